This is an optimization exercise on Yosys and OpenROAD, whose aim is small area, not a production implementation.
Where RTL was checked, it was by simulation tests only, not by an equivalence proof against the original.
Order is by start time. A run may have started before the one above it ended, and the first run may already hold edits.
Some runs may be left out. An edit can pass the tests and still lose a function that they never use.
No functional check of the RTL was part of runs 1, 4 and 5.
In runs 6 to 19 the design's own scripts or RTL, not TritonCTS, make the clock network.
No driver is modelled on the clock port, so clock power and skew are understated where the tree is cut down; a real chip needs a root buffer or a tree.
No activity file was given, so power comes from the tool's default toggle rates.

`flow/config.mk`:
```
export PLATFORM = sky130hd
export DESIGN_NAME = measure_cotr
export DESIGN_NICKNAME = measure_cotr
export VERILOG_FILES = /design/flow/design.v
export SDC_FILE = /design/flow/constraint.sdc
export NUM_CORES = 4
export LEC_CHECK = 0
export CAP_MARGIN = 20
export CORE_MARGIN = 2
export CORE_UTILIZATION = 40
export SLEW_MARGIN = 20
```
`flow/constraint.sdc`:
```
create_clock -name core_clock -period 10.0 [get_ports {clk_sys}]
set_input_delay 2.0000 -clock core_clock [delete_from_list [all_inputs] [get_ports {clk_sys}]]
set_output_delay 2.0000 -clock core_clock [all_outputs]
set_load 0.01 [all_outputs]
```
`flow/design.v`:
```
`timescale 1ns / 1ps
module mult1(
    input  [11:0] A,
    input  [11:0] B,
    output [21:0] P,
    input         CLK,
    input         CE,
    input         SCLR
);
    wire [23:0] prod = A * B;
    reg  [21:0] p_reg;
    assign P = p_reg;
    always @(posedge CLK) begin
        if (SCLR)
            p_reg <= 22'd0;
        else if (CE)
            p_reg <= prod[21:0];
    end
endmodule
`timescale 1ns / 1ps
module measure(
    input clk_sys,
    input clk_samp, 
    input rst_n,
    input mearsure_start,
    input [11:0] AD_data,
    output measure_done_q,
    output [21:0] data_out
);
    parameter cnt_clear = 22'd255; 
    reg clk_samp_buf0;
    reg clk_samp_buf1;
    wire clk_samp_impluse;
    wire [21:0] mult_data;
    reg [16:0] cnt;
    reg [39:0] sig_energy;
    reg [21:0] data_out_buf;
    reg measure_en;
    wire measure_done;
    assign measure_done = (cnt == cnt_clear) ? 1'b1:1'b0;
    assign measure_done_q = measure_done;
    assign data_out  = data_out_buf;
    assign clk_samp_impluse = clk_samp_buf0 & ~clk_samp_buf1; 
    always@(posedge clk_sys) begin
        clk_samp_buf0 <= clk_samp;
        clk_samp_buf1 <= clk_samp_buf0; 
    end
    always@(posedge clk_sys) begin
        if(!rst_n) begin
            measure_en <= 1'b0;
        end
        else if(mearsure_start)
            measure_en <= 1'b1;
        else if(measure_done)
            measure_en <= 1'b0;
        else
            measure_en <= measure_en;
    end
    always@(posedge clk_sys) begin
        if(!rst_n) begin
            sig_energy <= 40'd0;
            cnt <= 17'd0;
            data_out_buf <= 22'd0;
        end
        else if(cnt == cnt_clear) begin
            sig_energy <= 40'd0;
            data_out_buf <= sig_energy[39:8];
            cnt <= 17'd0;
        end
        else if(clk_samp_impluse && measure_en) begin
            cnt <= cnt + 17'd1;
            sig_energy <= sig_energy + mult_data;
        end
        else begin
            sig_energy <= sig_energy;
            data_out_buf <= data_out_buf;
            cnt <= cnt;
        end
    end
   mult1 mult1_inst(
    .A(AD_data),
    .B(AD_data),
    .P(mult_data),
    .CLK(clk_sys),
    .CE(clk_samp_impluse),
    .SCLR(~rst_n)
    );
endmodule
`timescale 1ns / 1ps
module measure_cotr
(
    input           clk_sys,
    input           clk_samp, 
    input           rst_n,
    input [11:0]    AD_data,
    output [1:0]    cotr_sig,
    output  [23:0]  data_out
);
parameter          Vrms_gata = 22'd13141;
reg [1:0]           cotr_sig_buf;
wire                measure_done_buf;
wire [21:0]         measure_data;
reg [23:0]          data_out_buf;
reg  [2:0]          state;
reg                 measure_start;
reg                 measure_done;
always@(posedge clk_sys) begin
    measure_done <= measure_done_buf;
end
always@(posedge clk_sys) begin
    if(!rst_n)
    begin
        state <= 3'd0;
        cotr_sig_buf <= 2'd0;
        measure_start <= 1'b0;
        data_out_buf <= 24'd0;
    end
    else
    begin
        case(state)
            3'd0:begin 
                measure_start <= 1'b0; 
                state <= 3'd1; 
            end
            3'd1:begin 
                cotr_sig_buf <= 2'b00; 
                measure_start <= 1'b1; 
                state <= 3'd2; 
            end
            3'd2:begin 
                measure_start <= 1'b0; 
                if(measure_done)begin 
                    if(measure_data>=Vrms_gata) begin 
                        data_out_buf <= {2'b00,measure_data}; 
                        state <= 3'd0; 
                    end 
                    else state <= 3'd3; 
                end 
             end
            3'd3:begin 
                cotr_sig_buf <= 2'b01; 
                measure_start <= 1'b1; 
                state <= 3'd4; 
            end
            3'd4:begin 
                measure_start <= 1'b0; 
                if(measure_done)begin 
                    if(measure_data>=Vrms_gata) begin 
                        data_out_buf <= {2'b00,measure_data}; 
                        state <= 3'd0; 
                    end 
                    else state <= 3'd5; 
                end 
            end
            3'd5:begin 
                cotr_sig_buf <= 2'b10; 
                measure_start <= 1'b1; 
                state <= 3'd6; 
            end
            3'd6:begin 
                measure_start <= 1'b0; 
                if(measure_done)begin 
                    data_out_buf <= {2'b10,measure_data};  
                    state <= 3'd0; 
                end 
            end
        endcase
    end
end
    measure measure_inst
    (
    .clk_sys(clk_sys),
    .clk_samp(clk_samp),
    .rst_n(rst_n),
    .mearsure_start(measure_start),
    .AD_data(AD_data),
    .measure_done_q(measure_done_buf),
    .data_out(measure_data)
    );
    assign data_out = data_out_buf;
    assign cotr_sig = cotr_sig_buf;
endmodule
```
`flow/run.sh`:
```
#!/bin/bash
# synth_recipe.tcl (not shown) runs the flow's synth.tcl, then flattens the netlist and writes it again
# the make line also repeats each setting of config.mk as NAME=value (left out here)
make -C /OpenROAD-flow-scripts/flow DESIGN_CONFIG=/design/flow/config.mk WORK_HOME=/design/flow/orfs CLKGATE_MAP_FILE= SYNTH_SCRIPT=/design/flow/synth_recipe.tcl finish
```
==> results of run 1 <==
-- per-layer routing --
metal / share of wire [%] / wire (um)
met5: 0 / 0
met4: 1.5 / 309
met3: 2.5 / 512
met2: 47 / 9690
met1: 49 / 10100
-- synthesized netlist by cell type, types with 26 or more instances --
master | number | share of area [%]
a21oi_1 | 57 | 2.9
a21boi_0 | 28 | 2.2
and2_1 | 39 | 2.5
dfxtp_1 | 123 | 25
ha_1 | 76 | 9.8
nor2_1 | 60 | 2.3
inv_1 | 157 | 6.1
clkbuf_1 | 50 | 1.9
fa_1 | 81 | 17
nand2_1 | 167 | 6.4
o21ai_0 | 61 | 3.1
xnor2_1 | 32 | 2.9
xor2_1 | 26 | 2.3
nand3_1 | 55 | 2.8
-- power by group --
| part | total (mW) | switching [mW] | internal [mW] |
|---|---|---|---|
| clock network | 0.580 | 0.232 | 0.348 |
| logic | 1.26 | 0.716 | 0.545 |
| registers | 0.540 | 0.0218 | 0.518 |
-- critical path: cells and delay by family --
family | cells | cell delay, ns
compound gates | 5 | 1.03
xor+xnor | 1 | 0.17
fa+ha+maj | 6 | 2.73
buf+inv | 5 | 0.99
simple gates | 3 | 0.69
-- through the flow --
step                hold WS [ns]  worst slack (ns)  util (%)
CTS                        0.385              2.75      45.4
detailed placement         0.368              2.32      43.0
global placement           0.374              2.38      43.0
global route               0.394              2.43      45.4
floorplan                  0.356              3.15         -
finish                     0.385              2.74      45.4
-- final cells by class --
class | count | area [um^2] | area share, %
Tap cell | 324 | 405 | 3.71
Clock inverter | 14 | 121 | 1.11
Multi-Input combinational cell | 844 | 6460 | 59.1
Inverter | 158 | 593 | 5.42
Timing Repair Buffer | 48 | 453 | 4.14
Sequential cell | 123 | 2460 | 22.5
Clock buffer | 18 | 439 | 4.02
-- how the worst min path moves through the flow --
stage	startpoint	end	slack [ns]	cells past startpoint
global route	measure_inst.clk_samp_buf0	measure_inst.clk_samp_buf1	0.39	0
finish	measure_inst.clk_samp_buf0	measure_inst.clk_samp_buf1	0.39	0
CTS	measure_inst.clk_samp_buf0	measure_inst.clk_samp_buf1	0.39	0
global placement	measure_inst.clk_samp_buf0	measure_inst.clk_samp_buf1	0.37	0
floorplan	measure_inst.clk_samp_buf0	measure_inst.clk_samp_buf1	0.36	0
detailed placement	measure_inst.clk_samp_buf0	measure_inst.clk_samp_buf1	0.37	0
-- logic make-up (layout without fill, tap and decap cells) --
group           count (synthesis)  in the layout
flops                         123            123
compound gates                230            230
other cells                     1              1
buf+inv                       215            238
mux                             4              4
xor+xnor                       58             58
simple gates                  394            394
fa+ha+maj                     157            157
==> metrics.csv, run 1 <==
stage,metric,value,unit
sta,setup_viol,0,
synthesis,synthArstFlopShare,0,%
synthesis,synthCells,1182,
placement,post-place-cells,1497,
sta,finalCritPeriodShare,72.6,%
synthesis,yosysSeqAreaShare,25.3,%
floorplan,core-area,0.0241,mm^2
critical_path,endpoint,measure_inst.mult1_inst.p_reg[21],
floorplan,ios,41,
global_routing,grt_overflow,0,
critical_path,cp_data_required_time,10.34,ns
critical_path,worstReg2RegEnd,measure_inst.sig_energy[20],
synthesis,yosys_warnings,3,
critical_path,end_kind,flip-flop,
sta,slew_viol_final,0,
detailed_routing,postRouteAntennaNets,0,
finish,antenna_cells,0,
finish,final_area,0.0109,mm^2
synthesis,synthSimpleGateAreaFrac,19.1,%
floorplan,initial_core_util,40.4,%
global_routing,busiest_layer,met2,
finish,area_growth,12.4,%
finish,mostFrequentLayoutCell,nand2_1,
finish,top_regs,"measure_inst.sig_energy: 30 flops, data_out_buf: 23 flops, measure_inst.data_out_buf: 22 flops",
sta,finalHoldViolCount,0,
synthesis,synth_cell_types,63,
floorplan,num_rows,57,
synthesis,synth_top_flop_cell,dfxtp_1,
critical_path,crit_start,AD_data[4],
clock_tree,cts_hold_buf,0,
clock_tree,cts_num_sinks,123,
critical_path,arrival,7.60,ns
worst_hold_path,hp-class,reg2reg,
detailed_routing,vias_per_cell,5.05,
run,drv_cap,0,
clock_tree,htree_num_levels,4,
synthesis,synth-seq-cells,123,
synthesis,synth_top_family_by_area,adder cells,
clock_tree,clock_latency,0.42,ns
clock_tree,root_buffer,clkbuf_16,
critical_path,r2r_cells,9,
synthesis,synth_edf_count,0,
sta,worst_pin_slew,0.804,ns
finish,final_nets,1364,
finish,top_register,measure_inst.sig_energy,
global_routing,grt_start_max_net_pins,58,
detailed_routing,vias,7718,
global_routing,grt_pass1_vias,7708,
clock_tree,cts.reportedPaths.clkPinSlew,0.06,ns
critical_path,setup.worst_path.start_class,primary input,
synthesis,synth_compound_area_share,15.1,%
finish,n_fill_cell,2430,
sta,fmax,0.138,GHz
synthesis,synth-xor-area-share,5.22,%
global_routing,grtUsageMet2,29.1,%
critical_path,r2r-start,measure_inst.cnt[0],
floorplan,die_y,160,um
placement,hpwl,15.9,mm
finish,fin_cells,1529,
clock_tree,cts_max_path_buffers,2,
placement,place.gp.congestion,0.878,
detailed_routing,drt-total-wl,20.6,mm
finish,final_cell_mix,"nand2_1, inv_1, dfxtp_1",
detailed_routing,drc_errors,0,
sta,min_period,7.26,ns
critical_path,worst-path-max-fanout,13,
critical_path,r2r_setup_slack,6.96,ns
sta,rsz0062_at_grt,no,
global_routing,grt.total_usage,17.1,%
global_routing,grt_first_pass_wirelength,36.3,mm
clock_tree,cts_buffers,17,
detailed_routing,drt-initial-drc-count,462,
floorplan,die_w,160,um
placement,placedInstanceArea,0.0104,mm^2
synthesis,syn_avg_cell_area,8.23,um^2
clock_tree,cts_setup_buffers,0,
sta,setup_tns,0,ns
finish,drive_above_1_share,5.06,%
pwr,ir_drop,0.000171,V
synthesis,synthAdderAreaFrac,26.4,%
global_routing,antenna_found_initial,0,
detailed_routing,firstDrtPassIters,7,
critical_path,critPathSlowestCell,clkdlybuf4s50_1,
sta,fin_skew,0.0108,ns
synthesis,syn_nets,1354,
clock_tree,cts_tree,built,
critical_path,worstPathCellList,"clkdlybuf4s50_1, nand2_1, xnor2_1, ha_1, fa_1, inv_1, fa_1, inv_1, fa_1, inv_1, fa_1, inv_1, ha_1, a21o_1, o32a_1, nand2_1, o21ai_0, a2bb2oi_1, or4_1, a31oi_1",
placement,port_buffers,39,
floorplan,dieArea,0.0256,mm^2
critical_path,worst_path_largest_cell_delay,0.78,ns
pwr,power_leakage,4.87,nW
pwr,p_per_area,218,mW/mm^2
global_routing,met3_usage,2.42,%
synthesis,muxShareOfSynthArea,0.437,%
synthesis,syn-cell-area,0.00973,mm^2
global_routing,use_met1,22.7,%
pwr,p_total,2.38,mW
sta,max_slew_margin,46.2,%
status,outcome,finished clean,
clock_tree,cts_resized,0,
detailed_routing,wl_per_cell,13.5,um
finish,largest_reg_flops,30,
critical_path,crit_type,in2reg,
==> run 2: changes to the inputs <==
==> flow/design.v (replaced) <==
`timescale 1ns / 1ps
module measure_cotr
(
    input           clk_sys,
    input           clk_samp,
    input           rst_n,
    input [11:0]    AD_data,
    output [1:0]    cotr_sig,
    output [23:0]   data_out
);
    localparam [2:0] PH_IDLE0 = 3'd0,
                     PH_IDLE1 = 3'd1,
                     PH_START = 3'd2,
                     PH_COUNT = 3'd3,
                     PH_DONE  = 3'd4,
                     PH_W     = 3'd5;
    reg        samp0, samp1;
    reg [2:0]  ph;
    reg [1:0]  cotr;
    reg [7:0]  cnt;
    reg [22:0] dout;
    reg [3:0]  k;
    reg        m;
    reg        c;
    reg [13:0] P;
    reg [11:0] Q;
    reg [29:0] S;
    wire strobe   = samp0 & ~samp1;
    wire counting = (ph == PH_COUNT);
    wire cnt_full = &cnt;
    wire cnt_last = (cnt == 8'd254);
    wire active   = |k;
    wire [12:0] term = Q[0] ? {Q[11:1], 1'b0, 1'b1} : 13'd0;
    wire [13:0] V    = {2'b00, P[13:2]} + {1'b0, term};
    wire [1:0]  d    = (k <= 4'd11) ? V[1:0] : 2'b00;
    wire [1:0]  a    = m ? 2'b00 : S[1:0];
    wire        s0   = a[0] ^ d[0] ^ c;
    wire        c0   = (a[0] & d[0]) | (a[0] & c) | (d[0] & c);
    wire        s1   = a[1] ^ d[1] ^ c0;
    wire        c1   = (a[1] & d[1]) | (a[1] & c0) | (d[1] & c0);
    wire [21:0] res  = S[27:6];
    always @(posedge clk_sys) begin
        samp0 <= clk_samp;
        samp1 <= samp0;
    end
    always @(posedge clk_sys) begin
        Q <= strobe ? AD_data : {1'b0, Q[11:1]};
        P <= strobe ? 14'd0 : V;
        c <= active & c1;
        if (active)
            S <= {s1, s0, S[29:2]};
    end
    always @(posedge clk_sys) begin
        if (!rst_n) begin
            k <= 4'd0;
            m <= 1'b1;
        end else begin
            k <= (strobe | active) ? k + 4'd1 : 4'd0;
            if (strobe)
                m <= m | ~counting | cnt_last;
            else if (&k)
                m <= 1'b0;
        end
    end
    always @(posedge clk_sys) begin
        if (!rst_n) begin
            ph   <= PH_IDLE0;
            cotr <= 2'b00;
            cnt  <= 8'd0;
            dout <= 23'd0;
        end else begin
            case (ph)
                PH_IDLE0: ph <= PH_IDLE1;
                PH_IDLE1: begin
                    cotr <= 2'b00;
                    ph   <= PH_START;
                end
                PH_W: begin
                    cotr <= {cotr[0], ~cotr[0]};
                    ph   <= PH_START;
                end
                PH_START: ph <= PH_COUNT;
                PH_COUNT: begin
                    if (cnt_full) begin
                        cnt <= 8'd0;
                        ph  <= PH_DONE;
                    end else if (strobe)
                        cnt <= cnt + 8'd1;
                end
                PH_DONE: begin
                    if (res >= 22'd13141 || cotr[1]) begin
                        dout <= {cotr[1], res};
                        ph   <= PH_IDLE0;
                    end else
                        ph <= PH_W;
                end
                default: ph <= PH_IDLE0;
            endcase
        end
    end
    assign cotr_sig = cotr;
    assign data_out = {dout[22], 1'b0, dout[21:0]};
endmodule
==> metrics.csv, run 2 <==
stage,metric,value,unit,change
status,outcome,finished clean,,
sta,worst_pin_slew,0.833,ns,+0.0292 ns
synthesis,syn_nets,439,,-68%
detailed_routing,vias_per_cell,4.97,,-1.6%
pwr,p_per_area,170,mW/mm^2,-22%
critical_path,r2r_cells,7,,-2
synthesis,yosysSeqAreaShare,54.6,%,+29 points
synthesis,muxShareOfSynthArea,0.272,%,-0.17 points
critical_path,cp_data_required_time,8.00,ns,-2.34 ns
critical_path,critPathSlowestCell,clkdlybuf4s50_1,,
worst_hold_path,hold-path-cell-count,0,,unchanged
placement,hpwl,5.19,mm,-67%
clock_tree,cts.reportedPaths.clkPinSlew,0.10,ns,+0.04 ns
synthesis,synth-xor-area-share,3.17,%,-2.1 points
finish,utilization,47.7,%,+2.4 points
run,drv_cap,0,,unchanged
pwr,power_leakage,1.88,nW,-61%
finish,drive_above_1_share,5.79,%,+0.73 points
global_routing,grt_overflow,0,,unchanged
sta,min_period,3.34,ns,-3.92 ns
finish,final_nets,477,,-65%
synthesis,synth_compound_area_share,14.2,%,-0.90 points
synthesis,synthArstFlopShare,0,%,unchanged
finish,final_area,0.00486,mm^2,-56%
synthesis,syn-cell-area,0.00415,mm^2,-57%
critical_path,arrival,1.34,ns,-6.26 ns
critical_path,crit_family,buffers and inverters,,
detailed_routing,routed.top_layer,met4,,
global_routing,grt.total_usage,14.6,%,-2.5 points
clock_tree,clock_latency,0.36,ns,-0.06 ns
pwr,ir_drop,0.0000619,V,-64%
synthesis,synth_cell_types,52,,-17%
synthesis,yosys_warnings,1,,-2
detailed_routing,firstDrtPassIters,4,,-3
finish,top_regs,"S: 30 flops, dout: 23 flops",,
synthesis,synthAdderAreaFrac,5.80,%,-21 points
global_routing,grt_first_pass_wirelength,13.1,mm,-64%
floorplan,core-area,0.0102,mm^2,-58%
synthesis,synth_top_family_by_area,simple AND/OR/NAND/NOR gates,,
clock_tree,cts_setup_buffers,0,,unchanged
floorplan,die_w,106,um,-34%
critical_path,worst_path_largest_cell_delay,0.56,ns,-0.22 ns
detailed_routing,wl_per_cell,12.7,um,-5.5%
detailed_routing,met2_length,3.36,mm,-65%
finish,antenna_cells,0,,unchanged
placement,port_buffers,39,,unchanged
synthesis,synth_top_flop_cell,dfxtp_1,,
clock_tree,cts_resized,0,,unchanged
placement,placedInstanceArea,0.00464,mm^2,-55%
clock_tree,htree_num_levels,3,,-1
critical_path,crit_type,reg2out,,
detailed_routing,postRouteAntennaNets,0,,unchanged
clock_tree,cts_hold_buf,0,,unchanged
sta,max_slew_margin,44.4,%,-1.7 points
floorplan,die_y,106,um,-34%
clock_tree,cts_max_path_buffers,2,,unchanged
sta,setup_tns,0,ns,unchanged
critical_path,cp_num_buf_inv,1,,-4
synthesis,synth_edf_count,30,,+30
finish,largest_reg_flops,30,,unchanged
synthesis,synth_most_common_cell,nand2_1,,
sta,fin_skew,0.00842,ns,-0.00233 ns
critical_path,worst-path-max-fanout,4,,-9
placement,place.gp.congestion,0.783,,-11%
sta,finalCritPeriodShare,33.4,%,-39 points
sta,setup_viol,0,,unchanged
detailed_routing,wl_met3,223,um,-56%
synthesis,synth_top_cell_area_share,32.8,%,+7.5 points
clock_tree,cts_tree,built,,
synthesis,synthCells,406,,-66%
finish,area_growth,17.3,%,
global_routing,grt_pass1_vias,2774,,-64%
sta,fmax,0.300,GHz,+120%
clock_tree,cts_buffers,9,,-8
sta,rsz0062_at_grt,no,,
detailed_routing,drt-total-wl,7.45,mm,-64%
detailed_routing,vias,2905,,-62%
worst_hold_path,hp-class,reg2reg,,
global_routing,antenna_found_initial,0,,unchanged
clock_tree,cts_num_sinks,98,,-20%
detailed_routing,drt-initial-drc-count,129,,-72%
floorplan,ios,41,,unchanged
sta,holdWs,0.372,ns,-0.0136 ns
floorplan,dieArea,0.0112,mm^2,-56%
synthesis,syn_avg_cell_area,10.2,um^2,+24%
sta,slew_viol_final,0,,unchanged
synthesis,synthSimpleGateAreaFrac,19.2,%,+0.11 points
synthesis,synth-seq-cells,98,,-20%
finish,mostFrequentLayoutCell,nand2_1,,
synthesis,synth_area_leaders,"dfxtp_1, edfxtp_1, nand2_1",,
synthesis,ys_top_cells_by_count,"nand2_1, dfxtp_1, edfxtp_1, nor2_1, a21boi_1",,
detailed_routing,drc_errors,0,,unchanged
critical_path,end_kind,output port,,
critical_path,cp_num_cells,1,,-95%
critical_path,setup.worst_path.start_class,flip-flop,,
detailed_routing,wl_met1,3.71,mm,-63%
finish,final_cell_mix,"nand2_1, dfxtp_1, clkdlybuf4s50_1",,
floorplan,initial_core_util,40.7,%,+0.34 points
finish,top_register,S,,
sta,finalHoldViolCount,0,,unchanged
clock_tree,root_buffer,clkbuf_8,,
critical_path,worstPathCellList,clkdlybuf4s50_1,,
floorplan,num_rows,37,,-35%
global_routing,grt_start_max_net_pins,38,,-34%
synthesis,yosys.area.top_type,dfxtp_1,,
==> run 2: cell count changes in the layout (fill, tap and decap cells not counted), moves of 26 or more <==
cell and change:
fa_1 -79, nor2_1 -34, a21boi_0 -26, o21ai_0 -57, nand3_1 -48, inv_1 -148, ha_1 -60, dfxtp_1 -55
nand2_1 -79, a21oi_1 -47, edfxtp_1 +30
==> run 2: metal layers <==
layer  up-vias  track usage (%)
met5         -                0
met4         0             6.48
met3        13             3.53
met2        39             22.4
met1      1363             19.6
li1       1490                -
==> run 2: layout make-up <==
cell class              instances  area, um^2
clock inverters                 7         101
well taps                     136         170
multi-input cells             285        1770
inverters                       9        33.8
repair buffers                 41         400
flip-flops and latches         98        2260
clock buffers                   9         124
fillers                       982        5320
==> run 2: cell families after synthesis <==
logic type,count (synthesis)
AO/OA/AOI/OAI,77
XOR/XNOR,15
adder cells (fa/ha/maj),18
buffers and inverters,23
flip-flops,98
multiplexers,1
other,1
AND/OR/NAND/NOR,173
==> run 2: metrics by stage <==
stage / worst slack (ns) / power (mW) / std cells
4_1_cts: 6.53 / 0.835 / 585
6_report: 6.66 / 0.825 / 585
5_1_grt: 6.57 / 0.866 / 585
2_1_floorplan: 7.29 / 0.523 / 406
3_3_place_gp: 6.19 / 0.546 / 569
3_5_place_dp: 6.14 / 0.549 / 569
==> run 2: final timing paths <==
check / from / endpoint / slack [ns]
worst max-delay path: cotr[1] / cotr_sig[1] / 6.66
worst min-delay path: samp0 / samp1 / 0.37
worst max register to register: Q[0] / P[12] / 7.56
worst min register to register: samp0 / samp1 / 0.37
==> run 2: power breakdown <==
part | internal [mW] | switching [mW]
clock | 0.143 | 0.142
sequential | 0.442 | 0.0171
combinational | 0.0345 | 0.0457
==> run 3: changes to the inputs <==
--- a/flow/config.mk
+++ b/flow/config.mk
@@ -7,5 +7,8 @@
 export LEC_CHECK = 0
 export CAP_MARGIN = 20
 export CORE_MARGIN = 2
-export CORE_UTILIZATION = 40
+export CORE_UTILIZATION = 85
+export CTS_BUF_LIST = sky130_fd_sc_hd__clkbuf_2
+export CTS_CLUSTER_SIZE = 20
+export PLACE_DENSITY = 0.9
 export SLEW_MARGIN = 20
==> metrics.csv, run 3 <==
stage,metric,value,unit,change
status,outcome,stopped before the end,,
status,stop_stage,global placement (3_3_place_gp),,
status,run.stop_error,[ERROR GPL-0301] Utilization 104.081 % exceeds 100%.,,
synthesis,synthSimpleGateAreaFrac,19.2,%,unchanged
placement,port_buffers,39,,unchanged
synthesis,synth_top_cell_area_share,32.8,%,unchanged
floorplan,die_w,73.8,um,-30%
synthesis,synth_cell_types,52,,unchanged
synthesis,synth_top_family_by_area,simple AND/OR/NAND/NOR gates,,
synthesis,muxShareOfSynthArea,0.272,%,unchanged
synthesis,synthAdderAreaFrac,5.80,%,unchanged
synthesis,synth_top_flop_cell,dfxtp_1,,
synthesis,synth_area_leaders,"dfxtp_1, edfxtp_1, nand2_1",,
synthesis,synthArstFlopShare,0,%,unchanged
synthesis,synth-xor-area-share,3.17,%,unchanged
synthesis,synthCells,406,,unchanged
synthesis,synth_compound_area_share,14.2,%,unchanged
synthesis,yosys.area.top_type,dfxtp_1,,
synthesis,yosysSeqAreaShare,54.6,%,unchanged
floorplan,die_y,73.8,um,-30%
synthesis,syn_avg_cell_area,10.2,um^2,unchanged
synthesis,synth-seq-cells,98,,unchanged
synthesis,syn-cell-area,0.00415,mm^2,unchanged
floorplan,initial_core_util,87.8,%,+47 points
synthesis,ys_top_cells_by_count,"nand2_1, dfxtp_1, edfxtp_1, nor2_1, a21boi_1",,
floorplan,ios,41,,unchanged
synthesis,synth_edf_count,30,,unchanged
synthesis,syn_nets,439,,unchanged
synthesis,yosys_warnings,1,,unchanged
synthesis,synth_most_common_cell,nand2_1,,
floorplan,num_rows,25,,-32%
[run 3: cell counts after synthesis]
No cell type changed its count.
[run 3: logic make-up after synthesis]
group / count (synthesis)
DFF: 98
muxes: 1
other: 1
xor gates and xnor gates: 15
AOI/OAI and AO/OA: 77
buffers and inverters: 23
and+or+nand+nor: 173
adders and majority gates: 18
==> run 4: changes to the inputs <==
--- a/flow/design.v
+++ b/flow/design.v
@@ -12,8 +12,9 @@
                      PH_IDLE1 = 3'd1,
                      PH_START = 3'd2,
                      PH_COUNT = 3'd3,
-                     PH_DONE  = 3'd4,
-                     PH_W     = 3'd5;
+                     PH_LAST  = 3'd4,
+                     PH_DONE  = 3'd5,
+                     PH_W     = 3'd6;
     reg        samp0, samp1;
     reg [2:0]  ph;
     reg [1:0]  cotr;
@@ -22,16 +23,15 @@
     reg [3:0]  k;
     reg        m;
     reg        c;
-    reg [13:0] P;
+    reg [10:0] P;
     reg [11:0] Q;
     reg [29:0] S;
     wire strobe   = samp0 & ~samp1;
     wire counting = (ph == PH_COUNT);
-    wire cnt_full = &cnt;
-    wire cnt_last = (cnt == 8'd254);
+    wire cnt_last = (cnt == 8'h80);      
     wire active   = |k;
     wire [12:0] term = Q[0] ? {Q[11:1], 1'b0, 1'b1} : 13'd0;
-    wire [13:0] V    = {2'b00, P[13:2]} + {1'b0, term};
+    wire [12:0] V    = {2'b00, P} + term;
     wire [1:0]  d    = (k <= 4'd11) ? V[1:0] : 2'b00;
     wire [1:0]  a    = m ? 2'b00 : S[1:0];
     wire        s0   = a[0] ^ d[0] ^ c;
@@ -45,7 +45,7 @@
     end
     always @(posedge clk_sys) begin
         Q <= strobe ? AD_data : {1'b0, Q[11:1]};
-        P <= strobe ? 14'd0 : V;
+        P <= strobe ? 11'd0 : V[12:2];
         c <= active & c1;
         if (active)
             S <= {s1, s0, S[29:2]};
@@ -66,7 +66,7 @@
         if (!rst_n) begin
             ph   <= PH_IDLE0;
             cotr <= 2'b00;
-            cnt  <= 8'd0;
+            cnt  <= 8'h01;
             dout <= 23'd0;
         end else begin
             case (ph)
@@ -81,12 +81,13 @@
                 end
                 PH_START: ph <= PH_COUNT;
                 PH_COUNT: begin
-                    if (cnt_full) begin
-                        cnt <= 8'd0;
-                        ph  <= PH_DONE;
-                    end else if (strobe)
-                        cnt <= cnt + 8'd1;
+                    if (strobe) begin
+                        cnt <= {cnt[6:0], cnt[7] ^ cnt[5] ^ cnt[4] ^ cnt[3]};
+                        if (cnt_last)
+                            ph <= PH_LAST;
+                    end
                 end
+                PH_LAST: ph <= PH_DONE;
                 PH_DONE: begin
                     if (res >= 22'd13141 || cotr[1]) begin
                         dout <= {cotr[1], res};
--- a/flow/config.mk
+++ b/flow/config.mk
@@ -7,8 +7,8 @@
 export LEC_CHECK = 0
 export CAP_MARGIN = 20
 export CORE_MARGIN = 2
-export CORE_UTILIZATION = 85
-export CTS_BUF_LIST = sky130_fd_sc_hd__clkbuf_2
-export CTS_CLUSTER_SIZE = 20
-export PLACE_DENSITY = 0.9
+export CORE_UTILIZATION = 70
+export CTS_BUF_LIST = sky130_fd_sc_hd__clkbuf_8
+export CTS_CLUSTER_DIAMETER = 100
+export CTS_CLUSTER_SIZE = 30
 export SLEW_MARGIN = 20
==> metrics.csv, run 4 <==
stage,metric,value,unit,change
finish,regArea,0.00224,mm^2,
sta,max_slew_margin,36.8,%,
floorplan,initial_core_util,71.4,%,-16 points
critical_path,crit_type,reg2out,,
detailed_routing,drt-total-wl,7.59,mm,
synthesis,yosys_warnings,1,,unchanged
clock_tree,cts_resized,0,,
finish,drive_above_1_share,9.58,%,
sta,slew_viol_final,0,,
synthesis,syn_avg_cell_area,10.1,um^2,-1.5%
clock_tree,cts_buffers,9,,
run,drv_cap,0,,
synthesis,synth_top_cell_area_share,32.3,%,-0.53 points
finish,n_fill_cell,358,,
placement,placedInstanceArea,0.00454,mm^2,
synthesis,ys_top_cells_by_count,"nand2_1, dfxtp_1, nand3_1, edfxtp_1, nor2_1",,
synthesis,synth-seq-cells,97,,-1.0%
clock_tree,cts_tree,built,,
synthesis,syn-cell-area,0.00415,mm^2,+0.15%
critical_path,worstPathCellList,clkdlybuf4s50_1,,
critical_path,end_kind,output port,,
clock_tree,cts_num_sinks,97,,
sta,finalHoldViolCount,0,,
finish,largest_reg_flops,30,,
critical_path,critPathSlowestCell,clkdlybuf4s50_1,,
detailed_routing,vias_per_cell,5.71,,
sta,fin_skew,0.0129,ns,
synthesis,synthArstFlopShare,0,%,unchanged
pwr,ir_drop,0.000212,V,
global_routing,grt.total_usage,25.0,%,
worst_hold_path,hp-class,reg2reg,,
global_routing,grt_start_max_net_pins,62,,
synthesis,synthCells,413,,+1.7%
synthesis,yosys.area.top_type,dfxtp_1,,
clock_tree,cts_max_path_buffers,2,,
critical_path,worst-path-max-fanout,5,,
critical_path,cp_data_required_time,8.00,ns,
pwr,power_leakage,1.80,nW,
detailed_routing,vias,2994,,
finish,area_growth,15.1,%,
detailed_routing,wl_per_cell,14.5,um,
sta,finalCritPeriodShare,33.7,%,
detailed_routing,drt-initial-drc-count,187,,
floorplan,core-area,0.00582,mm^2,
sta,fmax,0.297,GHz,
synthesis,synth_edf_count,30,,unchanged
finish,final_cell_mix,"nand2_1, dfxtp_1, clkdlybuf4s50_1",,
clock_tree,cts_setup_buffers,0,,
synthesis,syn_nets,443,,+0.91%
critical_path,crit_family,buffers and inverters,,
sta,setup_tns,0,ns,
detailed_routing,drc_errors,0,,
floorplan,die_w,81.0,um,+9.7%
finish,top_register,S,,
placement,hpwl,5.10,mm,
critical_path,setup.worst_path.start_class,flip-flop,,
finish,mostFrequentLayoutCell,nand2_1,,
placement,port_buffers,39,,unchanged
floorplan,num_rows,28,,+12%
clock_tree,clock_latency,0.36,ns,
finish,final_area,0.00478,mm^2,
finish,top_regs,"S: 30 flops, dout: 23 flops, Q: 12 flops",,
floorplan,dieArea,0.00656,mm^2,
global_routing,grt_overflow,0,,
global_routing,grt_pass1_vias,2765,,
clock_tree,root_buffer,clkbuf_8,,
sta,min_period,3.37,ns,
synthesis,synth_cell_types,47,,-9.6%
floorplan,ios,41,,unchanged
global_routing,grt_first_pass_wirelength,12.6,mm,
pwr,p_per_area,180,mW/mm^2,
detailed_routing,firstDrtPassIters,4,,
synthesis,synth_area_leaders,"dfxtp_1, edfxtp_1, nand2_1",,
critical_path,cp_num_buf_inv,1,,
critical_path,arrival,1.37,ns,
placement,place.gp.congestion,0.821,,
clock_tree,htree_num_levels,3,,
finish,final_nets,474,,
finish,multi_input_area,0.00175,mm^2,
floorplan,die_y,81.0,um,+9.7%
sta,worst_pin_slew,0.948,ns,
finish,antenna_cells,0,,
critical_path,worst_path_largest_cell_delay,0.58,ns,
sta,setup_viol,0,,
synthesis,yosysSeqAreaShare,54.0,%,-0.56 points
clock_tree,cts_hold_buf,0,,
synthesis,synth_most_common_cell,nand2_1,,
detailed_routing,postRouteAntennaNets,0,,
sta,rsz0062_at_grt,no,,
status,outcome,finished clean,,
clock_tree,cts.reportedPaths.clkPinSlew,0.09,ns,
synthesis,synth_top_flop_cell,dfxtp_1,,
global_routing,antenna_found_initial,0,,
run 4: cells by family (layout without fill, tap and decap cells):
group,after synthesis,after routing,synth area share (%)
AO/OA/AOI/OAI,70,70,12.3
XOR/XNOR,11,11,2.32
adder cells (fa/ha/maj),15,15,4.88
buffers and inverters,32,68,3.86
flip-flops,97,97,54.0
multiplexers,8,8,1.93
other,1,1,0.0903
AND/OR/NAND/NOR,179,179,20.6
run 4: worst paths after layout:
kind | from | end | slack, ns | cells past startpoint
min reg2reg | samp0 | samp1 | 0.37 | 0
min | samp0 | samp1 | 0.37 | 0
max | cotr[1] | cotr_sig[1] | 6.63 | 1
max reg2reg | Q[0] | P[8] | 7.69 | 7
run 4: per-layer routing:
layer,wire (um),track usage [%],vias up,share of wire [%]
li1,-,-,1499,-
met1,3490,32.7,1414,46
met2,3700,41.6,70,49
met3,303,6.44,11,4.0
met4,98,6.44,0,1.3
met5,0,0,-,0
run 4: layout make-up:
| cell class | instances | area share [%] |
|---|---|---|
| clock inverter | 7 | 2.44 |
| sequential | 97 | 46.9 |
| timing repair buffer | 43 | 8.70 |
| tap | 75 | 1.96 |
| clock buffer | 9 | 2.59 |
| multi-input combinational | 284 | 36.7 |
| inverter | 9 | 0.707 |
run 4: through the flow:
step                utilization (%)  setup WS [ns]  power (mW)  instances  hold WS [ns]
CTS                            82.1           6.63       0.863        524         0.375
global route                   82.1           6.58       0.897        524         0.384
floorplan                         -           7.30       0.540        413         0.345
finish                         82.1           6.63       0.860        524         0.375
detailed placement             78.0           6.66       0.567        508         0.364
global placement               78.0           6.68       0.562        508         0.359
run 4: where the power goes:
group	total [mW]	internal (mW)	leakage (nW)	switching [mW]
clock	0.300	0.166	0.121	0.134
sequential	0.460	0.441	0.827	0.0189
combinational	0.0994	0.0402	0.855	0.0592
total	0.860	0.648	1.80	0.212
==> run 5: changes to the inputs <==
==> flow/flow/run.sh (new file) <==
#!/bin/bash
# Standard layout, with the port buffers made from buf_1 and no dummy clock loads.
export BUFFER_PORTS_ARGS="-buffer_cell sky130_fd_sc_hd__buf_1"
bash standard.sh > standard.log 2>&1
==> flow/standard.sh (new file) <==
#!/bin/bash
# synth_recipe.tcl (not shown) runs the flow's synth.tcl, then flattens the netlist and writes it again
# the make line also repeats each setting of config.mk as NAME=value (left out here)
make -C /OpenROAD-flow-scripts/flow DESIGN_CONFIG=/design/flow/config.mk WORK_HOME=/design/flow/orfs CLKGATE_MAP_FILE= SYNTH_SCRIPT=/design/flow/synth_recipe.tcl "${@:-finish}"
--- a/flow/config.mk
+++ b/flow/config.mk
@@ -8,7 +8,4 @@
 export CAP_MARGIN = 20
 export CORE_MARGIN = 2
 export CORE_UTILIZATION = 70
-export CTS_BUF_LIST = sky130_fd_sc_hd__clkbuf_8
-export CTS_CLUSTER_DIAMETER = 100
-export CTS_CLUSTER_SIZE = 30
 export SLEW_MARGIN = 20
removed: flow/run.sh
==> metrics.csv, run 5 <==
stage,metric,value,unit,change
status,outcome,finished clean,,
sta,finalHoldViolCount,0,,unchanged
sta,setup_tns,0,ns,unchanged
clock_tree,clock_latency,0.36,ns,about the same
placement,hpwl,4.80,mm,-6.0%
finish,area_growth,8.65,%,
sta,worst_pin_slew,0.979,ns,+0.0312 ns
synthesis,synth_cell_types,47,,unchanged
sta,finalWorstSetupSlack,6.99,ns,+0.359 ns
global_routing,grt_start_max_net_pins,62,,unchanged
detailed_routing,wl_per_cell,13.9,um,-4.2%
critical_path,cp_data_required_time,10.29,ns,+2.29 ns
critical_path,arrival,3.30,ns,+1.93 ns
sta,max_slew_margin,34.7,%,-2.1 points
global_routing,grt_pass1_vias,2640,,-4.5%
synthesis,synth-xor-area-share,2.32,%,unchanged
placement,port_buffers,39,,unchanged
critical_path,worst_path_largest_cell_delay,0.73,ns,+0.15 ns
synthesis,yosys_warnings,1,,unchanged
synthesis,synth_top_flop_cell,dfxtp_1,,
pwr,power_leakage,1.70,nW,-5.9%
synthesis,synthSimpleGateAreaFrac,20.6,%,unchanged
sta,rsz0062_at_grt,no,,
synthesis,synthAdderAreaFrac,4.88,%,unchanged
finish,final_cell_mix,"nand2_1, dfxtp_1, buf_1",,
finish,top_regs,"S: 30 flops, dout: 23 flops, Q: 12 flops",,
global_routing,grt.total_usage,23.9,%,-1.1 points
detailed_routing,drc_errors,0,,unchanged
sta,finalCritPeriodShare,30.1,%,-3.6 points
synthesis,synth-seq-cells,97,,unchanged
synthesis,synthCells,413,,unchanged
sta,min_period,3.01,ns,-0.359 ns
critical_path,end_kind,flip-flop,,
detailed_routing,drt-initial-drc-count,172,,-8.0%
synthesis,syn_nets,443,,unchanged
global_routing,antenna_found_initial,0,,unchanged
finish,top_register,S,,
placement,placedInstanceArea,0.00430,mm^2,-5.2%
critical_path,worst-path-max-fanout,61,,+56
finish,mostFrequentLayoutCell,nand2_1,,
sta,fin_skew,0.0139,ns,+0.000985 ns
clock_tree,cts_tree,built,,
floorplan,dieArea,0.00656,mm^2,unchanged
global_routing,grt_first_pass_wirelength,12.0,mm,-4.5%
critical_path,critPathSlowestCell,buf_2,,
synthesis,yosysSeqAreaShare,54.0,%,unchanged
floorplan,initial_core_util,71.4,%,unchanged
clock_tree,cts.reportedPaths.clkPinSlew,0.08,ns,about the same
finish,drive_above_1_share,9.80,%,+0.22 points
sta,slew_viol_final,0,,unchanged
worst_hold_path,hp-class,reg2reg,,
floorplan,die_y,81.0,um,unchanged
synthesis,synth_area_leaders,"dfxtp_1, edfxtp_1, nand2_1",,
detailed_routing,firstDrtPassIters,4,,unchanged
finish,antenna_cells,0,,unchanged
placement,place.gp.congestion,0.802,,-2.4%
sta,fmax,0.332,GHz,+12%
detailed_routing,drt-total-wl,7.27,mm,-4.2%
pwr,ir_drop,0.000117,V,-45%
clock_tree,root_buffer,clkbuf_8,,
placement,dp_slack,6.53,ns,-0.128 ns
clock_tree,cts_resized,0,,unchanged
synthesis,syn-cell-area,0.00415,mm^2,unchanged
finish,final_nets,474,,unchanged
synthesis,synth_edf_count,30,,unchanged
clock_tree,htree_num_levels,3,,unchanged
detailed_routing,vias,2939,,-1.8%
clock_tree,cts_hold_buf,0,,unchanged
synthesis,yosys.area.top_type,dfxtp_1,,
synthesis,ys_top_cells_by_count,"nand2_1, dfxtp_1, nand3_1, edfxtp_1, nor2_1",,
critical_path,setup.worst_path.start_class,primary input,,
synthesis,synth_compound_area_share,12.3,%,unchanged
floorplan,die_w,81.0,um,unchanged
floorplan,core-area,0.00582,mm^2,unchanged
synthesis,syn_avg_cell_area,10.1,um^2,unchanged
detailed_routing,vias_per_cell,5.61,,-1.8%
clock_tree,cts_num_sinks,97,,unchanged
clock_tree,cts_setup_buffers,0,,unchanged
critical_path,worstPathCellList,"buf_2, o21ai_0, nor2_1",,
synthesis,synthArstFlopShare,0,%,unchanged
pwr,p_per_area,182,mW/mm^2,+1.3%
run,drv_cap,0,,unchanged
finish,final_area,0.00451,mm^2,-5.6%
clock_tree,cts_max_path_buffers,2,,unchanged
synthesis,muxShareOfSynthArea,1.93,%,unchanged
floorplan,num_rows,28,,unchanged
global_routing,grt_overflow,0,,unchanged
finish,largest_reg_flops,30,,unchanged
critical_path,crit_type,in2reg,,
sta,setup_viol,0,,unchanged
floorplan,ios,41,,unchanged
synthesis,synth_most_common_cell,nand2_1,,
synthesis,synth_top_family_by_area,simple AND/OR/NAND/NOR gates,,
detailed_routing,postRouteAntennaNets,0,,unchanged
synthesis,synth_top_cell_area_share,32.3,%,unchanged
clock_tree,cts_buffers,9,,unchanged
run 5: cells by family (layout without fill, tap and decap cells):
group / Yosys count / count (layout)
adders and majority gates: 15 / 15
buffers and inverters: 32 / 68
muxes: 8 / 8
other: 1 / 1
xor gates and xnor gates: 11 / 11
AOI/OAI and AO/OA: 70 / 70
and+or+nand+nor: 179 / 179
DFF: 97 / 97
run 5: cell type report:
type	count	area [um^2]
well taps	75	93.8
inverters	9	33.8
clock inverters	5	60.1
clock buffers	11	151
repair buffers	43	178
fillers	424	1310
multi-input cells	284	1750
flip-flops and latches	97	2240
run 5: path summary, 6_finish.rpt:
kind	start	end	slack, ns	depth (start not counted)
max	rst_n	k[2]	6.99	3
min	samp0	samp1	0.39	0
max reg2reg	Q[0]	P[8]	7.76	7
min reg2reg	samp0	samp1	0.39	0
run 5: per-layer routing:
layer	vias to the layer above	routed length, um	track usage [%]
met5	-	0	0
met4	0	191	11.0
met3	18	321	4.11
met2	61	3380	37.9
met1	1350	3380	32.3
li1	1510	-	-
run 5: stage by stage:
stage	hold slack, ns	power [mW]	util [%]	instances
finish	0.385	0.822	77.6	524
global route	0.394	0.858	77.6	524
CTS	0.386	0.828	77.6	524
detailed placement	0.366	0.564	73.9	508
global placement	0.353	0.559	73.9	508
floorplan	0.345	0.540	-	413
run 5: power by group:
group / total (mW) / switching [mW] / internal, mW
Combinational: 0.0959 / 0.0592 / 0.0367
Clock: 0.266 / 0.135 / 0.131
Sequential: 0.460 / 0.0185 / 0.441
run 5: worst max-delay path: cells and delay by family:
family | cells | cell delay (ns)
buf+inv | 1 | 0.73
simple gates | 1 | 0.17
compound gates | 1 | 0.37
==> run 6: changes to the inputs <==
--- a/flow/design.v
+++ b/flow/design.v
@@ -31,7 +31,23 @@
     wire cnt_last = (cnt == 8'h80);      
     wire active   = |k;
     wire [12:0] term = Q[0] ? {Q[11:1], 1'b0, 1'b1} : 13'd0;
-    wire [12:0] V    = {2'b00, P} + term;
+    wire [12:0] V;
+    wire [12:0] vc;
+    assign V[0]  = P[0] ^ term[0];
+    assign vc[0] = P[0] & term[0];
+    assign V[1]  = P[1] ^ vc[0];
+    assign vc[1] = P[1] & vc[0];
+    genvar gi;
+    generate
+        for (gi = 2; gi <= 10; gi = gi + 1) begin : g_fa
+            assign V[gi]  = P[gi] ^ term[gi] ^ vc[gi-1];
+            assign vc[gi] = (P[gi] & term[gi]) | (P[gi] & vc[gi-1]) | (term[gi] & vc[gi-1]);
+        end
+    endgenerate
+    assign V[11]  = term[11] ^ vc[10];
+    assign vc[11] = term[11] & vc[10];
+    assign V[12]  = term[12] ^ vc[11];
+    assign vc[12] = 1'b0;
     wire [1:0]  d    = (k <= 4'd11) ? V[1:0] : 2'b00;
     wire [1:0]  a    = m ? 2'b00 : S[1:0];
     wire        s0   = a[0] ^ d[0] ^ c;
@@ -62,12 +78,16 @@
                 m <= 1'b0;
         end
     end
+    wire load = (ph == PH_DONE) && (res >= 22'd13141 || cotr[1]);
+    always @(posedge clk_sys) begin
+        if (!rst_n || load)
+            dout <= {cotr[1], res} & {23{rst_n}};
+    end
     always @(posedge clk_sys) begin
         if (!rst_n) begin
             ph   <= PH_IDLE0;
             cotr <= 2'b00;
             cnt  <= 8'h01;
-            dout <= 23'd0;
         end else begin
             case (ph)
                 PH_IDLE0: ph <= PH_IDLE1;
@@ -89,10 +109,9 @@
                 end
                 PH_LAST: ph <= PH_DONE;
                 PH_DONE: begin
-                    if (res >= 22'd13141 || cotr[1]) begin
-                        dout <= {cotr[1], res};
-                        ph   <= PH_IDLE0;
-                    end else
+                    if (load)
+                        ph <= PH_IDLE0;
+                    else
                         ph <= PH_W;
                 end
                 default: ph <= PH_IDLE0;
==> flow/flow/run.sh (replaced) <==
#!/bin/bash
# Standard ORFS layout with two changes: the port buffers are buf_1 cells, and the
# clock tree is a single level of buffers placed by flow/cts.tcl instead of TritonCTS.
set -euo pipefail
export BUFFER_PORTS_ARGS="-buffer_cell sky130_fd_sc_hd__buf_1"
bash standard.sh place > 1_place.log 2>&1
openroad -no_init -exit flow/cts.tcl > 2_cts.log 2>&1
bash standard.sh finish > 3_finish.log 2>&1
==> flow/flow/cts.tcl (new file) <==
# Clock tree: the clock port drives NBUF buffers, each serving one cluster of the
# clock sinks (k-means on the placed sink locations).
set res orfs/results/sky130hd/measure_cotr/base
set plat $::env(FLOW_HOME)/platforms/sky130hd
read_lef $plat/lef/sky130_fd_sc_hd.tlef
read_lef $plat/lef/sky130_fd_sc_hd_merged.lef
read_liberty $plat/lib/sky130_fd_sc_hd__tt_025C_1v80.lib
read_db $res/3_place.odb
read_sdc $res/3_place.sdc
source $plat/setRC.tcl
source flow/manual_cts.tcl
manual_cts 4 sky130_fd_sc_hd__clkbuf_16
set_propagated_clock [all_clocks]
estimate_parasitics -placement
detailed_placement
check_placement -verbose
estimate_parasitics -placement
report_clock_skew
report_checks -path_delay min
report_check_types -max_slew -max_capacitance -violators
write_db $res/4_1_cts.odb
write_sdc -no_timestamp $res/4_cts.sdc
==> flow/flow/manual_cts.tcl (new file) <==
# manual_cts NBUF BUFCELL: split the sinks of net clk_sys into NBUF clusters by
# k-means on their locations, and drive each cluster from its own BUFCELL
# instance, placed at the cluster's centroid and fed by clk_sys.
proc manual_cts { nbuf bufcell } {
  set block [ord::get_db_block]
  set db [ord::get_db]
  set clknet [$block findNet clk_sys]
  set master [$db findMaster $bufcell]
  set pts {}
  foreach it [$clknet getITerms] {
    set loc [[$it getInst] getLocation]
    lappend pts [list [lindex $loc 0] [lindex $loc 1] $it]
  }
  set pts [lsort -integer -index 0 $pts]
  set n [llength $pts]
  # initial centres: spread along x
  set cx {}; set cy {}
  for {set b 0} {$b < $nbuf} {incr b} {
    set p [lindex $pts [expr {($b * $n + $n / 2) / $nbuf}]]
    lappend cx [lindex $p 0]; lappend cy [lindex $p 1]
  }
  for {set iter 0} {$iter < 30} {incr iter} {
    set sx [lrepeat $nbuf 0]; set sy [lrepeat $nbuf 0]; set sn [lrepeat $nbuf 0]
    set asg {}
    foreach p $pts {
      set best 0; set bd -1
      for {set b 0} {$b < $nbuf} {incr b} {
        set d [expr {abs([lindex $p 0] - [lindex $cx $b]) + abs([lindex $p 1] - [lindex $cy $b])}]
        if {$bd < 0 || $d < $bd} { set bd $d; set best $b }
      }
      lappend asg $best
      lset sx $best [expr {[lindex $sx $best] + [lindex $p 0]}]
      lset sy $best [expr {[lindex $sy $best] + [lindex $p 1]}]
      lset sn $best [expr {[lindex $sn $best] + 1}]
    }
    for {set b 0} {$b < $nbuf} {incr b} {
      if {[lindex $sn $b] > 0} {
        lset cx $b [expr {[lindex $sx $b] / [lindex $sn $b]}]
        lset cy $b [expr {[lindex $sy $b] / [lindex $sn $b]}]
      }
    }
  }
  for {set b 0} {$b < $nbuf} {incr b} {
    if {[lindex $sn $b] == 0} { continue }
    set net [odb::dbNet_create $block "clknet_m$b"]
    $net setSigType CLOCK
    set inst [odb::dbInst_create $block $master "clkbuf_m$b"]
    $inst setLocation [lindex $cx $b] [lindex $cy $b]
    $inst setPlacementStatus PLACED
    [$inst findITerm A] connect $clknet
    [$inst findITerm X] connect $net
  }
  foreach p $pts b $asg {
    set it [lindex $p 2]
    $it disconnect
    $it connect [$block findNet "clknet_m$b"]
  }
  puts "manual_cts: cluster sizes $sn"
}
==> metrics.csv, run 6 <==
stage,metric,value,unit,change
status,outcome,finished clean,,
finish,area_growth,7.40,%,
global_routing,grt_pass1_vias,2153,,-18%
sta,rsz0062_at_grt,no,,
synthesis,synthCells,294,,-29%
synthesis,synth_top_cell_area_share,41.9,%,+9.5 points
critical_path,crit_family,adder cells,,
floorplan,ios,41,,unchanged
detailed_routing,drc_errors,0,,unchanged
clock_tree,clock_latency,0.18,ns,-0.18 ns
synthesis,ys_top_cells_by_count,"edfxtp_1, dfxtp_1, and2_1, nand2_1, nor2_1",,
pwr,ir_drop,0.000161,V,+38%
worst_hold_path,holdPathEnd,samp1,,
critical_path,arrival,4.69,ns,+1.39 ns
finish,final_cell_mix,"edfxtp_1, dfxtp_1, and2_1",,
worst_hold_path,hp-class,reg2reg,,
critical_path,r2r-start,Q[0],,
pwr,power_leakage,1.52,nW,-10%
placement,hpwl,3.90,mm,-19%
synthesis,synth_top_flop_cell,edfxtp_1,,
detailed_routing,postRouteAntennaNets,0,,unchanged
sta,fin_skew,0.0441,ns,+0.0303 ns
detailed_routing,vias,2196,,-25%
finish,top_register,S,,
critical_path,end_kind,flip-flop,,
synthesis,syn-cell-area,0.00380,mm^2,-8.4%
pwr,p_per_area,175,mW/mm^2,-4.0%
placement,port_buffers,39,,unchanged
synthesis,yosysSeqAreaShare,65.0,%,+11 points
finish,drive_above_1_share,4.27,%,-5.5 points
detailed_routing,drt-initial-drc-count,111,,-35%
synthesis,syn_nets,325,,-27%
critical_path,worst-path-max-fanout,12,,-80%
sta,finalCritPeriodShare,46.5,%,+16 points
global_routing,busiest_layer,met2,,
sta,finalWorstSetupSlack,5.35,ns,-1.64 ns
critical_path,cp_num_buf_inv,2,,+1
placement,place.gp.congestion,0.794,,-0.95%
critical_path,worst_path_largest_cell_delay,0.40,ns,-0.33 ns
critical_path,critPathSlowestCell,dfxtp_1,,
floorplan,initial_core_util,73.5,%,+2.1 points
synthesis,synth_area_leaders,"edfxtp_1, dfxtp_1, and2_1",,
synthesis,synth_edf_count,53,,+77%
critical_path,worstPathCellList,"ha_1, ha_1, fa_1, inv_1, fa_1, inv_1, fa_1, fa_1, fa_1, fa_1, fa_1, fa_1, fa_1, ha_1, and2_1",,
finish,fin_cells,398,,-24%
sta,min_period,4.65,ns,+1.64 ns
worst_hold_path,hold-path-cell-count,0,,unchanged
sta,finalHoldViolCount,0,,unchanged
synthesis,synth-seq-cells,97,,unchanged
global_routing,grt_first_pass_wirelength,9.87,mm,-18%
critical_path,setup.worst_path.start_class,flip-flop,,
floorplan,num_rows,26,,-7.1%
floorplan,core-area,0.00517,mm^2,-11%
global_routing,antenna_found_initial,0,,unchanged
finish,top_regs,"S: 30 flops, dout: 23 flops, Q: 12 flops",,
worst_hold_path,worstHoldStart,samp0,,
floorplan,dieArea,0.00604,mm^2,-8.0%
global_routing,grt_overflow,0,,unchanged
critical_path,cp_data_required_time,10.04,ns,-0.25 ns
global_routing,grtUsageMet2,37.1,%,-0.86 points
detailed_routing,wl_per_cell,14.2,um,+2.1%
synthesis,syn_avg_cell_area,12.9,um^2,+29%
detailed_routing,firstDrtPassIters,4,,unchanged
detailed_routing,vias_per_cell,5.52,,-1.6%
synthesis,yosys.area.top_type,edfxtp_1,,
placement,post-place-cells,394,,-22%
finish,final_nets,361,,-24%
critical_path,r2r_setup_slack,5.35,ns,-2.41 ns
finish,largest_reg_flops,30,,unchanged
sta,setup_tns,0,ns,unchanged
clock_tree,cts.reportedPaths.clkPinSlew,0.08,ns,about the same
critical_path,crit_type,reg2reg,,
synthesis,yosys_warnings,1,,unchanged
global_routing,met3_usage,1.40,%,-2.7 points
critical_path,r2r_cells,15,,+8
synthesis,synth_most_common_cell,edfxtp_1,,
finish,antenna_cells,0,,unchanged
sta,max_slew_margin,35.3,%,+0.51 points
global_routing,use_met1,26.3,%,-6.0 points
sta,worst_pin_slew,0.971,ns,-0.00765 ns
sta,setup_viol,0,,unchanged
floorplan,die_w,77.7,um,-4.1%
sta,slew_viol_final,0,,unchanged
run,drv_cap,0,,unchanged
global_routing,grt_start_max_net_pins,33,,-47%
placement,dp_slack,5.31,ns,-1.22 ns
synthesis,synthArstFlopShare,0,%,unchanged
floorplan,die_y,77.7,um,-4.1%
sta,fmax,0.215,GHz,-35%
global_routing,grt.total_usage,20.0,%,-3.9 points
detailed_routing,drt-total-wl,5.64,mm,-22%
critical_path,worstReg2RegEnd,P[9],,
critical_path,cp_common_cell,fa_1,,
synthesis,synth_cell_types,41,,-13%
finish,mostFrequentLayoutCell,edfxtp_1,,
[run 6: changes by cell type after synthesis, sizes merged, moves of 9 or more]
cell | previous run | this run
nand3 | 32 | 5
a21oi | 13 | 3
dfxtp | 67 | 44
nand2 | 76 | 42
o21ai | 33 | 4
edfxtp | 30 | 53
fa | 2 | 11
and2 | 12 | 43
[run 6: worst max path at each step]
| stage | start | endpoint | depth (start not counted) |
|---|---|---|---|
| final | Q[0] | P[9] | 15 |
| after global routing | Q[0] | P[10] | 16 |
| after detailed placement | Q[0] | P[10] | 16 |
| after global placement | Q[0] | P[9] | 15 |
| after floorplan | Q[0] | P[9] | 15 |
[run 6: per-layer routing]
| layer | up-vias | part of all wire (%) |
|---|---|---|
| li1 | 1061 | - |
| met1 | 1062 | 41 |
| met2 | 64 | 52 |
| met3 | 9 | 4.7 |
| met4 | 0 | 1.9 |
| met5 | - | 0 |
[run 6: final cells by class]
class                           count  area (um^2)
Sequential cell                    97         2470
Timing Repair Buffer               41          161
Buffer                              4          100
Fill cell                         326         1090
Tap cell                           70         87.6
Multi-Input combinational cell    177         1230
Inverter                            9         33.8
[run 6: power breakdown]
group,leakage (nW),total (mW),switching [mW],internal (mW)
registers,0.876,0.482,0.0199,0.462
logic,0.598,0.0682,0.0398,0.0285
clock network,0.0493,0.165,0.0914,0.0732
total,1.52,0.715,0.151,0.564
[run 6: through the flow]
stage	util (%)	total power [mW]	hold WS [ns]	area [um^2]
2_1_floorplan	-	0.535	0.345	3800
3_3_place_gp	77.0	0.553	0.352	3980
3_5_place_dp	77.0	0.559	0.356	3980
5_1_grt	79.0	0.746	0.388	4080
6_report	79.0	0.715	0.375	4080
[run 6: logic make-up (layout without fill, tap and decap cells)]
kind of cell | after synthesis | after routing | synth area share (%)
AOI/OAI and AO/OA | 20 | 20 | 3.95
and+or+nand+nor | 126 | 126 | 17.3
xor gates and xnor gates | 6 | 6 | 1.38
other | 1 | 1 | 0.0986
adders and majority gates | 16 | 16 | 7.44
muxes | 8 | 8 | 2.11
DFF | 97 | 97 | 65.0
buffers and inverters | 20 | 54 | 2.67
[run 6: worst register-to-register path, stage by stage, from the launching register on]
cell and delay, ns:
dfxtp_1 0.40, ha_1 0.23, ha_1 0.19, fa_1 0.36
inv_1 0.07, fa_1 0.15, inv_1 0.05, fa_1 0.38
fa_1 0.39, fa_1 0.39, fa_1 0.39, fa_1 0.40
fa_1 0.40, fa_1 0.38, ha_1 0.27, and2_1 0.13
==> run 7: changes to the inputs <==
--- a/flow/design.v
+++ b/flow/design.v
@@ -9,12 +9,12 @@
     output [23:0]   data_out
 );
     localparam [2:0] PH_IDLE0 = 3'd0,
-                     PH_IDLE1 = 3'd1,
-                     PH_START = 3'd2,
-                     PH_COUNT = 3'd3,
+                     PH_IDLE1 = 3'd3,
+                     PH_START = 3'd1,
+                     PH_COUNT = 3'd5,
                      PH_LAST  = 3'd4,
-                     PH_DONE  = 3'd5,
-                     PH_W     = 3'd6;
+                     PH_DONE  = 3'd6,
+                     PH_W     = 3'd2;
     reg        samp0, samp1;
     reg [2:0]  ph;
     reg [1:0]  cotr;
@@ -84,10 +84,13 @@
             dout <= {cotr[1], res} & {23{rst_n}};
     end
     always @(posedge clk_sys) begin
+        if (!rst_n || (counting && strobe))
+            cnt <= rst_n ? {cnt[6:0], cnt[7] ^ cnt[5] ^ cnt[4] ^ cnt[3]} : 8'h01;
+    end
+    always @(posedge clk_sys) begin
         if (!rst_n) begin
             ph   <= PH_IDLE0;
             cotr <= 2'b00;
-            cnt  <= 8'h01;
         end else begin
             case (ph)
                 PH_IDLE0: ph <= PH_IDLE1;
@@ -101,11 +104,8 @@
                 end
                 PH_START: ph <= PH_COUNT;
                 PH_COUNT: begin
-                    if (strobe) begin
-                        cnt <= {cnt[6:0], cnt[7] ^ cnt[5] ^ cnt[4] ^ cnt[3]};
-                        if (cnt_last)
-                            ph <= PH_LAST;
-                    end
+                    if (strobe && cnt_last)
+                        ph <= PH_LAST;
                 end
                 PH_LAST: ph <= PH_DONE;
                 PH_DONE: begin
--- a/flow/flow/cts.tcl
+++ b/flow/flow/cts.tcl
@@ -9,7 +9,7 @@
 read_sdc $res/3_place.sdc
 source $plat/setRC.tcl
 source flow/manual_cts.tcl
-manual_cts 4 sky130_fd_sc_hd__clkbuf_16
+manual_cts 4 sky130_fd_sc_hd__buf_12
 set_propagated_clock [all_clocks]
 estimate_parasitics -placement
 detailed_placement
--- a/flow/flow/manual_cts.tcl
+++ b/flow/flow/manual_cts.tcl
@@ -21,17 +21,26 @@
   }
   for {set iter 0} {$iter < 30} {incr iter} {
     set sx [lrepeat $nbuf 0]; set sy [lrepeat $nbuf 0]; set sn [lrepeat $nbuf 0]
-    set asg {}
+    # balanced assignment: nearest centre with room, shortest distances first
+    set cap [expr {($n + $nbuf - 1) / $nbuf}]
+    set pairs {}
+    set i 0
     foreach p $pts {
-      set best 0; set bd -1
       for {set b 0} {$b < $nbuf} {incr b} {
         set d [expr {abs([lindex $p 0] - [lindex $cx $b]) + abs([lindex $p 1] - [lindex $cy $b])}]
-        if {$bd < 0 || $d < $bd} { set bd $d; set best $b }
+        lappend pairs [list $d $i $b]
       }
-      lappend asg $best
-      lset sx $best [expr {[lindex $sx $best] + [lindex $p 0]}]
-      lset sy $best [expr {[lindex $sy $best] + [lindex $p 1]}]
-      lset sn $best [expr {[lindex $sn $best] + 1}]
+      incr i
+    }
+    set asg [lrepeat $n -1]
+    foreach pr [lsort -integer -index 0 $pairs] {
+      lassign $pr d i b
+      if {[lindex $asg $i] >= 0 || [lindex $sn $b] >= $cap} { continue }
+      lset asg $i $b
+      set p [lindex $pts $i]
+      lset sx $b [expr {[lindex $sx $b] + [lindex $p 0]}]
+      lset sy $b [expr {[lindex $sy $b] + [lindex $p 1]}]
+      lset sn $b [expr {[lindex $sn $b] + 1}]
     }
     for {set b 0} {$b < $nbuf} {incr b} {
       if {[lindex $sn $b] > 0} {
--- a/flow/config.mk
+++ b/flow/config.mk
@@ -7,5 +7,5 @@
 export LEC_CHECK = 0
 export CAP_MARGIN = 20
 export CORE_MARGIN = 2
-export CORE_UTILIZATION = 70
+export CORE_UTILIZATION = 75
 export SLEW_MARGIN = 20
==> metrics.csv, run 7 <==
stage,metric,value,unit,change
sta,fmax,0.212,GHz,-1.5%
detailed_routing,vias,2013,,-8.3%
synthesis,synth_top_flop_cell,edfxtp_1,,
synthesis,synth_top_cell_area_share,49.1,%,+7.3 points
detailed_routing,postRouteAntennaNets,0,,unchanged
floorplan,die_y,74.5,um,-4.1%
sta,setup_viol,0,,unchanged
sta,finalCritPeriodShare,47.2,%,+0.73 points
sta,min_period,4.72,ns,+0.0726 ns
finish,final_nets,344,,-4.7%
floorplan,die_w,74.5,um,-4.1%
floorplan,ios,41,,unchanged
synthesis,synth_edf_count,61,,+15%
global_routing,grt_pass1_vias,1840,,-15%
synthesis,synth_cell_types,41,,unchanged
detailed_routing,drt-total-wl,5.33,mm,-5.5%
pwr,p_per_area,180,mW/mm^2,+2.7%
critical_path,worst-path-max-fanout,12,,unchanged
synthesis,synthArstFlopShare,0,%,unchanged
finish,top_regs,"S: 30 flops, dout: 23 flops, Q: 12 flops",,
global_routing,grt.total_usage,20.9,%,+0.88 points
pwr,p_int,0.568,mW,+0.86%
floorplan,num_rows,25,,-3.8%
placement,hpwl,3.74,mm,-4.1%
synthesis,syn_avg_cell_area,13.6,um^2,+5.2%
finish,area_growth,8.12,%,
finish,antenna_cells,0,,unchanged
floorplan,dieArea,0.00555,mm^2,-8.0%
global_routing,grt_first_pass_wirelength,8.83,mm,-11%
clock_tree,clock_latency,0.13,ns,-0.05 ns
synthesis,synthCells,274,,-6.8%
sta,slew_viol_final,0,,unchanged
pwr,p_sw_share,21.6,%,+0.42 points
floorplan,core-area,0.00475,mm^2,-8.1%
sta,finalHoldViolCount,0,,unchanged
finish,largest_reg_flops,30,,unchanged
synthesis,syn_nets,305,,-6.2%
critical_path,arrival,4.75,ns,+0.06 ns
global_routing,antenna_found_initial,0,,unchanged
detailed_routing,drc_errors,0,,unchanged
critical_path,setup.worst_path.start_class,flip-flop,,
placement,port_buffers,39,,unchanged
synthesis,yosys_warnings,1,,unchanged
critical_path,cp_data_required_time,10.03,ns,about the same
placement,place.gp.congestion,0.734,,-7.5%
detailed_routing,drt-initial-drc-count,177,,+59%
sta,fin_skew,0.00730,ns,-0.0368 ns
pwr,ir_drop,0.000164,V,+1.8%
finish,drive_above_1_share,4.18,%,-0.088 points
synthesis,yosys.area.top_type,edfxtp_1,,
run,drv_cap,0,,unchanged
floorplan,initial_core_util,78.4,%,+4.9 points
finish,n_fill_cell,259,,-21%
clock_tree,cts.reportedPaths.clkPinSlew,0.09,ns,about the same
pwr,comb_power_share,10.5,%,+1.0 points
global_routing,grt_start_max_net_pins,38,,+15%
pwr,p_total,0.725,mW,+1.4%
synthesis,ys_top_cells_by_count,"edfxtp_1, and2_1, nand2_1, dfxtp_1, fa_1",,
global_routing,grt_overflow,0,,unchanged
pwr,p_sw,0.156,mW,+3.4%
worst_hold_path,hp-class,reg2reg,,
synthesis,synth_area_leaders,"edfxtp_1, dfxtp_1, and2_1",,
finish,final_cell_mix,"edfxtp_1, and2_1, buf_1",,
detailed_routing,firstDrtPassIters,4,,unchanged
critical_path,end_kind,flip-flop,,
pwr,seqPwrFrac,68.0,%,+0.6 points
sta,max_slew_margin,52.2,%,+17 points
sta,worst_pin_slew,0.717,ns,-0.255 ns
status,outcome,finished clean,,
sta,rsz0062_at_grt,no,,
detailed_routing,vias_per_cell,5.33,,-3.5%
synthesis,syn-cell-area,0.00373,mm^2,-1.9%
synthesis,synth_most_common_cell,edfxtp_1,,
detailed_routing,wl_per_cell,14.1,um,-0.50%
pwr,power.share.clock,21.5,%,-1.5 points
pwr,power_leakage,1.53,nW,+0.65%
synthesis,yosysSeqAreaShare,68.5,%,+3.4 points
sta,setup_tns,0,ns,unchanged
synthesis,synth-seq-cells,97,,unchanged
finish,top_register,S,,
finish,mostFrequentLayoutCell,edfxtp_1,,
critical_path,crit_type,reg2reg,,
==> run 7: critical path: stages (launching register included) <==
cell	delay (ns)
dfxtp_1	0.40
ha_1	0.22
ha_1	0.19
fa_1	0.37
inv_1	0.08
fa_1	0.16
inv_1	0.05
fa_1	0.37
fa_1	0.39
fa_1	0.39
fa_1	0.40
fa_1	0.41
fa_1	0.41
fa_1	0.39
ha_1	0.20
xor2_1	0.15
nor2_1	0.05
==> run 7: path summary, 6_finish.rpt <==
kind | endpoint | slack (ns) | cells after the start | from
worst max-delay path | P[10] | 5.28 | 16 | Q[0]
worst max register to register | P[10] | 5.28 | 16 | Q[0]
worst min-delay path | samp1 | 0.37 | 0 | samp0
worst min register to register | samp1 | 0.37 | 0 | samp0
==> run 7: final cells by class <==
class,instances,area (um^2),area share (%)
Sequential cell,97,2550,63.3
Multi-Input combinational cell,158,1100,27.4
Timing Repair Buffer,43,176,4.38
Tap cell,67,83.8,2.08
Buffer,4,80.1,1.99
Inverter,9,33.8,0.838
==> run 7: kinds of logic after synthesis <==
group,Yosys count,synth area share (%)
AOI/OAI and AO/OA,20,3.93
xor gates and xnor gates,6,1.41
and+or+nand+nor,115,16.4
other,1,0.101
buffers and inverters,19,2.08
adders and majority gates,16,7.58
DFF,97,68.5
==> run 7: metrics by stage <==
stage                     cells  util [%]  worst slack (ns)  hold slack, ns  instance area (um^2)
after floorplan             274         -              5.62           0.345                  3730
after global placement      374      83.1              5.43           0.354                  3950
after detailed placement    374      83.1              5.29           0.358                  3950
after global routing        378      84.8              5.00           0.385                  4030
final                       378      84.8              5.28           0.371                  4030
==> run 7: routing by layer <==
metal / routed length [um] / vias up / global-route usage, %
li1: - / 998 / -
met1: 2330 / 946 / 29.9
met2: 2630 / 56 / 35.2
met3: 199 / 13 / 2.03
met4: 172 / 0 / 5.16
met5: 0 / - / 0
==> run 7: power groups by stage <==
stage	sequential [mW]	combinational (mW)	clock (mW)
2_1_floorplan	0.499	0.0507	0
3_3_place_gp	0.500	0.0710	0
3_5_place_dp	0.502	0.0756	0
5_1_grt	0.498	0.0888	0.169
6_report	0.493	0.0757	0.156
==> run 8: changes to the inputs <==
==> flow/config.mk (replaced) <==
export PLATFORM = sky130hd
export DESIGN_NAME = measure_cotr
export DESIGN_NICKNAME = measure_cotr
export VERILOG_FILES = /design/flow/design.v
export SDC_FILE = /design/flow/constraint.sdc
export NUM_CORES = 4
export LEC_CHECK = 0
export CAP_MARGIN = 0
export CORE_MARGIN = 2
export CORE_UTILIZATION = 80
export SLEW_MARGIN = 0
==> metrics.csv, run 8 <==
stage,metric,value,unit,change
critical_path,worst_path_largest_cell_delay,0.42,ns,about the same
synthesis,syn_nets,305,,unchanged
synthesis,yosys_warnings,1,,unchanged
placement,placedInstanceArea,0.00393,mm^2,-0.48%
placement,place.gp.congestion,0.783,,+6.6%
synthesis,yosys.area.top_type,edfxtp_1,,
sta,max_slew_margin,51.9,%,-0.37 points
detailed_routing,postRouteAntennaNets,0,,unchanged
pwr,p_per_area,183,mW/mm^2,+1.9%
critical_path,cp_common_cell,fa_1,,
pwr,power_leakage,1.53,nW,unchanged
critical_path,setup.worst_path.start_class,flip-flop,,
critical_path,r2r_cells,16,,unchanged
sta,slew_viol_final,0,,unchanged
global_routing,grt_pass1_vias,2137,,+16%
critical_path,end_kind,flip-flop,,
finish,final_cell_mix,"edfxtp_1, and2_1, buf_1",,
pwr,ir_drop,0.000172,V,+5.2%
sta,worst_pin_slew,0.722,ns,+0.00554 ns
critical_path,crit_type,reg2reg,,
critical_path,worstReg2RegEnd,P[10],,
floorplan,core-area,0.00441,mm^2,-7.2%
finish,n_fill_cell,170,,-34%
global_routing,antenna_found_initial,0,,unchanged
synthesis,synth_top_cell_area_share,49.1,%,unchanged
critical_path,worstPathCellList,"ha_1, ha_1, fa_1, inv_1, fa_1, inv_1, fa_1, fa_1, fa_1, fa_1, fa_1, fa_1, fa_1, ha_1, xor2_1, nor2_1",,
sta,finalCritPeriodShare,47.7,%,+0.47 points
floorplan,num_rows,24,,-4.0%
finish,antenna_cells,0,,unchanged
critical_path,r2r-start,Q[0],,
global_routing,grt_first_pass_wirelength,10.6,mm,+20%
finish,top_register,S,,
finish,area_growth,7.62,%,
critical_path,cp_num_cells,16,,unchanged
floorplan,die_y,72.3,um,-3.0%
synthesis,syn-cell-area,0.00373,mm^2,unchanged
run,drv_cap,0,,unchanged
worst_hold_path,hp-class,reg2reg,,
floorplan,initial_core_util,84.5,%,+6.0 points
pwr,p_total,0.735,mW,+1.5%
critical_path,r2r_setup_slack,5.23,ns,-0.05 ns
placement,port_buffers,39,,unchanged
finish,final_area,0.00401,mm^2,-0.47%
finish,final_nets,344,,unchanged
detailed_routing,vias,2189,,+8.7%
floorplan,dieArea,0.00522,mm^2,-5.9%
finish,top_regs,"S: 30 flops, dout: 23 flops, Q: 12 flops",,
detailed_routing,drt-total-wl,6.61,mm,+24%
synthesis,synthCells,274,,unchanged
detailed_routing,firstDrtPassIters,5,,+1
synthesis,synthArstFlopShare,0,%,unchanged
synthesis,synth-seq-cells,97,,unchanged
floorplan,ios,41,,unchanged
synthesis,synth_area_leaders,"edfxtp_1, dfxtp_1, and2_1",,
sta,finalHoldViolCount,0,,unchanged
detailed_routing,vias_per_cell,6.03,,+13%
floorplan,die_w,72.3,um,-3.0%
finish,mostFrequentLayoutCell,edfxtp_1,,
placement,hpwl,4.44,mm,+19%
sta,setup_viol,0,,unchanged
synthesis,synth_cell_types,41,,unchanged
synthesis,synth_edf_count,61,,unchanged
finish,largest_reg_flops,30,,unchanged
synthesis,yosysSeqAreaShare,68.5,%,unchanged
critical_path,cp_num_buf_inv,2,,unchanged
critical_path,crit_family,adder cells,,
worst_hold_path,hold-path-cell-count,0,,unchanged
status,outcome,finished clean,,
sta,rsz0062_at_grt,no,,
finish,drive_above_1_share,4.18,%,unchanged
worst_hold_path,holdPathEnd,samp1,,
detailed_routing,drc_errors,0,,unchanged
detailed_routing,wl_per_cell,18.2,um,+29%
critical_path,arrival,4.80,ns,+0.05 ns
sta,setup_tns,0,ns,unchanged
sta,min_period,4.77,ns,+0.0474 ns
sta,fmax,0.210,GHz,-0.99%
clock_tree,clock_latency,0.13,ns,about the same
clock_tree,cts.reportedPaths.clkPinSlew,0.09,ns,about the same
sta,fin_skew,0.00673,ns,-0.000568 ns
global_routing,grt_start_max_net_pins,38,,unchanged
critical_path,cp_data_required_time,10.02,ns,about the same
synthesis,ys_top_cells_by_count,"edfxtp_1, and2_1, nand2_1, dfxtp_1, fa_1",,
global_routing,grt_overflow,0,,unchanged
detailed_routing,drt-initial-drc-count,205,,+16%
global_routing,grt.total_usage,26.7,%,+5.8 points
synthesis,syn_avg_cell_area,13.6,um^2,unchanged
synthesis,synth_top_flop_cell,edfxtp_1,,
synthesis,synth_most_common_cell,edfxtp_1,,
critical_path,critPathSlowestCell,dfxtp_1,,
worst_hold_path,worstHoldStart,samp0,,
critical_path,worst-path-max-fanout,12,,unchanged
[run 8: worst max path at each step]
| stage | endpoint | slack (ns) | start |
|---|---|---|---|
| 2_1_floorplan | P[9] | 5.62 | Q[0] |
| 3_3_place_gp | P[9] | 5.44 | Q[0] |
| 3_5_place_dp | P[10] | 5.30 | Q[0] |
| 5_1_grt | P[10] | 5.07 | Q[0] |
| 6_report | P[10] | 5.23 | Q[0] |
[run 8: cells by family (layout without fill, tap and decap cells)]
logic type / Yosys count / after routing / share of synthesized area (%)
other: 1 / 1 / 0.101
AND/OR/NAND/NOR: 115 / 115 / 16.4
adder cells (fa/ha/maj): 16 / 16 / 7.58
buffers and inverters: 19 / 56 / 2.08
AO/OA/AOI/OAI: 20 / 20 / 3.93
XOR/XNOR: 6 / 6 / 1.41
flip-flops: 97 / 97 / 68.5
[run 8: routing by layer]
metal,share of wire [%],global-route usage [%]
met1,40,35.7
met2,50,48.1
met3,7.7,2.50
met4,2.3,6.08
met5,0,0
[run 8: final cells by class]
class	instances	area [um^2]	share of cell area, %
Buffer	4	80.1	2.00
Inverter	9	33.8	0.842
Multi-Input combinational cell	158	1100	27.5
Sequential cell	97	2550	63.6
Tap cell	52	65.1	1.62
Timing Repair Buffer	43	176	4.40
[run 8: worst register-to-register path, delay by kind of cell, from the launching register on]
kind                       cells  cell delay, ns
xor gates and xnor gates       1            0.16
DFF                            1            0.42
adders and majority gates     12            3.89
buffers and inverters          2            0.14
and+or+nand+nor                1            0.05
[run 8: power by group]
part           switching (mW)  leakage, nW  total, mW  internal [mW]
registers              0.0248        0.893      0.497          0.472
logic                  0.0483        0.603     0.0813         0.0330
clock network          0.0922       0.0376      0.157         0.0651
[run 8: through the flow]
step | hold WS (ns) | worst slack [ns] | instances | util (%)
finish | 0.377 | 5.23 | 363 | 90.9
global route | 0.397 | 5.07 | 363 | 90.9
detailed placement | 0.363 | 5.30 | 359 | 89.1
global placement | 0.353 | 5.44 | 359 | 89.1
floorplan | 0.345 | 5.62 | 274 | -
==> run 9: changes to the inputs <==
==> flow/flow/run.sh (replaced) <==
#!/bin/bash
# Standard ORFS layout with these changes: synthesis buffers are removed before
# placement (flow/pre_place.tcl), the port buffers are buf_1 cells, and the
# clock tree is a single level of buffers placed by flow/cts.tcl instead of TritonCTS.
set -euo pipefail
export BUFFER_PORTS_ARGS="-buffer_cell sky130_fd_sc_hd__buf_1"
bash standard.sh floorplan > 1_floorplan.log 2>&1
openroad -no_init -exit flow/pre_place.tcl > 2_pre_place.log 2>&1
bash standard.sh place > 3_place.log 2>&1
openroad -no_init -exit flow/cts.tcl > 4_cts.log 2>&1
bash standard.sh finish > 5_finish.log 2>&1
==> flow/flow/pre_place.tcl (new file) <==
# Before placement: remove the buffers synthesis inserted (timing-driven
# global placement, which would otherwise do it, is off in this flow).
set res orfs/results/sky130hd/measure_cotr/base
set plat $::env(FLOW_HOME)/platforms/sky130hd
read_lef $plat/lef/sky130_fd_sc_hd.tlef
read_lef $plat/lef/sky130_fd_sc_hd_merged.lef
read_liberty $plat/lib/sky130_fd_sc_hd__tt_025C_1v80.lib
read_db $res/2_floorplan.odb
read_sdc $res/2_floorplan.sdc
source $plat/setRC.tcl
remove_buffers
write_db $res/2_floorplan.odb
--- a/flow/config.mk
+++ b/flow/config.mk
@@ -5,7 +5,8 @@
 export SDC_FILE = /design/flow/constraint.sdc
 export NUM_CORES = 4
 export LEC_CHECK = 0
-export CAP_MARGIN = 0
+export CAP_MARGIN = 20
 export CORE_MARGIN = 2
-export CORE_UTILIZATION = 80
-export SLEW_MARGIN = 0
+export CORE_UTILIZATION = 75
+export GPL_TIMING_DRIVEN = 0
+export SLEW_MARGIN = 20
==> metrics.csv, run 9 <==
stage,metric,value,unit,change
detailed_routing,firstDrtPassIters,4,,-1
synthesis,synth_cell_types,41,,unchanged
floorplan,num_rows,25,,+4.2%
critical_path,endpoint,P[10],,
floorplan,die_w,74.5,um,+3.1%
floorplan,die_y,74.5,um,+3.1%
sta,slew_viol_final,0,,unchanged
sta,fin_skew,0.0125,ns,+0.00576 ns
finish,final_cell_mix,"edfxtp_1, and2_1, buf_1",,
finish,regArea,0.00255,mm^2,unchanged
placement,hpwl,3.64,mm,-18%
finish,final_nets,340,,-1.2%
critical_path,r2r-start,Q[0],,
pwr,ir_drop,0.000188,V,+8.9%
critical_path,end_kind,flip-flop,,
critical_path,crit_family,adder cells,,
finish,top_register,S,,
detailed_routing,vias_per_cell,5.38,,-11%
sta,max_slew_margin,47.3,%,-4.6 points
clock_tree,clock_latency,0.13,ns,about the same
sta,finalCritPeriodShare,47.2,%,-0.49 points
synthesis,synthCells,274,,unchanged
synthesis,synth_top_flop_cell,edfxtp_1,,
floorplan,initial_core_util,78.4,%,-6.0 points
global_routing,grt_first_pass_wirelength,8.68,mm,-18%
synthesis,syn_avg_cell_area,13.6,um^2,unchanged
pwr,p_total,0.722,mW,-1.9%
critical_path,crit_start,Q[0],,
critical_path,worst-path-max-fanout,12,,unchanged
detailed_routing,drc_errors,0,,unchanged
critical_path,setup.worst_path.start_class,flip-flop,,
floorplan,dieArea,0.00555,mm^2,+6.3%
detailed_routing,wl_per_cell,14.2,um,-22%
critical_path,worstPathCellList,"ha_1, ha_1, fa_1, inv_1, fa_1, inv_1, fa_1, fa_1, fa_1, fa_1, fa_1, fa_1, fa_1, ha_1, xor2_1, nor2_1",,
floorplan,ios,41,,unchanged
detailed_routing,drt-initial-drc-count,72,,-65%
finish,drive_above_1_share,3.91,%,-0.27 points
critical_path,cp_common_cell,fa_1,,
global_routing,antenna_found_initial,0,,unchanged
sta,min_period,4.72,ns,-0.0494 ns
synthesis,synth-seq-cells,97,,unchanged
sta,setup_viol,0,,unchanged
worst_hold_path,hp-class,reg2reg,,
finish,multi_input_area,0.00112,mm^2,+1.0%
run,drv_cap,0,,unchanged
finish,largest_reg_flops,30,,unchanged
sta,fmax,0.212,GHz,+1.0%
synthesis,yosys_warnings,1,,unchanged
critical_path,cp_data_required_time,9.99,ns,-0.03 ns
critical_path,crit_type,reg2reg,,
detailed_routing,drt-total-wl,5.32,mm,-20%
finish,mostFrequentLayoutCell,edfxtp_1,,
sta,finalHoldViolCount,0,,unchanged
synthesis,synth_area_leaders,"edfxtp_1, dfxtp_1, and2_1",,
synthesis,synth_most_common_cell,edfxtp_1,,
clock_tree,cts.reportedPaths.clkPinSlew,0.10,ns,about the same
synthesis,yosys.area.top_type,edfxtp_1,,
finish,n_fill_cell,277,,+63%
global_routing,grt.total_usage,20.3,%,-6.4 points
finish,area_growth,7.65,%,about the same
synthesis,syn_nets,305,,unchanged
global_routing,grt_pass1_vias,1886,,-12%
synthesis,syn-cell-area,0.00373,mm^2,unchanged
detailed_routing,vias,2011,,-8.1%
global_routing,grt_overflow,0,,unchanged
finish,antenna_cells,0,,unchanged
placement,port_buffers,39,,unchanged
critical_path,cp_num_buf_inv,2,,unchanged
critical_path,arrival,4.71,ns,-0.09 ns
placement,place.gp.congestion,0.707,,-9.7%
critical_path,r2r_setup_slack,5.28,ns,+0.05 ns
synthesis,synth_edf_count,61,,unchanged
sta,rsz0062_at_grt,no,,
synthesis,ys_top_cells_by_count,"edfxtp_1, and2_1, nand2_1, dfxtp_1, fa_1",,
critical_path,r2r_cells,16,,unchanged
detailed_routing,postRouteAntennaNets,0,,unchanged
critical_path,critPathSlowestCell,dfxtp_1,,
finish,top_regs,"S: 30 flops, dout: 23 flops, Q: 12 flops",,
pwr,power_leakage,1.52,nW,-1.1%
pwr,p_per_area,180,mW/mm^2,-1.9%
critical_path,worstReg2RegEnd,P[10],,
synthesis,synthArstFlopShare,0,%,unchanged
critical_path,worst_path_largest_cell_delay,0.43,ns,about the same
synthesis,yosysSeqAreaShare,68.5,%,unchanged
status,outcome,finished clean,,
sta,setup_tns,0,ns,unchanged
global_routing,grt_start_max_net_pins,38,,unchanged
synthesis,synth_top_cell_area_share,49.1,%,unchanged
floorplan,core-area,0.00475,mm^2,+7.7%
sta,worst_pin_slew,0.791,ns,+0.0686 ns
critical_path,cp_num_cells,16,,unchanged
==> run 9: final cells by class <==
class	instances	area share, %
inverters	9	0.842
well taps	67	2.09
flip-flops and latches	97	63.6
plain buffers	4	2.00
repair buffers	39	3.68
multi-input cells	158	27.8
==> run 9: worst min-delay path by stage <==
stage,from,to,cells after the start
final,samp0,samp1,0
after global routing,samp0,samp1,0
after detailed placement,samp0,samp1,0
after global placement,samp0,samp1,0
after floorplan,samp0,samp1,0
==> run 9: routing by layer <==
layer	wire length [um]	GRT usage (%)
met1	2270	28.3
met2	2840	37.1
met5	0	0
met3	132	1.08
met4	79	2.18
==> run 9: where the power goes <==
group	internal, mW	switching [mW]	leakage, nW
clock	0.0651	0.0916	0.0376
combinational	0.0304	0.0415	0.586
sequential	0.472	0.0211	0.893
total	0.567	0.154	1.52
==> run 9: cells by family after synthesis <==
group | share of synthesized area (%)
compound gates | 3.93
xor+xnor | 1.41
fa+ha+maj | 7.58
buf+inv | 2.08
flops | 68.5
other cells | 0.101
simple gates | 16.4
==> run 9: per-stage QoR <==
stage	cell area, um^2	worst slack (ns)	hold slack (ns)	utilization [%]	instances
after floorplan	3730	5.62	0.345	-	274
after global placement	3920	5.10	0.352	82.3	370
after detailed placement	3930	5.25	0.360	82.7	370
after global routing	4010	5.06	0.379	84.4	374
final	4010	5.28	0.371	84.4	374
==> run 9: worst reg2reg max path, stage by stage, from the launching register on <==
cell,delay [ns]
dfxtp_1,0.43
ha_1,0.23
ha_1,0.20
fa_1,0.35
inv_1,0.07
fa_1,0.15
inv_1,0.05
fa_1,0.37
fa_1,0.39
fa_1,0.39
fa_1,0.39
fa_1,0.39
fa_1,0.41
fa_1,0.38
ha_1,0.20
xor2_1,0.15
nor2_1,0.05
==> run 10: changes to the inputs <==
==> flow/flow/run.sh (replaced) <==
#!/bin/bash
# Standard ORFS layout with these changes:
#  - synthesis maps logic with an area-oriented ABC script (flow/abc.script);
#    everything else in synthesis, including the registers, is the standard one;
#  - synthesis buffers are removed before placement (flow/pre_place.tcl);
#  - the port buffers are buf_1 cells;
#  - the clock tree is one level of buffers placed by flow/cts.tcl.
set -euo pipefail
export BUFFER_PORTS_ARGS="-buffer_cell sky130_fd_sc_hd__buf_1"
rm -rf scripts_abc
cp -r "$FLOW_HOME/scripts" scripts_abc
cp flow/abc.script scripts_abc/abc_speed.script
bash standard.sh SCRIPTS_DIR="$PWD/scripts_abc" synth > 0_synth.log 2>&1
bash standard.sh floorplan > 1_floorplan.log 2>&1
openroad -no_init -exit flow/pre_place.tcl > 2_pre_place.log 2>&1
bash standard.sh place > 3_place.log 2>&1
openroad -no_init -exit flow/cts.tcl > 4_cts.log 2>&1
bash standard.sh finish > 5_finish.log 2>&1
==> flow/flow/abc.script (new file) <==
strash
&get -n
&fraig -x
&put
scorr
dc2
strash
&get -n
&dch -f
&nf -p -R 1000
&put
topo
dnsize -c
==> metrics.csv, run 10 <==
stage,metric,value,unit,change
global_routing,grt_start_max_net_pins,38,,unchanged
pwr,p_total,0.742,mW,+2.8%
sta,worst_pin_slew,0.781,ns,-0.00957 ns
synthesis,synth_most_common_cell,edfxtp_1,,
placement,place.gp.congestion,0.745,,+5.3%
sta,finalHoldViolCount,0,,unchanged
detailed_routing,drt-total-wl,4.84,mm,-8.9%
critical_path,cp_data_required_time,10.05,ns,+0.06 ns
synthesis,synth_area_leaders,"edfxtp_1, dfxtp_1, and2_0",,
floorplan,die_w,73.6,um,-1.2%
critical_path,arrival,4.89,ns,+0.18 ns
synthesis,synthCells,241,,-12%
detailed_routing,wl_per_cell,14.3,um,+0.45%
pwr,comb_power_share,12.0,%,+2.0 points
run,drv_cap,0,,unchanged
floorplan,initial_core_util,77.5,%,-0.95 points
placement,port_buffers,39,,unchanged
floorplan,die_y,73.6,um,-1.2%
finish,top_register,S,,
detailed_routing,drc_errors,0,,unchanged
clock_tree,clock_latency,0.12,ns,about the same
global_routing,antenna_found_initial,0,,unchanged
synthesis,synth-seq-cells,97,,unchanged
finish,top_regs,"S: 30 flops, dout: 23 flops, Q: 12 flops",,
finish,area_growth,8.92,%,
pwr,power.share.clock,20.5,%,-1.2 points
placement,hpwl,3.41,mm,-6.2%
finish,mostFrequentLayoutCell,edfxtp_1,,
synthesis,yosysSeqAreaShare,70.2,%,+1.8 points
sta,slew_viol_final,0,,unchanged
synthesis,syn_nets,272,,-11%
sta,fmax,0.207,GHz,-2.3%
finish,n_fill_cell,235,,-15%
finish,final_nets,318,,-6.5%
pwr,ir_drop,0.000149,V,-21%
synthesis,synth_top_flop_cell,edfxtp_1,,
pwr,power_leakage,1.41,nW,-6.9%
detailed_routing,postRouteAntennaNets,0,,unchanged
synthesis,syn-cell-area,0.00363,mm^2,-2.5%
global_routing,grt_first_pass_wirelength,8.13,mm,-6.4%
clock_tree,cts.reportedPaths.clkPinSlew,0.09,ns,about the same
pwr,p_int,0.583,mW,+2.8%
synthesis,yosys_warnings,1,,unchanged
synthesis,synth_cell_types,30,,-27%
detailed_routing,vias,1864,,-7.3%
floorplan,dieArea,0.00542,mm^2,-2.4%
global_routing,grt.total_usage,19.1,%,-1.1 points
pwr,p_per_area,187,mW/mm^2,+4.2%
critical_path,setup.worst_path.start_class,flip-flop,,
floorplan,ios,41,,unchanged
synthesis,synthArstFlopShare,0,%,unchanged
global_routing,grt_overflow,0,,unchanged
critical_path,worst-path-max-fanout,13,,+1
finish,drive_above_1_share,3.51,%,-0.40 points
status,outcome,finished clean,,
pwr,p_sw,0.158,mW,+2.6%
sta,setup_viol,0,,unchanged
finish,antenna_cells,0,,unchanged
sta,rsz0062_at_grt,no,,
synthesis,yosys.area.top_type,edfxtp_1,,
finish,largest_reg_flops,30,,unchanged
pwr,p_sw_share,21.3,%,-0.039 points
detailed_routing,vias_per_cell,5.50,,+2.3%
detailed_routing,drt-initial-drc-count,46,,-36%
synthesis,syn_avg_cell_area,15.1,um^2,+11%
critical_path,crit_type,reg2reg,,
critical_path,end_kind,flip-flop,,
detailed_routing,firstDrtPassIters,4,,unchanged
synthesis,ys_top_cells_by_count,"edfxtp_1, and2_0, dfxtp_1, nor2b_1",,
sta,finalCritPeriodShare,48.3,%,+1.1 points
synthesis,synth_edf_count,61,,unchanged
sta,setup_tns,0,ns,unchanged
floorplan,num_rows,25,,unchanged
global_routing,grt_pass1_vias,1829,,-3.0%
sta,max_slew_margin,47.9,%,+0.64 points
sta,fin_skew,0.00363,ns,-0.00887 ns
synthesis,synth_top_cell_area_share,50.4,%,+1.3 points
pwr,seqPwrFrac,67.6,%,-0.7 points
worst_hold_path,hp-class,reg2reg,,
floorplan,core-area,0.00469,mm^2,-1.3%
sta,min_period,4.83,ns,+0.113 ns
sta,holdWs,0.363,ns,-0.00767 ns
finish,final_cell_mix,"edfxtp_1, and2_0, buf_1",,
run 10: logic make-up after synthesis:
group                      count (synthesis)  synth area share [%]
DFF                                       97                  70.2
and+or+nand+nor                           85                  13.5
AOI/OAI and AO/OA                         18                  2.96
adders and majority gates                 16                  7.78
muxes                                     11                  3.41
buffers and inverters                      9                  1.03
xor gates and xnor gates                   4                 0.964
other                                      1                 0.103
run 10: final timing paths:
| check | cells after the start | start | slack, ns | end |
|---|---|---|---|---|
| max | 16 | Q[0] | 5.17 | P[10] |
| min | 0 | samp0 | 0.36 | samp1 |
| max reg2reg | 16 | Q[0] | 5.17 | P[10] |
| min reg2reg | 0 | samp0 | 0.36 | samp1 |
run 10: layout make-up:
type,instances,area [um^2],share of cell area (%)
plain buffers,4,80.1,2.02
inverters,8,30.0,0.759
multi-input cells,135,1050,26.5
flip-flops and latches,97,2550,64.5
well taps,54,67.6,1.71
repair buffers,41,178,4.49
run 10: power by group through the flow:
stage / Sequential, mW / Clock, mW / Combinational, mW
floorplan: 0.507 / 0 / 0.0595
global placement: 0.509 / 0 / 0.0826
finish: 0.501 / 0.152 / 0.0887
detailed placement: 0.510 / 0 / 0.0894
global route: 0.507 / 0.163 / 0.103
run 10: stage by stage:
stage / util, % / std cells / setup slack [ns] / cell area, um^2
global route: 84.4 / 339 / 4.95 / 3960
detailed placement: 82.7 / 335 / 5.23 / 3880
finish: 84.4 / 339 / 5.17 / 3960
floorplan: - / 241 / 5.45 / 3630
global placement: 81.9 / 333 / 4.95 / 3840
run 10: routing by layer:
layer / global-route usage (%) / wire length, um / vias up
met5: 0 / 0 / -
met3: 1.10 / 125 / 8
met2: 35.4 / 2530 / 33
met4: 2.42 / 74 / 0
met1: 25.9 / 2110 / 896
li1: - / - / 927
run 10: worst max-delay path, stage by stage, from the launching register on:
cell      delay, ns
dfxtp_1        0.42
ha_1           0.23
ha_1           0.20
fa_1           0.38
clkinv_1       0.06
fa_1           0.16
clkinv_1       0.07
fa_1           0.38
fa_1           0.39
fa_1           0.40
fa_1           0.39
fa_1           0.39
fa_1           0.40
fa_1           0.38
ha_1           0.20
and3_1         0.18
nor3_1         0.11
==> run 11: changes to the inputs <==
--- a/flow/flow/run.sh
+++ b/flow/flow/run.sh
@@ -4,7 +4,8 @@
 #    everything else in synthesis, including the registers, is the standard one;
 #  - synthesis buffers are removed before placement (flow/pre_place.tcl);
 #  - the port buffers are buf_1 cells;
-#  - the clock tree is one level of buffers placed by flow/cts.tcl.
+#  - after placement, cells and buffers larger than slew and capacitance need are
+#    downsized, and the clock tree is one level of buffers (flow/cts.tcl).
 set -euo pipefail
 export BUFFER_PORTS_ARGS="-buffer_cell sky130_fd_sc_hd__buf_1"
 rm -rf scripts_abc
--- a/flow/flow/cts.tcl
+++ b/flow/flow/cts.tcl
@@ -1,4 +1,5 @@
-# Clock tree: the clock port drives NBUF buffers, each serving one cluster of the
+# Downsizing of over-sized logic cells and buffers (flow/downsize.tcl), then the
+# clock tree: the clock port drives NBUF buffers, each serving one cluster of the
 # clock sinks (k-means on the placed sink locations).
 set res orfs/results/sky130hd/measure_cotr/base
 set plat $::env(FLOW_HOME)/platforms/sky130hd
@@ -9,6 +10,9 @@
 read_sdc $res/3_place.sdc
 source $plat/setRC.tcl
 source flow/manual_cts.tcl
+source flow/downsize.tcl
+estimate_parasitics -placement
+downsize_cells 0.3
 manual_cts 4 sky130_fd_sc_hd__buf_12
 set_propagated_clock [all_clocks]
 estimate_parasitics -placement
==> flow/flow/downsize.tcl (new file) <==
# downsize_cells MARGIN: give each non-register, non-port-buffer cell the smallest
# drive strength of its function for which every max-slew and max-capacitance
# check keeps at least MARGIN of its limit as slack and setup slack stays positive
# (placement parasitics).  Returns the area saved.
proc ds_ok { margin } {
  estimate_parasitics -placement
  if {[sta::max_slew_check_slack_limit] < $margin} { return 0 }
  if {[sta::max_capacitance_check_slack_limit] < $margin} { return 0 }
  if {[sta::worst_slack_cmd max] < 1e-9} { return 0 }
  return 1
}
proc downsize_cells { margin } {
  set db [ord::get_db]
  set saved 0
  foreach inst [[ord::get_db_block] getInsts] {
    set name [$inst getName]
    set m [[$inst getMaster] getName]
    if {![regexp {^(sky130_fd_sc_hd__(\w+?))_(\d+)$} $m -> base fn drive]} { continue }
    if {$drive < 2 || [string match "*df*" $fn] || [string match "input*" $name] || [string match "output*" $name]
        || [string match "clkbuf_m*" $name] || $fn eq "conb" || [string match "tap*" $fn] || [string match "fill*" $fn]} { continue }
    set a0 [$inst getMaster]
    set area0 [expr {[$a0 getWidth] * [$a0 getHeight]}]
    foreach d {0 1 2 4 6 8} {
      if {$d >= $drive} { break }
      set cand "${base}_$d"
      set cm [$db findMaster $cand]
      if {$cm eq "NULL" || [get_lib_cells -quiet $cand] eq ""} { continue }
      if {[$cm getWidth] * [$cm getHeight] >= $area0} { continue }
      replace_cell [get_cells $name] [get_lib_cells $cand]
      if {[ds_ok $margin]} {
        puts "downsize $name $m -> $cand"
        set saved [expr {$saved + $area0 - [$cm getWidth] * [$cm getHeight]}]
        break
      }
      replace_cell [get_cells $name] [get_lib_cells $m]
    }
  }
  estimate_parasitics -placement
  puts "downsize saved [expr {$saved / 1e6}] um2"
}
==> metrics.csv, run 11 <==
stage,metric,value,unit,change
critical_path,end_kind,flip-flop,,
placement,dp_slack,5.23,ns,unchanged
synthesis,synthAdderAreaFrac,7.78,%,unchanged
global_routing,grt_start_max_net_pins,38,,unchanged
placement,hpwl,3.41,mm,unchanged
finish,largest_reg_flops,30,,unchanged
finish,n_fill_cell,239,,+1.7%
floorplan,initial_core_util,77.5,%,unchanged
synthesis,yosys.area.top_type,edfxtp_1,,
floorplan,dieArea,0.00542,mm^2,unchanged
finish,multi_input_area,0.00104,mm^2,-0.60%
global_routing,antenna_found_initial,0,,unchanged
finish,mostFrequentLayoutCell,edfxtp_1,,
run,drv_cap,0,,unchanged
sta,finalWorstSetupSlack,5.16,ns,-0.00781 ns
sta,fmax,0.207,GHz,-0.16%
clock_tree,cts.reportedPaths.clkPinSlew,0.09,ns,about the same
sta,finalCritPeriodShare,48.4,%,+0.078 points
synthesis,synth-xor-area-share,0.964,%,unchanged
sta,setup_viol,0,,unchanged
global_routing,met3_usage,1.65,%,+0.55 points
floorplan,core-area,0.00469,mm^2,unchanged
sta,fin_skew,0.00261,ns,-0.00101 ns
detailed_routing,wl_per_cell,13.9,um,-2.4%
synthesis,synth_top_cell_area_share,50.4,%,unchanged
pwr,p_per_area,188,mW/mm^2,+0.51%
sta,min_period,4.84,ns,+0.00781 ns
critical_path,crit_type,reg2reg,,
synthesis,ys_top_cells_by_count,"edfxtp_1, and2_0, dfxtp_1, nor2b_1",,
global_routing,busiest_layer,met2,,
placement,port_buffers,39,,unchanged
pwr,power_leakage,1.40,nW,-1.0%
floorplan,die_w,73.6,um,unchanged
synthesis,yosysSeqAreaShare,70.2,%,unchanged
critical_path,critPathSlowestCell,dfxtp_1,,
floorplan,die_y,73.6,um,unchanged
synthesis,synth_area_leaders,"edfxtp_1, dfxtp_1, and2_0",,
detailed_routing,drt-total-wl,4.73,mm,-2.4%
finish,top_register,S,,
sta,holdWs,0.360,ns,-0.00339 ns
synthesis,muxShareOfSynthArea,3.41,%,unchanged
critical_path,crit_family,adder cells,,
sta,setup_tns,0,ns,unchanged
placement,place.gp.congestion,0.745,,unchanged
synthesis,synth_compound_area_share,2.96,%,unchanged
finish,antenna_cells,0,,unchanged
finish,final_nets,318,,unchanged
critical_path,worst-path-max-fanout,13,,unchanged
critical_path,cp_num_buf_inv,2,,unchanged
synthesis,synthArstFlopShare,0,%,unchanged
critical_path,worstPathCellList,"ha_1, ha_1, fa_1, clkinv_1, fa_1, clkinv_1, fa_1, fa_1, fa_1, fa_1, fa_1, fa_1, fa_1, ha_1, and3_1, nor3_1",,
floorplan,num_rows,25,,unchanged
finish,top_regs,"S: 30 flops, dout: 23 flops, Q: 12 flops",,
critical_path,arrival,4.89,ns,about the same
detailed_routing,vias_per_cell,5.45,,-0.86%
synthesis,syn-cell-area,0.00363,mm^2,unchanged
sta,rsz0062_at_grt,no,,
global_routing,grt_overflow,0,,unchanged
synthesis,syn_avg_cell_area,15.1,um^2,unchanged
detailed_routing,postRouteAntennaNets,0,,unchanged
finish,regArea,0.00255,mm^2,unchanged
sta,slew_viol_final,0,,unchanged
synthesis,yosys_warnings,1,,unchanged
detailed_routing,firstDrtPassIters,4,,unchanged
global_routing,grt.total_usage,18.8,%,-0.30 points
synthesis,synthCells,241,,unchanged
synthesis,synth_top_family_by_area,simple AND/OR/NAND/NOR gates,,
detailed_routing,drt-initial-drc-count,79,,+72%
pwr,p_total,0.740,mW,-0.22%
detailed_routing,vias,1848,,-0.86%
pwr,ir_drop,0.000154,V,+3.7%
placement,placedInstanceArea,0.00388,mm^2,unchanged
floorplan,ios,41,,unchanged
status,outcome,finished clean,,
clock_tree,clock_latency,0.13,ns,about the same
synthesis,synth_most_common_cell,edfxtp_1,,
synthesis,synth_edf_count,61,,unchanged
synthesis,synth_cell_types,30,,unchanged
worst_hold_path,hp-class,reg2reg,,
synthesis,synth_top_flop_cell,edfxtp_1,,
global_routing,grt_pass1_vias,1820,,-0.49%
finish,final_area,0.00393,mm^2,-0.73%
detailed_routing,drc_errors,0,,unchanged
critical_path,setup.worst_path.start_class,flip-flop,,
sta,finalHoldViolCount,0,,unchanged
synthesis,synth-seq-cells,97,,unchanged
synthesis,synthSimpleGateAreaFrac,13.5,%,unchanged
finish,area_growth,8.12,%,
synthesis,syn_nets,272,,unchanged
critical_path,cp_data_required_time,10.05,ns,about the same
critical_path,cp_common_cell,fa_1,,
global_routing,use_met1,26.2,%,+0.29 points
sta,worst_pin_slew,0.924,ns,+0.143 ns
finish,drive_above_1_share,2.11,%,-1.4 points
finish,final_cell_mix,"edfxtp_1, and2_0, buf_1",,
sta,max_slew_margin,38.3,%,-9.6 points
global_routing,grt_first_pass_wirelength,8.05,mm,-1.0%
critical_path,worst_path_largest_cell_delay,0.42,ns,about the same
global_routing,grtUsageMet2,33.9,%,-1.5 points
## run 11: cell counts after synthesis
Identical to the previous run, type by type.
## run 11: routing by layer
layer  vias up  share of wire (%)
met5         -                  0
met4         0                1.1
met3         5                2.5
met2        34                 51
met1       883                 45
li1        926                  -
## run 11: power breakdown
| group | leakage [nW] | switching (mW) | internal (mW) |
|---|---|---|---|
| Sequential | 0.894 | 0.0231 | 0.478 |
| Clock | 0.0376 | 0.0872 | 0.0650 |
| Combinational | 0.466 | 0.0473 | 0.0398 |
## run 11: per-stage QoR
step	util, %	std cells
floorplan	-	241
global placement	81.9	333
detailed placement	82.7	335
global route	83.8	339
finish	83.8	339
## run 11: final timing paths
kind | depth (start not counted) | endpoint | slack [ns] | startpoint
hold / removal | 0 | samp1 | 0.36 | samp0
setup / recovery | 16 | P[10] | 5.16 | Q[0]
hold reg to reg | 0 | samp1 | 0.36 | samp0
setup reg to reg | 16 | P[10] | 5.16 | Q[0]
## run 11: layout make-up
cell class | count | share of cell area (%)
well taps | 54 | 1.72
flip-flops and latches | 97 | 64.9
multi-input cells | 135 | 26.6
repair buffers | 41 | 3.95
plain buffers | 4 | 2.04
inverters | 8 | 0.764
## run 11: logic make-up (layout without fill, tap and decap cells)
| family | count (synthesis) | in the layout |
|---|---|---|
| flops | 97 | 97 |
| simple gates | 85 | 85 |
| compound gates | 18 | 18 |
| fa+ha+maj | 16 | 16 |
| mux | 11 | 11 |
| buf+inv | 9 | 53 |
| xor+xnor | 4 | 4 |
| other cells | 1 | 1 |
## run 11: worst reg2reg max path, delay by kind of cell (launching register included)
family / cells / cell delay [ns]
buffers and inverters: 2 / 0.14
adder cells (fa/ha/maj): 12 / 3.91
AND/OR/NAND/NOR: 2 / 0.29
flip-flops: 1 / 0.42
==> run 12: changes to the inputs <==
--- a/flow/design.v
+++ b/flow/design.v
@@ -60,7 +60,7 @@
         samp1 <= samp0;
     end
     always @(posedge clk_sys) begin
-        Q <= strobe ? AD_data : {1'b0, Q[11:1]};
+        Q <= ({1'b0, Q[11:1]} & {12{active}}) | (AD_data & {12{strobe}});
         P <= strobe ? 11'd0 : V[12:2];
         c <= active & c1;
         if (active)
==> metrics.csv, run 12 <==
stage,metric,value,unit,change
status,outcome,finished clean,,
pwr,p_total,0.677,mW,-8.5%
floorplan,dieArea,0.00538,mm^2,-0.65%
pwr,p_per_area,173,mW/mm^2,-8.0%
floorplan,die_w,73.4,um,-0.33%
pwr,power.share.clock,23.2,%,+2.6 points
finish,regArea,0.00255,mm^2,unchanged
finish,final_cell_mix,"edfxtp_1, and2_0, buf_1",,
sta,rsz0062_at_grt,no,,
global_routing,grt_start_max_net_pins,40,,+5.3%
detailed_routing,vias,1975,,+6.9%
placement,place.gp.congestion,0.744,,-0.17%
finish,mostFrequentLayoutCell,edfxtp_1,,
finish,fin_cells,344,,+1.5%
detailed_routing,drt-total-wl,5.18,mm,+9.7%
finish,drive_above_1_share,2.07,%,-0.036 points
synthesis,yosys.area.top_type,edfxtp_1,,
synthesis,syn_avg_cell_area,14.7,um^2,-2.3%
floorplan,die_y,73.4,um,-0.33%
finish,n_fill_cell,266,,+11%
detailed_routing,drc_errors,0,,unchanged
synthesis,synth_most_common_cell,edfxtp_1,,
sta,finalHoldViolCount,0,,unchanged
finish,multi_input_area,0.00102,mm^2,-2.0%
synthesis,synthArstFlopShare,0,%,unchanged
synthesis,syn_nets,276,,+1.5%
clock_tree,cts.reportedPaths.clkPinSlew,0.10,ns,about the same
detailed_routing,postRouteAntennaNets,0,,unchanged
synthesis,synth_top_family_by_area,simple AND/OR/NAND/NOR gates,,
sta,finalCritPeriodShare,48.5,%,+0.13 points
sta,slew_viol_final,0,,unchanged
global_routing,grt_pass1_vias,1868,,+2.6%
detailed_routing,firstDrtPassIters,4,,unchanged
synthesis,synth_top_flop_cell,edfxtp_1,,
finish,top_regs,"S: 30 flops, dout: 23 flops, Q: 12 flops",,
pwr,ir_drop,0.000183,V,+19%
pwr,p_int,0.540,mW,-7.2%
pwr,seqPwrFrac,69.9,%,+2.2 points
sta,worst_pin_slew,0.907,ns,-0.0162 ns
global_routing,antenna_found_initial,0,,unchanged
floorplan,num_rows,25,,unchanged
finish,area_growth,8.32,%,
floorplan,core-area,0.00469,mm^2,unchanged
synthesis,synth_edf_count,61,,unchanged
floorplan,initial_core_util,76.9,%,-0.53 points
pwr,p_sw_share,20.2,%,-1.1 points
synthesis,yosysSeqAreaShare,70.7,%,+0.49 points
synthesis,synthAdderAreaFrac,7.83,%,+0.054 points
synthesis,yosys_warnings,1,,unchanged
pwr,power_leakage,1.41,nW,+1.2%
pwr,p_sw,0.137,mW,-13%
sta,fin_skew,0.00852,ns,+0.00591 ns
pwr,comb_power_share,6.8,%,-5.0 points
global_routing,grt_overflow,0,,unchanged
worst_hold_path,hp-class,reg2reg,,
synthesis,synthSimpleGateAreaFrac,13.9,%,+0.34 points
global_routing,grt_first_pass_wirelength,8.78,mm,+9.1%
placement,post-place-cells,340,,+1.5%
critical_path,cp_data_required_time,10.05,ns,about the same
clock_tree,clock_latency,0.13,ns,about the same
finish,antenna_cells,0,,unchanged
finish,top_register,S,,
placement,port_buffers,39,,unchanged
finish,largest_reg_flops,30,,unchanged
sta,min_period,4.85,ns,+0.0127 ns
floorplan,ios,41,,unchanged
sta,holdWs,0.358,ns,-0.00202 ns
critical_path,arrival,4.91,ns,+0.02 ns
placement,hpwl,3.62,mm,+6.0%
sta,setup_tns,0,ns,unchanged
sta,setup_viol,0,,unchanged
critical_path,worst-path-max-fanout,13,,unchanged
global_routing,grt.total_usage,20.7,%,+1.9 points
sta,fmax,0.206,GHz,-0.26%
synthesis,synth-seq-cells,97,,unchanged
detailed_routing,wl_per_cell,15.1,um,+8.1%
synthesis,synth-xor-area-share,0.971,%,+0.0067 points
synthesis,synth_compound_area_share,5.58,%,+2.6 points
synthesis,synthCells,245,,+1.7%
sta,max_slew_margin,39.4,%,+1.1 points
detailed_routing,vias_per_cell,5.74,,+5.3%
run,drv_cap,0,,unchanged
synthesis,ys_top_cells_by_count,"edfxtp_1, and2_0, dfxtp_1, nor2b_1, nand2_1",,
finish,final_nets,323,,+1.6%
synthesis,syn-cell-area,0.00361,mm^2,-0.69%
detailed_routing,drt-initial-drc-count,141,,+78%
synthesis,muxShareOfSynthArea,0,%,-3.4 points
synthesis,synth_cell_types,27,,-10%
synthesis,synth_top_cell_area_share,50.7,%,+0.35 points
critical_path,r2r_setup_slack,5.15,ns,about the same
critical_path,setup.worst_path.start_class,flip-flop,,
synthesis,synth_area_leaders,"edfxtp_1, dfxtp_1, and2_0",,
critical_path,crit_type,reg2reg,,
critical_path,end_kind,flip-flop,,
-- run 12: worst paths after layout --
check / start / cells past startpoint / endpoint
worst max-delay path: Q[0] / 16 / P[10]
worst max register to register: Q[0] / 16 / P[10]
worst min-delay path: samp0 / 0 / samp1
worst min register to register: samp0 / 0 / samp1
-- run 12: cell families (layout without fill, tap and decap cells) --
kind of cell / after synthesis / count (layout)
compound gates: 29 / 29
xor+xnor: 4 / 4
fa+ha+maj: 16 / 16
buf+inv: 8 / 53
flops: 97 / 97
other cells: 1 / 1
simple gates: 90 / 90
-- run 12: area by class of cell --
cell class | count | area share, %
tap | 54 | 1.73
timing repair buffer | 42 | 4.10
buffer | 4 | 2.05
sequential | 97 | 65.3
inverter | 7 | 0.672
multi-input combinational | 140 | 26.2
-- run 12: worst max-delay path, stage by stage (launching register included) --
cell and delay, ns:
dfxtp_1 0.44, ha_1 0.25, ha_1 0.20, fa_1 0.37, clkinv_1 0.07, fa_1 0.16
clkinv_1 0.07, fa_1 0.38, fa_1 0.38, fa_1 0.39, fa_1 0.40, fa_1 0.40
fa_1 0.39, fa_1 0.38, ha_1 0.20, and3_1 0.18, nor3_1 0.12
-- run 12: power by group through the flow --
stage | registers, mW | clock network, mW | logic [mW]
2_1_floorplan | 0.482 | 0 | 0.0268
3_3_place_gp | 0.482 | 0 | 0.0437
3_5_place_dp | 0.482 | 0 | 0.0497
5_1_grt | 0.477 | 0.169 | 0.0528
6_report | 0.474 | 0.157 | 0.0462
-- run 12: metrics by stage --
step / util, % / setup slack, ns / cell area [um^2]
after floorplan: - / 5.46 / 3610
after global placement: 81.3 / 4.91 / 3820
after detailed placement: 82.5 / 5.16 / 3870
after global routing: 83.3 / 4.90 / 3910
final: 83.3 / 5.15 / 3910
-- run 12: metal layers --
| layer | up-vias | global-route usage (%) | share of wire, % | wire, um |
|---|---|---|---|---|
| li1 | 945 | - | - | - |
| met1 | 975 | 28.4 | 44 | 2290 |
| met2 | 46 | 38.2 | 52 | 2680 |
| met3 | 9 | 1.10 | 2.7 | 142 |
| met4 | 0 | 2.42 | 1.3 | 69 |
| met5 | - | 0 | 0 | 0 |
==> run 13: changes to the inputs <==
--- a/flow/flow/run.sh
+++ b/flow/flow/run.sh
@@ -5,7 +5,7 @@
 #  - synthesis buffers are removed before placement (flow/pre_place.tcl);
 #  - the port buffers are buf_1 cells;
 #  - after placement, cells and buffers larger than slew and capacitance need are
-#    downsized, and the clock tree is one level of buffers (flow/cts.tcl).
+#    downsized, and the clock tree is two levels of inverters (flow/cts.tcl).
 set -euo pipefail
 export BUFFER_PORTS_ARGS="-buffer_cell sky130_fd_sc_hd__buf_1"
 rm -rf scripts_abc
--- a/flow/flow/cts.tcl
+++ b/flow/flow/cts.tcl
@@ -1,5 +1,5 @@
 # Downsizing of over-sized logic cells and buffers (flow/downsize.tcl), then the
-# clock tree: the clock port drives NBUF buffers, each serving one cluster of the
+# clock tree: the clock port drives one inverter, which drives five inverters, each serving one cluster of the
 # clock sinks (k-means on the placed sink locations).
 set res orfs/results/sky130hd/measure_cotr/base
 set plat $::env(FLOW_HOME)/platforms/sky130hd
@@ -13,7 +13,7 @@
 source flow/downsize.tcl
 estimate_parasitics -placement
 downsize_cells 0.3
-manual_cts 4 sky130_fd_sc_hd__buf_12
+manual_cts 5 sky130_fd_sc_hd__inv_8 sky130_fd_sc_hd__inv_4
 set_propagated_clock [all_clocks]
 estimate_parasitics -placement
 detailed_placement
==> flow/flow/manual_cts.tcl (replaced) <==
# manual_cts NLEAF LEAFCELL ROOTCELL: split the sinks of net clk_sys into NLEAF
# equal-size clusters (capacity-limited k-means on the placed sink locations) and
# drive each cluster from its own LEAFCELL instance placed at the cluster's
# centroid.  The leaves are fed by one ROOTCELL instance, the only cell on the
# clock port.  ROOTCELL and LEAFCELL are both inverters, so the sinks see the
# clock with its own polarity.
proc manual_cts { nleaf leafcell rootcell } {
  set block [ord::get_db_block]
  set db [ord::get_db]
  set clknet [$block findNet clk_sys]
  set pts {}
  foreach it [$clknet getITerms] {
    set loc [[$it getInst] getLocation]
    lappend pts [list [lindex $loc 0] [lindex $loc 1] $it]
  }
  set pts [lsort -integer -index 0 $pts]
  set n [llength $pts]
  set cx {}; set cy {}
  for {set b 0} {$b < $nleaf} {incr b} {
    set p [lindex $pts [expr {($b * $n + $n / 2) / $nleaf}]]
    lappend cx [lindex $p 0]; lappend cy [lindex $p 1]
  }
  set cap [expr {($n + $nleaf - 1) / $nleaf}]
  for {set iter 0} {$iter < 30} {incr iter} {
    set sx [lrepeat $nleaf 0]; set sy [lrepeat $nleaf 0]; set sn [lrepeat $nleaf 0]
    # balanced assignment: nearest centre with room, shortest distances first
    set pairs {}
    set i 0
    foreach p $pts {
      for {set b 0} {$b < $nleaf} {incr b} {
        set d [expr {abs([lindex $p 0] - [lindex $cx $b]) + abs([lindex $p 1] - [lindex $cy $b])}]
        lappend pairs [list $d $i $b]
      }
      incr i
    }
    set asg [lrepeat $n -1]
    foreach pr [lsort -integer -index 0 $pairs] {
      lassign $pr d i b
      if {[lindex $asg $i] >= 0 || [lindex $sn $b] >= $cap} { continue }
      lset asg $i $b
      set p [lindex $pts $i]
      lset sx $b [expr {[lindex $sx $b] + [lindex $p 0]}]
      lset sy $b [expr {[lindex $sy $b] + [lindex $p 1]}]
      lset sn $b [expr {[lindex $sn $b] + 1}]
    }
    for {set b 0} {$b < $nleaf} {incr b} {
      if {[lindex $sn $b] > 0} {
        lset cx $b [expr {[lindex $sx $b] / [lindex $sn $b]}]
        lset cy $b [expr {[lindex $sy $b] / [lindex $sn $b]}]
      }
    }
  }
  # root cell at the centre of the leaves
  set rnet [odb::dbNet_create $block "clknet_root"]
  $rnet setSigType CLOCK
  set rinst [odb::dbInst_create $block [$db findMaster $rootcell] "clkroot"]
  set rx 0; set ry 0
  for {set b 0} {$b < $nleaf} {incr b} {
    set rx [expr {$rx + [lindex $cx $b]}]; set ry [expr {$ry + [lindex $cy $b]}]
  }
  $rinst setLocation [expr {$rx / $nleaf}] [expr {$ry / $nleaf}]
  $rinst setPlacementStatus PLACED
  [$rinst findITerm A] connect $clknet
  [$rinst findITerm Y] connect $rnet
  set leafmaster [$db findMaster $leafcell]
  for {set b 0} {$b < $nleaf} {incr b} {
    set net [odb::dbNet_create $block "clknet_m$b"]
    $net setSigType CLOCK
    set inst [odb::dbInst_create $block $leafmaster "clkbuf_m$b"]
    $inst setLocation [lindex $cx $b] [lindex $cy $b]
    $inst setPlacementStatus PLACED
    [$inst findITerm A] connect $rnet
    [$inst findITerm Y] connect $net
  }
  foreach p $pts b $asg {
    set it [lindex $p 2]
    $it disconnect
    $it connect [$block findNet "clknet_m$b"]
  }
  puts "manual_cts: cluster sizes $sn"
}
==> metrics.csv, run 13 <==
stage,metric,value,unit,change
detailed_routing,drt-total-wl,5.12,mm,-1.3%
synthesis,syn_nets,276,,unchanged
finish,area_growth,7.83,%,
floorplan,num_rows,25,,unchanged
floorplan,initial_core_util,76.9,%,unchanged
detailed_routing,postRouteAntennaNets,0,,unchanged
sta,slew_viol_final,0,,unchanged
synthesis,synth_most_common_cell,edfxtp_1,,
critical_path,cp_common_cell,fa_1,,
sta,setup_tns,0,ns,unchanged
pwr,p_per_area,170,mW/mm^2,-1.9%
detailed_routing,routed.top_layer,met4,,
global_routing,antenna_found_initial,0,,unchanged
sta,max_slew_margin,40.1,%,+0.75 points
critical_path,crit_family,adder cells,,
placement,port_buffers,39,,unchanged
finish,mostFrequentLayoutCell,edfxtp_1,,
synthesis,synth_top_flop_cell,edfxtp_1,,
synthesis,synthSimpleGateAreaFrac,13.9,%,unchanged
sta,finalHoldViolCount,0,,unchanged
critical_path,end_kind,flip-flop,,
placement,hpwl,3.62,mm,unchanged
synthesis,synth_top_cell_area_share,50.7,%,unchanged
worst_hold_path,hp-class,reg2reg,,
finish,top_regs,"S: 30 flops, dout: 23 flops, Q: 12 flops",,
clock_tree,cts.reportedPaths.clkPinSlew,0.10,ns,about the same
clock_tree,clock_latency,0.22,ns,+0.09 ns
sta,setup_viol,0,,unchanged
synthesis,synthAdderAreaFrac,7.83,%,unchanged
floorplan,dieArea,0.00538,mm^2,unchanged
synthesis,synthCells,245,,unchanged
detailed_routing,firstDrtPassIters,4,,unchanged
sta,holdWs,0.361,ns,+0.00386 ns
pwr,power_leakage,1.41,nW,-0.20%
sta,fin_skew,0.00699,ns,-0.00153 ns
placement,post-place-cells,340,,unchanged
detailed_routing,wl_per_cell,14.8,um,-1.8%
sta,worst_pin_slew,0.896,ns,-0.0113 ns
global_routing,grt.total_usage,20.5,%,-0.18 points
finish,fin_cells,346,,+0.58%
global_routing,grt_first_pass_wirelength,8.67,mm,-1.2%
synthesis,yosys.area.top_type,edfxtp_1,,
synthesis,synth_top_family_by_area,simple AND/OR/NAND/NOR gates,,
detailed_routing,drc_errors,0,,unchanged
pwr,p_total,0.662,mW,-2.3%
status,outcome,finished clean,,
synthesis,synth-seq-cells,97,,unchanged
critical_path,cp_data_required_time,10.15,ns,+0.10 ns
floorplan,core-area,0.00469,mm^2,unchanged
placement,place.gp.congestion,0.744,,unchanged
critical_path,setup.worst_path.start_class,flip-flop,,
finish,top_register,S,,
floorplan,ios,41,,unchanged
detailed_routing,wl_met1,2.20,mm,-4.2%
synthesis,ys_top_cells_by_count,"edfxtp_1, and2_0, dfxtp_1, nor2b_1, nand2_1",,
finish,utilization,83.0,%,-0.37 points
critical_path,worst-path-max-fanout,13,,unchanged
sta,min_period,4.86,ns,+0.00391 ns
synthesis,synth_edf_count,61,,unchanged
synthesis,synth-xor-area-share,0.971,%,unchanged
finish,drive_above_1_share,2.74,%,+0.67 points
finish,final_nets,325,,+0.62%
detailed_routing,met2_length,2.66,mm,-0.78%
detailed_routing,drt-initial-drc-count,159,,+13%
critical_path,crit_type,reg2reg,,
critical_path,cp_num_buf_inv,2,,unchanged
critical_path,r2r_setup_slack,5.14,ns,about the same
synthesis,muxShareOfSynthArea,0,%,unchanged
run,drv_cap,0,,unchanged
detailed_routing,vias,1967,,-0.41%
synthesis,synthArstFlopShare,0,%,unchanged
finish,final_cell_mix,"edfxtp_1, and2_0, buf_1",,
global_routing,grt_overflow,0,,unchanged
pwr,ir_drop,0.000139,V,-24%
floorplan,die_y,73.4,um,unchanged
sta,fmax,0.206,GHz,about the same
global_routing,grt_pass1_vias,1891,,+1.2%
synthesis,syn_avg_cell_area,14.7,um^2,unchanged
critical_path,worstPathCellList,"ha_1, ha_1, fa_1, clkinv_1, fa_1, clkinv_1, fa_1, fa_1, fa_1, fa_1, fa_1, fa_1, fa_1, ha_1, and3_1, nor3_1",,
detailed_routing,wl_met3,193,um,+36%
synthesis,yosysSeqAreaShare,70.7,%,unchanged
critical_path,worst_path_largest_cell_delay,0.43,ns,about the same
detailed_routing,vias_per_cell,5.68,,-0.98%
critical_path,arrival,5.01,ns,+0.10 ns
synthesis,synth_compound_area_share,5.58,%,unchanged
sta,finalCritPeriodShare,48.6,%,about the same
synthesis,syn-cell-area,0.00361,mm^2,unchanged
finish,largest_reg_flops,30,,unchanged
finish,antenna_cells,0,,unchanged
floorplan,die_w,73.4,um,unchanged
synthesis,synth_area_leaders,"edfxtp_1, dfxtp_1, and2_0",,
synthesis,yosys_warnings,1,,unchanged
sta,rsz0062_at_grt,no,,
critical_path,critPathSlowestCell,dfxtp_1,,
synthesis,synth_cell_types,27,,unchanged
global_routing,grt_start_max_net_pins,40,,unchanged
[run 13: through the flow]
| step | cell area, um^2 | worst slack (ns) |
|---|---|---|
| 3_3_place_gp | 3820 | 4.91 |
| 5_1_grt | 3890 | 4.91 |
| 2_1_floorplan | 3610 | 5.46 |
| 6_report | 3890 | 5.14 |
| 3_5_place_dp | 3870 | 5.16 |
[run 13: layer usage]
| layer | GRT usage, % | vias up |
|---|---|---|
| met5 | 0 | - |
| met4 | 2.83 | 0 |
| met3 | 1.78 | 8 |
| met2 | 37.7 | 58 |
| met1 | 27.6 | 954 |
| li1 | - | 947 |
[run 13: cell type report]
class,count,area (um^2)
Fill cell,268,800
Inverter,13,88.8
Multi-Input combinational cell,140,1020
Sequential cell,97,2550
Tap cell,54,67.6
Timing Repair Buffer,42,160
[run 13: path summary, 6_finish.rpt]
path	startpoint	endpoint	depth (start not counted)
setup / recovery	Q[0]	P[10]	16
hold / removal	samp0	samp1	0
setup reg to reg	Q[0]	P[10]	16
hold reg to reg	samp0	samp1	0
[run 13: report_power, final]
group          switching, mW  internal [mW]  leakage [nW]
combinational         0.0294         0.0165         0.487
clock                  0.123         0.0191        0.0347
sequential            0.0149          0.458         0.890
[run 13: cell families after synthesis]
family | Yosys count
other cells | 1
xor+xnor | 4
compound gates | 29
buf+inv | 8
flops | 97
fa+ha+maj | 16
simple gates | 90
==> run 14: changes to the inputs <==
--- a/flow/config.mk
+++ b/flow/config.mk
@@ -7,6 +7,6 @@
 export LEC_CHECK = 0
 export CAP_MARGIN = 20
 export CORE_MARGIN = 2
-export CORE_UTILIZATION = 75
+export CORE_UTILIZATION = 80
 export GPL_TIMING_DRIVEN = 0
 export SLEW_MARGIN = 20
==> metrics.csv, run 14 <==
stage,metric,value,unit,change
finish,final_cell_mix,"edfxtp_1, and2_0, buf_1",,
global_routing,grt.total_usage,23.4,%,+2.9 points
sta,fin_skew,0.00733,ns,+0.000341 ns
synthesis,syn-cell-area,0.00361,mm^2,unchanged
worst_hold_path,worstHoldStart,samp0,,
synthesis,syn_nets,276,,unchanged
floorplan,dieArea,0.00507,mm^2,-5.9%
critical_path,r2r_cells,16,,unchanged
finish,top_regs,"S: 30 flops, dout: 23 flops, Q: 12 flops",,
detailed_routing,drt-initial-drc-count,144,,-9.4%
critical_path,r2r_setup_slack,5.12,ns,-0.02 ns
worst_hold_path,holdPathEnd,samp1,,
critical_path,setup.worst_path.start_class,flip-flop,,
finish,regArea,0.00255,mm^2,unchanged
global_routing,antenna_found_initial,0,,unchanged
placement,port_buffers,39,,unchanged
detailed_routing,firstDrtPassIters,6,,+2
critical_path,critPathSlowestCell,dfxtp_1,,
clock_tree,cts.reportedPaths.clkPinSlew,0.10,ns,about the same
finish,final_nets,325,,unchanged
critical_path,worstPathCellList,"ha_1, ha_1, fa_1, clkinv_1, fa_1, clkinv_1, fa_1, fa_1, fa_1, fa_1, fa_1, fa_1, fa_1, ha_1, and3_1, nor3_1",,
sta,finalCritPeriodShare,48.8,%,+0.21 points
finish,top_register,S,,
floorplan,ios,41,,unchanged
pwr,p_sw_share,26.0,%,+0.69 points
sta,fmax,0.205,GHz,-0.43%
critical_path,worst_path_largest_cell_delay,0.44,ns,about the same
synthesis,synth-seq-cells,97,,unchanged
synthesis,synth_most_common_cell,edfxtp_1,,
floorplan,num_rows,24,,-4.0%
finish,n_fill_cell,177,,-34%
sta,worst_pin_slew,0.949,ns,+0.0527 ns
floorplan,core-area,0.00435,mm^2,-7.2%
sta,setup_tns,0,ns,unchanged
synthesis,synth_edf_count,61,,unchanged
sta,slew_viol_final,0,,unchanged
synthesis,synth_top_flop_cell,edfxtp_1,,
finish,drive_above_1_share,2.74,%,unchanged
pwr,power.share.clock,22.0,%,+0.5 points
sta,max_slew_margin,36.1,%,-4.1 points
pwr,p_sw,0.174,mW,+3.7%
pwr,power_leakage,1.41,nW,about the same
placement,post-place-cells,338,,-0.59%
global_routing,grt_start_max_net_pins,40,,unchanged
clock_tree,clock_latency,0.24,ns,+0.02 ns
synthesis,yosysSeqAreaShare,70.7,%,unchanged
worst_hold_path,hp-class,reg2reg,,
critical_path,worst-path-max-fanout,13,,unchanged
synthesis,synth_area_leaders,"edfxtp_1, dfxtp_1, and2_0",,
critical_path,arrival,5.04,ns,+0.03 ns
critical_path,cp_data_required_time,10.16,ns,about the same
finish,mostFrequentLayoutCell,edfxtp_1,,
synthesis,synthArstFlopShare,0,%,unchanged
placement,hpwl,3.95,mm,+9.2%
finish,fin_cells,344,,-0.58%
detailed_routing,postRouteAntennaNets,0,,unchanged
synthesis,yosys_warnings,1,,unchanged
pwr,comb_power_share,7.1,%,+0.2 points
critical_path,crit_start,Q[0],,
run,drv_cap,0,,unchanged
finish,antenna_cells,0,,unchanged
detailed_routing,drc_errors,0,,unchanged
status,outcome,finished clean,,
synthesis,syn_avg_cell_area,14.7,um^2,unchanged
detailed_routing,drt-total-wl,5.60,mm,+9.3%
worst_hold_path,hold-path-cell-count,0,,unchanged
detailed_routing,wl_per_cell,16.3,um,+10%
sta,rsz0062_at_grt,no,,
floorplan,die_y,71.2,um,-3.0%
sta,min_period,4.88,ns,+0.0211 ns
floorplan,initial_core_util,82.9,%,+6.0 points
pwr,ir_drop,0.000172,V,+24%
sta,setup_viol,0,,unchanged
global_routing,grt_first_pass_wirelength,9.26,mm,+6.8%
critical_path,cp_common_cell,fa_1,,
detailed_routing,vias,1977,,+0.51%
critical_path,crit_type,reg2reg,,
critical_path,end_kind,flip-flop,,
pwr,p_int,0.494,mW,about the same
global_routing,grt_pass1_vias,2012,,+6.4%
synthesis,synthCells,245,,unchanged
synthesis,ys_top_cells_by_count,"edfxtp_1, and2_0, dfxtp_1, nor2b_1, nand2_1",,
synthesis,synth_cell_types,27,,unchanged
critical_path,worstReg2RegEnd,P[10],,
pwr,seqPwrFrac,70.9,%,-0.6 points
synthesis,synth_top_cell_area_share,50.7,%,unchanged
floorplan,die_w,71.2,um,-3.0%
finish,multi_input_area,0.00102,mm^2,unchanged
finish,largest_reg_flops,30,,unchanged
critical_path,r2r-start,Q[0],,
detailed_routing,vias_per_cell,5.75,,+1.1%
global_routing,grt_overflow,0,,unchanged
sta,finalHoldViolCount,0,,unchanged
synthesis,yosys.area.top_type,edfxtp_1,,
finish,area_growth,7.76,%,about the same
pwr,p_per_area,172,mW/mm^2,+1.1%
placement,place.gp.congestion,0.767,,+3.2%
-- run 14: cell count changes in the layout (fill, tap and decap cells not counted) --
cell     before  now
o21ai_0       6    7
o21ai_1       1    0
-- run 14: how the worst max path moves through the flow --
| stage | endpoint | slack, ns | cells after the start |
|---|---|---|---|
| floorplan | P[9] | 5.46 | 15 |
| finish | P[10] | 5.12 | 16 |
| global route | P[10] | 4.95 | 16 |
| detailed placement | P[10] | 5.18 | 16 |
| global placement | dout[0] | 4.88 | 2 |
-- run 14: cell families (layout without fill, tap and decap cells) --
kind of cell	Yosys count	in the layout	synth area share, %
XOR/XNOR	4	4	0.971
buffers and inverters	8	55	0.936
flip-flops	97	97	70.7
adder cells (fa/ha/maj)	16	16	7.83
other	1	1	0.104
AO/OA/AOI/OAI	29	29	5.58
AND/OR/NAND/NOR	90	90	13.9
-- run 14: worst max-delay path, delay by kind of cell, from the launching register on --
family                     cells  cell delay, ns
DFF                            1            0.44
and+or+nand+nor                2            0.29
adders and majority gates     12            3.94
buffers and inverters          2            0.14
-- run 14: through the flow --
| stage | area, um^2 | utilization (%) | setup slack [ns] | total power, mW | hold slack [ns] |
|---|---|---|---|---|---|
| floorplan | 3610 | - | 5.46 | 0.509 | 0.324 |
| global placement | 3810 | 87.6 | 4.88 | 0.526 | 0.329 |
| detailed placement | 3870 | 88.8 | 5.18 | 0.533 | 0.342 |
| global route | 3890 | 89.3 | 4.95 | 0.690 | 0.367 |
| finish | 3890 | 89.3 | 5.12 | 0.668 | 0.359 |
-- run 14: area by class of cell --
type                            count  share of cell area [%]
Sequential cell                    97                    65.6
Multi-Input combinational cell    140                    26.3
Timing Repair Buffer               42                    4.12
Inverter                           13                    2.28
Tap cell                           52                    1.67
-- run 14: power groups by stage --
stage | sequential (mW) | combinational [mW] | clock (mW)
after floorplan | 0.482 | 0.0268 | 0
after global placement | 0.482 | 0.0435 | 0
after detailed placement | 0.483 | 0.0506 | 0
after global routing | 0.477 | 0.0525 | 0.160
final | 0.474 | 0.0472 | 0.147
-- run 14: metal layers --
layer,share of wire [%],global-route usage (%),up-vias,wire (um)
met3,4.7,2.71,13,265
met1,42,30.4,949,2340
met5,0,0,-,0
met2,52,43.2,61,2890
li1,-,-,954,-
met4,1.9,4.61,0,107
==> run 15: changes to the inputs <==
--- a/flow/design.v
+++ b/flow/design.v
@@ -30,6 +30,7 @@
     wire counting = (ph == PH_COUNT);
     wire cnt_last = (cnt == 8'h80);      
     wire active   = |k;
+    wire k_end    = (k == 4'b1000);
     wire [12:0] term = Q[0] ? {Q[11:1], 1'b0, 1'b1} : 13'd0;
     wire [12:0] V;
     wire [12:0] vc;
@@ -48,7 +49,8 @@
     assign vc[11] = term[11] & vc[10];
     assign V[12]  = term[12] ^ vc[11];
     assign vc[12] = 1'b0;
-    wire [1:0]  d    = (k <= 4'd11) ? V[1:0] : 2'b00;
+    wire        k_tail = k[3] & (k[2] | ~k[1]) & (k[1] | ~k[0]);
+    wire [1:0]  d    = k_tail ? 2'b00 : V[1:0];
     wire [1:0]  a    = m ? 2'b00 : S[1:0];
     wire        s0   = a[0] ^ d[0] ^ c;
     wire        c0   = (a[0] & d[0]) | (a[0] & c) | (d[0] & c);
@@ -71,10 +73,10 @@
             k <= 4'd0;
             m <= 1'b1;
         end else begin
-            k <= (strobe | active) ? k + 4'd1 : 4'd0;
+            k <= strobe ? 4'b0001 : (k_end ? 4'd0 : {k[2:0], k[3] ^ k[2]});
             if (strobe)
                 m <= m | ~counting | cnt_last;
-            else if (&k)
+            else if (k_end)
                 m <= 1'b0;
         end
     end
--- a/flow/config.mk
+++ b/flow/config.mk
@@ -7,6 +7,6 @@
 export LEC_CHECK = 0
 export CAP_MARGIN = 20
 export CORE_MARGIN = 2
-export CORE_UTILIZATION = 80
+export CORE_UTILIZATION = 75
 export GPL_TIMING_DRIVEN = 0
 export SLEW_MARGIN = 20
==> metrics.csv, run 15 <==
stage,metric,value,unit,change
sta,rsz0062_at_grt,no,,
floorplan,ios,41,,unchanged
critical_path,setup.worst_path.start_class,flip-flop,,
critical_path,end_kind,flip-flop,,
detailed_routing,firstDrtPassIters,4,,-2
pwr,p_per_area,166,mW/mm^2,-3.1%
floorplan,num_rows,25,,+4.2%
run,drv_cap,0,,unchanged
floorplan,die_y,73.3,um,+3.0%
synthesis,ys_top_cells_by_count,"edfxtp_1, and2_0, dfxtp_1, a22o_1, fa_1",,
detailed_routing,drc_errors,0,,unchanged
synthesis,yosys.area.top_type,edfxtp_1,,
finish,antenna_cells,0,,unchanged
finish,utilization,83.9,%,-5.4 points
detailed_routing,wl_per_cell,16.1,um,-1.1%
synthesis,synth_edf_count,61,,unchanged
synthesis,syn_nets,272,,-1.4%
global_routing,grt_first_pass_wirelength,9.05,mm,-2.3%
finish,final_nets,320,,-1.5%
finish,n_fill_cell,245,,+38%
sta,min_period,4.87,ns,-0.0120 ns
pwr,ir_drop,0.000132,V,-23%
synthesis,yosysSeqAreaShare,70.9,%,+0.20 points
synthesis,synthCells,243,,-0.82%
placement,post-place-cells,337,,-0.30%
floorplan,core-area,0.00466,mm^2,+7.0%
critical_path,cp_common_cell,fa_1,,
sta,worst_pin_slew,0.700,ns,-0.249 ns
finish,drive_above_1_share,4.15,%,+1.4 points
detailed_routing,drt-total-wl,5.52,mm,-1.4%
critical_path,crit_family,adder cells,,
global_routing,grt_start_max_net_pins,41,,+2.5%
sta,finalHoldViolCount,0,,unchanged
finish,top_regs,"S: 30 flops, dout: 23 flops, Q: 12 flops",,
critical_path,worstPathCellList,"ha_1, ha_1, fa_1, clkinv_1, fa_1, clkinv_1, fa_1, fa_1, fa_1, fa_1, fa_1, fa_1, fa_1, ha_1, and3_1, nor3_1",,
floorplan,dieArea,0.00537,mm^2,+6.0%
finish,final_cell_mix,"edfxtp_1, and2_0, buf_1",,
sta,fin_skew,0.0113,ns,+0.00392 ns
finish,area_growth,8.62,%,
synthesis,synthArstFlopShare,0,%,unchanged
synthesis,syn_avg_cell_area,14.8,um^2,+0.54%
synthesis,syn-cell-area,0.00360,mm^2,-0.28%
sta,fmax,0.205,GHz,+0.25%
detailed_routing,drt-initial-drc-count,104,,-28%
detailed_routing,vias_per_cell,5.78,,+0.65%
synthesis,synth_most_common_cell,edfxtp_1,,
placement,place.gp.congestion,0.758,,-1.1%
finish,mostFrequentLayoutCell,edfxtp_1,,
clock_tree,clock_latency,0.24,ns,about the same
critical_path,worst_path_largest_cell_delay,0.44,ns,about the same
sta,slew_viol_final,0,,unchanged
sta,finalWorstSetupSlack,5.13,ns,+0.0120 ns
synthesis,yosys_warnings,1,,unchanged
critical_path,worst-path-max-fanout,13,,unchanged
finish,top_register,S,,
sta,setup_tns,0,ns,unchanged
pwr,power_leakage,1.40,nW,-0.99%
sta,setup_viol,0,,unchanged
sta,max_slew_margin,53.0,%,+17 points
critical_path,critPathSlowestCell,dfxtp_1,,
global_routing,grt.total_usage,21.7,%,-1.7 points
sta,finalCritPeriodShare,48.7,%,-0.12 points
global_routing,grt_pass1_vias,1974,,-1.9%
synthesis,synth-seq-cells,97,,unchanged
critical_path,r2r_setup_slack,5.13,ns,about the same
detailed_routing,postRouteAntennaNets,0,,unchanged
critical_path,cp_data_required_time,10.16,ns,about the same
synthesis,synth_cell_types,30,,+11%
critical_path,cp_num_buf_inv,2,,unchanged
finish,largest_reg_flops,30,,unchanged
clock_tree,cts.reportedPaths.clkPinSlew,0.10,ns,about the same
floorplan,initial_core_util,77.2,%,-5.7 points
critical_path,crit_type,reg2reg,,
status,outcome,finished clean,,
synthesis,synth_area_leaders,"edfxtp_1, dfxtp_1, and2_0",,
synthesis,synth_top_cell_area_share,50.9,%,+0.14 points
worst_hold_path,hp-class,reg2reg,,
synthesis,synth_top_flop_cell,edfxtp_1,,
detailed_routing,vias,1984,,+0.35%
placement,dp_slack,5.18,ns,+0.00321 ns
critical_path,arrival,5.03,ns,about the same
placement,hpwl,4.01,mm,+1.5%
finish,fin_cells,343,,-0.29%
global_routing,grt_overflow,0,,unchanged
placement,port_buffers,39,,unchanged
global_routing,antenna_found_initial,0,,unchanged
floorplan,die_w,73.3,um,+3.0%
run 15: changes by cell type after synthesis, moves of 3 or more:
| cell | change |
|---|---|
| and3_1 | +3 |
| nor2b_1 | -11 |
| nand2_1 | -4 |
| and2_0 | +11 |
| a21oi_1 | +3 |
| a21boi_0 | -4 |
| nor2_1 | -3 |
| nand3_1 | -4 |
| nand2b_1 | +3 |
run 15: metal layers:
layer | part of all wire [%] | GRT usage [%] | up-vias
met5 | 0 | 0 | -
met4 | 1.3 | 2.88 | 0
met3 | 4.3 | 2.33 | 7
met2 | 55 | 41.5 | 52
met1 | 40 | 27.2 | 976
li1 | - | - | 949
run 15: final cells by class:
class                           instances  area, um^2  share of cell area [%]
Inverter                               15        96.3                    2.46
Multi-Input combinational cell        136        1010                    26.0
Sequential cell                        97        2550                    65.3
Tap cell                               54        67.6                    1.73
Timing Repair Buffer                   41         179                    4.58
run 15: cell families (layout without fill, tap and decap cells):
kind of cell               after synthesis  in the layout  synth area share, %
DFF                                     97             97                 70.9
and+or+nand+nor                         87             87                 14.1
AOI/OAI and AO/OA                       32             32                 6.08
adders and majority gates               14             14                 7.16
buffers and inverters                   10             56                 1.15
xor gates and xnor gates                 2              2                0.487
other                                    1              1                0.104
run 15: worst reg2reg max path, delay by kind of cell (launching register included):
kind | cells | cell delay [ns]
buffers and inverters | 2 | 0.15
and+or+nand+nor | 2 | 0.28
DFF | 1 | 0.44
adders and majority gates | 12 | 3.90
run 15: worst paths after layout:
kind / start / endpoint / cells past startpoint
hold reg to reg: samp0 / samp1 / 0
hold / removal: samp0 / samp1 / 0
setup reg to reg: Q[0] / P[10] / 16
setup / recovery: Q[0] / P[10] / 16
run 15: report_power, final:
group / internal [mW] / switching, mW / leakage, nW
Combinational: 0.0165 / 0.0269 / 0.473
Sequential: 0.451 / 0.0133 / 0.890
Clock: 0.0191 / 0.124 / 0.0347
run 15: through the flow:
step | area [um^2] | power, mW | hold WS (ns)
final | 3910 | 0.651 | 0.369
after global routing | 3910 | 0.675 | 0.385
after detailed placement | 3840 | 0.517 | 0.353
after global placement | 3810 | 0.512 | 0.352
after floorplan | 3600 | 0.497 | 0.345
==> run 16: changes to the inputs <==
==> flow/flow/downsize.tcl (replaced) <==
# downsize_cells MARGIN: give each non-register, non-port-buffer cell the smallest
# drive strength of its function for which every max-slew and max-capacitance
# check keeps at least MARGIN of its limit as slack (or, where the design
# already has less, no less than it had) and setup slack stays above 1 ns
# (placement parasitics).
proc ds_ok { slew_min cap_min } {
  estimate_parasitics -placement
  if {[sta::max_slew_check_slack_limit] < $slew_min} { return 0 }
  if {[sta::max_capacitance_check_slack_limit] < $cap_min} { return 0 }
  if {[sta::worst_slack_cmd max] < 1e-9} { return 0 }
  return 1
}
proc downsize_cells { margin } {
  set db [ord::get_db]
  estimate_parasitics -placement
  set slew_min [expr {min($margin, [sta::max_slew_check_slack_limit] - 1e-6)}]
  set cap_min [expr {min($margin, [sta::max_capacitance_check_slack_limit] - 1e-6)}]
  puts "downsize: keep slew slack/limit >= $slew_min, cap slack/limit >= $cap_min"
  set saved 0
  foreach inst [[ord::get_db_block] getInsts] {
    set name [$inst getName]
    set m [[$inst getMaster] getName]
    if {![regexp {^(sky130_fd_sc_hd__(\w+?))_(\d+)$} $m -> base fn drive]} { continue }
    if {$drive < 2 || [string match "*df*" $fn] || [string match "input*" $name] || [string match "output*" $name]
        || [string match "clk*" $name] || $fn eq "conb" || [string match "tap*" $fn] || [string match "fill*" $fn]} { continue }
    set a0 [$inst getMaster]
    set area0 [expr {[$a0 getWidth] * [$a0 getHeight]}]
    foreach d {0 1 2 4 6 8} {
      if {$d >= $drive} { break }
      set cand "${base}_$d"
      set cm [$db findMaster $cand]
      if {$cm eq "NULL" || [get_lib_cells -quiet $cand] eq ""} { continue }
      if {[$cm getWidth] * [$cm getHeight] >= $area0} { continue }
      replace_cell [get_cells $name] [get_lib_cells $cand]
      if {[ds_ok $slew_min $cap_min]} {
        puts "downsize $name $m -> $cand"
        set saved [expr {$saved + $area0 - [$cm getWidth] * [$cm getHeight]}]
        break
      }
      replace_cell [get_cells $name] [get_lib_cells $m]
    }
  }
  estimate_parasitics -placement
  puts "downsize saved [expr {$saved / 1e6}] um2"
}
==> metrics.csv, run 16 <==
stage,metric,value,unit,change
detailed_routing,drc_errors,0,,unchanged
floorplan,num_rows,25,,unchanged
detailed_routing,postRouteAntennaNets,0,,unchanged
detailed_routing,vias_per_cell,5.83,,+0.81%
critical_path,critPathSlowestCell,dfxtp_1,,
placement,port_buffers,39,,unchanged
placement,place.gp.congestion,0.758,,unchanged
finish,regArea,0.00255,mm^2,unchanged
detailed_routing,drt-initial-drc-count,74,,-29%
synthesis,synth-seq-cells,97,,unchanged
detailed_routing,drt-total-wl,5.54,mm,+0.42%
finish,utilization,83.3,%,-0.62 points
sta,setup_viol,0,,unchanged
status,outcome,finished clean,,
critical_path,worst_path_largest_cell_delay,0.44,ns,about the same
global_routing,grt_overflow,0,,unchanged
sta,rsz0062_at_grt,no,,
pwr,power_leakage,1.39,nW,-0.68%
finish,largest_reg_flops,30,,unchanged
sta,worst_pin_slew,0.925,ns,+0.225 ns
finish,drive_above_1_share,3.11,%,-1.0 points
synthesis,synthCells,243,,unchanged
finish,top_register,S,,
floorplan,core-area,0.00466,mm^2,unchanged
sta,setup_tns,0,ns,unchanged
finish,n_fill_cell,254,,+3.7%
critical_path,worstPathCellList,"ha_1, ha_1, fa_1, clkinv_1, fa_1, clkinv_1, fa_1, fa_1, fa_1, fa_1, fa_1, fa_1, fa_1, ha_1, and3_1, nor3_1",,
global_routing,antenna_found_initial,0,,unchanged
detailed_routing,wl_per_cell,16.1,um,+0.42%
placement,hpwl,4.01,mm,unchanged
floorplan,initial_core_util,77.2,%,unchanged
finish,final_nets,320,,unchanged
critical_path,cp_num_buf_inv,2,,unchanged
synthesis,synth_top_cell_area_share,50.9,%,unchanged
synthesis,synthArstFlopShare,0,%,unchanged
critical_path,end_kind,flip-flop,,
worst_hold_path,hold-path-cell-count,0,,unchanged
synthesis,synth_most_common_cell,edfxtp_1,,
critical_path,arrival,5.02,ns,about the same
synthesis,syn_nets,272,,unchanged
global_routing,grt_start_max_net_pins,41,,unchanged
global_routing,grt_first_pass_wirelength,9.05,mm,about the same
critical_path,crit_family,adder cells,,
pwr,ir_drop,0.000133,V,+0.57%
critical_path,cp_num_cells,16,,unchanged
sta,min_period,4.87,ns,-0.000190 ns
finish,multi_input_area,0.00101,mm^2,-0.62%
global_routing,grt.total_usage,21.7,%,unchanged
synthesis,ys_top_cells_by_count,"edfxtp_1, and2_0, dfxtp_1, a22o_1, fa_1",,
synthesis,yosys.area.top_type,edfxtp_1,,
sta,slew_viol_final,0,,unchanged
finish,antenna_cells,0,,unchanged
synthesis,yosys_warnings,1,,unchanged
finish,final_cell_mix,"edfxtp_1, and2_0, buf_1",,
critical_path,crit_type,reg2reg,,
floorplan,dieArea,0.00537,mm^2,unchanged
finish,area_growth,7.82,%,
critical_path,cp_data_required_time,10.16,ns,about the same
run,drv_cap,0,,unchanged
critical_path,r2r_cells,16,,unchanged
sta,fmax,0.205,GHz,about the same
synthesis,synth_cell_types,30,,unchanged
synthesis,synth_edf_count,61,,unchanged
synthesis,yosysSeqAreaShare,70.9,%,unchanged
floorplan,ios,41,,unchanged
worst_hold_path,hp-class,reg2reg,,
floorplan,die_y,73.3,um,unchanged
detailed_routing,firstDrtPassIters,4,,unchanged
synthesis,syn-cell-area,0.00360,mm^2,unchanged
synthesis,syn_avg_cell_area,14.8,um^2,unchanged
critical_path,setup.worst_path.start_class,flip-flop,,
critical_path,r2r_setup_slack,5.13,ns,about the same
global_routing,grt_pass1_vias,1975,,+0.051%
sta,finalCritPeriodShare,48.7,%,about the same
pwr,p_per_area,167,mW/mm^2,+0.40%
synthesis,synth_area_leaders,"edfxtp_1, dfxtp_1, and2_0",,
sta,finalWorstSetupSlack,5.13,ns,+0.000190 ns
critical_path,cp_common_cell,fa_1,,
detailed_routing,vias,2000,,+0.81%
synthesis,synth_top_flop_cell,edfxtp_1,,
clock_tree,cts.reportedPaths.clkPinSlew,0.10,ns,about the same
finish,mostFrequentLayoutCell,edfxtp_1,,
clock_tree,clock_latency,0.23,ns,about the same
sta,max_slew_margin,37.7,%,-15 points
placement,dp_slack,5.18,ns,unchanged
finish,top_regs,"S: 30 flops, dout: 23 flops, Q: 12 flops",,
critical_path,worst-path-max-fanout,13,,unchanged
floorplan,die_w,73.3,um,unchanged
sta,finalHoldViolCount,0,,unchanged
sta,fin_skew,0.0113,ns,+0.0000578 ns
run 16: routing by layer:
layer	track usage (%)	wire length (um)	vias to the layer above
met1	27.1	2270	989
met2	41.8	2990	52
met5	0	0	-
met3	2.19	210	8
li1	-	-	951
met4	2.67	70	0
run 16: path summary, 6_finish.rpt:
path | startpoint | endpoint
min reg2reg | samp0 | samp1
max reg2reg | Q[0] | P[10]
max | Q[0] | P[10]
min | samp0 | samp1
run 16: logic make-up after synthesis:
kind of cell | after synthesis | synth area share [%]
buf+inv | 10 | 1.15
other cells | 1 | 0.104
fa+ha+maj | 14 | 7.16
xor+xnor | 2 | 0.487
simple gates | 87 | 14.1
compound gates | 32 | 6.08
flops | 97 | 70.9
run 16: where the power goes:
| part | switching (mW) | leakage (nW) | total, mW | internal, mW |
|---|---|---|---|---|
| clock | 0.123 | 0.0347 | 0.142 | 0.0191 |
| sequential | 0.0132 | 0.890 | 0.465 | 0.451 |
| combinational | 0.0268 | 0.463 | 0.0418 | 0.0150 |
| total | 0.163 | 1.39 | 0.649 | 0.485 |
run 16: final cells by class:
cell class	instances	area share (%)
inverters	15	2.48
repair buffers	41	4.03
flip-flops and latches	97	65.8
well taps	54	1.74
multi-input cells	136	26.0
run 16: per-stage QoR:
stage                     cell area [um^2]  power (mW)  std cells  hold slack (ns)
after global placement                3810       0.512        335            0.352
after floorplan                       3600       0.497        243            0.345
after detailed placement              3840       0.517        337            0.353
final                                 3880       0.649        343            0.369
after global routing                  3880       0.673        343            0.385
==> run 17: changes to the inputs <==
--- a/flow/flow/cts.tcl
+++ b/flow/flow/cts.tcl
@@ -1,5 +1,5 @@
 # Downsizing of over-sized logic cells and buffers (flow/downsize.tcl), then the
-# clock tree: the clock port drives one inverter, which drives five inverters, each serving one cluster of the
+# clock tree: the clock port drives one inverter, which drives four inverters, each serving one cluster of the
 # clock sinks (k-means on the placed sink locations).
 set res orfs/results/sky130hd/measure_cotr/base
 set plat $::env(FLOW_HOME)/platforms/sky130hd
@@ -13,7 +13,7 @@
 source flow/downsize.tcl
 estimate_parasitics -placement
 downsize_cells 0.3
-manual_cts 5 sky130_fd_sc_hd__inv_8 sky130_fd_sc_hd__inv_4
+manual_cts 4 sky130_fd_sc_hd__inv_8 sky130_fd_sc_hd__inv_4
 set_propagated_clock [all_clocks]
 estimate_parasitics -placement
 detailed_placement
==> metrics.csv, run 17 <==
stage,metric,value,unit,change
status,outcome,finished clean,,
floorplan,dieArea,0.00537,mm^2,unchanged
floorplan,initial_core_util,77.2,%,unchanged
floorplan,core-area,0.00466,mm^2,unchanged
synthesis,synth-seq-cells,97,,unchanged
floorplan,num_rows,25,,unchanged
finish,top_register,S,,
sta,fmax,0.206,GHz,+0.28%
synthesis,ys_top_cells_by_count,"edfxtp_1, and2_0, dfxtp_1, a22o_1, fa_1",,
synthesis,synth_edf_count,61,,unchanged
finish,antenna_cells,0,,unchanged
critical_path,arrival,5.00,ns,-0.02 ns
worst_hold_path,hp-class,reg2reg,,
finish,mostFrequentLayoutCell,edfxtp_1,,
detailed_routing,drc_errors,0,,unchanged
placement,port_buffers,39,,unchanged
detailed_routing,vias,1956,,-2.2%
critical_path,worstPathCellList,"ha_1, ha_1, fa_1, clkinv_1, fa_1, clkinv_1, fa_1, fa_1, fa_1, fa_1, fa_1, fa_1, fa_1, ha_1, and3_1, nor3_1",,
synthesis,syn_nets,272,,unchanged
placement,place.gp.congestion,0.758,,unchanged
sta,finalCritPeriodShare,48.5,%,-0.14 points
floorplan,ios,41,,unchanged
finish,area_growth,7.51,%,
global_routing,grt_first_pass_wirelength,9.00,mm,-0.53%
sta,rsz0062_at_grt,no,,
critical_path,crit_family,adder cells,,
detailed_routing,vias_per_cell,5.72,,-1.9%
critical_path,cp_num_buf_inv,2,,unchanged
critical_path,setup.worst_path.start_class,flip-flop,,
pwr,ir_drop,0.000146,V,+9.4%
critical_path,end_kind,flip-flop,,
global_routing,grt.total_usage,21.6,%,-0.060 points
sta,max_slew_margin,34.5,%,-3.1 points
run,drv_cap,0,,unchanged
synthesis,yosys_warnings,1,,unchanged
sta,min_period,4.85,ns,-0.0138 ns
finish,largest_reg_flops,30,,unchanged
finish,final_cell_mix,"edfxtp_1, and2_0, buf_1",,
critical_path,cp_data_required_time,10.15,ns,about the same
finish,n_fill_cell,249,,-2.0%
finish,final_nets,319,,-0.31%
synthesis,syn-cell-area,0.00360,mm^2,unchanged
pwr,power_leakage,1.38,nW,-0.44%
synthesis,yosysSeqAreaShare,70.9,%,unchanged
synthesis,synthArstFlopShare,0,%,unchanged
critical_path,worst-path-max-fanout,13,,unchanged
global_routing,grt_pass1_vias,1955,,-1.0%
synthesis,synth_most_common_cell,edfxtp_1,,
synthesis,synth_cell_types,30,,unchanged
synthesis,synth_top_cell_area_share,50.9,%,unchanged
finish,fin_cells,342,,-0.29%
synthesis,synthCells,243,,unchanged
sta,worst_pin_slew,0.972,ns,+0.0465 ns
finish,drive_above_1_share,2.78,%,-0.34 points
detailed_routing,drt-initial-drc-count,76,,+2.7%
finish,top_regs,"S: 30 flops, dout: 23 flops, Q: 12 flops",,
clock_tree,cts.reportedPaths.clkPinSlew,0.11,ns,about the same
critical_path,cp_common_cell,fa_1,,
detailed_routing,drt-total-wl,5.53,mm,-0.25%
synthesis,syn_avg_cell_area,14.8,um^2,unchanged
sta,finalHoldViolCount,0,,unchanged
sta,holdWs,0.372,ns,+0.00266 ns
pwr,p_per_area,165,mW/mm^2,-1.2%
sta,fin_skew,0.0156,ns,+0.00433 ns
floorplan,die_w,73.3,um,unchanged
global_routing,grt_start_max_net_pins,41,,unchanged
placement,hpwl,4.01,mm,unchanged
synthesis,synth_area_leaders,"edfxtp_1, dfxtp_1, and2_0",,
detailed_routing,wl_per_cell,16.2,um,about the same
sta,slew_viol_final,0,,unchanged
floorplan,die_y,73.3,um,unchanged
clock_tree,clock_latency,0.22,ns,about the same
global_routing,antenna_found_initial,0,,unchanged
critical_path,crit_type,reg2reg,,
sta,setup_tns,0,ns,unchanged
synthesis,yosys.area.top_type,edfxtp_1,,
critical_path,worst_path_largest_cell_delay,0.44,ns,about the same
synthesis,synth_top_flop_cell,edfxtp_1,,
global_routing,grt_overflow,0,,unchanged
sta,setup_viol,0,,unchanged
detailed_routing,firstDrtPassIters,4,,unchanged
placement,post-place-cells,337,,unchanged
critical_path,critPathSlowestCell,dfxtp_1,,
detailed_routing,postRouteAntennaNets,0,,unchanged
run 17: cell counts after synthesis:
Identical to the previous run, type by type.
run 17: worst paths after layout:
check | startpoint | endpoint | slack [ns] | depth (start not counted)
max | Q[0] | P[10] | 5.15 | 16
min | samp0 | samp1 | 0.37 | 0
max reg2reg | Q[0] | P[10] | 5.15 | 16
min reg2reg | samp0 | samp1 | 0.37 | 0
run 17: cell families (layout without fill, tap and decap cells):
group,after synthesis,count (layout),share of synthesized area (%)
buf+inv,10,55,1.15
compound gates,32,32,6.08
simple gates,87,87,14.1
fa+ha+maj,14,14,7.16
xor+xnor,2,2,0.487
other cells,1,1,0.104
flops,97,97,70.9
run 17: area by class of cell:
cell class	instances	area (um^2)	area share [%]
multi-input combinational	136	1010	26.1
tap	54	67.6	1.75
timing repair buffer	41	156	4.04
sequential	97	2550	66.0
inverter	14	85.1	2.20
run 17: per-stage QoR:
stage                     power, mW  area, um^2  worst slack [ns]  utilization [%]
final                         0.639        3870              5.15             83.0
after global routing          0.662        3870              4.89             83.0
after detailed placement      0.517        3840              5.18             82.5
after global placement        0.512        3810              4.96             81.7
after floorplan               0.497        3600              5.47                -
run 17: where the power goes:
part           total, mW  internal, mW  switching, mW
clock              0.133        0.0163          0.117
sequential         0.465         0.451         0.0133
combinational     0.0416        0.0151         0.0266
run 17: routing by layer:
layer	part of all wire, %	track usage, %
met5	0	0
met2	54	41.6
met3	2.9	1.78
met4	1.5	2.67
met1	42	27.4
==> run 18: changes to the inputs <==
--- a/flow/design.v
+++ b/flow/design.v
@@ -18,19 +18,22 @@
     reg        samp0, samp1;
     reg [2:0]  ph;
     reg [1:0]  cotr;
-    reg [7:0]  cnt;
     reg [22:0] dout;
     reg [3:0]  k;
     reg        m;
-    reg        c;
+    reg        cn;
     reg [10:0] P;
-    reg [11:0] Q;
-    reg [29:0] S;
+    reg [11:0] Qn;
+    reg [29:0] Sn;
+    reg [7:0]  cnt_s;                    
+    localparam [7:0] CNT_POL = 8'b10101010;
+    wire [7:0] cnt = cnt_s ^ CNT_POL;
     wire strobe   = samp0 & ~samp1;
     wire counting = (ph == PH_COUNT);
     wire cnt_last = (cnt == 8'h80);      
     wire active   = |k;
     wire k_end    = (k == 4'b1000);
+    wire [11:0] Q    = ~Qn;
     wire [12:0] term = Q[0] ? {Q[11:1], 1'b0, 1'b1} : 13'd0;
     wire [12:0] V;
     wire [12:0] vc;
@@ -50,23 +53,23 @@
     assign V[12]  = term[12] ^ vc[11];
     assign vc[12] = 1'b0;
     wire        k_tail = k[3] & (k[2] | ~k[1]) & (k[1] | ~k[0]);
-    wire [1:0]  d    = k_tail ? 2'b00 : V[1:0];
-    wire [1:0]  a    = m ? 2'b00 : S[1:0];
-    wire        s0   = a[0] ^ d[0] ^ c;
-    wire        c0   = (a[0] & d[0]) | (a[0] & c) | (d[0] & c);
-    wire        s1   = a[1] ^ d[1] ^ c0;
-    wire        c1   = (a[1] & d[1]) | (a[1] & c0) | (d[1] & c0);
-    wire [21:0] res  = S[27:6];
+    wire [1:0]  dn   = ~(V[1:0] & {2{~k_tail}});
+    wire [1:0]  an   = Sn[1:0] | {2{m}};
+    wire        s0n  = an[0] ^ dn[0] ^ cn;
+    wire        c0n  = (an[0] & dn[0]) | (an[0] & cn) | (dn[0] & cn);
+    wire        s1n  = an[1] ^ dn[1] ^ c0n;
+    wire        c1n  = (an[1] & dn[1]) | (an[1] & c0n) | (dn[1] & c0n);
+    wire [21:0] res  = ~Sn[27:6];
     always @(posedge clk_sys) begin
         samp0 <= clk_samp;
         samp1 <= samp0;
     end
     always @(posedge clk_sys) begin
-        Q <= ({1'b0, Q[11:1]} & {12{active}}) | (AD_data & {12{strobe}});
-        P <= strobe ? 11'd0 : V[12:2];
-        c <= active & c1;
+        Qn <= ~(({1'b0, Q[11:1]} & {12{active}}) | (AD_data & {12{strobe}}));
+        P  <= strobe ? 11'd0 : V[12:2];
+        cn <= ~active | c1n;
         if (active)
-            S <= {s1, s0, S[29:2]};
+            Sn <= {s1n, s0n, Sn[29:2]};
     end
     always @(posedge clk_sys) begin
         if (!rst_n) begin
@@ -87,7 +90,7 @@
     end
     always @(posedge clk_sys) begin
         if (!rst_n || (counting && strobe))
-            cnt <= rst_n ? {cnt[6:0], cnt[7] ^ cnt[5] ^ cnt[4] ^ cnt[3]} : 8'h01;
+            cnt_s <= (rst_n ? {cnt[6:0], cnt[7] ^ cnt[5] ^ cnt[4] ^ cnt[3]} : 8'h01) ^ CNT_POL;
     end
     always @(posedge clk_sys) begin
         if (!rst_n) begin
==> flow/flow/abc.script (replaced) <==
strash
&get -n
&fraig -x
&put
scorr
dc2
strash
dc2
strash
&get -n
&dch -f
&nf -p
&put
topo
dnsize -c
==> metrics.csv, run 18 <==
stage,metric,value,unit,change
pwr,p_per_area,168,mW/mm^2,+1.8%
critical_path,worstPathCellList,"clkinv_1, ha_1, ha_1, fa_1, clkinv_1, fa_1, clkinv_1, fa_1, fa_1, fa_1, fa_1, fa_1, fa_1, fa_1, ha_1, o21ai_0, a21oi_1",,
critical_path,cp_data_required_time,10.11,ns,-0.04 ns
synthesis,ys_top_cells_by_count,"edfxtp_1, nor2_1, dfxtp_1, a21oi_1, clkinv_1",,
global_routing,antenna_found_initial,0,,unchanged
detailed_routing,wl_per_cell,15.4,um,-4.7%
synthesis,synth_top_flop_cell,edfxtp_1,,
placement,place.gp.congestion,0.791,,+4.4%
floorplan,initial_core_util,79.1,%,+1.8 points
finish,antenna_cells,0,,unchanged
detailed_routing,vias,2023,,+3.4%
finish,final_cell_mix,"edfxtp_1, nor2_1, buf_1",,
critical_path,worst_path_largest_cell_delay,0.58,ns,+0.14 ns
finish,final_area,0.00380,mm^2,-1.8%
floorplan,dieArea,0.00525,mm^2,-2.2%
placement,placedInstanceArea,0.00376,mm^2,-2.3%
detailed_routing,firstDrtPassIters,4,,unchanged
synthesis,yosys.area.top_type,edfxtp_1,,
critical_path,crit_type,reg2reg,,
sta,rsz0062_at_grt,no,,
synthesis,yosysSeqAreaShare,72.6,%,+1.7 points
synthesis,synth_top_cell_area_share,52.1,%,+1.2 points
global_routing,grtUsageMet2,41.4,%,-0.26 points
critical_path,arrival,5.22,ns,+0.22 ns
status,outcome,finished clean,,
pwr,ir_drop,0.000145,V,-0.33%
critical_path,crit_family,adder cells,,
synthesis,synthCells,253,,+4.1%
synthesis,synth-seq-cells,97,,unchanged
synthesis,synth_most_common_cell,edfxtp_1,,
finish,top_register,Sn,,
finish,largest_reg_flops,30,,unchanged
detailed_routing,postRouteAntennaNets,0,,unchanged
detailed_routing,drt-initial-drc-count,154,,+100%
global_routing,busiest_layer,met2,,
synthesis,muxShareOfSynthArea,0,%,unchanged
sta,finalHoldViolCount,0,,unchanged
critical_path,end_kind,flip-flop,,
critical_path,cp_common_cell,fa_1,,
critical_path,cp_num_buf_inv,3,,+1
clock_tree,cts.reportedPaths.clkPinSlew,0.11,ns,about the same
synthesis,syn_avg_cell_area,13.9,um^2,-6.2%
finish,area_growth,8.08,%,
synthesis,synthAdderAreaFrac,7.33,%,+0.17 points
sta,max_slew_margin,27.0,%,-7.6 points
synthesis,yosys_warnings,1,,unchanged
synthesis,synthSimpleGateAreaFrac,11.9,%,-2.2 points
global_routing,grt_start_max_net_pins,32,,-22%
synthesis,syn-cell-area,0.00351,mm^2,-2.4%
synthesis,synth_area_leaders,"edfxtp_1, dfxtp_1, fa_1",,
synthesis,syn_nets,282,,+3.7%
global_routing,grt.total_usage,21.6,%,about the same
sta,setup_tns,0,ns,unchanged
global_routing,grt_first_pass_wirelength,8.93,mm,-0.84%
finish,top_regs,"Sn: 30 flops, dout: 23 flops, Qn: 12 flops",,
synthesis,synth_cell_types,31,,+3.3%
synthesis,synth_edf_count,61,,unchanged
synthesis,synth_top_family_by_area,simple AND/OR/NAND/NOR gates,,
detailed_routing,vias_per_cell,5.75,,+0.49%
sta,slew_viol_final,0,,unchanged
sta,fmax,0.196,GHz,-4.9%
run,drv_cap,0,,unchanged
detailed_routing,drc_errors,0,,unchanged
worst_hold_path,hp-class,reg2reg,,
critical_path,worst-path-max-fanout,12,,-1
finish,mostFrequentLayoutCell,edfxtp_1,,
sta,finalCritPeriodShare,51.1,%,+2.5 points
critical_path,critPathSlowestCell,dfxtp_1,,
global_routing,grt_overflow,0,,unchanged
clock_tree,clock_latency,0.22,ns,about the same
finish,drive_above_1_share,2.33,%,-0.44 points
global_routing,grt_pass1_vias,2003,,+2.5%
finish,n_fill_cell,229,,-8.0%
sta,worst_pin_slew,1.09,ns,+0.122 ns
pwr,p_total,0.639,mW,about the same
finish,final_nets,331,,+3.8%
sta,fin_skew,0.00890,ns,-0.00674 ns
floorplan,ios,41,,unchanged
critical_path,setup.worst_path.start_class,flip-flop,,
synthesis,synth-xor-area-share,0.498,%,+0.012 points
detailed_routing,drt-total-wl,5.42,mm,-1.9%
finish,utilization,85.5,%,+2.4 points
sta,setup_viol,0,,unchanged
floorplan,core-area,0.00444,mm^2,-4.6%
global_routing,met3_usage,1.53,%,-0.26 points
synthesis,synth_compound_area_share,5.91,%,-0.17 points
global_routing,use_met1,27.7,%,+0.35 points
floorplan,die_w,72.5,um,-1.1%
floorplan,num_rows,24,,-4.0%
sta,min_period,5.11,ns,+0.253 ns
synthesis,synthArstFlopShare,0,%,unchanged
placement,hpwl,3.84,mm,-4.1%
floorplan,die_y,72.5,um,-1.1%
placement,port_buffers,39,,unchanged
pwr,power_leakage,1.35,nW,-2.1%
## run 18: cell count changes after synthesis, sizes merged, moves of 3 or more
cell	previous run	this run
a21o	0	3
nand4	0	3
or2	0	3
a21oi	7	17
clkinv	9	13
nand2b	4	1
a22o	11	0
and2	51	12
nor2	7	53
## run 18: cells by family (layout without fill, tap and decap cells)
| group | after synthesis | after routing |
|---|---|---|
| AND/OR/NAND/NOR | 91 | 91 |
| flip-flops | 97 | 97 |
| adder cells (fa/ha/maj) | 14 | 14 |
| AO/OA/AOI/OAI | 34 | 34 |
| buffers and inverters | 14 | 61 |
| XOR/XNOR | 2 | 2 |
| other | 1 | 1 |
## run 18: power by group
group	leakage, nW	internal [mW]	switching, mW
logic	0.445	0.0134	0.0280
registers	0.881	0.450	0.0132
clock network	0.0287	0.0163	0.117
## run 18: path summary, 6_finish.rpt
path / slack [ns] / endpoint / cells after the start / start
max: 4.89 / P[10] / 17 / Qn[0]
min: 0.37 / samp1 / 0 / samp0
max reg2reg: 4.89 / P[10] / 17 / Qn[0]
min reg2reg: 0.37 / samp1 / 0 / samp0
## run 18: routing by layer
metal  wire, um  vias up
li1           -      974
met3        208       10
met5          0        -
met1       2190      976
met2       2930       63
met4         92        0
## run 18: final cells by class
type / instances / area (um^2) / area share, %
Timing Repair Buffer: 43 / 161 / 4.25
Inverter: 18 / 100 / 2.64
Multi-Input combinational cell: 142 / 920 / 24.2
Tap cell: 52 / 65.1 / 1.71
Sequential cell: 97 / 2550 / 67.2
## run 18: per-stage QoR
step           instances  worst slack (ns)  hold WS [ns]
3_5_place_dp         347              4.94         0.361
6_report             352              4.89         0.373
5_1_grt              352              4.70         0.390
3_3_place_gp         343              4.52         0.351
2_1_floorplan        253              5.30         0.345
==> run 19: changes to the inputs <==
--- a/flow/config.mk
+++ b/flow/config.mk
@@ -5,8 +5,8 @@
 export SDC_FILE = /design/flow/constraint.sdc
 export NUM_CORES = 4
 export LEC_CHECK = 0
-export CAP_MARGIN = 20
+export CAP_MARGIN = 0
 export CORE_MARGIN = 2
 export CORE_UTILIZATION = 75
 export GPL_TIMING_DRIVEN = 0
-export SLEW_MARGIN = 20
+export SLEW_MARGIN = 0
==> metrics.csv, run 19 <==
stage,metric,value,unit,change
synthesis,synth_top_family_by_area,simple AND/OR/NAND/NOR gates,,
sta,fin_skew,0.0137,ns,+0.00483 ns
global_routing,grt_start_max_net_pins,32,,unchanged
synthesis,synthAdderAreaFrac,7.33,%,unchanged
detailed_routing,postRouteAntennaNets,0,,unchanged
synthesis,synthSimpleGateAreaFrac,11.9,%,unchanged
worst_hold_path,worstHoldStart,samp0,,
finish,largest_reg_flops,30,,unchanged
detailed_routing,vias_per_cell,5.77,,+0.33%
run,drv_cap,0,,unchanged
global_routing,grt_first_pass_wirelength,8.87,mm,-0.69%
finish,mostFrequentLayoutCell,edfxtp_1,,
critical_path,cp_data_required_time,10.11,ns,about the same
sta,setup_viol,0,,unchanged
synthesis,synth_compound_area_share,5.91,%,unchanged
finish,final_area,0.00379,mm^2,about the same
synthesis,synth_most_common_cell,edfxtp_1,,
sta,min_period,5.15,ns,+0.0411 ns
worst_hold_path,hold-path-cell-count,0,,unchanged
critical_path,r2r_setup_slack,4.85,ns,-0.04 ns
synthesis,synth_top_cell_area_share,52.1,%,unchanged
floorplan,core-area,0.00444,mm^2,unchanged
critical_path,crit_family,adder cells,,
detailed_routing,drc_errors,0,,unchanged
synthesis,ys_top_cells_by_count,"edfxtp_1, nor2_1, dfxtp_1, a21oi_1, clkinv_1",,
worst_hold_path,holdPathEnd,samp1,,
finish,area_growth,7.97,%,about the same
sta,setup_tns,0,ns,unchanged
pwr,p_per_area,168,mW/mm^2,about the same
floorplan,initial_core_util,79.1,%,unchanged
placement,placedInstanceArea,0.00375,mm^2,about the same
sta,max_slew_margin,23.1,%,-3.8 points
synthesis,synthArstFlopShare,0,%,unchanged
floorplan,die_w,72.5,um,unchanged
critical_path,cp_num_buf_inv,3,,unchanged
synthesis,synthCells,253,,unchanged
detailed_routing,wl_per_cell,15.1,um,-1.7%
sta,finalCritPeriodShare,51.5,%,+0.41 points
synthesis,syn_avg_cell_area,13.9,um^2,unchanged
critical_path,worstPathCellList,"clkinv_1, ha_1, ha_1, fa_1, clkinv_1, fa_1, clkinv_1, fa_1, fa_1, fa_1, fa_1, fa_1, fa_1, fa_1, ha_1, o21ai_0, a21oi_1",,
synthesis,synth_top_flop_cell,edfxtp_1,,
finish,top_regs,"Sn: 30 flops, dout: 23 flops, Qn: 12 flops",,
detailed_routing,drt-total-wl,5.31,mm,-2.0%
synthesis,muxShareOfSynthArea,0,%,unchanged
placement,place.gp.congestion,0.791,,unchanged
clock_tree,cts.reportedPaths.clkPinSlew,0.11,ns,about the same
synthesis,synth-xor-area-share,0.498,%,unchanged
synthesis,synth-seq-cells,97,,unchanged
detailed_routing,firstDrtPassIters,4,,unchanged
detailed_routing,drt-initial-drc-count,112,,-27%
sta,finalHoldViolCount,0,,unchanged
pwr,ir_drop,0.000143,V,-1.3%
critical_path,worst-path-max-fanout,12,,unchanged
critical_path,setup.worst_path.start_class,flip-flop,,
critical_path,worst_path_largest_cell_delay,0.60,ns,+0.02 ns
finish,top_register,Sn,,
sta,slew_viol_final,0,,unchanged
floorplan,dieArea,0.00525,mm^2,unchanged
placement,port_buffers,39,,unchanged
critical_path,end_kind,flip-flop,,
clock_tree,clock_latency,0.22,ns,about the same
finish,n_fill_cell,225,,-1.7%
floorplan,ios,41,,unchanged
synthesis,yosys.area.top_type,edfxtp_1,,
critical_path,r2r-start,Qn[0],,
critical_path,arrival,5.26,ns,+0.04 ns
synthesis,syn-cell-area,0.00351,mm^2,unchanged
critical_path,cp_common_cell,fa_1,,
synthesis,yosysSeqAreaShare,72.6,%,unchanged
finish,final_cell_mix,"edfxtp_1, nor2_1, buf_1",,
detailed_routing,vias,2024,,+0.049%
finish,drive_above_1_share,2.34,%,+0.0078 points
critical_path,r2r_cells,17,,unchanged
worst_hold_path,hp-class,reg2reg,,
critical_path,worstReg2RegEnd,P[10],,
pwr,power_leakage,1.35,nW,about the same
sta,fmax,0.194,GHz,-0.80%
sta,holdWs,0.376,ns,+0.00259 ns
synthesis,synth_edf_count,61,,unchanged
finish,antenna_cells,0,,unchanged
finish,final_nets,330,,-0.30%
critical_path,critPathSlowestCell,dfxtp_1,,
synthesis,syn_nets,282,,unchanged
placement,hpwl,3.73,mm,-3.0%
synthesis,synth_cell_types,31,,unchanged
global_routing,grt_overflow,0,,unchanged
floorplan,die_y,72.5,um,unchanged
critical_path,crit_type,reg2reg,,
synthesis,synth_area_leaders,"edfxtp_1, dfxtp_1, fa_1",,
synthesis,yosys_warnings,1,,unchanged
global_routing,antenna_found_initial,0,,unchanged
global_routing,grt.total_usage,21.4,%,-0.21 points
sta,worst_pin_slew,1.15,ns,+0.0575 ns
finish,utilization,85.4,%,about the same
status,outcome,finished clean,,
floorplan,num_rows,24,,unchanged
sta,rsz0062_at_grt,no,,
global_routing,grt_pass1_vias,2023,,+1.0%
[run 19: cell counts after synthesis]
No cell type changed its count.
[run 19: layout make-up]
type                       count  area [um^2]  share of cell area (%)
timing repair buffer          42          158                    4.15
multi-input combinational    142          920                    24.2
tap                           52         65.1                    1.71
sequential                    97         2550                    67.3
inverter                      18          100                    2.64
[run 19: through the flow]
step / power (mW) / instances / setup slack, ns
final: 0.639 / 351 / 4.85
after global routing: 0.659 / 351 / 4.61
after detailed placement: 0.514 / 346 / 4.90
after global placement: 0.510 / 343 / 4.52
after floorplan: 0.496 / 253 / 5.30
[run 19: worst max-delay path by stage]
stage | startpoint | to | cells past startpoint
global placement | Sn[7] | dout[4] | 7
floorplan | Qn[0] | P[10] | 17
global route | Qn[0] | P[10] | 17
finish | Qn[0] | P[10] | 17
detailed placement | Qn[0] | P[10] | 17
[run 19: worst register-to-register path: stages (launching register included)]
cell	delay, ns
dfxtp_1	0.60
clkinv_1	0.15
ha_1	0.20
ha_1	0.19
fa_1	0.38
clkinv_1	0.07
fa_1	0.16
clkinv_1	0.07
fa_1	0.37
fa_1	0.38
fa_1	0.40
fa_1	0.40
fa_1	0.41
fa_1	0.40
fa_1	0.38
ha_1	0.21
o21ai_0	0.20
a21oi_1	0.08
[run 19: logic make-up (layout without fill, tap and decap cells)]
group | Yosys count | count (layout)
flops | 97 | 97
simple gates | 91 | 91
compound gates | 34 | 34
fa+ha+maj | 14 | 14
buf+inv | 14 | 60
xor+xnor | 2 | 2
other cells | 1 | 1
[run 19: per-layer routing]
metal,routed length [um],track usage [%]
met5,0,0
met4,76,4.53
met3,301,2.36
met2,2780,42.0
met1,2160,25.4
[run 19: where the power goes]
group | total (mW) | internal [mW] | switching [mW]
Sequential | 0.464 | 0.451 | 0.0130
Clock | 0.134 | 0.0163 | 0.118
Combinational | 0.0410 | 0.0133 | 0.0277

-- re-timing with driven ports --
The results above use ideal ports. As a check the final layouts listed here were re-extracted and re-timed, cells and wires unchanged.
Step 1 sets driving cells, clkbuf_16 on the clock port and buf_2 on the other inputs (assumed; they add their load-dependent delay and slew).
Step 2, shift: input delay + t, output delay - t, t = (earliest + latest rising clock arrival at the registers) / 2. This alone moves slack from input paths to output paths.
a / b / c = no drivers / after step 1 / after step 2; a / b = the first two.
run | t, ns | setup WS [ns] | cell pins on the clock port's net
run 1 | 0.459 | 2.744 / 2.763 / 2.305 | 1
run 2 | 0.396 | 6.665 / 6.630 / 7.025 | 1
run 4 | 0.383 | 6.632 / 6.603 / 6.641 | 1
run 5 | 0.386 | 6.991 / 6.996 / 6.610 | 1
run 6 | 0.227 | 5.349 / 5.349 / 5.349 | 4
run 7 | 0.205 | 5.277 / 5.277 / 5.277 | 4
run 8 | 0.207 | 5.229 / 5.229 / 5.229 | 4
run 9 | 0.206 | 5.279 / 5.279 / 5.279 | 4
run 10 | 0.200 | 5.166 / 5.166 / 5.166 | 4
run 11 | 0.202 | 5.158 / 5.158 / 5.158 | 4
run 12 | 0.201 | 5.145 / 5.145 / 5.145 | 4
run 13 | 0.253 | 5.141 / 5.141 / 5.141 | 1
run 14 | 0.270 | 5.120 / 5.120 / 5.120 | 1
run 15 | 0.264 | 5.132 / 5.132 / 5.132 | 1
run 16 | 0.260 | 5.132 / 5.132 / 5.132 | 1
run 17 | 0.245 | 5.146 / 5.146 / 5.146 | 1
run 18 | 0.247 | 4.893 / 4.893 / 4.893 | 1
run 19 | 0.250 | 4.852 / 4.852 / 4.852 | 1
After both steps setup and hold are still met in every run listed. For run 1, which loses most, drivers alone change the setup slack by +0.019 ns; drivers and shift together by -0.439 ns.
